From an optimization exercise on the open Yosys and OpenROAD flow, aimed at small area; shortcuts taken in it are not production practice. RTL that was checked went through simulation tests only; none was proved equivalent to the original. The runs stand in the order in which they began. Some may have run side by side, so a run need not build on the results above it, and the first need not be the original design. The series may have gaps, and a smaller design here may also do less where the tests do not look. No functional check of the RTL was part of run 10. The clock cells of runs 11, 13 to 20 and 22 to 24 come from the design's own scripts or RTL, not from TritonCTS. The clock input has no modelled driver; a real chip could not lean on it and would need a root buffer or a full tree.

==> design.v <==
module spi_master
(
input               clk             ,
input               rst_n           ,
output              SPI4wire_SCK    ,
output              SPI4wire_CS_N   ,
output              SPI4wire_MOSI   ,
input               SPI4wire_MISO   ,
input   [15:0]      par_freq_div    , 
input   [7:0]       par_adr_sclknum , 
input   [7:0]       par_dat_sclknum , 
input               par_cpha        ,
input               par_cpol        ,
input               tx_tvalid       ,
input   [31:0]      tx_tdata        , 
output              tx_tready       ,
output              rx_tvalid       ,
output  [31:0]      rx_tdata          
);
wire [7:0] SCLK_NUM;
reg [7:0] sck_cnt;
reg [15:0]div_cnt;
reg [3:0] state;
reg tx_tready_inte;
reg sck;
reg cs_n;
reg flag;
reg [31:0] shift_txdata;
reg [31:0] shift_rxdata;
reg rx_tvalid_inte;
reg [31:0] rx_tdata_inte;
wire shift_txdata_31; 
assign rx_tdata = rx_tdata_inte;
assign rx_tvalid = rx_tvalid_inte;
assign SCLK_NUM = par_adr_sclknum + par_dat_sclknum;
assign tx_tready = tx_tready_inte;
assign shift_txdata_31 = shift_txdata[31];
assign SPI4wire_SCK = sck;
assign SPI4wire_CS_N = cs_n;
assign SPI4wire_MOSI = shift_txdata_31;
always@(posedge clk or negedge rst_n)
begin
    if(rst_n == 1'b0)
    begin
        state <= 'd0;
        div_cnt <= 'd0;
        sck_cnt <= 'd0;
    end
    else 
    begin
    case(state)
    'd0:    begin
                if(tx_tvalid && tx_tready)
                    state <= 'd1;
                else 
                    state <= 'd0;
            end
    'd1:    begin
                if(div_cnt < par_freq_div-1)
                    div_cnt <= div_cnt + 1'b1;
                else if(sck_cnt < SCLK_NUM+1)
                begin
                    div_cnt <= 'd0;
                    sck_cnt <= sck_cnt + 1'b1;
                end
                else 
                begin
                    div_cnt <= 'd0;
                    sck_cnt <= 'd0;
                    state <= 'd2;
                end
            end
    'd2:    begin
                state <= 'd0;
            end
    endcase
    end
end
always@(posedge clk or negedge rst_n)
begin
    if(rst_n == 1'b0)
        tx_tready_inte <= 'd0;
    else if(state == 'd0)
    begin
        if(tx_tvalid && tx_tready)
            tx_tready_inte <= 'd0;
        else 
            tx_tready_inte <= 'd1;
    end
    else 
        tx_tready_inte <= 'd0;
end
always@(posedge clk or negedge rst_n)
begin
    if(rst_n == 1'b0)
        sck <= 'd0;
    else if(state == 'd0)
        sck <= par_cpol;
    else if(((div_cnt == par_freq_div-1)||(div_cnt == (par_freq_div>>1)-1)) && (sck_cnt>=1) && (sck_cnt < SCLK_NUM+1))
        sck <= !sck;
    else 
        sck <= sck;
end
always@(posedge clk or negedge rst_n)
begin
    if(rst_n == 1'b0)
        cs_n <= 'd1;
    else if((state==1) && (div_cnt==0) && (sck_cnt==0))
        cs_n <= 'd0;
    else if((state==1)&&(div_cnt == par_freq_div-1)&&(sck_cnt == SCLK_NUM+1))
        cs_n <= 'd1;
end
always@(posedge clk or negedge rst_n)
begin
    if(rst_n == 1'b0)
        shift_txdata <= 32'd0;
    else if(tx_tvalid && tx_tready)
        shift_txdata <= tx_tdata;
    else if(((div_cnt == par_freq_div-1)) && (sck_cnt>=1) && (sck_cnt < SCLK_NUM) && (par_cpha == 0))
        shift_txdata <= {shift_txdata[30:0],1'b0};
    else if(((div_cnt == (par_freq_div>>1)-1)) && (sck_cnt>=2) && (sck_cnt < SCLK_NUM+1)&& (par_cpha == 1))
        shift_txdata <= {shift_txdata[30:0],1'b0};
end
always@(posedge clk or negedge rst_n)
begin
    if(rst_n == 1'b0)
        shift_rxdata <= 32'd0;
    else if(state == 'd2)
        shift_rxdata <= 32'd0;
    else if(((div_cnt == (par_freq_div>>1)-1)) && (sck_cnt>=1) && (sck_cnt < SCLK_NUM+1)&& (par_cpha == 0))
        shift_rxdata <= {shift_rxdata[30:0],SPI4wire_MISO};
    else if(((div_cnt == par_freq_div-1)) && (sck_cnt>=1) && (sck_cnt < SCLK_NUM+1)&& (par_cpha == 1))
        shift_rxdata <= {shift_rxdata[30:0],SPI4wire_MISO};
end
always@(posedge clk or negedge rst_n)
begin
    if(rst_n == 1'b0)
        flag <= 'd1;
    else if(tx_tvalid && tx_tready)
        flag <= tx_tdata[31];   
end
always@(posedge clk or negedge rst_n)
begin
    if(rst_n == 1'b0)
    begin
        rx_tvalid_inte <= 1'b0;
        rx_tdata_inte <= 32'd0;
    end
    else if(state == 'd2 && flag)
    begin
        rx_tvalid_inte <= 'd1;
        rx_tdata_inte <= shift_rxdata;
    end
    else 
        rx_tvalid_inte <= 'd0;
end
endmodule
==> run.sh <==
#!/bin/bash
# synth_recipe.tcl (not shown) runs the flow's synth.tcl, then flattens the netlist and writes it again
# the make line also repeats each setting of config.mk as NAME=value (left out here)
make -C /OpenROAD-flow-scripts/flow DESIGN_CONFIG=/design/flow/config.mk WORK_HOME=/design/flow/orfs CLKGATE_MAP_FILE= SYNTH_SCRIPT=/design/flow/synth_recipe.tcl finish
==> config.mk <==
export PLATFORM = sky130hd
export DESIGN_NAME = spi_master
export DESIGN_NICKNAME = spi_master
export VERILOG_FILES = /design/flow/design.v
export SDC_FILE = /design/flow/constraint.sdc
export NUM_CORES = 4
export LEC_CHECK = 0
export CAP_MARGIN = 20
export CORE_MARGIN = 2
export CORE_UTILIZATION = 40
export SLEW_MARGIN = 20
==> constraint.sdc <==
create_clock -name core_clock -period 6.0 [get_ports {clk}]
set_input_delay 1.2000 -clock core_clock [delete_from_list [all_inputs] [get_ports {clk}]]
set_output_delay 1.2000 -clock core_clock [all_outputs]
set_load 0.01 [all_outputs]
==> results.yml, run 1 <==
timing:
  clock_skew_ns: 0.00900
  setup_viol: 0
  fmax_ghz: 0.190
  finalSetupTns_ns: 0
  hold_viol_final: 0
  slew_headroom_pct: 35.8
  worst_slack_ns: 0.749
  fin_hold_ws_ns: 0.457
  rsz0062_at_grt: "false"
  worstMarginPinSlew_ns: 0.963
  slew_viol_final: 0
  finalCritPeriodShare_pct: 87.5
  post-route-min-period_ns: 5.25
grt:
  grt_pass1_wl_mm: 29.0
  antenna_found_initial: 0
  first_global_vias: 5952
  grt_use_total_pct: 16.4
  grt_max_degree: 82
  overflow: 0
die:
  ioPinCount: 107
  dieArea_um2: 21200
  die_w_um: 146
  start_util_pct: 41.0
  rows: 51
  core_um2: 19600
  chipHeight_um: 146
hold_path:
  hp-start: "flag"
  hold_depth: 2
  hold_path.class: "reg2reg"
  holdPathEnd: "flag"
worst_setup_path:
  cpPeakStageDelay_ns: 0.64
  required_ns: 6.30
  reg2reg_depth: 8
  crit_chain: "clkdlybuf4s50_1 > ha_1 > fa_1 > a211oi_1 > o21bai_1 > a21oi_1 > xnor2_1 > inv_1 > nor3_1 > xnor2_1 > ha_1 > nor2_1 > o211ai_1 > o22ai_1 > a31oi_1 > o311a_4 > mux2_2"
  crit_start: "par_adr_sclknum[0]"
  critPathBufInv: 2
  cp_max_fo: 32
  r2r-start: "div_cnt[3]"
  start_kind: "primary input"
  r2r_end: "shift_txdata[24]"
  cp_top_family: "compound AO/OA/AOI/OAI gates"
  path_class: "in2reg"
  slowest_stage: "o311a_4"
  worstSetupEndpointType: "flop"
  cp.arrival_ns: 5.55
  ff2ff_setup_slack_ns: 2.95
synthesis:
  synthMuxAreaShare_pct: 19.3
  synth_edf_count: 0
  synth_top_family_by_area: "multiplexers"
  synth_cells: 731
  synth_compound_area_share_pct: 7.46
  synth_area_um2: 8040
  synth_nets: 855
  synth_cell_types: 68
  yosys_warnings: 1
  synthXorXnorAreaFrac_pct: 5.89
  synth_simple_gate_area_share_pct: 15.3
  ys_ff_latch: 127
  ys.flop_type: "dfrtp_1"
  postSynth.asyncResetShare_pct: 100
  yosysSeqAreaShare_pct: 39.6
  synth_area_leaders: "dfrtp_1 39%, mux2_2 9.1%, ha_1 8.3%, mux2_4 5.4%, mux2i_1 4.7%"
  synth_top_area_share_pct: 38.9
  synth_fa_ha_area_share_pct: 8.50
  syn_area_per_cell_um2: 11.0
  yosys.area.top_type: "dfrtp_1"
drt:
  viasPerCell: 5.21
  antenna_left: 0
  drtPass1Iterations: 4
  routed_wl_mm: 17.1
  vias: 5742
  drt_iter0_drc: 277
  wl_per_cell_um: 15.5
  drc: 0
placed_design:
  detailedPlace.worstSlack_ns: 0.371
  dp_hpwl_mm: 12.4
  place_inst: 1071
  gp_congestion: 0.856
  port_buffers: 106
finish:
  syn_to_final_growth_pct: 22.0
  drive_gt1_share_pct: 16.9
  antenna_cells: 0
  nFillCells: 1800
  ff_latch_area_um2: 3180
  multiInputGateArea_um2: 4530
  fin_cells: 1103
  nets: 949
clock_network:
  cts_tree: "yes"
  clk_latency_ns: 0.42
  cts_max_level: 4
  cts_buffer_depth: 2
  cts_made_buffers: 17
  hold_buffers: 0
  clock-sinks: 127
  cts_setup_buffers: 0
  cts_root_buffer: "clkbuf_16"
  clk_pin_slew_worst_paths_ns: 0.06
  cts_resized: 0
job:
  max_cap_violations: 0
run_status:
  status: "finished clean"
flip-flops by register name, summed over array words and instances, names as in the netlist, 2 cells and up:
name and cells:
rx_tdata_inte 32, sck_cnt 8, div_cnt 16, shift_rxdata 32
state 2, shift_txdata 32
how the worst max path moves through the flow:
stage	end	cells past startpoint
2_1_floorplan	state[0]	16
3_3_place_gp	shift_txdata[1]	17
3_5_place_dp	shift_txdata[2]	17
4_1_cts	shift_txdata[1]	17
5_1_grt	sck_cnt[2]	17
6_report	shift_txdata[1]	17
routing by layer:
metal	vias up	share of wire [%]	track usage, %
li1	2815	-	-
met1	2787	46	21.1
met2	115	49	27.8
met3	25	3.5	3.42
met4	0	1.6	5.29
met5	-	0	0
logic make-up (layout without fill, tap and decap cells):
family	after synthesis	count (layout)
muxes	132	132
buffers and inverters	59	166
DFF	127	127
xor gates and xnor gates	54	54
adders and majority gates	54	54
and+or+nand+nor	214	214
AOI/OAI and AO/OA	91	91
worst register-to-register path: stages (launching register included):
cell and delay [ns]:
dfrtp_1 0.48, xnor2_1 0.26, nor2_1 0.06, nor3_1 0.14, nand4_1 0.15, nand4b_1 0.19
or4b_1 0.61, o311a_4 0.62, mux2_4 0.41
layout make-up:
class / instances / area share [%]
multi-input combinational: 545 / 46.2
sequential: 127 / 32.4
timing repair buffer: 111 / 11.3
clock buffer: 18 / 4.38
tap: 265 / 3.38
clock inverter: 14 / 1.38
inverter: 23 / 0.880
synth_stat cells, drive strengths merged, types with 23 or more instances:
cell    count
dfrtp     125
ha         53
inv        23
mux2       94
mux2i      38
nand2      35
nand2b     39
nand3      24
nor2       33
o21ai      24
xnor2      31
xor2       23
cells in the final DEF (no fill, tap or decap), types with 5 or more instances in the layout:
master | synthesis | final
a211oi_1 | 5 | 5
a21o_1 | 10 | 10
a21oi_1 | 20 | 20
and3_1 | 9 | 9
clkbuf_16 | 0 | 17
clkdlybuf4s50_1 | 0 | 105
dfrtp_1 | 125 | 125
ha_1 | 53 | 53
inv_1 | 23 | 23
mux2_2 | 65 | 65
mux2_4 | 29 | 29
mux2i_1 | 38 | 38
nand2_1 | 34 | 34
nand2b_1 | 39 | 39
nand3_1 | 24 | 24
nand4_1 | 13 | 13
nor2_1 | 33 | 33
nor2b_1 | 8 | 8
nor3_1 | 13 | 13
nor4_1 | 9 | 9
o21ai_0 | 24 | 24
o31ai_1 | 5 | 5
xnor2_1 | 31 | 31
xor2_1 | 23 | 23
through the flow:
step / cell area, um^2 / util (%)
6_report: 9810 / 50.1
5_1_grt: 9810 / 50.1
4_1_cts: 9800 / 50.0
3_5_place_dp: 9240 / 47.2
3_3_place_gp: 9240 / 47.2
2_1_floorplan: 8040 / -
Power of run 1 is not shown: the default activity estimate is doubtful for this run.
==> run 2: changes to the inputs <==
==> design.v (replaced) <==
module spi_master
(
input               clk             ,
input               rst_n           ,
output              SPI4wire_SCK    ,
output              SPI4wire_CS_N   ,
output              SPI4wire_MOSI   ,
input               SPI4wire_MISO   ,
input   [15:0]      par_freq_div    ,
input   [7:0]       par_adr_sclknum ,
input   [7:0]       par_dat_sclknum ,
input               par_cpha        ,
input               par_cpol        ,
input               tx_tvalid       ,
input   [31:0]      tx_tdata        ,
output              tx_tready       ,
output              rx_tvalid       ,
output  [31:0]      rx_tdata
);
localparam IDLE = 2'd0, LEAD = 2'd1, RUN = 2'd3, FIN = 2'd2;
reg [1:0]  state;
reg        tready;
reg        sck;
reg        cs_n;
reg        rvalid;
reg [14:0] half_cnt;    
reg        half;        
reg [5:0]  bit_cnt;     
reg [31:0] shreg;
reg        mosi;
reg        flag;
wire [5:0] sclk_num = par_adr_sclknum[5:0] + par_dat_sclknum[5:0];
wire       accept   = tx_tvalid & tready;
wire       idle     = (state == IDLE);
wire       active   = state[0];
wire       trail    = bit_cnt[5] & bit_cnt[4];
wire       term     = (half_cnt[14:1] == 14'd0) & (half_cnt[0] ^ (half & par_freq_div[0]));
wire       ev_mid   = active & term & ~half;
wire       ev_end   = active & term & half;
wire       in_bits  = (state == RUN) & ~trail;
wire       sample   = in_bits & (par_cpha ? ev_end : ev_mid);
wire       tx_step  = par_cpha ? (ev_mid & ~trail) : (ev_end & ~trail & (bit_cnt != 6'd0));
assign SPI4wire_SCK  = sck;
assign SPI4wire_CS_N = cs_n;
assign SPI4wire_MOSI = mosi;
assign tx_tready     = tready;
assign rx_tvalid     = rvalid;
assign rx_tdata      = shreg;
always @(posedge clk or negedge rst_n)
begin
    if (!rst_n) begin
        state  <= IDLE;
        tready <= 1'b0;
        sck    <= 1'b0;
        cs_n   <= 1'b1;
        rvalid <= 1'b0;
    end else begin
        case (state)
        IDLE: if (accept) state <= LEAD;
        LEAD: if (ev_end) state <= RUN;
        RUN:  if (ev_end & trail) state <= FIN;
        FIN:  state <= IDLE;
        endcase
        tready <= idle & ~accept;
        if (idle)
            sck <= par_cpol;
        else if (term & in_bits)
            sck <= ~sck;
        cs_n   <= ~active | (ev_end & trail);
        rvalid <= (state == FIN) & flag;
    end
end
always @(posedge clk)
begin
    if (~active | term)
        half_cnt <= par_freq_div[15:1];
    else
        half_cnt <= half_cnt - 1'b1;
    half <= active & (half ^ term);
    if (idle)
        bit_cnt <= sclk_num;
    else if (ev_end)
        bit_cnt <= bit_cnt - 1'b1;
end
integer i;
always @(posedge clk)
begin
    if (accept) begin
        for (i = 0; i < 32; i = i + 1)
            shreg[i] <= tx_tdata[i] & ((31 - i) < sclk_num);
        flag <= tx_tdata[31];
    end else if (sample)
        shreg <= {shreg[30:0], SPI4wire_MISO};
    if ((state == LEAD) | tx_step)
        mosi <= shreg[31];
end
endmodule
==> results.yml, run 2 <==
run_status:
  status: "finished clean"
timing:
  finalSetupTns_ns: 0
  setup_viol: 0
  fin_hold_ws_ns: 0.452
  worstMarginPinSlew_ns: 0.875
  fmax_ghz: 0.256
  rsz0062_at_grt: "false"
  clock_skew_ns: 0.00844
  slew_headroom_pct: 41.5
  hold_viol_final: 0
  slew_viol_final: 0
  finalCritPeriodShare_pct: 65.0
  post-route-min-period_ns: 3.90
drt:
  wl_per_cell_um: 16.0
  drc: 0
  antenna_left: 0
  drt_iter0_drc: 158
  viasPerCell: 5.32
  vias: 3078
  drtPass1Iterations: 4
  routed_wl_mm: 9.29
synthesis:
  synth.most_common_cell: "nand2_1"
  synth_edf_count: 40
  synth.cells.most_frequent: "67 x nand2_1, 41 x o21ai_0, 40 x edfxtp_1"
  yosysSeqAreaShare_pct: 47.6
  synth_area_leaders: "edfxtp_1 34%, dfxtp_1 9.1%, nand2_1 7.2%, o21ai_0 5.8%, xnor2_1 5.0%"
  synth_top_area_share_pct: 34.2
  ys_ff_latch: 62
  postSynth.asyncResetShare_pct: 9.68
  yosys_warnings: 1
  synth_area_um2: 3510
  ys.flop_type: "edfxtp_1"
  synth_nets: 452
  syn_area_per_cell_um2: 9.52
  synth_cells: 369
  yosys.area.top_type: "edfxtp_1"
  synth_cell_types: 54
placed_design:
  port_buffers: 102
  dp_hpwl_mm: 6.73
  post_dp_cell_area_um2: 4600
  gp_congestion: 0.832
clock_network:
  cts_buffer_depth: 2
  clk_latency_ns: 0.35
  cts_root_buffer: "clkbuf_8"
  cts_tree: "yes"
  clk_pin_slew_worst_paths_ns: 0.08
  clock-sinks: 62
  cts_made_buffers: 9
  hold_buffers: 0
  cts_setup_buffers: 0
  cts_resized: 0
  cts_max_level: 3
finish:
  syn_to_final_growth_pct: 36.9
  nets: 549
  largest_register_ff_count: 32
  top_register: "shreg"
  drive_gt1_share_pct: 5.73
  final_cell_mix: "102 x clkdlybuf4s50_1, 67 x nand2_1, 40 x o21ai_0, 40 x edfxtp_1"
  fin_util_pct: 55.7
  layout_commonest_cell: "clkdlybuf4s50_1"
  nFillCells: 807
  reg_top3: "shreg: 32 flops, half_cnt: 15 flops, bit_cnt: 6 flops"
  fin_area_um2: 4810
  antenna_cells: 0
grt:
  antenna_found_initial: 0
  first_global_vias: 2965
  grt_max_degree: 46
  grt_use_total_pct: 19.7
  overflow: 0
  grt_pass1_wl_mm: 15.1
die:
  dieArea_um2: 9550
  start_util_pct: 40.7
  core_um2: 8640
  die_w_um: 97.7
  rows: 34
  chipHeight_um: 97.7
  ioPinCount: 107
worst_setup_path:
  slowest_stage: "nor2b_1"
  worstSetupEndpointType: "flop"
  crit_chain: "clkdlybuf4s50_1 > ha_1 > nand2_2 > or3b_1 > nand3_1 > nor2b_1 > a21oi_1 > a32o_1"
  path_class: "in2reg"
  cp.arrival_ns: 4.00
  cpPeakStageDelay_ns: 0.65
  required_ns: 6.10
  start_kind: "primary input"
  cp_max_fo: 12
job:
  max_cap_violations: 0
hold_path:
  hold_path.class: "reg2reg"
-- run 2: routing by layer --
metal  routed length [um]  track usage, %
met3                  525            4.24
met2                 4180            30.6
met4                   86            5.24
met1                 4500            28.2
met5                    0               0
-- run 2: cell type report --
| class | count | area, um^2 | share of cell area, % |
|---|---|---|---|
| Timing Repair Buffer | 103 | 1030 | 21.4 |
| Clock inverter | 5 | 41.3 | 0.858 |
| Multi-Input combinational cell | 283 | 1730 | 36.0 |
| Sequential cell | 62 | 1670 | 34.8 |
| Tap cell | 108 | 135 | 2.81 |
| Clock buffer | 11 | 174 | 3.62 |
| Inverter | 7 | 26.3 | 0.546 |
-- run 2: cells by family after synthesis --
family	share of synthesized area, %
AO/OA/AOI/OAI	15.5
flip-flops	47.6
XOR/XNOR	7.23
AND/OR/NAND/NOR	21.6
buffers and inverters	3.17
adder cells (fa/ha/maj)	4.84
-- run 2: metrics by stage --
step	std cells	worst slack (ns)
finish	579	2.10
global route	579	1.85
CTS	579	2.14
detailed placement	563	1.77
global placement	563	1.76
floorplan	369	1.46
-- run 2: path summary, 6_finish.rpt --
| path | startpoint | end | slack (ns) | depth (start not counted) |
|---|---|---|---|---|
| setup / recovery | par_adr_sclknum[4] | shreg[8] | 2.10 | 8 |
| hold / removal | shreg[31] | mosi | 0.45 | 0 |
| setup reg to reg | tready | shreg[21] | 3.35 | 4 |
| hold reg to reg | shreg[31] | mosi | 0.45 | 0 |
| max in group asynchronous | rst_n | cs_n | 4.62 | 1 |
| min in group asynchronous | rst_n | sck | 1.10 | 1 |
-- run 2: worst max-delay path: cells and delay by family --
kind | cells | cell delay, ns
buf+inv | 1 | 0.40
fa+ha+maj | 1 | 0.54
simple gates | 4 | 1.23
compound gates | 2 | 0.62
Power of run 2 is not shown: the default activity estimate is doubtful for this run.
==> run 3: changes to the inputs <==
==> flow/run.sh (new file) <==
#!/bin/bash
# Standard ORFS layout; the only change is the port buffer cell (buf_1).
set -euo pipefail
export BUFFER_PORTS_ARGS="-buffer_cell sky130_fd_sc_hd__buf_1"
bash standard.sh finish > standard_flow.log 2>&1
==> standard.sh (new file) <==
#!/bin/bash
# synth_recipe.tcl (not shown) runs the flow's synth.tcl, then flattens the netlist and writes it again
# the make line also repeats each setting of config.mk as NAME=value (left out here)
make -C /OpenROAD-flow-scripts/flow DESIGN_CONFIG=/design/flow/config.mk WORK_HOME=/design/flow/orfs CLKGATE_MAP_FILE= SYNTH_SCRIPT=/design/flow/synth_recipe.tcl "${@:-finish}"
--- a/config.mk
+++ b/config.mk
@@ -8,4 +8,5 @@
 export CAP_MARGIN = 20
 export CORE_MARGIN = 2
 export CORE_UTILIZATION = 40
+export CTS_BUF_LIST = sky130_fd_sc_hd__clkbuf_1 sky130_fd_sc_hd__clkbuf_2 sky130_fd_sc_hd__clkbuf_4
 export SLEW_MARGIN = 20
removed: run.sh
==> results.yml, run 3 <==
timing:
  slew_viol_final: 0
  post-route-min-period_ns: 3.46
  slew_headroom_pct: 41.7
  finalSetupTns_ns: 0
  fmax_ghz: 0.289
  rsz0062_at_grt: "false"
  worst_slack_ns: 2.54
  setup_viol: 0
  clock_skew_ns: 0.0141
  hold_viol_final: 0
  worstMarginPinSlew_ns: 0.872
  finalCritPeriodShare_pct: 57.6
drt:
  drc: 0
  drt_iter0_drc: 226
  vias: 3047
  antenna_left: 0
  viasPerCell: 5.26
  drtPass1Iterations: 4
  routed_wl_mm: 8.66
  wl_per_cell_um: 15.0
finish:
  largest_register_ff_count: 32
  final_cell_mix: "102 x buf_1, 67 x nand2_1, 40 x o21ai_0, 40 x edfxtp_1"
  antenna_cells: 0
  nFillCells: 877
  syn_to_final_growth_pct: 16.8
  drive_gt1_share_pct: 5.31
  nets: 549
  top_register: "shreg"
  layout_commonest_cell: "buf_1"
  reg_top3: "shreg: 32 flops, half_cnt: 15 flops, bit_cnt: 6 flops"
worst_setup_path:
  cp.arrival_ns: 3.65
  path_class: "in2reg"
  required_ns: 6.19
  cp_max_fo: 12
  start_kind: "primary input"
  worstSetupEndpointType: "flop"
synthesis:
  ys.flop_type: "edfxtp_1"
  synth_cell_types: 54
  ys_ff_latch: 62
  postSynth.asyncResetShare_pct: 9.68
  yosys_warnings: 1
  synth.most_common_cell: "nand2_1"
  synth_edf_count: 40
  synth.cells.most_frequent: "67 x nand2_1, 41 x o21ai_0, 40 x edfxtp_1"
  syn_area_per_cell_um2: 9.52
  synth_top_area_share_pct: 34.2
  synth_nets: 452
  synth_area_leaders: "edfxtp_1 34%, dfxtp_1 9.1%, nand2_1 7.2%, o21ai_0 5.8%, xnor2_1 5.0%"
  yosysSeqAreaShare_pct: 47.6
  yosys.area.top_type: "edfxtp_1"
  synth_area_um2: 3510
  synth_cells: 369
clock_network:
  clk_pin_slew_worst_paths_ns: 0.11
  cts_setup_buffers: 0
  cts_made_buffers: 9
  clk_latency_ns: 0.42
  cts_buffer_depth: 2
  cts_resized: 0
  cts_root_buffer: "clkbuf_4"
  clock-sinks: 62
  hold_buffers: 0
  cts_max_level: 3
  cts_tree: "yes"
placed_design:
  gp_congestion: 0.865
  detailedPlace.worstSlack_ns: 2.09
  port_buffers: 102
  dp_hpwl_mm: 6.29
hold_path:
  hold_path.class: "reg2reg"
die:
  core_um2: 8640
  ioPinCount: 107
  rows: 34
  die_w_um: 97.7
  dieArea_um2: 9550
  start_util_pct: 40.7
  chipHeight_um: 97.7
grt:
  first_global_vias: 2811
  grt_pass1_wl_mm: 14.1
  grt_use_total_pct: 18.4
  grt_max_degree: 46
  antenna_found_initial: 0
  overflow: 0
job:
  max_cap_violations: 0
run_status:
  status: "finished clean"
## run 3: cell counts after synthesis
No cell type changed its count.
## run 3: path summary, 6_finish.rpt
check	startpoint	to	slack [ns]	cells past startpoint
hold reg to reg	shreg[31]	mosi	0.46	0
setup reg to reg	tready	shreg[23]	3.35	4
setup / recovery	par_adr_sclknum[4]	shreg[15]	2.54	8
min in group asynchronous	rst_n	state[1]	0.65	1
max in group asynchronous	rst_n	cs_n	5.03	1
hold / removal	shreg[31]	mosi	0.46	0
## run 3: cell type report
type	instances	area, um^2	share of cell area (%)
tap	108	135	3.29
clock buffer	10	71.3	1.74
clock inverter	6	76.3	1.86
timing repair buffer	103	390	9.51
sequential	62	1670	40.7
inverter	7	26.3	0.640
multi-input combinational	283	1730	42.2
## run 3: logic make-up after synthesis
logic type                 synth area share (%)
buffers and inverters                      3.17
and+or+nand+nor                            21.6
adders and majority gates                  4.84
DFF                                        47.6
AOI/OAI and AO/OA                          15.5
xor gates and xnor gates                   7.23
## run 3: layer usage
layer  routed length, um  part of all wire (%)  global-route usage (%)
met1                4230                    49                    27.5
met3                 493                   5.7                    3.24
met5                   0                     0                       0
met2                3800                    44                    26.9
met4                 137                   1.6                    6.73
## run 3: critical path, stage by stage
cell,delay [ns]
buf_1,0.08
ha_1,0.53
nand2_2,0.09
or3b_1,0.40
nand3_1,0.11
nor2b_1,0.63
a21oi_1,0.29
a32o_1,0.32
## run 3: per-stage QoR
stage | hold WS, ns | cell area, um^2 | utilization (%) | instances
3_5_place_dp | 0.440 | 3960 | 45.8 | 563
4_1_cts | 0.466 | 4110 | 47.5 | 579
3_3_place_gp | 0.449 | 3960 | 45.8 | 563
5_1_grt | 0.504 | 4110 | 47.5 | 579
6_report | 0.461 | 4110 | 47.5 | 579
2_1_floorplan | 0.433 | 3510 | - | 369
Power of run 3 is not shown: the default activity estimate is doubtful for this run.
==> run 4: changes to the inputs <==
--- a/design.v
+++ b/design.v
@@ -82,12 +82,17 @@
     else if (ev_end)
         bit_cnt <= bit_cnt - 1'b1;
 end
+wire [3:0]  t2 = {1'b0, sclk_num[1] & sclk_num[0], sclk_num[1], sclk_num[1] | sclk_num[0]};
+wire [7:0]  t3 = {t2 & {4{sclk_num[2]}}, t2 | {4{sclk_num[2]}}};
+wire [15:0] t4 = {t3 & {8{sclk_num[3]}}, t3 | {8{sclk_num[3]}}};
+wire        hi = sclk_num[5] | sclk_num[4];
+wire [31:0] keep = {(t4 & {16{sclk_num[4]}}) | {16{sclk_num[5]}}, t4 | {16{hi}}};
 integer i;
 always @(posedge clk)
 begin
     if (accept) begin
         for (i = 0; i < 32; i = i + 1)
-            shreg[i] <= tx_tdata[i] & ((31 - i) < sclk_num);
+            shreg[i] <= tx_tdata[i] & keep[31 - i];
         flag <= tx_tdata[31];
     end else if (sample)
         shreg <= {shreg[30:0], SPI4wire_MISO};
==> flow/run.sh (replaced) <==
#!/bin/bash
# Standard ORFS layout (standard.sh) with three changes:
#  - synthesis maps logic with an area-oriented ABC script (flow/area.abc);
#    everything else in the synthesis script is the standard flow's own synth_recipe.tcl
#  - port buffers use buf_1
#  - CTS without dummy loads and with larger sink clusters
set -euo pipefail
W=$PWD
{ head -1 synth_recipe.tcl
  echo "proc abc {args} { set i [lsearch \$args -script]; lset args [expr {\$i+1}] $W/flow/area.abc; yosys abc {*}\$args }"
  tail -n +2 synth_recipe.tcl; } > area_synth.tcl
export BUFFER_PORTS_ARGS="-buffer_cell sky130_fd_sc_hd__buf_1"
export CTS_ARGS="-sink_clustering_enable -repair_clock_nets -dont_use_dummy_load ${CTS_EXTRA:-}"
bash standard.sh SYNTH_SCRIPT=$W/area_synth.tcl finish > standard_flow.log 2>&1
==> flow/area.abc (new file) <==
strash
&get -n
&fraig -x
&put
scorr
dc2
strash
dc2
dc2
&get -n
&dch -f
&nf -R 1000
&put
--- a/config.mk
+++ b/config.mk
@@ -8,5 +8,4 @@
 export CAP_MARGIN = 20
 export CORE_MARGIN = 2
 export CORE_UTILIZATION = 40
-export CTS_BUF_LIST = sky130_fd_sc_hd__clkbuf_1 sky130_fd_sc_hd__clkbuf_2 sky130_fd_sc_hd__clkbuf_4
 export SLEW_MARGIN = 20
==> results.yml, run 4 <==
synthesis:
  synth.cells.most_frequent: "55 x nand2_1, 40 x edfxtp_1, 27 x nor2_1"
  yosys_warnings: 1
  ys.flop_type: "edfxtp_1"
  synth_cell_types: 30
  synth_cells: 308
  yosysSeqAreaShare_pct: 53.3
  synth_area_um2: 3140
  synth_top_area_share_pct: 38.3
  synth.most_common_cell: "nand2_1"
  postSynth.asyncResetShare_pct: 9.68
  synth_area_leaders: "edfxtp_1 38%, dfxtp_1 10%, nand2_1 6.6%, ha_1 4.8%, o21ai_0 4.1%"
  ys_ff_latch: 62
  syn_area_per_cell_um2: 10.2
  synth_nets: 391
  yosys.area.top_type: "edfxtp_1"
  synth_edf_count: 40
timing:
  finalCritPeriodShare_pct: 62.8
  rsz0062_at_grt: "false"
  hold_viol_final: 0
  slew_viol_final: 0
  slew_headroom_pct: 34.4
  post-route-min-period_ns: 3.77
  worst_slack_ns: 2.23
  clock_skew_ns: 0.0207
  finalSetupTns_ns: 0
  worstMarginPinSlew_ns: 0.980
  setup_viol: 0
  fmax_ghz: 0.265
clock_network:
  cts_made_buffers: 9
  clk_pin_slew_worst_paths_ns: 0.07
  cts_max_level: 3
  hold_buffers: 0
  cts_root_buffer: "clkbuf_8"
  clock-sinks: 62
  cts_tree: "yes"
  clk_latency_ns: 0.33
  cts_resized: 0
  cts_setup_buffers: 0
  cts_buffer_depth: 2
hold_path:
  hold_path.class: "reg2reg"
  hp-start: "flag"
  hold_depth: 1
worst_setup_path:
  r2r-start: "half_cnt[0]"
  path_class: "in2reg"
  cp.arrival_ns: 3.96
  required_ns: 6.19
  cp_max_fo: 13
  crit_start: "par_adr_sclknum[1]"
  reg2reg_depth: 11
  worstSetupEndpointType: "flop"
  start_kind: "primary input"
drt:
  drt_iter0_drc: 121
  vias: 2695
  viasPerCell: 5.15
  antenna_left: 0
  routed_wl_mm: 7.85
  wl_per_cell_um: 15.0
  drc: 0
  drtPass1Iterations: 4
grt:
  grt_pass1_wl_mm: 12.7
  grt_max_degree: 43
  grt_use_total_pct: 19.2
  overflow: 0
  first_global_vias: 2648
  antenna_found_initial: 0
run_status:
  status: "finished clean"
placed_design:
  detailedPlace.worstSlack_ns: 1.87
  post_dp_cell_area_um2: 3660
  port_buffers: 102
  gp_congestion: 0.790
  dp_hpwl_mm: 5.75
finish:
  layout_commonest_cell: "buf_1"
  antenna_cells: 0
  nets: 506
  syn_to_final_growth_pct: 20.8
  top_register: "shreg"
  fin_util_pct: 49.5
  largest_register_ff_count: 32
  drive_gt1_share_pct: 3.09
  final_cell_mix: "102 x buf_1, 55 x nand2_1, 40 x edfxtp_1, 26 x nor2_1, 26 x o21ai_0"
  fin_area_um2: 3790
  reg_top3: "shreg: 32 flops, half_cnt: 15 flops, bit_cnt: 6 flops"
die:
  rows: 32
  core_um2: 7650
  start_util_pct: 41.0
  dieArea_um2: 8570
  die_w_um: 92.6
  chipHeight_um: 92.6
  ioPinCount: 107
job:
  max_cap_violations: 0
run 4: cell count changes after synthesis, moves of 7 or more:
cell / change
clkbuf_1: -9
xnor2_1: -8
nand2_1: -12
nor2_1: +7
nor3_1: -8
nand3_1: -7
o21ai_0: -15
clkinv_1: +8
a31oi_1: +11
and2_1: -9
run 4: layout make-up:
| cell class | count | area, um^2 |
|---|---|---|
| inverters | 9 | 33.8 |
| repair buffers | 104 | 398 |
| clock buffers | 9 | 124 |
| flip-flops and latches | 62 | 1670 |
| fillers | 750 | 3860 |
| well taps | 102 | 128 |
| multi-input cells | 237 | 1430 |
run 4: stage by stage:
step,hold slack [ns],std cells
floorplan,0.435,308
global placement,0.477,514
detailed placement,0.472,514
CTS,0.484,523
global route,0.495,523
finish,0.491,523
run 4: path summary, 6_finish.rpt:
| kind | endpoint | slack (ns) |
|---|---|---|
| setup / recovery | shreg[15] | 2.23 |
| hold / removal | rvalid | 0.49 |
| setup reg to reg | half_cnt[14] | 3.07 |
| hold reg to reg | rvalid | 0.49 |
| max in group asynchronous | cs_n | 4.99 |
| min in group asynchronous | tready | 0.72 |
run 4: logic make-up (layout without fill, tap and decap cells):
logic type	Yosys count	in the layout	synth area share [%]
buffers and inverters	9	122	1.08
adder cells (fa/ha/maj)	13	13	5.42
AO/OA/AOI/OAI	88	88	18.3
flip-flops	62	62	53.3
AND/OR/NAND/NOR	118	118	16.8
XOR/XNOR	18	18	5.03
run 4: metal layers:
metal	up-vias	GRT usage, %	part of all wire [%]
li1	1370	-	-
met1	1243	24.2	44
met2	80	31.4	48
met3	2	6.43	7.0
met4	0	5.72	0.37
met5	-	0	0
run 4: worst max-delay path, cell delays in order:
cell and delay, ns:
buf_1 0.10, ha_1 0.29, a21o_1 0.15, a21oi_1 0.30, o21bai_1 0.10, a21oi_1 0.18, xnor2_1 0.26, nor2b_1 0.26
nor2_1 0.79, o211ai_1 0.20, nand2_1 0.11
Power of run 4 is not shown: the default activity estimate is doubtful for this run.
==> run 5: changes to the inputs <==
--- a/flow/run.sh
+++ b/flow/run.sh
@@ -10,5 +10,5 @@
   echo "proc abc {args} { set i [lsearch \$args -script]; lset args [expr {\$i+1}] $W/flow/area.abc; yosys abc {*}\$args }"
   tail -n +2 synth_recipe.tcl; } > area_synth.tcl
 export BUFFER_PORTS_ARGS="-buffer_cell sky130_fd_sc_hd__buf_1"
-export CTS_ARGS="-sink_clustering_enable -repair_clock_nets -dont_use_dummy_load ${CTS_EXTRA:-}"
+export CTS_ARGS="-sink_clustering_enable -repair_clock_nets -dont_use_dummy_load"
 bash standard.sh SYNTH_SCRIPT=$W/area_synth.tcl finish > standard_flow.log 2>&1
==> results.yml, run 5 <==
run_status:
  status: "finished clean"
timing:
  finalCritPeriodShare_pct: 62.8
  slew_headroom_pct: 34.4
  post-route-min-period_ns: 3.77
  clock_skew_ns: 0.0207
  rsz0062_at_grt: "false"
  worstMarginPinSlew_ns: 0.980
  setup_viol: 0
  fmax_ghz: 0.265
  slew_viol_final: 0
  finalSetupTns_ns: 0
  fin_hold_ws_ns: 0.491
  hold_viol_final: 0
placed_design:
  dp_hpwl_mm: 5.75
  post_dp_cell_area_um2: 3660
  gp_congestion: 0.790
  port_buffers: 102
drt:
  drt_iter0_drc: 121
  wl_per_cell_um: 15.0
  drc: 0
  antenna_left: 0
  drtPass1Iterations: 4
  viasPerCell: 5.15
  wl_met1_mm: 3.49
  wl_met3_um: 551
  vias: 2695
  routed_wl_mm: 7.85
  wl_met2_mm: 3.78
  dr.max_layer_used: "met4"
finish:
  syn_to_final_growth_pct: 20.8
  antenna_cells: 0
  final_cell_mix: "102 x buf_1, 55 x nand2_1, 40 x edfxtp_1, 26 x nor2_1, 26 x o21ai_0"
  fin_area_um2: 3790
  nets: 506
  layout_commonest_cell: "buf_1"
  reg_top3: "shreg: 32 flops, half_cnt: 15 flops, bit_cnt: 6 flops"
  drive_gt1_share_pct: 3.09
  largest_register_ff_count: 32
  top_register: "shreg"
synthesis:
  yosys_warnings: 1
  synth_area_um2: 3140
  syn_area_per_cell_um2: 10.2
  yosysSeqAreaShare_pct: 53.3
  synth.cells.most_frequent: "55 x nand2_1, 40 x edfxtp_1, 27 x nor2_1"
  synth_cell_types: 30
  synth_nets: 391
  ys_ff_latch: 62
  synth_area_leaders: "edfxtp_1 38%, dfxtp_1 10%, nand2_1 6.6%, ha_1 4.8%, o21ai_0 4.1%"
  ys.flop_type: "edfxtp_1"
  synth.most_common_cell: "nand2_1"
  synth_top_area_share_pct: 38.3
  yosys.area.top_type: "edfxtp_1"
  postSynth.asyncResetShare_pct: 9.68
  synth_cells: 308
  synth_edf_count: 40
worst_setup_path:
  r2r_end: "half_cnt[14]"
  crit_chain: "buf_1 > ha_1 > a21o_1 > a21oi_1 > o21bai_1 > a21oi_1 > xnor2_1 > nor2b_1 > nor2_1 > o211ai_1 > nand2_1"
  slowest_stage: "nor2_1"
  path_depth: 11
  worstSetupEndpointType: "flop"
  ff2ff_setup_slack_ns: 3.07
  cp.arrival_ns: 3.96
  reg2reg_depth: 11
  start_kind: "primary input"
  cp_max_fo: 13
  path_class: "in2reg"
  required_ns: 6.19
  cpPeakStageDelay_ns: 0.79
  crit_path_frequent_cell: "a21oi_1"
  cp_top_family: "simple AND/OR/NAND/NOR gates"
  critPathBufInv: 1
  r2r-start: "half_cnt[0]"
hold_path:
  hold_path.class: "reg2reg"
  hp-start: "flag"
  holdPathEnd: "rvalid"
  hold_depth: 1
grt:
  grt_use_total_pct: 19.2
  first_global_vias: 2648
  overflow: 0
  grt_max_degree: 43
  grt_pass1_wl_mm: 12.7
  antenna_found_initial: 0
die:
  rows: 32
  core_um2: 7650
  die_w_um: 92.6
  ioPinCount: 107
  start_util_pct: 41.0
  chipHeight_um: 92.6
  dieArea_um2: 8570
clock_network:
  cts_tree: "yes"
  clk_latency_ns: 0.33
  hold_buffers: 0
  cts_max_level: 3
  cts_buffer_depth: 2
  cts_root_buffer: "clkbuf_8"
  cts_made_buffers: 9
  cts_setup_buffers: 0
  cts_resized: 0
  clock-sinks: 62
  clk_pin_slew_worst_paths_ns: 0.07
job:
  max_cap_violations: 0
run 5: cell counts in the layout (fill, tap and decap cells not counted):
No cell type changed its count.
run 5: worst max-delay path by stage:
stage	endpoint	start	slack, ns
final	shreg[15]	par_adr_sclknum[1]	2.23
after global routing	shreg[15]	par_adr_sclknum[1]	2.02
after CTS	shreg[15]	par_adr_sclknum[1]	2.24
after detailed placement	shreg[15]	par_adr_sclknum[1]	1.87
after global placement	shreg[15]	par_adr_sclknum[1]	1.90
after floorplan	shreg[27]	par_adr_sclknum[1]	2.54
run 5: cell type report:
class,instances,area [um^2]
fillers,750,3860
multi-input cells,237,1430
clock buffers,9,124
flip-flops and latches,62,1670
repair buffers,104,398
well taps,102,128
inverters,9,33.8
run 5: stage by stage:
| step | instances | setup WS, ns | utilization (%) |
|---|---|---|---|
| 2_1_floorplan | 308 | 2.54 | - |
| 3_3_place_gp | 514 | 1.90 | 47.9 |
| 3_5_place_dp | 514 | 1.87 | 47.9 |
| 4_1_cts | 523 | 2.24 | 49.5 |
| 5_1_grt | 523 | 2.02 | 49.5 |
| 6_report | 523 | 2.23 | 49.5 |
run 5: per-layer routing:
| metal | vias up | global-route usage [%] |
|---|---|---|
| li1 | 1370 | - |
| met4 | 0 | 5.72 |
| met3 | 2 | 6.43 |
| met2 | 80 | 31.4 |
| met5 | - | 0 |
| met1 | 1243 | 24.2 |
run 5: cells by family after synthesis:
group	count (synthesis)	synth area share (%)
DFF	62	53.3
and+or+nand+nor	118	16.8
xor gates and xnor gates	18	5.03
AOI/OAI and AO/OA	88	18.3
buffers and inverters	9	1.08
adders and majority gates	13	5.42
Power of run 5 is not shown: the default activity estimate is doubtful for this run.
==> run 6: changes to the inputs <==
--- a/flow/run.sh
+++ b/flow/run.sh
@@ -10,5 +10,5 @@
   echo "proc abc {args} { set i [lsearch \$args -script]; lset args [expr {\$i+1}] $W/flow/area.abc; yosys abc {*}\$args }"
   tail -n +2 synth_recipe.tcl; } > area_synth.tcl
 export BUFFER_PORTS_ARGS="-buffer_cell sky130_fd_sc_hd__buf_1"
-export CTS_ARGS="-sink_clustering_enable -repair_clock_nets -dont_use_dummy_load"
+export CTS_ARGS="-sink_clustering_enable -repair_clock_nets -dont_use_dummy_load -sink_clustering_size 64 -sink_clustering_max_diameter 200 -buf_list {sky130_fd_sc_hd__clkbuf_4 sky130_fd_sc_hd__clkbuf_8 sky130_fd_sc_hd__clkbuf_16}"
 bash standard.sh SYNTH_SCRIPT=$W/area_synth.tcl finish > standard_flow.log 2>&1
==> results.yml, run 6 <==
grt:
  antenna_found_initial: 0
  first_global_vias: 2648
  grt_max_degree: 43
  overflow: 0
  grt_use_total_pct: 19.2
  grt_pass1_wl_mm: 12.7
drt:
  routed_wl_mm: 7.85
  drtPass1Iterations: 4
  drt_iter0_drc: 121
  viasPerCell: 5.15
  wl_per_cell_um: 15.0
  drc: 0
  vias: 2695
  antenna_left: 0
worst_setup_path:
  r2r-start: "half_cnt[0]"
  path_class: "in2reg"
  cp.arrival_ns: 3.96
  required_ns: 6.19
  worstSetupEndpointType: "flop"
  r2r_end: "half_cnt[14]"
  reg2reg_depth: 11
  ff2ff_setup_slack_ns: 3.07
  start_kind: "primary input"
  cp_max_fo: 13
synthesis:
  synth_nets: 391
  ys_ff_latch: 62
  yosys_warnings: 1
  postSynth.asyncResetShare_pct: 9.68
  synth.cells.most_frequent: "55 x nand2_1, 40 x edfxtp_1, 27 x nor2_1"
  ys.flop_type: "edfxtp_1"
  yosysSeqAreaShare_pct: 53.3
  syn_area_per_cell_um2: 10.2
  synth_top_area_share_pct: 38.3
  synth_area_leaders: "edfxtp_1 38%, dfxtp_1 10%, nand2_1 6.6%, ha_1 4.8%, o21ai_0 4.1%"
  synth_edf_count: 40
  yosys.area.top_type: "edfxtp_1"
  synth_area_um2: 3140
  synth.most_common_cell: "nand2_1"
  synth_cells: 308
  synth_cell_types: 30
finish:
  fin_area_um2: 3790
  antenna_cells: 0
  nets: 506
  final_cell_mix: "102 x buf_1, 55 x nand2_1, 40 x edfxtp_1, 26 x nor2_1, 26 x o21ai_0"
  top_register: "shreg"
  nFillCells: 750
  drive_gt1_share_pct: 3.09
  syn_to_final_growth_pct: 20.8
  largest_register_ff_count: 32
  reg_top3: "shreg: 32 flops, half_cnt: 15 flops, bit_cnt: 6 flops"
  fin_util_pct: 49.5
  layout_commonest_cell: "buf_1"
placed_design:
  post_dp_cell_area_um2: 3660
  gp_congestion: 0.790
  port_buffers: 102
  dp_hpwl_mm: 5.75
timing:
  finalCritPeriodShare_pct: 62.8
  clock_skew_ns: 0.0207
  setup_viol: 0
  slew_viol_final: 0
  post-route-min-period_ns: 3.77
  finalSetupTns_ns: 0
  worstMarginPinSlew_ns: 0.980
  fmax_ghz: 0.265
  hold_viol_final: 0
  slew_headroom_pct: 34.4
  rsz0062_at_grt: "false"
  fin_hold_ws_ns: 0.491
die:
  start_util_pct: 41.0
  dieArea_um2: 8570
  chipHeight_um: 92.6
  die_w_um: 92.6
  core_um2: 7650
  rows: 32
  ioPinCount: 107
clock_network:
  cts_setup_buffers: 0
  clk_latency_ns: 0.33
  clk_pin_slew_worst_paths_ns: 0.07
  cts_made_buffers: 9
  cts_resized: 0
  cts_max_level: 3
  cts_tree: "yes"
  hold_buffers: 0
  cts_root_buffer: "clkbuf_8"
  cts_buffer_depth: 2
  clock-sinks: 62
hold_path:
  hold_depth: 1
  hp-start: "flag"
  hold_path.class: "reg2reg"
  holdPathEnd: "rvalid"
run_status:
  status: "finished clean"
job:
  max_cap_violations: 0
run 6: cell counts in the layout (fill, tap and decap cells not counted):
No cell type changed its count.
run 6: worst max-delay path: stages:
cell	delay [ns]
buf_1	0.10
ha_1	0.29
a21o_1	0.15
a21oi_1	0.30
o21bai_1	0.10
a21oi_1	0.18
xnor2_1	0.26
nor2b_1	0.26
nor2_1	0.79
o211ai_1	0.20
nand2_1	0.11
run 6: per-layer routing:
metal	global-route usage, %	part of all wire (%)
met1	24.2	44
met2	31.4	48
met3	6.43	7.0
met4	5.72	0.37
met5	0	0
run 6: cell type report:
cell class	instances	area, um^2	share of cell area, %
Sequential cell	62	1670	44.2
Multi-Input combinational cell	237	1430	37.8
Timing Repair Buffer	104	398	10.5
Tap cell	102	128	3.37
Clock buffer	9	124	3.27
Inverter	9	33.8	0.892
run 6: how the worst max path moves through the flow:
stage | from | endpoint | slack (ns) | cells after the start
global placement | par_adr_sclknum[1] | shreg[15] | 1.90 | 11
CTS | par_adr_sclknum[1] | shreg[15] | 2.24 | 11
detailed placement | par_adr_sclknum[1] | shreg[15] | 1.87 | 11
finish | par_adr_sclknum[1] | shreg[15] | 2.23 | 11
global route | par_adr_sclknum[1] | shreg[15] | 2.02 | 11
floorplan | par_adr_sclknum[1] | shreg[27] | 2.54 | 11
run 6: kinds of logic after synthesis:
kind of cell    synth area share, %
compound gates                 18.3
flops                          53.3
simple gates                   16.8
xor+xnor                       5.03
fa+ha+maj                      5.42
buf+inv                        1.08
run 6: metrics by stage:
stage / worst slack, ns / std cells
2_1_floorplan: 2.54 / 308
3_3_place_gp: 1.90 / 514
3_5_place_dp: 1.87 / 514
4_1_cts: 2.24 / 523
5_1_grt: 2.02 / 523
6_report: 2.23 / 523
Power of run 6 is not shown: the default activity estimate is doubtful for this run.
==> run 7: changes to the inputs <==
==> flow/run.sh (replaced) <==
#!/bin/bash
# Standard ORFS layout (standard.sh) with these changes:
#  - synthesis maps logic with an area-oriented ABC script (flow/area.abc);
#    everything else in the synthesis script is the standard flow's own synth_recipe.tcl
#  - port buffers use buf_1
#  - CTS with clkbuf_4 only and no dummy loads; afterwards leaf buffers whose
#    flip-flops see a slow clock edge are upsized to clkbuf_8 (flow/post_cts.tcl)
set -euo pipefail
W=$PWD
{ head -1 synth_recipe.tcl
  echo "proc abc {args} { set i [lsearch \$args -script]; lset args [expr {\$i+1}] $W/flow/area.abc; yosys abc {*}\$args }"
  tail -n +2 synth_recipe.tcl; } > area_synth.tcl
export BUFFER_PORTS_ARGS="-buffer_cell sky130_fd_sc_hd__buf_1"
export CTS_ARGS="-sink_clustering_enable -repair_clock_nets -dont_use_dummy_load -buf_list {sky130_fd_sc_hd__clkbuf_4}"
export POST_CTS_TCL=$W/flow/post_cts.tcl
bash standard.sh SYNTH_SCRIPT=$W/area_synth.tcl finish > standard_flow.log 2>&1
==> flow/post_cts.tcl (new file) <==
# After CTS: upsize each leaf clock buffer (one that drives flip-flops) whose
# flip-flop clock pins see a slew above the threshold, then re-legalize.
proc upsize_leaf_clock_buffers { limit_ns bigger } {
  estimate_parasitics -placement
  set n 0
  foreach inst [[ord::get_db_block] getInsts] {
    set m [[$inst getMaster] getName]
    if {![string match sky130_fd_sc_hd__clkbuf_* $m] || $m == $bigger} continue
    set net [[$inst findITerm X] getNet]
    set worst 0.0
    set flops 0
    foreach pin [get_pins -of_objects [get_nets [$net getName]]] {
      if {[get_property $pin direction] != "input"} continue
      if {[get_property $pin name] != "CLK"} continue
      incr flops
      set s [get_property $pin slew_max]
      if {$s > $worst} { set worst $s }
    }
    puts "clock buffer [$inst getName] $m drives $flops flip-flops, worst clock-pin slew $worst"
    if {$flops > 0 && $worst > $limit_ns} {
      $inst swapMaster [[ord::get_db] findMaster $bigger]
      incr n
    }
  }
  puts "upsized $n clock buffers"
  if {$n > 0} {
    detailed_placement
    estimate_parasitics -placement
  }
}
upsize_leaf_clock_buffers 0.095 sky130_fd_sc_hd__clkbuf_8
==> results.yml, run 7 <==
finish:
  final_cell_mix: "102 x buf_1, 55 x nand2_1, 40 x edfxtp_1, 26 x nor2_1, 26 x o21ai_0"
  antenna_cells: 0
  top_register: "shreg"
  largest_register_ff_count: 32
  nets: 506
  drive_gt1_share_pct: 3.09
  nFillCells: 752
  syn_to_final_growth_pct: 19.6
  reg_top3: "shreg: 32 flops, half_cnt: 15 flops, bit_cnt: 6 flops"
  layout_commonest_cell: "buf_1"
synthesis:
  synthMuxAreaShare_pct: 0
  synth_cells: 308
  synth_cell_types: 30
  synth_top_area_share_pct: 38.3
  synthXorXnorAreaFrac_pct: 5.03
  synth.cells.most_frequent: "55 x nand2_1, 40 x edfxtp_1, 27 x nor2_1"
  synth_fa_ha_area_share_pct: 5.42
  synth_area_leaders: "edfxtp_1 38%, dfxtp_1 10%, nand2_1 6.6%, ha_1 4.8%, o21ai_0 4.1%"
  ys_ff_latch: 62
  synth_compound_area_share_pct: 18.3
  synth_edf_count: 40
  postSynth.asyncResetShare_pct: 9.68
  ys.flop_type: "edfxtp_1"
  synth_top_family_by_area: "compound AO/OA/AOI/OAI gates"
  yosys.area.top_type: "edfxtp_1"
  yosysSeqAreaShare_pct: 53.3
  synth_nets: 391
  synth.most_common_cell: "nand2_1"
  syn_area_per_cell_um2: 10.2
  yosys_warnings: 1
  synth_simple_gate_area_share_pct: 16.8
  synth_area_um2: 3140
die:
  core_um2: 7650
  rows: 32
  chipHeight_um: 92.6
  die_w_um: 92.6
  ioPinCount: 107
  dieArea_um2: 8570
  start_util_pct: 41.0
grt:
  overflow: 0
  first_global_vias: 2655
  antenna_found_initial: 0
  grt_use_total_pct: 19.2
  grt_pass1_wl_mm: 12.8
  grt_max_degree: 43
drt:
  routed_wl_mm: 7.78
  wl_per_cell_um: 14.9
  drt_iter0_drc: 106
  vias: 2692
  wl_met1_mm: 3.44
  wl_met2_mm: 3.75
  antenna_left: 0
  dr.max_layer_used: "met3"
  drtPass1Iterations: 4
  drc: 0
  viasPerCell: 5.15
  wl_met3_um: 598
worst_setup_path:
  start_kind: "primary input"
  required_ns: 6.24
  worstSetupEndpointType: "flop"
  reg2reg_depth: 11
  path_class: "in2reg"
  cp_max_fo: 13
  cp.arrival_ns: 3.94
clock_network:
  clock-sinks: 62
  clk_latency_ns: 0.39
  clk_pin_slew_worst_paths_ns: 0.09
  cts_tree: "yes"
timing:
  post-route-min-period_ns: 3.70
  worstMarginPinSlew_ns: 0.955
  hold_viol_final: 0
  finalSetupTns_ns: 0
  slew_viol_final: 0
  clock_skew_ns: 0.0213
  finalCritPeriodShare_pct: 61.7
  slew_headroom_pct: 36.1
  fmax_ghz: 0.270
  rsz0062_at_grt: "false"
  setup_viol: 0
job:
  max_cap_violations: 0
hold_path:
  hold_path.class: "reg2reg"
  hold_depth: 0
placed_design:
  gp_congestion: 0.790
  dp_hpwl_mm: 5.75
  port_buffers: 102
run_status:
  status: "finished clean"
## run 7: changes by cell type in the layout (fill, tap and decap cells not counted)
cell / change
clkbuf_4: +6
clkbuf_8: -6
## run 7: worst paths after layout
| kind | startpoint | endpoint | slack, ns |
|---|---|---|---|
| min in group asynchronous | rst_n | tready | 0.68 |
| hold reg to reg | shreg[31] | mosi | 0.51 |
| hold / removal | shreg[31] | mosi | 0.51 |
| setup reg to reg | half_cnt[0] | half_cnt[14] | 3.11 |
| setup / recovery | par_adr_sclknum[1] | shreg[15] | 2.30 |
| max in group asynchronous | rst_n | cs_n | 5.03 |
## run 7: area by class of cell
| class | count | area (um^2) | area share, % |
|---|---|---|---|
| Sequential cell | 62 | 1670 | 44.6 |
| Multi-Input combinational cell | 237 | 1430 | 38.2 |
| Timing Repair Buffer | 104 | 398 | 10.6 |
| Tap cell | 102 | 128 | 3.40 |
| Clock buffer | 9 | 86.3 | 2.30 |
| Inverter | 9 | 33.8 | 0.901 |
## run 7: kinds of logic (layout without fill, tap and decap cells)
family / after synthesis / after routing
DFF: 62 / 62
xor gates and xnor gates: 18 / 18
buffers and inverters: 9 / 122
AOI/OAI and AO/OA: 88 / 88
adders and majority gates: 13 / 13
and+or+nand+nor: 118 / 118
## run 7: routing by layer
| metal | up-vias | global-route usage [%] |
|---|---|---|
| met5 | - | 0 |
| met4 | 0 | 6.09 |
| met3 | 0 | 5.94 |
| met2 | 96 | 31.5 |
| met1 | 1224 | 24.2 |
| li1 | 1372 | - |
## run 7: through the flow
stage	cells	area (um^2)	utilization, %	hold WS, ns	setup slack, ns
6_report	523	3750	49.1	0.508	2.30
5_1_grt	523	3750	49.1	0.539	2.07
3_5_place_dp	514	3660	47.9	0.472	1.87
3_3_place_gp	514	3660	47.9	0.477	1.90
2_1_floorplan	308	3140	-	0.435	2.54
## run 7: worst max-delay path, stage by stage
cell,delay [ns]
buf_1,0.10
ha_1,0.29
a21o_1,0.15
a21oi_1,0.30
o21bai_1,0.10
a21oi_1,0.18
xnor2_1,0.26
nor2b_1,0.26
nor2_1,0.77
o211ai_1,0.20
nand2_1,0.11
Power of run 7 is not shown: the default activity estimate is doubtful for this run.
==> run 8: changes to the inputs <==
--- a/config.mk
+++ b/config.mk
@@ -7,5 +7,5 @@
 export LEC_CHECK = 0
 export CAP_MARGIN = 20
 export CORE_MARGIN = 2
-export CORE_UTILIZATION = 40
+export CORE_UTILIZATION = 65
 export SLEW_MARGIN = 20
==> results.yml, run 8 <==
timing:
  finalCritPeriodShare_pct: 61.2
  finalSetupTns_ns: 0
  setup_viol: 0
  hold_viol_final: 0
  rsz0062_at_grt: "false"
  slew_viol_final: 0
  fmax_ghz: 0.272
  worstMarginPinSlew_ns: 0.907
  slew_headroom_pct: 39.3
  post-route-min-period_ns: 3.67
  clock_skew_ns: 0.0261
worst_setup_path:
  start_kind: "primary input"
  required_ns: 6.26
  path_class: "in2reg"
  cp_max_fo: 13
  cp.arrival_ns: 3.93
  worstSetupEndpointType: "flop"
synthesis:
  synth_area_um2: 3140
  synth.cells.most_frequent: "55 x nand2_1, 40 x edfxtp_1, 27 x nor2_1"
  synth_cell_types: 30
  yosysSeqAreaShare_pct: 53.3
  synth.most_common_cell: "nand2_1"
  synth_top_area_share_pct: 38.3
  synth_edf_count: 40
  synth_nets: 391
  syn_area_per_cell_um2: 10.2
  synth_area_leaders: "edfxtp_1 38%, dfxtp_1 10%, nand2_1 6.6%, ha_1 4.8%, o21ai_0 4.1%"
  yosys_warnings: 1
  synth_cells: 308
  yosys.area.top_type: "edfxtp_1"
  postSynth.asyncResetShare_pct: 9.68
  ys.flop_type: "edfxtp_1"
  ys_ff_latch: 62
grt:
  grt_use_total_pct: 30.1
  overflow: 0
  grt_pass1_wl_mm: 12.2
  antenna_found_initial: 0
  first_global_vias: 2700
  grt_max_degree: 32
die:
  core_um2: 4690
  start_util_pct: 66.9
  chipHeight_um: 73.5
  rows: 25
  ioPinCount: 107
  dieArea_um2: 5400
  die_w_um: 73.5
finish:
  multiInputGateArea_um2: 1430
  nFillCells: 369
  reg_top3: "shreg: 32 flops, half_cnt: 15 flops, bit_cnt: 6 flops"
  fin_area_um2: 3680
  top_register: "shreg"
  ff_latch_area_um2: 1670
  final_cell_mix: "102 x buf_1, 55 x nand2_1, 40 x edfxtp_1, 26 x nor2_1, 26 x o21ai_0"
  nets: 506
  syn_to_final_growth_pct: 17.5
  layout_commonest_cell: "buf_1"
  drive_gt1_share_pct: 3.09
  antenna_cells: 0
  fin_util_pct: 78.5
  largest_register_ff_count: 32
drt:
  drtPass1Iterations: 6
  antenna_left: 0
  wl_per_cell_um: 16.1
  viasPerCell: 5.97
  vias: 2837
  drc: 0
  routed_wl_mm: 7.64
  drt_iter0_drc: 170
placed_design:
  dp_hpwl_mm: 5.67
  post_dp_cell_area_um2: 3600
  gp_congestion: 0.849
  port_buffers: 102
run_status:
  status: "finished clean"
clock_network:
  cts_tree: "yes"
  clock-sinks: 62
  clk_latency_ns: 0.41
  clk_pin_slew_worst_paths_ns: 0.09
hold_path:
  hold_path.class: "reg2reg"
job:
  max_cap_violations: 0
## run 8: cell counts after synthesis
Identical to the previous run, type by type.
## run 8: cell families after synthesis
group,count (synthesis),synth area share (%)
adder cells (fa/ha/maj),13,5.42
flip-flops,62,53.3
AO/OA/AOI/OAI,88,18.3
AND/OR/NAND/NOR,118,16.8
XOR/XNOR,18,5.03
buffers and inverters,9,1.08
## run 8: metal layers
metal / vias to the layer above / part of all wire, % / global-route usage (%)
met1: 1300 / 38 / 36.6
met3: 22 / 8.3 / 5.76
met2: 146 / 50 / 50.7
li1: 1369 / - / -
met4: 0 / 3.1 / 15.8
met5: - / 0 / 0
## run 8: worst max-delay path, cell delays in order
cell and delay (ns):
buf_1 0.10, ha_1 0.29, a21o_1 0.15, a21oi_1 0.28
o21bai_1 0.10, a21oi_1 0.17, xnor2_1 0.25, nor2b_1 0.26
nor2_1 0.74, o211ai_1 0.26, nand2_1 0.12
## run 8: worst paths after layout
check | startpoint | end | slack (ns) | depth (start not counted)
worst min register to register | shreg[31] | mosi | 0.45 | 0
worst max-delay path | par_adr_sclknum[1] | shreg[15] | 2.33 | 11
worst min-delay path | shreg[31] | mosi | 0.45 | 0
worst max register to register | half_cnt[11] | shreg[19] | 2.75 | 7
min in group asynchronous | rst_n | rvalid | 0.63 | 1
max in group asynchronous | rst_n | cs_n | 5.06 | 1
## run 8: final cells by class
class	count	share of cell area (%)
flip-flops and latches	62	45.4
repair buffers	104	10.8
well taps	54	1.83
inverters	9	0.917
multi-input cells	237	38.9
clock buffers	9	2.17
## run 8: through the flow
step                hold slack [ns]  setup WS [ns]  cells
floorplan                     0.435           2.54    308
global placement              0.428           2.05    466
detailed placement            0.433           2.03    466
global route                  0.468           2.13    475
finish                        0.452           2.33    475
Power of run 8 is not shown: the default activity estimate is doubtful for this run.
==> run 9: changes to the inputs <==
--- a/design.v
+++ b/design.v
@@ -17,12 +17,10 @@
 output              rx_tvalid       ,
 output  [31:0]      rx_tdata
 );
-localparam IDLE = 2'd0, LEAD = 2'd1, RUN = 2'd3, FIN = 2'd2;
-reg [1:0]  state;
-reg        tready;
+localparam I0 = 3'b000, I1 = 3'b001, IR = 3'b010, FN = 3'b011,
+           L1 = 3'b100, LD = 3'b101, RN = 3'b111;
+reg [2:0]  state;
 reg        sck;
-reg        cs_n;
-reg        rvalid;
 reg [14:0] half_cnt;    
 reg        half;        
 reg [5:0]  bit_cnt;     
@@ -30,14 +28,17 @@
 reg        mosi;
 reg        flag;
 wire [5:0] sclk_num = par_adr_sclknum[5:0] + par_dat_sclknum[5:0];
+wire       tready   = (state == I1);
+wire       rvalid   = (state == IR);
+wire       cs_n     = ~(state[2] & state[0]);
 wire       accept   = tx_tvalid & tready;
-wire       idle     = (state == IDLE);
-wire       active   = state[0];
+wire       idle     = ~state[2] & ~(state[1] & state[0]);
+wire       active   = state[2];
 wire       trail    = bit_cnt[5] & bit_cnt[4];
 wire       term     = (half_cnt[14:1] == 14'd0) & (half_cnt[0] ^ (half & par_freq_div[0]));
 wire       ev_mid   = active & term & ~half;
 wire       ev_end   = active & term & half;
-wire       in_bits  = (state == RUN) & ~trail;
+wire       in_bits  = state[2] & state[1] & ~trail;
 wire       sample   = in_bits & (par_cpha ? ev_end : ev_mid);
 wire       tx_step  = par_cpha ? (ev_mid & ~trail) : (ev_end & ~trail & (bit_cnt != 6'd0));
 assign SPI4wire_SCK  = sck;
@@ -49,25 +50,22 @@
 always @(posedge clk or negedge rst_n)
 begin
     if (!rst_n) begin
-        state  <= IDLE;
-        tready <= 1'b0;
+        state  <= I0;
         sck    <= 1'b0;
-        cs_n   <= 1'b1;
-        rvalid <= 1'b0;
     end else begin
         case (state)
-        IDLE: if (accept) state <= LEAD;
-        LEAD: if (ev_end) state <= RUN;
-        RUN:  if (ev_end & trail) state <= FIN;
-        FIN:  state <= IDLE;
+        I0, IR: state <= I1;
+        I1: if (tx_tvalid) state <= L1;
+        L1: state <= LD;
+        LD: if (ev_end) state <= RN;
+        RN: if (ev_end & trail) state <= FN;
+        FN: state <= flag ? IR : I0;
+        default: state <= I0;
         endcase
-        tready <= idle & ~accept;
         if (idle)
             sck <= par_cpol;
         else if (term & in_bits)
             sck <= ~sck;
-        cs_n   <= ~active | (ev_end & trail);
-        rvalid <= (state == FIN) & flag;
     end
 end
 always @(posedge clk)
@@ -96,7 +94,7 @@
         flag <= tx_tdata[31];
     end else if (sample)
         shreg <= {shreg[30:0], SPI4wire_MISO};
-    if ((state == LEAD) | tx_step)
+    if ((state[2] & ~state[1]) | tx_step)
         mosi <= shreg[31];
 end
 endmodule
==> results.yml, run 9 <==
clock_network:
  clock-sinks: 60
  cts_tree: "yes"
  clk_pin_slew_worst_paths_ns: 0.09
  clk_latency_ns: 0.39
synthesis:
  synth.cells.most_frequent: "59 x nand2_1, 40 x edfxtp_1, 28 x o21ai_0"
  ys_ff_latch: 60
  ys.flop_type: "edfxtp_1"
  synth_area_leaders: "edfxtp_1 39%, dfxtp_1 10%, nand2_1 7.2%, o21ai_0 4.6%, a32o_1 4.2%"
  synth_cells: 308
  yosys.area.top_type: "edfxtp_1"
  postSynth.asyncResetShare_pct: 6.67
  synth_cell_types: 35
  syn_area_per_cell_um2: 9.99
  synth_top_area_share_pct: 39.1
  synth_nets: 387
  synth_edf_count: 40
  synth_area_um2: 3080
  synth.most_common_cell: "nand2_1"
  yosysSeqAreaShare_pct: 52.7
  yosys_warnings: 1
finish:
  reg_top3: "shreg: 32 flops, half_cnt: 15 flops, bit_cnt: 6 flops"
  multiInputGateArea_um2: 1430
  drive_gt1_share_pct: 3.08
  final_cell_mix: "102 x buf_1, 59 x nand2_1, 40 x edfxtp_1, 28 x o21ai_0, 21 x nor2_1"
  antenna_cells: 0
  nets: 503
  syn_to_final_growth_pct: 17.9
  top_register: "shreg"
  layout_commonest_cell: "buf_1"
  nFillCells: 342
  largest_register_ff_count: 32
  ff_latch_area_um2: 1620
die:
  chipHeight_um: 72.8
  dieArea_um2: 5300
  core_um2: 4630
  start_util_pct: 66.4
  ioPinCount: 107
  die_w_um: 72.8
  rows: 25
timing:
  post-route-min-period_ns: 3.71
  fmax_ghz: 0.270
  slew_viol_final: 0
  setup_viol: 0
  rsz0062_at_grt: "false"
  slew_headroom_pct: 31.1
  finalCritPeriodShare_pct: 61.8
  worstMarginPinSlew_ns: 1.03
  clock_skew_ns: 0.0245
  finalSetupTns_ns: 0
  hold_viol_final: 0
worst_setup_path:
  worstSetupEndpointType: "flop"
  cpPeakStageDelay_ns: 0.61
  crit_chain: "buf_1 > ha_1 > a21o_1 > a21oi_1 > o21bai_1 > a21oi_1 > xnor2_1 > buf_4 > nor2b_1 > nor2_1 > a32o_1"
  slowest_stage: "nor2b_1"
  required_ns: 6.15
  critPathBufInv: 2
  start_kind: "primary input"
  cp_max_fo: 12
  cp.arrival_ns: 3.85
  path_class: "in2reg"
  crit_path_frequent_cell: "a21oi_1"
  cp_top_family: "compound AO/OA/AOI/OAI gates"
drt:
  wl_per_cell_um: 15.3
  viasPerCell: 5.92
  drt_iter0_drc: 142
  vias: 2816
  drtPass1Iterations: 5
  routed_wl_mm: 7.29
  antenna_left: 0
  drc: 0
grt:
  grt_pass1_wl_mm: 11.6
  antenna_found_initial: 0
  grt_max_degree: 43
  grt_use_total_pct: 28.8
  overflow: 0
  first_global_vias: 2609
placed_design:
  dp_hpwl_mm: 5.32
  gp_congestion: 0.833
  port_buffers: 102
run_status:
  status: "finished clean"
job:
  max_cap_violations: 0
hold_path:
  hold_path.class: "reg2reg"
==> run 9: path summary, 6_finish.rpt <==
| kind | to | slack (ns) | cells past startpoint | from |
|---|---|---|---|---|
| setup / recovery | shreg[14] | 2.29 | 11 | par_adr_sclknum[1] |
| hold / removal | mosi | 0.50 | 0 | shreg[31] |
| setup reg to reg | shreg[16] | 3.01 | 8 | half_cnt[11] |
| hold reg to reg | mosi | 0.50 | 0 | shreg[31] |
| max in group asynchronous | sck | 5.20 | 1 | rst_n |
| min in group asynchronous | state[0] | 0.63 | 1 | rst_n |
==> run 9: worst register-to-register path, cell delays in order, from the launching register on <==
cell	delay (ns)
dfxtp_1	0.34
nor4_1	0.52
nand3_1	0.13
nor4_1	0.59
nand3_1	0.30
a21oi_1	0.19
o21ai_0	0.10
nand2_1	0.07
buf_4	0.38
==> run 9: per-layer routing <==
| layer | share of wire [%] | track usage, % |
|---|---|---|
| met2 | 50 | 50.6 |
| met4 | 2.1 | 11.7 |
| met1 | 41 | 34.1 |
| met3 | 6.7 | 6.22 |
| met5 | 0 | 0 |
==> run 9: kinds of logic (layout without fill, tap and decap cells) <==
kind of cell               Yosys count  count (layout)  synth area share, %
and+or+nand+nor                    132             132                 19.9
muxes                                1               1                0.366
xor gates and xnor gates            17              17                 4.84
AOI/OAI and AO/OA                   81              81                 17.3
adders and majority gates            9               9                 3.91
DFF                                 60              60                 52.7
buffers and inverters                8             122                0.976
==> run 9: final cells by class <==
type                       instances  area share [%]
timing repair buffer             105            11.2
clock buffer                       9            2.04
multi-input combinational        240            39.4
inverter                           8           0.828
tap                               54            1.86
sequential                        60            44.7
==> run 9: through the flow <==
step	area, um^2	std cells	hold slack (ns)	utilization, %	setup slack (ns)
2_1_floorplan	3080	308	0.466	-	2.36
3_3_place_gp	3550	467	0.471	76.6	1.97
3_5_place_dp	3550	467	0.460	76.6	1.92
5_1_grt	3620	476	0.519	78.3	2.09
6_report	3620	476	0.497	78.3	2.29
Power of run 9 is not shown: the default activity estimate is doubtful for this run.
==> run 10: changes to the inputs <==
--- a/design.v
+++ b/design.v
@@ -17,7 +17,7 @@
 output              rx_tvalid       ,
 output  [31:0]      rx_tdata
 );
-localparam I0 = 3'b000, I1 = 3'b001, IR = 3'b010, FN = 3'b011,
+localparam I1 = 3'b000, I0 = 3'b001, IR = 3'b010, FN = 3'b011,
            L1 = 3'b100, LD = 3'b101, RN = 3'b111;
 reg [2:0]  state;
 reg        sck;
@@ -33,7 +33,7 @@
 wire       cs_n     = ~(state[2] & state[0]);
 wire       accept   = tx_tvalid & tready;
 wire       idle     = ~state[2] & ~(state[1] & state[0]);
-wire       active   = state[2];
+wire       active   = state[2];    
 wire       trail    = bit_cnt[5] & bit_cnt[4];
 wire       term     = (half_cnt[14:1] == 14'd0) & (half_cnt[0] ^ (half & par_freq_div[0]));
 wire       ev_mid   = active & term & ~half;
==> results.yml, run 10 <==
run_status:
  status: "finished clean"
synthesis:
  synth.most_common_cell: "nand2_1"
  ys_ff_latch: 60
  synth_nets: 386
  yosys_warnings: 1
  synth_area_leaders: "edfxtp_1 39%, dfxtp_1 10%, nand2_1 6.8%, a32o_1 4.6%, xnor2_1 4.6%"
  synth_top_area_share_pct: 39.0
  ys.flop_type: "edfxtp_1"
  synth_area_um2: 3080
  synth_edf_count: 40
  postSynth.asyncResetShare_pct: 6.67
  yosys.area.top_type: "edfxtp_1"
  yosysSeqAreaShare_pct: 52.7
  syn_area_per_cell_um2: 10.0
  synth_cell_types: 32
  synth.cells.most_frequent: "56 x nand2_1, 40 x edfxtp_1, 27 x nor2_1"
  synth_cells: 307
finish:
  final_cell_mix: "102 x buf_1, 56 x nand2_1, 40 x edfxtp_1, 26 x nor2_1, 23 x o21ai_0"
  fin_util_pct: 78.2
  drive_gt1_share_pct: 3.10
  reg_top3: "shreg: 32 flops, half_cnt: 15 flops, bit_cnt: 6 flops"
  fin_cells: 474
  syn_to_final_growth_pct: 17.6
  layout_commonest_cell: "buf_1"
  top_register: "shreg"
  antenna_cells: 0
  nFillCells: 353
  largest_register_ff_count: 32
  nets: 501
timing:
  hold_viol_final: 0
  post-route-min-period_ns: 4.33
  worstMarginPinSlew_ns: 1.03
  clock_skew_ns: 0.0267
  finalCritPeriodShare_pct: 72.2
  finalSetupTns_ns: 0
  fmax_ghz: 0.231
  rsz0062_at_grt: "false"
  slew_viol_final: 0
  setup_viol: 0
  slew_headroom_pct: 31.6
die:
  dieArea_um2: 5300
  ioPinCount: 107
  start_util_pct: 66.5
  rows: 25
  die_w_um: 72.8
  chipHeight_um: 72.8
  core_um2: 4630
drt:
  routed_wl_mm: 7.65
  drt_iter0_drc: 179
  drc: 0
  drtPass1Iterations: 5
  viasPerCell: 5.97
  vias: 2829
  wl_per_cell_um: 16.1
  antenna_left: 0
job:
  max_cap_violations: 0
clock_network:
  clk_pin_slew_worst_paths_ns: 0.08
  clock-sinks: 60
  cts_tree: "yes"
  clk_latency_ns: 0.41
placed_design:
  gp_congestion: 0.927
  place_inst: 465
  port_buffers: 102
  dp_hpwl_mm: 5.45
worst_setup_path:
  cp_max_fo: 14
  start_kind: "primary input"
  path_class: "in2reg"
  cp.arrival_ns: 4.47
  ff2ff_setup_slack_ns: 2.85
  required_ns: 6.14
  worstSetupEndpointType: "flop"
hold_path:
  hold_path.class: "reg2reg"
grt:
  first_global_vias: 2540
  overflow: 0
  grt_max_degree: 38
  antenna_found_initial: 0
  grt_pass1_wl_mm: 11.9
  grt_use_total_pct: 29.7
-- run 10: kinds of logic after synthesis --
logic type / share of synthesized area [%]
simple gates: 18.8
compound gates: 17.2
flops: 52.7
xor+xnor: 5.98
fa+ha+maj: 3.90
buf+inv: 0.976
mux: 0.366
-- run 10: worst max-delay path: stages --
cell and delay [ns]:
buf_1 0.10, ha_1 0.29, a21o_1 0.11, a21oi_1 0.11, o21bai_1 0.14, a21oi_1 0.09
xnor2_1 0.80, nand2b_1 0.42, and2_0 0.59, nor2b_1 0.31, a32o_1 0.29
-- run 10: path summary, 6_finish.rpt --
path / start / to / cells after the start
max reg2reg: state[0] / shreg[2] / 7
max: par_adr_sclknum[1] / shreg[2] / 11
min reg2reg: flag / state[0] / 1
max in group asynchronous: rst_n / state[0] / 1
min in group asynchronous: rst_n / sck / 1
min: flag / state[0] / 1
-- run 10: final cells by class --
| cell class | count | area [um^2] | area share, % |
|---|---|---|---|
| flip-flops and latches | 60 | 1620 | 44.8 |
| multi-input cells | 239 | 1430 | 39.4 |
| repair buffers | 104 | 398 | 11.0 |
| clock buffers | 9 | 73.8 | 2.04 |
| well taps | 54 | 67.6 | 1.87 |
| inverters | 8 | 30.0 | 0.830 |
-- run 10: routing by layer --
| metal | wire (um) | global-route usage [%] | part of all wire [%] |
|---|---|---|---|
| met5 | 0 | 0 | 0 |
| met4 | 182 | 12.3 | 2.4 |
| met3 | 535 | 7.73 | 7.0 |
| met2 | 3910 | 48.3 | 51 |
| met1 | 3020 | 37.9 | 40 |
-- run 10: metrics by stage --
stage / hold slack, ns / instance area [um^2] / worst slack [ns]
after floorplan: 0.392 / 3080 / 2.15
after global placement: 0.417 / 3540 / 1.37
after detailed placement: 0.419 / 3540 / 1.29
after global routing: 0.465 / 3620 / 1.44
final: 0.434 / 3620 / 1.67
Power of run 10 is not shown: the default activity estimate is doubtful for this run.
==> run 11: changes to the inputs <==
--- a/design.v
+++ b/design.v
@@ -34,13 +34,13 @@
 wire       accept   = tx_tvalid & tready;
 wire       idle     = ~state[2] & ~(state[1] & state[0]);
 wire       active   = state[2];    
-wire       trail    = bit_cnt[5] & bit_cnt[4];
 wire       term     = (half_cnt[14:1] == 14'd0) & (half_cnt[0] ^ (half & par_freq_div[0]));
 wire       ev_mid   = active & term & ~half;
 wire       ev_end   = active & term & half;
-wire       in_bits  = state[2] & state[1] & ~trail;
+wire       last_end = bit_cnt[5] & ~bit_cnt[0];           
+wire       in_bits  = state[2] & state[1] & (half ? ~last_end : ~bit_cnt[5]);
 wire       sample   = in_bits & (par_cpha ? ev_end : ev_mid);
-wire       tx_step  = par_cpha ? (ev_mid & ~trail) : (ev_end & ~trail & (bit_cnt != 6'd0));
+wire       tx_step  = ~bit_cnt[5] & (par_cpha ? ev_mid : ev_end);
 assign SPI4wire_SCK  = sck;
 assign SPI4wire_CS_N = cs_n;
 assign SPI4wire_MOSI = mosi;
@@ -58,7 +58,7 @@
         I1: if (tx_tvalid) state <= L1;
         L1: state <= LD;
         LD: if (ev_end) state <= RN;
-        RN: if (ev_end & trail) state <= FN;
+        RN: if (ev_end & last_end) state <= FN;
         FN: state <= flag ? IR : I0;
         default: state <= I0;
         endcase
@@ -77,7 +77,7 @@
     half <= active & (half ^ term);
     if (idle)
         bit_cnt <= sclk_num;
-    else if (ev_end)
+    else if (ev_mid)
         bit_cnt <= bit_cnt - 1'b1;
 end
 wire [3:0]  t2 = {1'b0, sclk_num[1] & sclk_num[0], sclk_num[1], sclk_num[1] | sclk_num[0]};
--- a/flow/run.sh
+++ b/flow/run.sh
@@ -3,8 +3,8 @@
 #  - synthesis maps logic with an area-oriented ABC script (flow/area.abc);
 #    everything else in the synthesis script is the standard flow's own synth_recipe.tcl
 #  - port buffers use buf_1
-#  - CTS with clkbuf_4 only and no dummy loads; afterwards leaf buffers whose
-#    flip-flops see a slow clock edge are upsized to clkbuf_8 (flow/post_cts.tcl)
+#  - CTS, then the clock tree is rebuilt as four buffers driven by the clock
+#    port, one per cluster of flip-flops (flow/post_cts.tcl)
 set -euo pipefail
 W=$PWD
 { head -1 synth_recipe.tcl
==> flow/post_cts.tcl (replaced) <==
# After CTS: rebuild the clock tree as four clkbuf_8 buffers driven by the
# clock port, one per cluster of flip-flops; a buffer whose flip-flops see a
# clock slew above 0.1 ns becomes clkbuf_16.
source [file dirname [info script]]/rebuild_clock.tcl
rebuild_clock_tree 4 sky130_fd_sc_hd__clkbuf_8 sky130_fd_sc_hd__clkbuf_16 0.1
==> flow/rebuild_clock.tcl (new file) <==
# After CTS: replace the clock tree by $k buffers driven by the clock port
# directly, one per cluster of flip-flops (k-means on their locations). Each
# buffer is $master at the centroid of its cluster, upsized to $bigger if its
# flip-flops see a clock slew above $limit_ns.
proc rebuild_clock_tree { k master bigger limit_ns } {
  set block [ord::get_db_block]
  set db [ord::get_db]
  set clk [$block findNet clk]
  # walk the tree from the clock port
  set sinks {}; set bufs {}; set nets {}
  set todo [list $clk]
  while {[llength $todo]} {
    set net [lindex $todo 0]; set todo [lrange $todo 1 end]
    foreach it [$net getITerms] {
      if {[$it isOutputSignal]} continue
      set inst [$it getInst]
      set m [[$inst getMaster] getName]
      if {[string match sky130_fd_sc_hd__clkbuf_* $m]} {
        lappend bufs $inst
        set o [[$inst findITerm X] getNet]
        lappend nets $o; lappend todo $o
      } elseif {[[$it getMTerm] getName] == "CLK"} {
        lappend sinks $it
      } else {
        puts "rebuild_clock_tree: clock drives [$inst getName]/[[$it getMTerm] getName], skipped"; return
      }
    }
  }
  set n [llength $sinks]
  if {$n < $k} { puts "rebuild_clock_tree: $n sinks, skipped"; return }
  set xs {}; set ys {}
  foreach it $sinks {
    set bb [[$it getInst] getBBox]
    lappend xs [expr {([$bb xMin] + [$bb xMax]) / 2.0}]
    lappend ys [expr {([$bb yMin] + [$bb yMax]) / 2.0}]
  }
  # k-means, seeded with sinks spread along the sorted x+y order
  set order [lsort -real -indices [lmap x $xs y $ys {expr {$x + $y}}]]
  set cx {}; set cy {}
  for {set c 0} {$c < $k} {incr c} {
    set i [lindex $order [expr {int(($c + 0.5) * $n / $k)}]]
    lappend cx [lindex $xs $i]; lappend cy [lindex $ys $i]
  }
  for {set iter 0} {$iter < 50} {incr iter} {
    set asg {}
    for {set i 0} {$i < $n} {incr i} {
      set best -1
      for {set c 0} {$c < $k} {incr c} {
        set d [expr {abs([lindex $xs $i] - [lindex $cx $c]) + abs([lindex $ys $i] - [lindex $cy $c])}]
        if {$best < 0 || $d < $best} { set best $d; set bc $c }
      }
      lappend asg $bc
    }
    for {set c 0} {$c < $k} {incr c} { set sx($c) 0.0; set sy($c) 0.0; set sn($c) 0 }
    for {set i 0} {$i < $n} {incr i} {
      set c [lindex $asg $i]
      set sx($c) [expr {$sx($c) + [lindex $xs $i]}]; set sy($c) [expr {$sy($c) + [lindex $ys $i]}]; incr sn($c)
    }
    for {set c 0} {$c < $k} {incr c} {
      if {$sn($c) > 0} { lset cx $c [expr {$sx($c) / $sn($c)}]; lset cy $c [expr {$sy($c) / $sn($c)}] }
    }
  }
  # remove the old tree
  foreach it $sinks { $it disconnect }
  foreach b $bufs {
    foreach it [$b getITerms] { if {[$it getNet] != "NULL"} { $it disconnect } }
    odb::dbInst_destroy $b
  }
  foreach net $nets { odb::dbNet_destroy $net }
  # new buffers
  set newbufs {}
  for {set c 0} {$c < $k} {incr c} {
    if {$sn($c) == 0} continue
    set inst [odb::dbInst_create $block [$db findMaster $master] clkbuf_leaf_$c]
    set net [odb::dbNet_create $block clknet_leaf_$c]
    $net setSigType CLOCK
    [$inst findITerm A] connect $clk
    [$inst findITerm X] connect $net
    $inst setLocation [expr {int([lindex $cx $c])}] [expr {int([lindex $cy $c])}]
    $inst setPlacementStatus PLACED
    lappend newbufs $inst
    set bufnet($c) $net
  }
  for {set i 0} {$i < $n} {incr i} { [lindex $sinks $i] connect $bufnet([lindex $asg $i]) }
  for {set c 0} {$c < $k} {incr c} { puts "rebuild_clock_tree: cluster $c has $sn($c) flip-flops" }
  detailed_placement
  estimate_parasitics -placement
  set up 0
  foreach inst $newbufs {
    set net [[$inst findITerm X] getNet]
    set worst 0.0
    foreach pin [get_pins -of_objects [get_nets [$net getName]]] {
      if {[get_property $pin direction] != "input"} continue
      set s [get_property $pin slew_max]
      if {$s > $worst} { set worst $s }
    }
    puts "rebuild_clock_tree: [$inst getName] worst clock-pin slew $worst"
    if {$worst > $limit_ns} { $inst swapMaster [$db findMaster $bigger]; incr up }
  }
  if {$up > 0} {
    detailed_placement
    estimate_parasitics -placement
  }
  puts "rebuild_clock_tree: [llength $newbufs] buffers, $up upsized"
}
==> results.yml, run 11 <==
grt:
  grt_pass1_wl_mm: 11.5
  grt_max_degree: 42
  first_global_vias: 2521
  grt_use_total_pct: 28.5
  overflow: 0
  antenna_found_initial: 0
timing:
  slew_viol_final: 0
  finalSetupTns_ns: 0
  rsz0062_at_grt: "false"
  fin_hold_ws_ns: 0.464
  finalCritPeriodShare_pct: 64.0
  worstMarginPinSlew_ns: 1.03
  clock_skew_ns: 0.0145
  hold_viol_final: 0
  setup_viol: 0
  slew_headroom_pct: 31.2
  fmax_ghz: 0.261
  post-route-min-period_ns: 3.84
synthesis:
  synth_simple_gate_area_share_pct: 16.4
  synth_fa_ha_area_share_pct: 3.54
  synth_area_leaders: "edfxtp_1 40%, dfxtp_1 11%, nand2_1 6.8%, a32o_1 4.6%, xnor2_1 4.3%"
  postSynth.asyncResetShare_pct: 6.67
  synthXorXnorAreaFrac_pct: 6.63
  synth_cell_types: 36
  synthMuxAreaShare_pct: 0.371
  synth_cells: 298
  synth_nets: 376
  ys_ff_latch: 60
  yosysSeqAreaShare_pct: 53.4
  yosys.area.top_type: "edfxtp_1"
  yosys_warnings: 1
  synth_compound_area_share_pct: 18.6
  synth_area_um2: 3040
  ys.flop_type: "edfxtp_1"
  synth.cells.most_frequent: "55 x nand2_1, 40 x edfxtp_1, 26 x nor2_1"
  synth_top_area_share_pct: 39.5
  synth_edf_count: 40
  syn_area_per_cell_um2: 10.2
  synth.most_common_cell: "nand2_1"
  synth_top_family_by_area: "compound AO/OA/AOI/OAI gates"
die:
  rows: 24
  ioPinCount: 107
  chipHeight_um: 72.4
  core_um2: 4410
  start_util_pct: 68.8
  dieArea_um2: 5240
  die_w_um: 72.4
finish:
  nets: 488
  final_cell_mix: "102 x buf_1, 55 x nand2_1, 40 x edfxtp_1, 26 x nor2_1"
  antenna_cells: 0
  drive_gt1_share_pct: 2.21
  syn_to_final_growth_pct: 17.5
  layout_commonest_cell: "buf_1"
  nFillCells: 327
  top_register: "shreg"
  reg_top3: "shreg: 32 flops, half_cnt: 15 flops, bit_cnt: 6 flops"
  largest_register_ff_count: 32
clock_network:
  clk_pin_slew_worst_paths_ns: 0.10
  clock-sinks: 60
  clk_latency_ns: 0.15
worst_setup_path:
  cp_max_fo: 13
  path_class: "in2reg"
  worstSetupEndpointType: "flop"
  required_ns: 5.91
  start_kind: "primary input"
  crit_chain: "buf_1 > ha_1 > a21o_1 > a21oi_1 > o21bai_1 > a21oi_1 > xnor2_1 > and2_0 > nand2_1 > o211ai_1 > nand2_1"
  cp.arrival_ns: 3.75
  slowest_stage: "xnor2_1"
  cpPeakStageDelay_ns: 0.73
run_status:
  status: "finished clean"
placed_design:
  dp_hpwl_mm: 5.30
  port_buffers: 102
  gp_congestion: 0.800
hold_path:
  hold_path.class: "reg2reg"
job:
  max_cap_violations: 0
drt:
  drc: 0
  wl_per_cell_um: 15.6
  viasPerCell: 6.00
  drt_iter0_drc: 185
  vias: 2761
  antenna_left: 0
  routed_wl_mm: 7.17
  drtPass1Iterations: 5
[run 11: routing by layer]
metal	vias to the layer above	GRT usage (%)	wire (um)
li1	1336	-	-
met1	1269	38.3	2960
met2	146	47.4	3540
met3	10	4.44	559
met4	0	9.85	107
met5	-	0	0
[run 11: per-stage QoR]
stage	instance area, um^2	worst slack [ns]	utilization [%]	instances
global route	3570	1.98	80.9	460
floorplan	3040	2.52	-	298
global placement	3520	2.06	79.6	456
finish	3570	2.16	80.9	460
detailed placement	3520	2.02	79.6	456
[run 11: kinds of logic after synthesis]
| kind of cell | after synthesis |
|---|---|
| mux | 1 |
| fa+ha+maj | 8 |
| flops | 60 |
| simple gates | 112 |
| compound gates | 85 |
| buf+inv | 9 |
| xor+xnor | 23 |
[run 11: area by class of cell]
type,count,area (um^2),share of cell area (%)
sequential,60,1620,45.4
multi-input combinational,229,1380,38.7
timing repair buffer,106,413,11.6
tap,52,65.1,1.82
buffer,4,55.1,1.54
inverter,9,33.8,0.946
[run 11: path summary, 6_finish.rpt]
check,startpoint,to,slack (ns),depth (start not counted)
max in group asynchronous,rst_n,state[0],4.90,1
worst min register to register,shreg[31],mosi,0.46,0
worst min-delay path,shreg[31],mosi,0.46,0
worst max register to register,half_cnt[6],shreg[4],3.55,8
worst max-delay path,par_dat_sclknum[1],shreg[31],2.16,11
min in group asynchronous,rst_n,sck,0.85,1
[run 11: worst max-delay path, delay by kind of cell]
kind	cells	cell delay, ns
xor gates and xnor gates	1	0.73
and+or+nand+nor	3	0.72
adders and majority gates	1	0.29
buffers and inverters	1	0.13
AOI/OAI and AO/OA	5	0.67
Power of run 11 is not shown: the default activity estimate is doubtful for this run.
==> run 12: changes to the inputs <==
--- a/flow/run.sh
+++ b/flow/run.sh
@@ -3,8 +3,8 @@
 #  - synthesis maps logic with an area-oriented ABC script (flow/area.abc);
 #    everything else in the synthesis script is the standard flow's own synth_recipe.tcl
 #  - port buffers use buf_1
-#  - CTS, then the clock tree is rebuilt as four buffers driven by the clock
-#    port, one per cluster of flip-flops (flow/post_cts.tcl)
+#  - CTS with clkbuf_4 only and no dummy loads; afterwards leaf buffers whose
+#    flip-flops see a slow clock edge are upsized to clkbuf_8 (flow/post_cts.tcl)
 set -euo pipefail
 W=$PWD
 { head -1 synth_recipe.tcl
==> flow/post_cts.tcl (replaced) <==
# After CTS: upsize each leaf clock buffer (one that drives flip-flops) whose
# flip-flop clock pins see a slew above the threshold, then re-legalize.
proc upsize_leaf_clock_buffers { limit_ns bigger } {
  estimate_parasitics -placement
  set n 0
  foreach inst [[ord::get_db_block] getInsts] {
    set m [[$inst getMaster] getName]
    if {![string match sky130_fd_sc_hd__clkbuf_* $m] || $m == $bigger} continue
    set net [[$inst findITerm X] getNet]
    set worst 0.0
    set flops 0
    foreach pin [get_pins -of_objects [get_nets [$net getName]]] {
      if {[get_property $pin direction] != "input"} continue
      if {[get_property $pin name] != "CLK"} continue
      incr flops
      set s [get_property $pin slew_max]
      if {$s > $worst} { set worst $s }
    }
    puts "clock buffer [$inst getName] $m drives $flops flip-flops, worst clock-pin slew $worst"
    if {$flops > 0 && $worst > $limit_ns} {
      $inst swapMaster [[ord::get_db] findMaster $bigger]
      incr n
    }
  }
  puts "upsized $n clock buffers"
  if {$n > 0} {
    detailed_placement
    estimate_parasitics -placement
  }
}
upsize_leaf_clock_buffers 0.095 sky130_fd_sc_hd__clkbuf_8
removed: flow/rebuild_clock.tcl
==> results.yml, run 12 <==
worst_setup_path:
  cp_top_family: "simple AND/OR/NAND/NOR gates"
  path_class: "in2reg"
  worstSetupEndpointType: "flop"
  crit_chain: "buf_1 > ha_1 > a21o_1 > a21oi_1 > o21bai_1 > a21oi_1 > xnor2_1 > and2_0 > nand2_1 > o211ai_1 > nand2_1"
  cp.arrival_ns: 3.77
  start_kind: "primary input"
  cp_max_fo: 13
  cpPeakStageDelay_ns: 0.73
  slowest_stage: "xnor2_1"
  critPathBufInv: 1
  required_ns: 6.16
drt:
  wl_met1_mm: 2.96
  vias: 2790
  drt_iter0_drc: 187
  viasPerCell: 6.00
  dr.max_layer_used: "met4"
  wl_met2_mm: 3.53
  drtPass1Iterations: 5
  wl_met3_um: 578
  antenna_left: 0
  routed_wl_mm: 7.25
  wl_per_cell_um: 15.6
  drc: 0
synthesis:
  postSynth.asyncResetShare_pct: 6.67
  synth_edf_count: 40
  yosys.area.top_type: "edfxtp_1"
  synth_area_leaders: "edfxtp_1 40%, dfxtp_1 11%, nand2_1 6.8%, a32o_1 4.6%, xnor2_1 4.3%"
  synth.cells.most_frequent: "55 x nand2_1, 40 x edfxtp_1, 26 x nor2_1"
  ys_ff_latch: 60
  syn_area_per_cell_um2: 10.2
  synth_nets: 376
  ys.flop_type: "edfxtp_1"
  synth_top_family_by_area: "compound AO/OA/AOI/OAI gates"
  yosys_warnings: 1
  synth_simple_gate_area_share_pct: 16.4
  synth_area_um2: 3040
  synth_compound_area_share_pct: 18.6
  synth_fa_ha_area_share_pct: 3.54
  synth_cell_types: 36
  synthMuxAreaShare_pct: 0.371
  synth_top_area_share_pct: 39.5
  synth_cells: 298
  yosysSeqAreaShare_pct: 53.4
  synth.most_common_cell: "nand2_1"
  synthXorXnorAreaFrac_pct: 6.63
grt:
  overflow: 0
  first_global_vias: 2606
  grt_use_total_pct: 29.2
  grt_max_degree: 42
  grt_pass1_wl_mm: 11.6
  antenna_found_initial: 0
die:
  start_util_pct: 68.8
  die_w_um: 72.4
  core_um2: 4410
  rows: 24
  dieArea_um2: 5240
  ioPinCount: 107
  chipHeight_um: 72.4
timing:
  slew_headroom_pct: 32.4
  finalSetupTns_ns: 0
  worstMarginPinSlew_ns: 1.01
  fmax_ghz: 0.277
  slew_viol_final: 0
  clock_skew_ns: 0.0235
  rsz0062_at_grt: "false"
  setup_viol: 0
  post-route-min-period_ns: 3.61
  finalCritPeriodShare_pct: 60.2
  hold_viol_final: 0
finish:
  nets: 493
  layout_commonest_cell: "buf_1"
  nFillCells: 328
  reg_top3: "shreg: 32 flops, half_cnt: 15 flops, bit_cnt: 6 flops"
  multiInputGateArea_um2: 1380
  ff_latch_area_um2: 1620
  top_register: "shreg"
  fin_util_pct: 81.2
  drive_gt1_share_pct: 3.39
  final_cell_mix: "102 x buf_1, 55 x nand2_1, 40 x edfxtp_1, 26 x nor2_1"
  antenna_cells: 0
  largest_register_ff_count: 32
  syn_to_final_growth_pct: 18.0
placed_design:
  gp_congestion: 0.800
  port_buffers: 102
  dp_hpwl_mm: 5.30
clock_network:
  clk_pin_slew_worst_paths_ns: 0.09
  clk_latency_ns: 0.40
  clock-sinks: 60
  cts_tree: "yes"
run_status:
  status: "finished clean"
job:
  max_cap_violations: 0
hold_path:
  hold_path.class: "reg2reg"
==> run 12: cell count changes in the layout (fill, tap and decap cells not counted) <==
cell,previous run,this run
clkbuf_8,4,0
clkbuf_4,0,9
==> run 12: final timing paths <==
path	to	slack (ns)	from	cells past startpoint
setup / recovery	shreg[31]	2.39	par_adr_sclknum[1]	11
hold / removal	mosi	0.46	shreg[31]	0
setup reg to reg	shreg[7]	3.50	half_cnt[6]	8
hold reg to reg	mosi	0.46	shreg[31]	0
max in group asynchronous	state[0]	5.15	rst_n	1
min in group asynchronous	sck	0.61	rst_n	1
==> run 12: logic make-up (layout without fill, tap and decap cells) <==
family,after synthesis,in the layout
simple gates,112,112
compound gates,85,85
flops,60,60
xor+xnor,23,23
buf+inv,9,124
fa+ha+maj,8,8
mux,1,1
==> run 12: cell type report <==
type	instances	share of cell area, %
flip-flops and latches	60	45.3
well taps	52	1.82
multi-input cells	229	38.5
repair buffers	106	11.5
clock buffers	9	1.89
inverters	9	0.943
==> run 12: worst register-to-register path, stage by stage (launching register included) <==
cell and delay, ns:
dfxtp_1 0.34, nor4_1 0.32, nor2b_1 0.25, and4_1 0.30, nand3_1 0.17, a21oi_1 0.18
o21ai_0 0.10, nand2_1 0.07, buf_4 0.37
==> run 12: per-layer routing <==
metal / vias to the layer above / track usage (%)
met5: - / 0
met2: 154 / 46.8
met3: 21 / 5.28
met4: 0 / 14.9
met1: 1272 / 38.1
li1: 1343 / -
==> run 12: through the flow <==
stage | cells | instance area, um^2 | setup slack [ns] | hold slack (ns)
after floorplan | 298 | 3040 | 2.52 | 0.392
after global placement | 456 | 3520 | 2.06 | 0.447
after detailed placement | 456 | 3520 | 2.02 | 0.448
after global routing | 465 | 3580 | 2.22 | 0.480
final | 465 | 3580 | 2.39 | 0.462
Power of run 12 is not shown: the default activity estimate is doubtful for this run.
==> run 13: changes to the inputs <==
--- a/flow/run.sh
+++ b/flow/run.sh
@@ -3,8 +3,8 @@
 #  - synthesis maps logic with an area-oriented ABC script (flow/area.abc);
 #    everything else in the synthesis script is the standard flow's own synth_recipe.tcl
 #  - port buffers use buf_1
-#  - CTS with clkbuf_4 only and no dummy loads; afterwards leaf buffers whose
-#    flip-flops see a slow clock edge are upsized to clkbuf_8 (flow/post_cts.tcl)
+#  - CTS, then the clock tree is rebuilt as four buffers driven by the clock
+#    port, one per cluster of flip-flops (flow/post_cts.tcl)
 set -euo pipefail
 W=$PWD
 { head -1 synth_recipe.tcl
==> flow/post_cts.tcl (replaced) <==
# After CTS: rebuild the clock tree as four clkbuf_8 buffers driven by the
# clock port, one per cluster of flip-flops; a buffer whose flip-flops see a
# clock slew above 0.1 ns becomes clkbuf_16.
source [file dirname [info script]]/rebuild_clock.tcl
rebuild_clock_tree 4 sky130_fd_sc_hd__clkbuf_8 sky130_fd_sc_hd__clkbuf_16 0.1
==> flow/rebuild_clock.tcl: back to that of run 11 <==
--- a/config.mk
+++ b/config.mk
@@ -8,4 +8,5 @@
 export CAP_MARGIN = 20
 export CORE_MARGIN = 2
 export CORE_UTILIZATION = 65
+export GPL_TIMING_DRIVEN = 0
 export SLEW_MARGIN = 20
==> results.yml, run 13 <==
die:
  core_um2: 4410
  ioPinCount: 107
  start_util_pct: 68.8
  die_w_um: 72.4
  chipHeight_um: 72.4
  rows: 24
  dieArea_um2: 5240
synthesis:
  synth_area_um2: 3040
  syn_area_per_cell_um2: 10.2
  ys.flop_type: "edfxtp_1"
  synth_cells: 298
  synth_edf_count: 40
  synth_area_leaders: "edfxtp_1 40%, dfxtp_1 11%, nand2_1 6.8%, a32o_1 4.6%, xnor2_1 4.3%"
  synth.cells.most_frequent: "55 x nand2_1, 40 x edfxtp_1, 26 x nor2_1"
  postSynth.asyncResetShare_pct: 6.67
  synth_cell_types: 36
  ys_ff_latch: 60
  yosys_warnings: 1
  synth_nets: 376
  yosysSeqAreaShare_pct: 53.4
  yosys.area.top_type: "edfxtp_1"
  synth.most_common_cell: "nand2_1"
  synth_top_area_share_pct: 39.5
placed_design:
  detailedPlace.worstSlack_ns: 1.70
  port_buffers: 102
  gp_congestion: 0.805
  dp_hpwl_mm: 5.48
finish:
  final_cell_mix: "102 x buf_1, 53 x nand2_1, 40 x edfxtp_1, 26 x nor2_1, 23 x o21ai_0"
  layout_commonest_cell: "buf_1"
  nets: 484
  top_register: "shreg"
  reg_top3: "shreg: 32 flops, half_cnt: 15 flops, bit_cnt: 6 flops"
  drive_gt1_share_pct: 1.98
  largest_register_ff_count: 32
  syn_to_final_growth_pct: 17.2
  antenna_cells: 0
drt:
  drc: 0
  wl_per_cell_um: 16.8
  wl_met2_mm: 3.79
  drtPass1Iterations: 5
  viasPerCell: 6.07
  routed_wl_mm: 7.65
  drt_iter0_drc: 228
  wl_met1_mm: 3.13
  vias: 2770
  antenna_left: 0
  dr.max_layer_used: "met4"
  wl_met3_um: 530
timing:
  worstMarginPinSlew_ns: 1.09
  finalCritPeriodShare_pct: 66.2
  rsz0062_at_grt: "false"
  finalSetupTns_ns: 0
  worst_slack_ns: 2.03
  clock_skew_ns: 0.0252
  fmax_ghz: 0.252
  hold_viol_final: 0
  slew_viol_final: 0
  setup_viol: 0
  post-route-min-period_ns: 3.97
  slew_headroom_pct: 27.4
hold_path:
  hold_path.class: "reg2reg"
run_status:
  status: "finished clean"
worst_setup_path:
  crit_chain: "buf_1 > ha_1 > a21o_1 > a21oi_1 > o21bai_1 > a21oi_1 > xnor2_1 > a21oi_2 > nor2b_1 > a32o_1"
  slowest_stage: "xnor2_1"
  start_kind: "primary input"
  cp.arrival_ns: 3.85
  cp_max_fo: 14
  required_ns: 5.88
  cpPeakStageDelay_ns: 0.79
  crit_path_frequent_cell: "a21oi_1"
  path_class: "in2reg"
  worstSetupEndpointType: "flop"
grt:
  grt_max_degree: 42
  grt_pass1_wl_mm: 12.1
  first_global_vias: 2691
  overflow: 0
  grt_use_total_pct: 29.9
  antenna_found_initial: 0
clock_network:
  clk_latency_ns: 0.15
  clk_pin_slew_worst_paths_ns: 0.09
  clock-sinks: 60
job:
  max_cap_violations: 0
==> run 13: cell counts after synthesis <==
Identical to the previous run, type by type.
==> run 13: routing by layer <==
metal / vias up / track usage [%]
li1: 1323 / -
met3: 23 / 6.39
met5: - / 0
met2: 128 / 52.0
met4: 0 / 9.85
met1: 1296 / 37.2
==> run 13: per-stage QoR <==
stage,cells,hold slack (ns),area (um^2),utilization (%)
after floorplan,298,0.392,3040,-
after global placement,452,0.444,3490,79.0
after detailed placement,452,0.448,3490,79.1
after global routing,456,0.484,3560,80.7
final,456,0.472,3560,80.7
==> run 13: final timing paths <==
| check | cells after the start | start | to | slack [ns] |
|---|---|---|---|---|
| setup / recovery | 10 | par_adr_sclknum[1] | shreg[2] | 2.03 |
| hold / removal | 0 | shreg[31] | mosi | 0.47 |
| setup reg to reg | 5 | state[2] | shreg[2] | 3.26 |
| hold reg to reg | 0 | shreg[31] | mosi | 0.47 |
| max in group asynchronous | 1 | rst_n | state[0] | 4.91 |
| min in group asynchronous | 1 | rst_n | state[1] | 0.85 |
==> run 13: worst max-delay path, delay by kind of cell <==
kind | cells | cell delay (ns)
AOI/OAI and AO/OA | 6 | 1.16
xor gates and xnor gates | 1 | 0.79
adders and majority gates | 1 | 0.29
buffers and inverters | 1 | 0.12
and+or+nand+nor | 1 | 0.27
==> run 13: area by class of cell <==
type | instances | area (um^2)
plain buffers | 4 | 66.3
inverters | 9 | 33.8
multi-input cells | 229 | 1390
fillers | 303 | 853
flip-flops and latches | 60 | 1620
well taps | 52 | 65.1
repair buffers | 102 | 383
==> run 13: cells by family (layout without fill, tap and decap cells) <==
family          count (synthesis)  after routing  share of synthesized area [%]
fa+ha+maj                       8              8                           3.54
compound gates                 85             85                           18.6
buf+inv                         9            115                           1.11
mux                             1              1                          0.371
flops                          60             60                           53.4
simple gates                  112            112                           16.4
xor+xnor                       23             23                           6.63
Power of run 13 is not shown: the default activity estimate is doubtful for this run.
==> run 14: changes to the inputs <==
==> flow/run.sh (replaced) <==
#!/bin/bash
# Standard ORFS layout (standard.sh) with these changes:
#  - synthesis maps logic with an area-oriented ABC script (flow/area.abc) and
#    leaves adders to ABC (ADDER_MAP_FILE empty); everything else in the
#    synthesis script is the standard flow's own synth_recipe.tcl
#  - port buffers use buf_1
#  - CTS, then the clock tree is rebuilt as four buffers driven by the clock
#    port, one per cluster of flip-flops (flow/post_cts.tcl)
set -euo pipefail
W=$PWD
{ head -1 synth_recipe.tcl
  echo "proc abc {args} { set i [lsearch \$args -script]; lset args [expr {\$i+1}] $W/flow/area.abc; yosys abc {*}\$args }"
  tail -n +2 synth_recipe.tcl; } > area_synth.tcl
export BUFFER_PORTS_ARGS="-buffer_cell sky130_fd_sc_hd__buf_1"
export CTS_ARGS="-sink_clustering_enable -repair_clock_nets -dont_use_dummy_load -buf_list {sky130_fd_sc_hd__clkbuf_4}"
export POST_CTS_TCL=$W/flow/post_cts.tcl
bash standard.sh SYNTH_SCRIPT=$W/area_synth.tcl ADDER_MAP_FILE= finish > standard_flow.log 2>&1
==> flow/area.abc (replaced) <==
strash
&get -n
&fraig -x
&put
scorr
dc2
strash
balance -l; resub -K 6 -l; rewrite -l; resub -K 6 -N 2 -l; refactor -l; resub -K 8 -l; balance -l; resub -K 8 -N 2 -l; rewrite -l; resub -K 10 -l; rewrite -z -l; resub -K 10 -N 2 -l; balance -l; resub -K 12 -l; refactor -z -l; resub -K 12 -N 2 -l; rewrite -z -l; balance -l
&get -n
&deepsyn -T 30
&put
&get -n
&dch -f
&nf -R 1000
&put
==> results.yml, run 14 <==
finish:
  layout_commonest_cell: "buf_1"
  largest_register_ff_count: 32
  reg_top3: "shreg: 32 flops, half_cnt: 15 flops, bit_cnt: 6 flops"
  top_register: "shreg"
  syn_to_final_growth_pct: 19.7
  fin_area_um2: 3470
  drive_gt1_share_pct: 2.60
  final_cell_mix: "102 x buf_1, 53 x nand2_1, 40 x edfxtp_1, 26 x o21ai_0, 18 x a21oi_1"
  nets: 457
  antenna_cells: 0
grt:
  grt_max_degree: 38
  overflow: 0
  first_global_vias: 2554
  antenna_found_initial: 0
  grt_pass1_wl_mm: 11.4
  grt_use_total_pct: 28.8
worst_setup_path:
  cp.arrival_ns: 4.57
  reg2reg_depth: 6
  crit_chain: "buf_1 > nand2_1 > o21ai_0 > maj3_1 > maj3_1 > maj3_1 > xnor2_1 > and2_0 > a21oi_1 > nor2b_1 > a32o_1"
  slowest_stage: "xnor2_1"
  required_ns: 5.92
  worstSetupEndpointType: "flop"
  r2r_end: "shreg[3]"
  start_kind: "primary input"
  r2r-start: "state[2]"
  ff2ff_setup_slack_ns: 3.30
  cpPeakStageDelay_ns: 0.65
  crit_path_frequent_cell: "maj3_1"
  path_class: "in2reg"
  cp_max_fo: 11
timing:
  clock_skew_ns: 0.0219
  slew_headroom_pct: 43.1
  setup_viol: 0
  slew_viol_final: 0
  post-route-min-period_ns: 4.65
  rsz0062_at_grt: "false"
  hold_viol_final: 0
  finalCritPeriodShare_pct: 77.5
  worstMarginPinSlew_ns: 0.844
  finalSetupTns_ns: 0
  fmax_ghz: 0.215
synthesis:
  yosysSeqAreaShare_pct: 56.0
  synth.cells.most_frequent: "54 x nand2_1, 40 x edfxtp_1, 28 x o21ai_0"
  postSynth.asyncResetShare_pct: 6.67
  synth_cell_types: 31
  ys.flop_type: "edfxtp_1"
  yosys.area.top_type: "edfxtp_1"
  synth_area_um2: 2900
  synth.most_common_cell: "nand2_1"
  yosys_warnings: 1
  syn_area_per_cell_um2: 10.5
  synth_nets: 347
  synth_edf_count: 40
  synth_top_area_share_pct: 41.4
  synth_cells: 277
  synth_area_leaders: "edfxtp_1 41%, dfxtp_1 11%, nand2_1 7.0%, a32o_1 5.5%, o21ai_0 4.8%"
  ys_ff_latch: 60
hold_path:
  hold_depth: 1
  hp-start: "flag"
  holdPathEnd: "state[0]"
  hold_path.class: "reg2reg"
placed_design:
  port_buffers: 102
  post_dp_cell_area_um2: 3400
  gp_congestion: 0.822
  dp_hpwl_mm: 5.20
drt:
  wl_per_cell_um: 16.0
  drc: 0
  drtPass1Iterations: 4
  viasPerCell: 5.99
  drt_iter0_drc: 218
  antenna_left: 0
  vias: 2616
  routed_wl_mm: 7.00
clock_network:
  clock-sinks: 60
  clk_pin_slew_worst_paths_ns: 0.10
  clk_latency_ns: 0.16
die:
  chipHeight_um: 70.8
  ioPinCount: 107
  rows: 24
  start_util_pct: 67.1
  die_w_um: 70.8
  dieArea_um2: 5010
  core_um2: 4320
run_status:
  status: "finished clean"
job:
  max_cap_violations: 0
[run 14: kinds of logic (layout without fill, tap and decap cells)]
logic type | count (synthesis) | after routing | synth area share [%]
adder cells (fa/ha/maj) | 3 | 3 | 1.04
multiplexers | 1 | 1 | 0.345
XOR/XNOR | 24 | 24 | 7.25
flip-flops | 60 | 60 | 56.0
AO/OA/AOI/OAI | 82 | 82 | 19.1
buffers and inverters | 3 | 111 | 0.388
AND/OR/NAND/NOR | 104 | 104 | 16.0
[run 14: worst max-delay path by stage]
stage                             from        end  slack, ns  cells past startpoint
detailed placement  par_adr_sclknum[0]  shreg[19]       1.20                     11
floorplan              par_freq_div[0]   shreg[0]       1.48                      5
global route        par_adr_sclknum[0]  shreg[18]       1.12                     11
global placement       par_freq_div[0]   shreg[3]       0.34                      6
finish              par_adr_sclknum[0]  shreg[19]       1.35                     11
[run 14: per-layer routing]
metal / GRT usage, % / vias up / part of all wire, %
met2: 46.5 / 115 / 49
met1: 37.5 / 1223 / 41
met3: 8.69 / 16 / 7.5
met4: 9.43 / 0 / 2.4
li1: - / 1262 / -
met5: 0 / - / 0
[run 14: through the flow]
| step | hold WS (ns) | std cells | util [%] | setup WS (ns) |
|---|---|---|---|---|
| finish | 0.445 | 437 | 80.3 | 1.35 |
| global route | 0.451 | 437 | 80.3 | 1.12 |
| detailed placement | 0.431 | 433 | 78.7 | 1.20 |
| global placement | 0.433 | 431 | 77.4 | 0.338 |
| floorplan | 0.391 | 277 | - | 1.48 |
[run 14: layout make-up]
cell class / instances / area [um^2]
Sequential cell: 60 / 1620
Multi-Input combinational cell: 214 / 1280
Fill cell: 308 / 853
Timing Repair Buffer: 104 / 422
Buffer: 4 / 66.3
Tap cell: 52 / 65.1
Inverter: 3 / 11.3
[run 14: worst max-delay path: cells and delay by family]
kind                     cells  cell delay, ns
XOR/XNOR                     1            0.65
adder cells (fa/ha/maj)      3            1.21
buffers and inverters        1            0.12
AO/OA/AOI/OAI                3            0.65
AND/OR/NAND/NOR              3            0.74
Power of run 14 is not shown: the default activity estimate is doubtful for this run.
==> run 15: changes to the inputs <==
--- a/config.mk
+++ b/config.mk
@@ -5,8 +5,8 @@
 export SDC_FILE = /design/flow/constraint.sdc
 export NUM_CORES = 4
 export LEC_CHECK = 0
-export CAP_MARGIN = 20
+export CAP_MARGIN = 0
 export CORE_MARGIN = 2
 export CORE_UTILIZATION = 65
 export GPL_TIMING_DRIVEN = 0
-export SLEW_MARGIN = 20
+export SLEW_MARGIN = 0
==> results.yml, run 15 <==
die:
  die_w_um: 70.8
  start_util_pct: 67.1
  dieArea_um2: 5010
  ioPinCount: 107
  core_um2: 4320
  chipHeight_um: 70.8
  rows: 24
synthesis:
  ys_ff_latch: 60
  synth.cells.most_frequent: "54 x nand2_1, 40 x edfxtp_1, 28 x o21ai_0"
  yosysSeqAreaShare_pct: 56.0
  synth_cells: 277
  yosys_warnings: 1
  synth_cell_types: 31
  synth_area_um2: 2900
  ys.flop_type: "edfxtp_1"
  synth_area_leaders: "edfxtp_1 41%, dfxtp_1 11%, nand2_1 7.0%, a32o_1 5.5%, o21ai_0 4.8%"
  syn_area_per_cell_um2: 10.5
  postSynth.asyncResetShare_pct: 6.67
  yosys.area.top_type: "edfxtp_1"
  synth_edf_count: 40
  synth_top_area_share_pct: 41.4
  synth_nets: 347
  synth.most_common_cell: "nand2_1"
timing:
  finalCritPeriodShare_pct: 78.3
  fin_hold_ws_ns: 0.434
  setup_viol: 0
  finalSetupTns_ns: 0
  slew_headroom_pct: 14.8
  post-route-min-period_ns: 4.70
  rsz0062_at_grt: "false"
  worst_slack_ns: 1.30
  worstMarginPinSlew_ns: 1.27
  slew_viol_final: 0
  fmax_ghz: 0.213
  hold_viol_final: 0
  clock_skew_ns: 0.0107
placed_design:
  gp_congestion: 0.822
  dp_hpwl_mm: 5.21
  place_inst: 433
  detailedPlace.worstSlack_ns: 1.17
  port_buffers: 102
finish:
  final_cell_mix: "102 x buf_1, 54 x nand2_1, 40 x edfxtp_1, 26 x o21ai_0, 18 x a21oi_1"
  top_register: "shreg"
  antenna_cells: 0
  largest_register_ff_count: 32
  reg_top3: "shreg: 32 flops, half_cnt: 15 flops, bit_cnt: 6 flops"
  syn_to_final_growth_pct: 19.5
  nets: 457
  fin_cells: 437
  layout_commonest_cell: "buf_1"
  drive_gt1_share_pct: 2.34
worst_setup_path:
  worstSetupEndpointType: "flop"
  required_ns: 5.91
  path_class: "in2reg"
  cp_max_fo: 11
  cp.arrival_ns: 4.60
  start_kind: "primary input"
clock_network:
  clk_pin_slew_worst_paths_ns: 0.09
  clk_latency_ns: 0.15
  clock-sinks: 60
grt:
  grt_use_total_pct: 28.8
  grt_max_degree: 38
  first_global_vias: 2537
  grt_pass1_wl_mm: 11.5
  antenna_found_initial: 0
  overflow: 0
drt:
  vias: 2612
  drtPass1Iterations: 5
  viasPerCell: 5.98
  routed_wl_mm: 7.01
  drt_iter0_drc: 233
  wl_per_cell_um: 16.0
  drc: 0
  antenna_left: 0
job:
  max_cap_violations: 0
hold_path:
  hold_path.class: "reg2reg"
run_status:
  status: "finished clean"
==> run 15: changes by cell type in the layout (fill, tap and decap cells not counted) <==
cell / before / now
buf_12: 0 / 1
buf_16: 1 / 0
buf_6: 1 / 0
buf_8: 0 / 1
nand2_1: 53 / 54
nand2_2: 1 / 0
==> run 15: logic make-up after synthesis <==
logic type	after synthesis	synth area share, %
flip-flops	60	56.0
multiplexers	1	0.345
AND/OR/NAND/NOR	104	16.0
AO/OA/AOI/OAI	82	19.1
adder cells (fa/ha/maj)	3	1.04
buffers and inverters	3	0.388
XOR/XNOR	24	7.25
==> run 15: path summary, 6_finish.rpt <==
kind                            depth (start not counted)   endpoint          startpoint  slack (ns)
max in group asynchronous                               1   state[0]               rst_n        4.87
worst min register to register                          1   state[0]                flag        0.43
worst min-delay path                                    1   state[0]                flag        0.43
min in group asynchronous                               1   state[1]               rst_n        0.87
worst max-delay path                                   11  shreg[19]  par_adr_sclknum[0]        1.30
worst max register to register                          6   shreg[6]            state[0]        2.79
==> run 15: layout make-up <==
type                            count  area, um^2
Buffer                              4        66.3
Inverter                            3        11.3
Timing Repair Buffer              104         418
Multi-Input combinational cell    214        1280
Tap cell                           52        65.1
Sequential cell                    60        1620
Fill cell                         295         860
==> run 15: per-stage QoR <==
step	area (um^2)	utilization (%)
after detailed placement	3400	78.6
after floorplan	2900	-
final	3460	80.1
after global placement	3350	77.4
after global routing	3460	80.1
==> run 15: layer usage <==
layer  GRT usage, %  vias up  part of all wire [%]
met1           37.6     1225                    41
li1               -     1260                     -
met2           48.8      117                    50
met3           6.70       10                   8.1
met5              0        -                     0
met4           7.34        0                   1.4
==> run 15: worst max-delay path: stages <==
cell and delay (ns):
buf_1 0.12, nand2_1 0.12, o21ai_0 0.15, maj3_1 0.41, maj3_1 0.41, maj3_1 0.39
xnor2_1 0.68, and2_0 0.35, a21oi_1 0.20, nor2b_1 0.28, a32o_1 0.28
Power of run 15 is not shown: the default activity estimate is doubtful for this run.
==> run 16: changes to the inputs <==
--- a/flow/run.sh
+++ b/flow/run.sh
@@ -14,4 +14,5 @@
 export BUFFER_PORTS_ARGS="-buffer_cell sky130_fd_sc_hd__buf_1"
 export CTS_ARGS="-sink_clustering_enable -repair_clock_nets -dont_use_dummy_load -buf_list {sky130_fd_sc_hd__clkbuf_4}"
 export POST_CTS_TCL=$W/flow/post_cts.tcl
+export PRE_RESIZE_TCL=$W/flow/pre_resize.tcl
 bash standard.sh SYNTH_SCRIPT=$W/area_synth.tcl ADDER_MAP_FILE= finish > standard_flow.log 2>&1
==> flow/pre_resize.tcl (new file) <==
# Before repair_design: keep its slew/capacitance buffers small.
set_dont_use {sky130_fd_sc_hd__buf_6 sky130_fd_sc_hd__buf_8 sky130_fd_sc_hd__buf_12 sky130_fd_sc_hd__buf_16}
--- a/config.mk
+++ b/config.mk
@@ -5,8 +5,8 @@
 export SDC_FILE = /design/flow/constraint.sdc
 export NUM_CORES = 4
 export LEC_CHECK = 0
-export CAP_MARGIN = 0
+export CAP_MARGIN = 20
 export CORE_MARGIN = 2
 export CORE_UTILIZATION = 65
 export GPL_TIMING_DRIVEN = 0
-export SLEW_MARGIN = 0
+export SLEW_MARGIN = 20
==> results.yml, run 16 <==
synthesis:
  synth_top_area_share_pct: 41.4
  synth_edf_count: 40
  synth_top_family_by_area: "compound AO/OA/AOI/OAI gates"
  synth_simple_gate_area_share_pct: 16.0
  synth_nets: 347
  synth_area_um2: 2900
  postSynth.asyncResetShare_pct: 6.67
  synth_area_leaders: "edfxtp_1 41%, dfxtp_1 11%, nand2_1 7.0%, a32o_1 5.5%, o21ai_0 4.8%"
  synthXorXnorAreaFrac_pct: 7.25
  synth_cell_types: 31
  yosysSeqAreaShare_pct: 56.0
  yosys.area.top_type: "edfxtp_1"
  synth.most_common_cell: "nand2_1"
  synth_fa_ha_area_share_pct: 1.04
  syn_area_per_cell_um2: 10.5
  synth.cells.most_frequent: "54 x nand2_1, 40 x edfxtp_1, 28 x o21ai_0"
  ys_ff_latch: 60
  synth_compound_area_share_pct: 19.1
  synth_cells: 277
  ys.flop_type: "edfxtp_1"
  yosys_warnings: 1
  synthMuxAreaShare_pct: 0.345
timing:
  slew_headroom_pct: 43.2
  fmax_ghz: 0.214
  worstMarginPinSlew_ns: 0.842
  setup_viol: 0
  hold_viol_final: 0
  slew_viol_final: 0
  finalSetupTns_ns: 0
  clock_skew_ns: 0.0145
  rsz0062_at_grt: "false"
  finalCritPeriodShare_pct: 77.8
  post-route-min-period_ns: 4.67
worst_setup_path:
  required_ns: 5.91
  start_kind: "primary input"
  crit_path_frequent_cell: "maj3_1"
  worstSetupEndpointType: "flop"
  path_class: "in2reg"
  cp.arrival_ns: 4.58
  crit_chain: "buf_1 > nand2_1 > o21ai_0 > maj3_1 > maj3_1 > maj3_1 > xnor2_1 > and2_0 > a21oi_1 > nor2b_1 > a32o_1"
  cpPeakStageDelay_ns: 0.70
  cp_max_fo: 11
  slowest_stage: "xnor2_1"
grt:
  overflow: 0
  grt_pass1_wl_mm: 11.3
  grt_max_degree: 38
  first_global_vias: 2505
  grt_use_total_pct: 28.3
  antenna_found_initial: 0
run_status:
  status: "finished clean"
clock_network:
  clock-sinks: 60
  clk_pin_slew_worst_paths_ns: 0.10
  clk_latency_ns: 0.15
die:
  dieArea_um2: 5010
  chipHeight_um: 70.8
  die_w_um: 70.8
  core_um2: 4320
  ioPinCount: 107
  start_util_pct: 67.1
  rows: 24
drt:
  viasPerCell: 5.87
  routed_wl_mm: 6.90
  vias: 2565
  antenna_left: 0
  drt_iter0_drc: 214
  drtPass1Iterations: 4
  drc: 0
  wl_per_cell_um: 15.8
placed_design:
  dp_hpwl_mm: 5.13
  port_buffers: 102
  gp_congestion: 0.822
finish:
  nets: 457
  drive_gt1_share_pct: 2.60
  largest_register_ff_count: 32
  nFillCells: 304
  syn_to_final_growth_pct: 19.2
  top_register: "shreg"
  layout_commonest_cell: "buf_1"
  final_cell_mix: "102 x buf_1, 53 x nand2_1, 40 x edfxtp_1, 26 x o21ai_0, 18 x a21oi_1"
  reg_top3: "shreg: 32 flops, half_cnt: 15 flops, bit_cnt: 6 flops"
  antenna_cells: 0
hold_path:
  hold_path.class: "reg2reg"
job:
  max_cap_violations: 0
-- run 16: critical path: cells and delay by family --
| kind | cells | cell delay, ns |
|---|---|---|
| adder cells (fa/ha/maj) | 3 | 1.19 |
| AND/OR/NAND/NOR | 3 | 0.72 |
| XOR/XNOR | 1 | 0.70 |
| AO/OA/AOI/OAI | 3 | 0.63 |
| buffers and inverters | 1 | 0.12 |
-- run 16: area by class of cell --
class	count	area, um^2	share of cell area, %
Inverter	3	11.3	0.326
Multi-Input combinational cell	214	1280	37.1
Sequential cell	60	1620	46.9
Buffer	4	66.3	1.92
Tap cell	52	65.1	1.88
Timing Repair Buffer	104	409	11.8
-- run 16: through the flow --
stage,hold WS [ns],setup slack (ns),cell area (um^2),util [%],std cells
6_report,0.442,1.33,3460,80.0,437
3_5_place_dp,0.431,1.19,3390,78.4,433
3_3_place_gp,0.433,0.338,3350,77.4,431
2_1_floorplan,0.391,1.48,2900,-,277
5_1_grt,0.465,1.09,3460,80.0,437
-- run 16: cells by family after synthesis --
kind of cell / after synthesis
AOI/OAI and AO/OA: 82
and+or+nand+nor: 104
buffers and inverters: 3
DFF: 60
muxes: 1
adders and majority gates: 3
xor gates and xnor gates: 24
-- run 16: path summary, 6_finish.rpt --
path / from / to / slack [ns] / depth (start not counted)
setup / recovery: par_adr_sclknum[0] / shreg[19] / 1.33 / 11
hold / removal: flag / state[0] / 0.44 / 1
setup reg to reg: half_cnt[7] / shreg[26] / 3.27 / 6
hold reg to reg: flag / state[0] / 0.44 / 1
max in group asynchronous: rst_n / state[0] / 4.88 / 1
min in group asynchronous: rst_n / sck / 0.87 / 1
-- run 16: routing by layer --
metal  global-route usage, %  vias up  share of wire (%)  wire [um]
li1                        -     1261                  -          -
met2                    45.8      102                 48       3330
met1                    39.2     1192                 43       2970
met4                    8.81        0                1.6        107
met3                    5.41       10                7.2        495
met5                       0        -                  0          0
Power of run 16 is not shown: the default activity estimate is doubtful for this run.
==> run 17: changes to the inputs <==
--- a/flow/run.sh
+++ b/flow/run.sh
@@ -6,6 +6,9 @@
 #  - port buffers use buf_1
 #  - CTS, then the clock tree is rebuilt as four buffers driven by the clock
 #    port, one per cluster of flip-flops (flow/post_cts.tcl)
+#  - repair_design may not use buffers above buf_4 (flow/pre_resize.tcl), and
+#    afterwards cells are downsized where no limit or timing needs them
+#    (flow/post_resize.tcl)
 set -euo pipefail
 W=$PWD
 { head -1 synth_recipe.tcl
@@ -15,4 +18,5 @@
 export CTS_ARGS="-sink_clustering_enable -repair_clock_nets -dont_use_dummy_load -buf_list {sky130_fd_sc_hd__clkbuf_4}"
 export POST_CTS_TCL=$W/flow/post_cts.tcl
 export PRE_RESIZE_TCL=$W/flow/pre_resize.tcl
+export POST_RESIZE_TCL=$W/flow/post_resize.tcl
 bash standard.sh SYNTH_SCRIPT=$W/area_synth.tcl ADDER_MAP_FILE= finish > standard_flow.log 2>&1
==> flow/downsize.tcl (new file) <==
# Greedy downsizing: swap each combinational cell (largest first) to the
# smallest cell of its family that leaves no max slew, max capacitance or max
# fanout violation and keeps the worst setup slack at least $min_slack ns.
proc downsize_cells { min_slack } {
  set db [ord::get_db]
  set block [ord::get_db_block]
  set libs [$db getLibs]
  # family -> masters sorted by area
  set fam [dict create]
  foreach lib $libs {
    foreach m [$lib getMasters] {
      set n [$m getName]
      if {![regexp {^(sky130_fd_sc_hd__[a-z0-9]+)_([0-9]+)$} $n -> base drive]} continue
      dict lappend fam $base [list [expr {[$m getWidth] * [$m getHeight]}] $n]
    }
  }
  set cands {}
  foreach inst [$block getInsts] {
    set m [$inst getMaster]
    set n [$m getName]
    if {[$inst isFixed]} continue
    if {![regexp {^(sky130_fd_sc_hd__[a-z0-9]+)_([0-9]+)$} $n -> base drive]} continue
    if {[string match *df* $base] || [string match *clk* $base] || [string match *tap* $base] || [string match *fill* $base] || [string match *decap* $base] || [string match *conb* $base]} continue
    lappend cands [list [expr {[$m getWidth] * [$m getHeight]}] $inst $base]
  }
  set cands [lsort -real -decreasing -index 0 $cands]
  set saved 0
  foreach c $cands {
    lassign $c area inst base
    set cur [[$inst getMaster] getName]
    foreach opt [lsort -real -index 0 [dict get $fam $base]] {
      lassign $opt oarea oname
      if {$oarea >= $area} break
      set m [$db findMaster $oname]
      if {$m == "NULL"} continue
      $inst swapMaster $m
      if {[sta::max_slew_violation_count] == 0 && [sta::max_capacitance_violation_count] == 0 && [sta::max_fanout_violation_count] == 0 && [sta::worst_slack_cmd max] >= $min_slack * 1e-9} {
        set saved [expr {$saved + $area - $oarea}]
        set cur $oname
        break
      }
      $inst swapMaster [$db findMaster $cur]
    }
  }
  puts "downsize_cells: saved [expr {$saved / 1e6}] um2"
}
==> flow/post_resize.tcl (new file) <==
# After repair_design: give back drive strength that the design does not need.
source [file dirname [info script]]/downsize.tcl
downsize_cells 0.5
==> results.yml, run 17 <==
placed_design:
  port_buffers: 102
  detailedPlace.worstSlack_ns: 1.16
  post_dp_cell_area_um2: 3370
  dp_hpwl_mm: 5.15
  gp_congestion: 0.822
finish:
  ff_latch_area_um2: 1620
  multiInputGateArea_um2: 1270
  reg_top3: "shreg: 32 flops, half_cnt: 15 flops, bit_cnt: 6 flops"
  nFillCells: 319
  layout_commonest_cell: "buf_1"
  syn_to_final_growth_pct: 18.2
  nets: 457
  final_cell_mix: "103 x buf_1, 53 x nand2_1, 40 x edfxtp_1, 27 x o21ai_0, 18 x a21oi_1"
  fin_area_um2: 3430
  fin_util_pct: 79.3
  antenna_cells: 0
  drive_gt1_share_pct: 1.82
  top_register: "shreg"
  largest_register_ff_count: 32
drt:
  drc: 0
  viasPerCell: 5.92
  routed_wl_mm: 6.88
  drtPass1Iterations: 4
  wl_per_cell_um: 15.7
  vias: 2586
  drt_iter0_drc: 265
  antenna_left: 0
grt:
  first_global_vias: 2513
  antenna_found_initial: 0
  grt_use_total_pct: 28.3
  grt_pass1_wl_mm: 11.3
  overflow: 0
  grt_max_degree: 38
synthesis:
  synth_edf_count: 40
  yosysSeqAreaShare_pct: 56.0
  synth.cells.most_frequent: "54 x nand2_1, 40 x edfxtp_1, 28 x o21ai_0"
  synth_top_area_share_pct: 41.4
  synth_area_um2: 2900
  syn_area_per_cell_um2: 10.5
  ys_ff_latch: 60
  synth_nets: 347
  synth.most_common_cell: "nand2_1"
  ys.flop_type: "edfxtp_1"
  synth_area_leaders: "edfxtp_1 41%, dfxtp_1 11%, nand2_1 7.0%, a32o_1 5.5%, o21ai_0 4.8%"
  yosys.area.top_type: "edfxtp_1"
  synth_cells: 277
  synth_cell_types: 31
  postSynth.asyncResetShare_pct: 6.67
  yosys_warnings: 1
worst_setup_path:
  start_kind: "primary input"
  worstSetupEndpointType: "flop"
  cp_max_fo: 11
  cp.arrival_ns: 4.57
  required_ns: 5.91
  path_class: "in2reg"
timing:
  fmax_ghz: 0.215
  slew_viol_final: 0
  setup_viol: 0
  slew_headroom_pct: 31.2
  worstMarginPinSlew_ns: 1.03
  rsz0062_at_grt: "false"
  finalCritPeriodShare_pct: 77.6
  post-route-min-period_ns: 4.66
  hold_viol_final: 0
  clock_skew_ns: 0.0153
  worst_slack_ns: 1.34
  finalSetupTns_ns: 0
die:
  die_w_um: 70.8
  start_util_pct: 67.1
  chipHeight_um: 70.8
  core_um2: 4320
  dieArea_um2: 5010
  rows: 24
  ioPinCount: 107
job:
  max_cap_violations: 0
hold_path:
  hold_path.class: "reg2reg"
run_status:
  status: "finished clean"
clock_network:
  clk_pin_slew_worst_paths_ns: 0.10
  clock-sinks: 60
  clk_latency_ns: 0.16
==> run 17: cell counts after synthesis <==
Identical to the previous run, type by type.
==> run 17: stage by stage <==
stage                     std cells  hold slack [ns]
final                           437            0.455
after global routing            437            0.465
after detailed placement        433            0.439
after global placement          431            0.433
after floorplan                 277            0.391
==> run 17: logic make-up (layout without fill, tap and decap cells) <==
group           Yosys count  count (layout)  share of synthesized area (%)
flops                    60              60                           56.0
xor+xnor                 24              24                           7.25
simple gates            104             104                           16.0
buf+inv                   3             111                          0.388
compound gates           82              82                           19.1
fa+ha+maj                 3               3                           1.04
mux                       1               1                          0.345
==> run 17: area by class of cell <==
type	count	area share (%)
inverter	3	0.328
timing repair buffer	104	11.8
buffer	4	1.61
multi-input combinational	214	37.0
tap	52	1.90
sequential	60	47.3
==> run 17: critical path: stages <==
cell,delay (ns)
buf_1,0.12
nand2_1,0.11
o21ai_0,0.15
maj3_1,0.41
maj3_1,0.40
maj3_1,0.39
xnor2_1,0.68
and2_0,0.36
a21oi_1,0.20
nor2b_1,0.26
a32o_1,0.28
==> run 17: path summary, 6_finish.rpt <==
| kind | start | endpoint | slack (ns) | cells after the start |
|---|---|---|---|---|
| max in group asynchronous | rst_n | state[0] | 4.90 | 1 |
| min in group asynchronous | rst_n | state[2] | 0.85 | 1 |
| max | par_adr_sclknum[0] | shreg[19] | 1.34 | 11 |
| min | flag | state[0] | 0.46 | 1 |
| max reg2reg | half_cnt[7] | shreg[8] | 2.89 | 6 |
| min reg2reg | flag | state[0] | 0.46 | 1 |
==> run 17: routing by layer <==
| layer | global-route usage, % | share of wire (%) |
|---|---|---|
| met1 | 38.0 | 42 |
| met2 | 47.5 | 49 |
| met3 | 4.99 | 7.8 |
| met4 | 8.60 | 1.7 |
| met5 | 0 | 0 |
Power of run 17 is not shown: the default activity estimate is doubtful for this run.
==> run 18: changes to the inputs <==
--- a/design.v
+++ b/design.v
@@ -27,13 +27,13 @@
 reg [31:0] shreg;
 reg        mosi;
 reg        flag;
-wire [5:0] sclk_num = par_adr_sclknum[5:0] + par_dat_sclknum[5:0];
 wire       tready   = (state == I1);
 wire       rvalid   = (state == IR);
 wire       cs_n     = ~(state[2] & state[0]);
 wire       accept   = tx_tvalid & tready;
 wire       idle     = ~state[2] & ~(state[1] & state[0]);
 wire       active   = state[2];    
+wire [5:0] sclk_num = (idle ? par_adr_sclknum[5:0] : bit_cnt) + (par_dat_sclknum[5:0] | {6{~idle}});
 wire       term     = (half_cnt[14:1] == 14'd0) & (half_cnt[0] ^ (half & par_freq_div[0]));
 wire       ev_mid   = active & term & ~half;
 wire       ev_end   = active & term & half;
@@ -75,10 +75,8 @@
     else
         half_cnt <= half_cnt - 1'b1;
     half <= active & (half ^ term);
-    if (idle)
+    if (idle | ev_mid)
         bit_cnt <= sclk_num;
-    else if (ev_mid)
-        bit_cnt <= bit_cnt - 1'b1;
 end
 wire [3:0]  t2 = {1'b0, sclk_num[1] & sclk_num[0], sclk_num[1], sclk_num[1] | sclk_num[0]};
 wire [7:0]  t3 = {t2 & {4{sclk_num[2]}}, t2 | {4{sclk_num[2]}}};
--- a/flow/area.abc
+++ b/flow/area.abc
@@ -13,3 +13,4 @@
 &dch -f
 &nf -R 1000
 &put
+mfs3 -ae
==> results.yml, run 18 <==
synthesis:
  synth_top_area_share_pct: 41.9
  synth_edf_count: 40
  synth_area_um2: 2870
  ys.flop_type: "edfxtp_1"
  yosys.area.top_type: "edfxtp_1"
  synth_cells: 279
  synth.cells.most_frequent: "51 x nand2_1, 40 x edfxtp_1, 31 x o21ai_0"
  yosysSeqAreaShare_pct: 56.6
  yosys_warnings: 1
  ys_ff_latch: 60
  synth_area_leaders: "edfxtp_1 42%, dfxtp_1 11%, nand2_1 6.7%, a32o_1 6.3%, o21ai_0 5.4%"
  synth_nets: 349
  postSynth.asyncResetShare_pct: 6.67
  synth_cell_types: 32
  synth.most_common_cell: "nand2_1"
  syn_area_per_cell_um2: 10.3
drt:
  routed_wl_mm: 6.78
  antenna_left: 0
  wl_per_cell_um: 15.4
  vias: 2602
  drc: 0
  drtPass1Iterations: 5
  drt_iter0_drc: 194
  viasPerCell: 5.91
timing:
  rsz0062_at_grt: "false"
  finalCritPeriodShare_pct: 74.9
  slew_headroom_pct: 41.4
  finalSetupTns_ns: 0
  worstMarginPinSlew_ns: 0.870
  clock_skew_ns: 0.0213
  setup_viol: 0
  post-route-min-period_ns: 4.49
  slew_viol_final: 0
  fmax_ghz: 0.223
  hold_viol_final: 0
clock_network:
  clk_latency_ns: 0.16
  clk_pin_slew_worst_paths_ns: 0.10
  clock-sinks: 60
die:
  core_um2: 4290
  chipHeight_um: 70.4
  die_w_um: 70.4
  start_util_pct: 66.8
  ioPinCount: 107
  rows: 24
  dieArea_um2: 4960
hold_path:
  hold_path.class: "reg2reg"
finish:
  antenna_cells: 0
  fin_cells: 440
  layout_commonest_cell: "buf_1"
  top_register: "shreg"
  syn_to_final_growth_pct: 18.6
  final_cell_mix: "103 x buf_1, 50 x nand2_1, 40 x edfxtp_1, 29 x o21ai_0, 21 x nor2_1"
  reg_top3: "shreg: 32 flops, half_cnt: 15 flops, bit_cnt: 6 flops"
  nets: 460
  drive_gt1_share_pct: 2.06
  nFillCells: 335
  largest_register_ff_count: 32
run_status:
  status: "finished clean"
grt:
  antenna_found_initial: 0
  first_global_vias: 2326
  overflow: 0
  grt_max_degree: 37
  grt_use_total_pct: 27.7
  grt_pass1_wl_mm: 10.8
placed_design:
  port_buffers: 102
  gp_congestion: 0.831
  place_inst: 435
  dp_hpwl_mm: 5.03
worst_setup_path:
  required_ns: 6.03
  path_class: "in2reg"
  start_kind: "primary input"
  cp_max_fo: 8
  worstSetupEndpointType: "flop"
  cp.arrival_ns: 4.52
job:
  max_cap_violations: 0
run 18: changes by cell type after synthesis, sizes merged, moves of 3 or more:
cell and change:
nand2 -3, a21o -3, a22o -4, maj3 -3, mux2i +4, o21ai +3
clkinv +9, nor3 +4, a21oi -6, xor2 -3, nor2 +5
run 18: worst paths after layout:
kind                       cells past startpoint          startpoint   endpoint  slack (ns)
max                                           15  par_adr_sclknum[1]  shreg[19]        1.51
min                                            0           shreg[31]       mosi        0.49
max reg2reg                                   14            state[0]  shreg[19]        1.56
min reg2reg                                    0           shreg[31]       mosi        0.49
max in group asynchronous                      1               rst_n   state[0]        4.86
min in group asynchronous                      1               rst_n   state[1]        0.88
run 18: layer usage:
| layer | track usage [%] | part of all wire (%) | vias to the layer above |
|---|---|---|---|
| met1 | 38.8 | 42 | 1219 |
| li1 | - | - | 1253 |
| met2 | 44.0 | 48 | 120 |
| met5 | 0 | 0 | - |
| met4 | 6.84 | 1.9 | 0 |
| met3 | 6.35 | 8.2 | 10 |
run 18: layout make-up:
type / count / area, um^2 / area share, %
Inverter: 12 / 45.0 / 1.32
Buffer: 4 / 66.3 / 1.95
Multi-Input combinational cell: 207 / 1200 / 35.3
Timing Repair Buffer: 105 / 399 / 11.7
Sequential cell: 60 / 1620 / 47.7
Tap cell: 52 / 65.1 / 1.91
run 18: stage by stage:
| stage | hold slack [ns] | area [um^2] | utilization, % | setup slack, ns |
|---|---|---|---|---|
| floorplan | 0.398 | 2870 | - | 1.48 |
| global placement | 0.452 | 3310 | 77.2 | 0.254 |
| detailed placement | 0.456 | 3320 | 77.4 | 1.44 |
| global route | 0.494 | 3400 | 79.2 | 1.15 |
| finish | 0.492 | 3400 | 79.2 | 1.51 |
run 18: critical path, cell delays in order:
cell and delay (ns):
buf_1 0.08, nor2_1 0.12, a21oi_1 0.09, a21boi_0 0.14, o21ai_0 0.16, nand2_1 0.11
a21oi_1 0.22, o21bai_1 0.14, o21ai_0 0.33, xor2_1 0.47, nand2_1 0.23, nand2_1 0.32
clkinv_1 0.23, o21ai_0 0.38, a32o_1 0.29
run 18: logic make-up (layout without fill, tap and decap cells):
kind of cell	Yosys count	count (layout)	synth area share (%)
AOI/OAI and AO/OA	76	76	17.9
xor gates and xnor gates	19	19	5.81
buffers and inverters	12	121	1.57
DFF	60	60	56.6
muxes	5	5	1.75
and+or+nand+nor	107	107	16.4
Power of run 18 is not shown: the default activity estimate is doubtful for this run.
==> run 19: changes to the inputs <==
--- a/flow/downsize.tcl
+++ b/flow/downsize.tcl
@@ -1,5 +1,5 @@
 # Greedy downsizing: swap each combinational cell (largest first) to the
-# smallest cell of its family that leaves no max slew, max capacitance or max
+# smallest cell of its family (bufbuf may become buf) that leaves no max slew, max capacitance or max
 # fanout violation and keeps the worst setup slack at least $min_slack ns.
 proc downsize_cells { min_slack } {
   set db [ord::get_db]
@@ -11,7 +11,10 @@
     foreach m [$lib getMasters] {
       set n [$m getName]
       if {![regexp {^(sky130_fd_sc_hd__[a-z0-9]+)_([0-9]+)$} $n -> base drive]} continue
-      dict lappend fam $base [list [expr {[$m getWidth] * [$m getHeight]}] $n]
+      set a [expr {[$m getWidth] * [$m getHeight]}]
+      dict lappend fam $base [list $a $n]
+      # buffers of both kinds are interchangeable
+      if {$base == "sky130_fd_sc_hd__buf" && $n != "sky130_fd_sc_hd__buf_16"} { dict lappend fam sky130_fd_sc_hd__bufbuf [list $a $n] }
     }
   }
   set cands {}
==> flow/pre_resize.tcl (replaced) <==
# Before repair_design: keep its slew/capacitance buffers small.
set_dont_use {sky130_fd_sc_hd__buf_6 sky130_fd_sc_hd__buf_8 sky130_fd_sc_hd__buf_12 sky130_fd_sc_hd__buf_16 sky130_fd_sc_hd__bufbuf_8 sky130_fd_sc_hd__bufbuf_16}
==> results.yml, run 19 <==
run_status:
  status: "finished clean"
synthesis:
  ys.flop_type: "edfxtp_1"
  synthXorXnorAreaFrac_pct: 5.81
  synth_fa_ha_area_share_pct: 0
  synth_top_area_share_pct: 41.9
  synth_area_leaders: "edfxtp_1 42%, dfxtp_1 11%, nand2_1 6.7%, a32o_1 6.3%, o21ai_0 5.4%"
  postSynth.asyncResetShare_pct: 6.67
  synth.cells.most_frequent: "51 x nand2_1, 40 x edfxtp_1, 31 x o21ai_0"
  synth_area_um2: 2870
  synth_cell_types: 32
  synth_simple_gate_area_share_pct: 16.4
  syn_area_per_cell_um2: 10.3
  synth_edf_count: 40
  yosysSeqAreaShare_pct: 56.6
  synth_nets: 349
  ys_ff_latch: 60
  yosys_warnings: 1
  synth.most_common_cell: "nand2_1"
  yosys.area.top_type: "edfxtp_1"
  synthMuxAreaShare_pct: 1.75
  synth_compound_area_share_pct: 17.9
  synth_cells: 279
  synth_top_family_by_area: "compound AO/OA/AOI/OAI gates"
worst_setup_path:
  critPathBufInv: 2
  cp_max_fo: 8
  ff2ff_setup_slack_ns: 1.56
  required_ns: 6.03
  r2r_end: "shreg[19]"
  slowest_stage: "xor2_1"
  cpPeakStageDelay_ns: 0.47
  cp_top_family: "compound AO/OA/AOI/OAI gates"
  start_kind: "primary input"
  path_class: "in2reg"
  cp.arrival_ns: 4.52
  r2r-start: "state[0]"
  reg2reg_depth: 14
  crit_chain: "buf_1 > nor2_1 > a21oi_1 > a21boi_0 > o21ai_0 > nand2_1 > a21oi_1 > o21bai_1 > o21ai_0 > xor2_1 > nand2_1 > nand2_1 > clkinv_1 > o21ai_0 > a32o_1"
  worstSetupEndpointType: "flop"
finish:
  layout_commonest_cell: "buf_1"
  largest_register_ff_count: 32
  fin_util_pct: 79.2
  drive_gt1_share_pct: 2.06
  reg_top3: "shreg: 32 flops, half_cnt: 15 flops, bit_cnt: 6 flops"
  final_cell_mix: "103 x buf_1, 50 x nand2_1, 40 x edfxtp_1, 29 x o21ai_0, 21 x nor2_1"
  fin_cells: 440
  nets: 460
  antenna_cells: 0
  top_register: "shreg"
  syn_to_final_growth_pct: 18.6
die:
  core_um2: 4290
  start_util_pct: 66.8
  chipHeight_um: 70.4
  dieArea_um2: 4960
  die_w_um: 70.4
  rows: 24
  ioPinCount: 107
timing:
  worstMarginPinSlew_ns: 0.870
  post-route-min-period_ns: 4.49
  slew_headroom_pct: 41.4
  setup_viol: 0
  hold_viol_final: 0
  clock_skew_ns: 0.0213
  rsz0062_at_grt: "false"
  fin_hold_ws_ns: 0.492
  finalCritPeriodShare_pct: 74.9
  finalSetupTns_ns: 0
  fmax_ghz: 0.223
  slew_viol_final: 0
drt:
  drt_iter0_drc: 194
  drc: 0
  routed_wl_mm: 6.78
  wl_per_cell_um: 15.4
  viasPerCell: 5.91
  drtPass1Iterations: 5
  antenna_left: 0
  vias: 2602
job:
  max_cap_violations: 0
placed_design:
  gp_congestion: 0.831
  port_buffers: 102
  place_inst: 435
  dp_hpwl_mm: 5.03
grt:
  antenna_found_initial: 0
  grt_pass1_wl_mm: 10.8
  grt_use_total_pct: 27.7
  overflow: 0
  first_global_vias: 2326
  grt_max_degree: 37
clock_network:
  clock-sinks: 60
  clk_pin_slew_worst_paths_ns: 0.10
  clk_latency_ns: 0.16
hold_path:
  hp-start: "shreg[31]"
  hold_path.class: "reg2reg"
  hold_depth: 0
  holdPathEnd: "mosi"
## run 19: cell counts after synthesis
Identical to the previous run, type by type.
## run 19: worst max path at each step
stage / from / slack [ns] / cells past startpoint / endpoint
floorplan: par_freq_div[0] / 1.48 / 5 / shreg[0]
global placement: par_freq_div[0] / 0.25 / 6 / shreg[9]
detailed placement: par_adr_sclknum[1] / 1.44 / 15 / shreg[19]
global route: state[0] / 1.15 / 14 / shreg[19]
finish: par_adr_sclknum[1] / 1.51 / 15 / shreg[19]
## run 19: logic make-up (layout without fill, tap and decap cells)
family / count (synthesis) / in the layout
mux: 5 / 5
compound gates: 76 / 76
simple gates: 107 / 107
buf+inv: 12 / 121
xor+xnor: 19 / 19
flops: 60 / 60
## run 19: cell type report
cell class | count | area [um^2]
fillers | 335 | 895
well taps | 52 | 65.1
plain buffers | 4 | 66.3
repair buffers | 105 | 399
multi-input cells | 207 | 1200
flip-flops and latches | 60 | 1620
inverters | 12 | 45.0
## run 19: layer usage
metal	track usage (%)	vias up	routed length [um]
li1	-	1253	-
met1	38.8	1219	2850
met4	6.84	0	132
met5	0	-	0
met2	44.0	120	3240
met3	6.35	10	557
## run 19: metrics by stage
step	cell area, um^2	setup WS, ns
after global routing	3400	1.15
after detailed placement	3320	1.44
after floorplan	2870	1.48
final	3400	1.51
after global placement	3310	0.254
Power of run 19 is not shown: the default activity estimate is doubtful for this run.
==> run 20: changes to the inputs <==
--- a/design.v
+++ b/design.v
@@ -83,15 +83,16 @@
 wire [15:0] t4 = {t3 & {8{sclk_num[3]}}, t3 | {8{sclk_num[3]}}};
 wire        hi = sclk_num[5] | sclk_num[4];
 wire [31:0] keep = {(t4 & {16{sclk_num[4]}}) | {16{sclk_num[5]}}, t4 | {16{hi}}};
+wire sh_hold = ~accept & ~sample;
 integer i;
 always @(posedge clk)
 begin
-    if (accept) begin
-        for (i = 0; i < 32; i = i + 1)
-            shreg[i] <= tx_tdata[i] & keep[31 - i];
+    for (i = 0; i < 32; i = i + 1)
+        shreg[i] <= (tx_tdata[i] & keep[31 - i] & accept)
+                  | ((i == 0 ? SPI4wire_MISO : shreg[i - 1]) & sample)
+                  | (shreg[i] & sh_hold);
+    if (accept)
         flag <= tx_tdata[31];
-    end else if (sample)
-        shreg <= {shreg[30:0], SPI4wire_MISO};
     if ((state[2] & ~state[1]) | tx_step)
         mosi <= shreg[31];
 end
--- a/flow/downsize.tcl
+++ b/flow/downsize.tcl
@@ -1,5 +1,6 @@
 # Greedy downsizing: swap each combinational cell (largest first) to the
-# smallest cell of its family (bufbuf may become buf) that leaves no max slew, max capacitance or max
+# smallest cell of its family (a bufbuf may become a buf) that leaves no
+# max slew, max capacitance or max
 # fanout violation and keeps the worst setup slack at least $min_slack ns.
 proc downsize_cells { min_slack } {
   set db [ord::get_db]
--- a/flow/rebuild_clock.tcl
+++ b/flow/rebuild_clock.tcl
@@ -1,5 +1,6 @@
 # After CTS: replace the clock tree by $k buffers driven by the clock port
-# directly, one per cluster of flip-flops (k-means on their locations). Each
+# directly, one per cluster of flip-flops (balanced k-means on their
+# locations). Each
 # buffer is $master at the centroid of its cluster, upsized to $bigger if its
 # flip-flops see a clock slew above $limit_ns.
 proc rebuild_clock_tree { k master bigger limit_ns } {
@@ -41,20 +42,28 @@
     set i [lindex $order [expr {int(($c + 0.5) * $n / $k)}]]
     lappend cx [lindex $xs $i]; lappend cy [lindex $ys $i]
   }
-  for {set iter 0} {$iter < 50} {incr iter} {
-    set asg {}
+  # k-means with balanced clusters: each pass assigns sinks greedily by
+  # distance, at most ceil(n/k) sinks per cluster, then recenters
+  set cap [expr {($n + $k - 1) / $k}]
+  for {set iter 0} {$iter < 30} {incr iter} {
+    set pairs {}
     for {set i 0} {$i < $n} {incr i} {
-      set best -1
       for {set c 0} {$c < $k} {incr c} {
-        set d [expr {abs([lindex $xs $i] - [lindex $cx $c]) + abs([lindex $ys $i] - [lindex $cy $c])}]
-        if {$best < 0 || $d < $best} { set best $d; set bc $c }
+        lappend pairs [list [expr {abs([lindex $xs $i] - [lindex $cx $c]) + abs([lindex $ys $i] - [lindex $cy $c])}] $i $c]
       }
-      lappend asg $bc
     }
-    for {set c 0} {$c < $k} {incr c} { set sx($c) 0.0; set sy($c) 0.0; set sn($c) 0 }
+    set asg [lrepeat $n -1]
+    for {set c 0} {$c < $k} {incr c} { set sn($c) 0 }
+    foreach p [lsort -real -index 0 $pairs] {
+      lassign $p d i c
+      if {[lindex $asg $i] >= 0 || $sn($c) >= $cap} continue
+      lset asg $i $c
+      incr sn($c)
+    }
+    for {set c 0} {$c < $k} {incr c} { set sx($c) 0.0; set sy($c) 0.0 }
     for {set i 0} {$i < $n} {incr i} {
       set c [lindex $asg $i]
-      set sx($c) [expr {$sx($c) + [lindex $xs $i]}]; set sy($c) [expr {$sy($c) + [lindex $ys $i]}]; incr sn($c)
+      set sx($c) [expr {$sx($c) + [lindex $xs $i]}]; set sy($c) [expr {$sy($c) + [lindex $ys $i]}]
     }
     for {set c 0} {$c < $k} {incr c} {
       if {$sn($c) > 0} { lset cx $c [expr {$sx($c) / $sn($c)}]; lset cy $c [expr {$sy($c) / $sn($c)}] }
==> results.yml, run 20 <==
finish:
  drive_gt1_share_pct: 1.65
  top_register: "shreg"
  layout_commonest_cell: "buf_1"
  largest_register_ff_count: 32
  reg_top3: "shreg: 32 flops, half_cnt: 15 flops, bit_cnt: 6 flops"
  syn_to_final_growth_pct: 19.3
  antenna_cells: 0
  final_cell_mix: "102 x buf_1, 70 x nand2_1, 48 x dfxtp_1, 41 x o21ai_0, 27 x a22oi_1"
  nets: 497
synthesis:
  synth_area_leaders: "dfxtp_1 35%, nand2_1 9.6%, edfxtp_1 8.8%, o21ai_0 7.5%, a22oi_1 7.4%"
  synth_simple_gate_area_share_pct: 19.0
  synth_area_um2: 2730
  synthMuxAreaShare_pct: 0.778
  synthXorXnorAreaFrac_pct: 6.73
  synth_top_family_by_area: "compound AO/OA/AOI/OAI gates"
  ys.flop_type: "dfxtp_1"
  synth.cells.most_frequent: "70 x nand2_1, 48 x dfxtp_1, 41 x o21ai_0"
  synth_fa_ha_area_share_pct: 0
  yosysSeqAreaShare_pct: 47.7
  synth.most_common_cell: "nand2_1"
  yosys.area.top_type: "dfxtp_1"
  synth_nets: 389
  synth_cell_types: 35
  syn_area_per_cell_um2: 8.57
  postSynth.asyncResetShare_pct: 6.67
  ys_ff_latch: 60
  yosys_warnings: 1
  synth_cells: 319
  synth_edf_count: 8
  synth_top_area_share_pct: 35.2
  synth_compound_area_share_pct: 24.2
clock_network:
  clk_pin_slew_worst_paths_ns: 0.10
  clock-sinks: 60
  clk_latency_ns: 0.15
drt:
  viasPerCell: 5.93
  routed_wl_mm: 6.98
  drtPass1Iterations: 5
  vias: 2815
  antenna_left: 0
  drt_iter0_drc: 201
  wl_per_cell_um: 14.7
  drc: 0
timing:
  post-route-min-period_ns: 4.87
  fmax_ghz: 0.205
  slew_headroom_pct: 32.9
  finalCritPeriodShare_pct: 81.2
  worstMarginPinSlew_ns: 1.01
  setup_viol: 0
  worst_slack_ns: 1.13
  clock_skew_ns: 0.0129
  slew_viol_final: 0
  rsz0062_at_grt: "false"
  hold_viol_final: 0
  finalSetupTns_ns: 0
placed_design:
  gp_congestion: 0.829
  detailedPlace.worstSlack_ns: 1.33
  dp_hpwl_mm: 4.99
  port_buffers: 102
hold_path:
  hold_path.class: "reg2reg"
  holdPathEnd: "state[0]"
  hold_depth: 1
  hp-start: "flag"
worst_setup_path:
  worstSetupEndpointType: "flop"
  crit_start: "state[2]"
  cp_max_fo: 14
  start_kind: "flop"
  r2r-start: "state[2]"
  cp.arrival_ns: 4.96
  required_ns: 6.09
  ff2ff_setup_slack_ns: 1.13
  reg2reg_depth: 14
  r2r_end: "shreg[25]"
  path_class: "reg2reg"
die:
  ioPinCount: 107
  core_um2: 4030
  rows: 23
  start_util_pct: 67.8
  dieArea_um2: 4740
  chipHeight_um: 68.8
  die_w_um: 68.8
grt:
  grt_use_total_pct: 29.0
  grt_max_degree: 34
  first_global_vias: 2226
  grt_pass1_wl_mm: 10.2
  antenna_found_initial: 0
  overflow: 0
run_status:
  status: "finished clean"
job:
  max_cap_violations: 0
-- run 20: changes by cell type in the layout (fill, tap and decap cells not counted), moves of 4 or more --
| cell | previous run | this run |
|---|---|---|
| dfxtp_1 | 16 | 48 |
| edfxtp_1 | 40 | 8 |
| a22oi_1 | 0 | 27 |
| nand2_1 | 50 | 70 |
| a32o_1 | 18 | 0 |
| o21ai_0 | 29 | 41 |
| nor2_1 | 21 | 14 |
| a221o_1 | 0 | 5 |
| a22o_1 | 4 | 0 |
| mux2i_1 | 5 | 1 |
| xnor2_1 | 7 | 11 |
-- run 20: cell type report --
type                    count  area (um^2)
multi-input cells         247         1400
flip-flops and latches     60         1300
fillers                   306          769
repair buffers            102          383
plain buffers               4         66.3
well taps                  50         62.6
inverters                  12         45.0
-- run 20: worst max-delay path, cell delays in order (launching register included) --
cell and delay (ns):
dfrtp_1 0.50, a21oi_1 0.82, clkinv_1 0.52, a21oi_1 0.39, a21oi_1 0.15, o32ai_1 0.22
nand2_1 0.15, o31ai_1 0.15, a21oi_1 0.17, xnor2_1 0.32, or2_0 0.34, clkinv_1 0.24
a21oi_1 0.56, o21ai_0 0.18, nand2_1 0.09
-- run 20: worst max path at each step --
| stage | endpoint | slack (ns) | depth (start not counted) |
|---|---|---|---|
| global placement | shreg[31] | 0.54 | 8 |
| finish | shreg[25] | 1.13 | 14 |
| floorplan | shreg[11] | 1.84 | 7 |
| global route | shreg[19] | 0.85 | 14 |
| detailed placement | shreg[25] | 1.33 | 14 |
-- run 20: routing by layer --
layer  track usage (%)  vias up  wire (um)
met3              5.84        6        594
met2              46.9      139       3260
met4              4.66        0         53
met5                 0        -          0
li1                  -     1372          -
met1              41.0     1298       3080
-- run 20: cell families (layout without fill, tap and decap cells) --
kind of cell	count (synthesis)	after routing
DFF	60	60
xor gates and xnor gates	21	21
buffers and inverters	12	118
and+or+nand+nor	120	120
AOI/OAI and AO/OA	104	104
muxes	2	2
-- run 20: stage by stage --
stage	cell area (um^2)	hold WS [ns]	cells	utilization (%)
detailed placement	3180	0.452	471	79.0
global placement	3180	0.447	471	78.9
floorplan	2730	0.385	319	-
global route	3260	0.450	475	80.9
finish	3260	0.452	475	80.9
Power of run 20 is not shown: the default activity estimate is doubtful for this run.
==> run 21: changes to the inputs <==
--- a/config.mk
+++ b/config.mk
@@ -7,6 +7,6 @@
 export LEC_CHECK = 0
 export CAP_MARGIN = 20
 export CORE_MARGIN = 2
-export CORE_UTILIZATION = 65
+export CORE_UTILIZATION = 80
 export GPL_TIMING_DRIVEN = 0
 export SLEW_MARGIN = 20
==> results.yml, run 21 <==
die:
  ioPinCount: 107
  start_util_pct: 82.5
  chipHeight_um: 62.4
  rows: 21
  die_w_um: 62.4
synthesis:
  yosysSeqAreaShare_pct: 47.7
  synth.cells.most_frequent: "70 x nand2_1, 48 x dfxtp_1, 41 x o21ai_0"
  synth_cell_types: 35
  synth_top_family_by_area: "compound AO/OA/AOI/OAI gates"
  synthXorXnorAreaFrac_pct: 6.73
  synth_top_area_share_pct: 35.2
  synth.most_common_cell: "nand2_1"
  synthMuxAreaShare_pct: 0.778
  ys_ff_latch: 60
  synth_nets: 389
  synth_area_um2: 2730
  synth_cells: 319
  syn_area_per_cell_um2: 8.57
  synth_edf_count: 8
  synth_compound_area_share_pct: 24.2
  postSynth.asyncResetShare_pct: 6.67
  synth_fa_ha_area_share_pct: 0
  yosys.area.top_type: "dfxtp_1"
  synth_area_leaders: "dfxtp_1 35%, nand2_1 9.6%, edfxtp_1 8.8%, o21ai_0 7.5%, a22oi_1 7.4%"
  synth_simple_gate_area_share_pct: 19.0
  ys.flop_type: "dfxtp_1"
  yosys_warnings: 1
run_status:
  stop_stage: "global placement (3_3_place_gp)"
  error_line: "[ERROR GPL-0301] Utilization 106.085 % exceeds 100%."
  status: "aborted with a tool error"
placed_design:
  port_buffers: 102
==> run 21: cell counts after synthesis <==
Identical to the previous run, type by type.
==> run 21: cells by family after synthesis <==
kind of cell           after synthesis
AND/OR/NAND/NOR                    120
buffers and inverters               12
flip-flops                          60
AO/OA/AOI/OAI                      104
XOR/XNOR                            21
multiplexers                         2
==> run 22: changes to the inputs <==
--- a/flow/area.abc
+++ b/flow/area.abc
@@ -14,3 +14,9 @@
 &nf -R 1000
 &put
 mfs3 -ae
+strash
+&get -n
+&dch -f
+&nf -R 1000
+&put
+mfs3 -ae
--- a/config.mk
+++ b/config.mk
@@ -7,6 +7,6 @@
 export LEC_CHECK = 0
 export CAP_MARGIN = 20
 export CORE_MARGIN = 2
-export CORE_UTILIZATION = 80
+export CORE_UTILIZATION = 65
 export GPL_TIMING_DRIVEN = 0
 export SLEW_MARGIN = 20
==> results.yml, run 22 <==
synthesis:
  syn_area_per_cell_um2: 8.54
  yosys.area.top_type: "dfxtp_1"
  synth_cells: 314
  ys.flop_type: "dfxtp_1"
  synth_cell_types: 32
  synth_area_um2: 2680
  synth_edf_count: 8
  synth_nets: 384
  yosysSeqAreaShare_pct: 48.6
  synth.most_common_cell: "nand2_1"
  postSynth.asyncResetShare_pct: 6.67
  yosys_warnings: 1
  synth_area_leaders: "dfxtp_1 36%, nand2_1 11%, edfxtp_1 9.0%, a22oi_1 7.8%, o21ai_0 7.5%"
  synth.cells.most_frequent: "76 x nand2_1, 48 x dfxtp_1, 40 x o21ai_0"
  ys_ff_latch: 60
  synth_top_area_share_pct: 35.8
drt:
  wl_per_cell_um: 14.6
  drc: 0
  vias: 2792
  drt_iter0_drc: 203
  viasPerCell: 5.92
  antenna_left: 0
  routed_wl_mm: 6.90
  drtPass1Iterations: 5
job:
  max_cap_violations: 0
finish:
  drive_gt1_share_pct: 1.90
  nFillCells: 290
  reg_top3: "shreg: 32 flops, half_cnt: 15 flops, bit_cnt: 6 flops"
  nets: 494
  syn_to_final_growth_pct: 20.1
  final_cell_mix: "103 x buf_1, 76 x nand2_1, 48 x dfxtp_1, 39 x o21ai_0, 28 x a22oi_1"
  layout_commonest_cell: "buf_1"
  antenna_cells: 0
  top_register: "shreg"
  largest_register_ff_count: 32
clock_network:
  clock-sinks: 60
  clk_latency_ns: 0.15
  clk_pin_slew_worst_paths_ns: 0.09
worst_setup_path:
  slowest_stage: "o21ai_0"
  cp.arrival_ns: 4.72
  path_class: "reg2reg"
  cp_top_family: "compound AO/OA/AOI/OAI gates"
  critPathBufInv: 2
  required_ns: 6.05
  worstSetupEndpointType: "flop"
  cpPeakStageDelay_ns: 0.85
  start_kind: "flop"
  crit_chain: "clkinv_1 > nand2_1 > clkinv_1 > and3_1 > a21oi_1 > a21oi_1 > o32ai_1 > a21oi_1 > o21ai_0 > xor2_1 > o21ai_0 > nand2_1 > nand2_1 > a31oi_1 > a221o_1"
  cp_max_fo: 13
grt:
  first_global_vias: 2399
  grt_pass1_wl_mm: 10.5
  overflow: 0
  grt_use_total_pct: 29.8
  antenna_found_initial: 0
  grt_max_degree: 34
die:
  core_um2: 3970
  rows: 23
  ioPinCount: 107
  chipHeight_um: 68.2
  start_util_pct: 67.5
  dieArea_um2: 4650
  die_w_um: 68.2
timing:
  slew_headroom_pct: 31.0
  clock_skew_ns: 0.0161
  setup_viol: 0
  finalSetupTns_ns: 0
  finalCritPeriodShare_pct: 77.9
  fmax_ghz: 0.214
  slew_viol_final: 0
  worstMarginPinSlew_ns: 1.02
  post-route-min-period_ns: 4.67
  rsz0062_at_grt: "false"
  hold_viol_final: 0
placed_design:
  port_buffers: 102
  gp_congestion: 0.796
  dp_hpwl_mm: 4.99
hold_path:
  hold_path.class: "reg2reg"
run_status:
  status: "finished clean"
-- run 22: metal layers --
layer  GRT usage, %  part of all wire, %
met2           48.2                   48
met4           8.75                  1.6
met5              0                    0
met3           7.07                  8.3
met1           39.7                   42
-- run 22: kinds of logic after synthesis --
kind of cell              Yosys count  share of synthesized area, %
buffers and inverters               5                         0.700
xor gates and xnor gates           21                          6.86
DFF                                60                          48.6
AOI/OAI and AO/OA                  98                          22.9
and+or+nand+nor                   129                          20.6
muxes                               1                         0.373
-- run 22: cell type report --
cell class / count / area (um^2) / share of cell area, %
Buffer: 4 / 66.3 / 2.06
Inverter: 5 / 18.8 / 0.583
Multi-Input combinational cell: 249 / 1380 / 42.7
Sequential cell: 60 / 1300 / 40.5
Tap cell: 50 / 62.6 / 1.94
Timing Repair Buffer: 104 / 394 / 12.2
-- run 22: final timing paths --
kind	slack, ns	from	to	depth (start not counted)
max in group asynchronous	4.89	rst_n	state[0]	1
min	0.46	flag	state[0]	1
min reg2reg	0.46	flag	state[0]	1
max	1.33	state[2]	shreg[21]	15
min in group asynchronous	0.87	rst_n	state[2]	1
max reg2reg	1.33	state[2]	shreg[21]	15
-- run 22: worst register-to-register path, cell delays in order, from the launching register on --
cell	delay [ns]
dfrtp_1	0.48
clkinv_1	0.16
nand2_1	0.34
clkinv_1	0.36
and3_1	0.28
a21oi_1	0.24
a21oi_1	0.16
o32ai_1	0.22
a21oi_1	0.16
o21ai_0	0.24
xor2_1	0.19
o21ai_0	0.85
nand2_1	0.40
nand2_1	0.16
a31oi_1	0.06
a221o_1	0.29
-- run 22: stage by stage --
stage	utilization [%]	hold slack (ns)	worst slack, ns	std cells	cell area (um^2)
detailed placement	79.0	0.435	1.38	467	3140
floorplan	-	0.385	1.95	314	2680
global route	81.1	0.486	0.851	472	3220
finish	81.1	0.462	1.33	472	3220
global placement	78.7	0.422	0.684	466	3130
Power of run 22 is not shown: the default activity estimate is doubtful for this run.
==> run 23: changes to the inputs <==
==> flow/post_cts.tcl (replaced) <==
# After CTS: rebuild the clock tree as four clkbuf_8 buffers driven by the
# clock port, one per cluster of flip-flops; a buffer whose flip-flops see a
# clock slew above 0.115 ns becomes clkbuf_16.
source [file dirname [info script]]/rebuild_clock.tcl
rebuild_clock_tree 4 sky130_fd_sc_hd__clkbuf_8 sky130_fd_sc_hd__clkbuf_16 0.115
==> results.yml, run 23 <==
die:
  die_w_um: 68.2
  ioPinCount: 107
  start_util_pct: 67.5
  chipHeight_um: 68.2
  rows: 23
  dieArea_um2: 4650
  core_um2: 3970
synthesis:
  yosysSeqAreaShare_pct: 48.6
  postSynth.asyncResetShare_pct: 6.67
  synth.most_common_cell: "nand2_1"
  synth_cell_types: 32
  ys_ff_latch: 60
  synth_area_leaders: "dfxtp_1 36%, nand2_1 11%, edfxtp_1 9.0%, a22oi_1 7.8%, o21ai_0 7.5%"
  syn_area_per_cell_um2: 8.54
  synth_edf_count: 8
  yosys.area.top_type: "dfxtp_1"
  synth_area_um2: 2680
  synth_nets: 384
  synth.cells.most_frequent: "76 x nand2_1, 48 x dfxtp_1, 40 x o21ai_0"
  yosys_warnings: 1
  ys.flop_type: "dfxtp_1"
  synth_cells: 314
  synth_top_area_share_pct: 35.8
grt:
  grt_use_total_pct: 29.7
  grt_max_degree: 34
  top_usage_layer: "met2"
  overflow: 0
  antenna_found_initial: 0
  grt_pass1_wl_mm: 10.4
  first_global_vias: 2372
  use_met1_pct: 39.7
  gr-usage-met2_pct: 48.1
  met3_usage_pct: 7.40
worst_setup_path:
  slowest_stage: "o21ai_0"
  cp_max_fo: 13
  cpPeakStageDelay_ns: 0.84
  path_class: "reg2reg"
  worstSetupEndpointType: "flop"
  required_ns: 6.05
  crit_chain: "clkinv_1 > nand2_1 > clkinv_1 > and3_1 > a21oi_1 > a21oi_1 > o32ai_1 > a21oi_1 > o21ai_0 > xor2_1 > o21ai_0 > nand2_1 > nand2_1 > a31oi_1 > a221o_1"
  cp.arrival_ns: 4.72
  start_kind: "flop"
drt:
  antenna_left: 0
  drt_iter0_drc: 182
  drc: 0
  drtPass1Iterations: 4
  wl_per_cell_um: 14.5
  viasPerCell: 5.89
  vias: 2779
  routed_wl_mm: 6.82
finish:
  drive_gt1_share_pct: 1.90
  nets: 494
  top_register: "shreg"
  syn_to_final_growth_pct: 19.6
  antenna_cells: 0
  final_cell_mix: "103 x buf_1, 76 x nand2_1, 48 x dfxtp_1, 39 x o21ai_0, 28 x a22oi_1"
  reg_top3: "shreg: 32 flops, half_cnt: 15 flops, bit_cnt: 6 flops"
  layout_commonest_cell: "buf_1"
  largest_register_ff_count: 32
  fin_util_pct: 80.8
clock_network:
  clk_pin_slew_worst_paths_ns: 0.11
  clock-sinks: 60
  clk_latency_ns: 0.16
placed_design:
  detailedPlace.worstSlack_ns: 1.38
  dp_hpwl_mm: 4.99
  gp_congestion: 0.796
  port_buffers: 102
timing:
  finalSetupTns_ns: 0
  clock_skew_ns: 0.0159
  slew_headroom_pct: 32.2
  worstMarginPinSlew_ns: 1.01
  slew_viol_final: 0
  post-route-min-period_ns: 4.67
  fin_hold_ws_ns: 0.430
  rsz0062_at_grt: "false"
  hold_viol_final: 0
  fmax_ghz: 0.214
  setup_viol: 0
  finalCritPeriodShare_pct: 77.8
  worst_slack_ns: 1.33
hold_path:
  hold_path.class: "reg2reg"
job:
  max_cap_violations: 0
run_status:
  status: "finished clean"
run 23: layer usage:
| layer | wire [um] | part of all wire, % |
|---|---|---|
| met1 | 2880 | 42 |
| met2 | 3260 | 48 |
| met3 | 591 | 8.7 |
| met4 | 91 | 1.3 |
| met5 | 0 | 0 |
run 23: path summary, 6_finish.rpt:
check / start / endpoint / slack, ns / depth (start not counted)
worst min register to register: flag / state[0] / 0.43 / 1
max in group asynchronous: rst_n / state[0] / 4.92 / 1
worst max-delay path: state[2] / shreg[21] / 1.33 / 15
worst min-delay path: flag / state[0] / 0.43 / 1
min in group asynchronous: rst_n / state[1] / 0.84 / 1
worst max register to register: state[2] / shreg[21] / 1.33 / 15
run 23: per-stage QoR:
| stage | instances | instance area [um^2] |
|---|---|---|
| global placement | 466 | 3130 |
| detailed placement | 467 | 3140 |
| floorplan | 314 | 2680 |
| finish | 472 | 3210 |
| global route | 472 | 3210 |
run 23: area by class of cell:
cell class                 instances  area [um^2]
timing repair buffer             104          394
tap                               50         62.6
fill                             297          763
multi-input combinational        249         1380
buffer                             4         55.1
sequential                        60         1300
inverter                           5         18.8
run 23: kinds of logic after synthesis:
kind of cell | Yosys count | synth area share [%]
simple gates | 129 | 20.6
compound gates | 98 | 22.9
mux | 1 | 0.373
xor+xnor | 21 | 6.86
buf+inv | 5 | 0.700
flops | 60 | 48.6
run 23: worst max-delay path: cells and delay by family (launching register included):
family | cells | cell delay, ns
AOI/OAI and AO/OA | 8 | 2.20
xor gates and xnor gates | 1 | 0.19
buffers and inverters | 2 | 0.51
DFF | 1 | 0.49
and+or+nand+nor | 4 | 1.16
Power of run 23 is not shown: the default activity estimate is doubtful for this run.
==> run 24: changes to the inputs <==
--- a/config.mk
+++ b/config.mk
@@ -5,8 +5,8 @@
 export SDC_FILE = /design/flow/constraint.sdc
 export NUM_CORES = 4
 export LEC_CHECK = 0
-export CAP_MARGIN = 20
+export CAP_MARGIN = 5
 export CORE_MARGIN = 2
 export CORE_UTILIZATION = 65
 export GPL_TIMING_DRIVEN = 0
-export SLEW_MARGIN = 20
+export SLEW_MARGIN = 5
==> results.yml, run 24 <==
grt:
  use_met1_pct: 39.6
  met3_usage_pct: 7.40
  gr-usage-met2_pct: 50.8
  top_usage_layer: "met2"
  grt_pass1_wl_mm: 10.6
  antenna_found_initial: 0
  overflow: 0
  grt_max_degree: 31
  grt_use_total_pct: 30.2
  first_global_vias: 2372
drt:
  routed_wl_mm: 7.08
  vias: 2823
  drc: 0
  drtPass1Iterations: 5
  wl_per_cell_um: 15.0
  viasPerCell: 5.97
  antenna_left: 0
  drt_iter0_drc: 284
synthesis:
  synth_top_family_by_area: "compound AO/OA/AOI/OAI gates"
  synth.most_common_cell: "nand2_1"
  yosys.area.top_type: "dfxtp_1"
  synth_edf_count: 8
  synth_fa_ha_area_share_pct: 0
  yosys_warnings: 1
  syn_area_per_cell_um2: 8.54
  synth_simple_gate_area_share_pct: 20.6
  ys_ff_latch: 60
  synth_cell_types: 32
  synthMuxAreaShare_pct: 0.373
  synth_nets: 384
  ys.flop_type: "dfxtp_1"
  synth_cells: 314
  synthXorXnorAreaFrac_pct: 6.86
  synth_compound_area_share_pct: 22.9
  postSynth.asyncResetShare_pct: 6.67
  synth_area_leaders: "dfxtp_1 36%, nand2_1 11%, edfxtp_1 9.0%, a22oi_1 7.8%, o21ai_0 7.5%"
  synth_top_area_share_pct: 35.8
  yosysSeqAreaShare_pct: 48.6
  synth.cells.most_frequent: "76 x nand2_1, 48 x dfxtp_1, 40 x o21ai_0"
  synth_area_um2: 2680
timing:
  hold_viol_final: 0
  finalCritPeriodShare_pct: 79.6
  finalSetupTns_ns: 0
  slew_viol_final: 0
  post-route-min-period_ns: 4.78
  fmax_ghz: 0.209
  worstMarginPinSlew_ns: 1.02
  slew_headroom_pct: 31.7
  rsz0062_at_grt: "false"
  setup_viol: 0
  clock_skew_ns: 0.0121
placed_design:
  dp_hpwl_mm: 5.16
  gp_congestion: 0.796
  port_buffers: 102
die:
  die_w_um: 68.2
  chipHeight_um: 68.2
  dieArea_um2: 4650
  start_util_pct: 67.5
  rows: 23
  ioPinCount: 107
  core_um2: 3970
worst_setup_path:
  path_class: "reg2reg"
  required_ns: 6.05
  start_kind: "flop"
  cp.arrival_ns: 4.83
  cp_max_fo: 13
  worstSetupEndpointType: "flop"
clock_network:
  clk_latency_ns: 0.16
  clock-sinks: 60
  clk_pin_slew_worst_paths_ns: 0.10
finish:
  top_register: "shreg"
  largest_register_ff_count: 32
  final_cell_mix: "105 x buf_1, 76 x nand2_1, 48 x dfxtp_1, 40 x o21ai_0, 28 x a22oi_1"
  reg_top3: "shreg: 32 flops, half_cnt: 15 flops, bit_cnt: 6 flops"
  syn_to_final_growth_pct: 19.1
  nets: 495
  antenna_cells: 0
  layout_commonest_cell: "buf_1"
  drive_gt1_share_pct: 1.18
job:
  max_cap_violations: 0
run_status:
  status: "finished clean"
hold_path:
  hold_path.class: "reg2reg"
[run 24: worst max-delay path, cell delays in order (launching register included)]
cell and delay, ns:
dfrtp_1 0.50, clkinv_1 0.16, nand2_1 0.35, clkinv_1 0.37, and3_1 0.29, a21oi_1 0.26, a21oi_1 0.16, o32ai_1 0.23
a21oi_1 0.16, o21ai_0 0.26, xor2_1 0.20, o21ai_0 0.83, nand2_1 0.39, nand2_1 0.16, a31oi_1 0.06, a221o_1 0.29
[run 24: stage by stage]
| stage | instances | hold WS [ns] | util, % | worst slack [ns] | area [um^2] |
|---|---|---|---|---|---|
| after floorplan | 314 | 0.385 | - | 1.95 | 2680 |
| after global placement | 466 | 0.422 | 78.7 | 0.684 | 3130 |
| after detailed placement | 469 | 0.437 | 79.0 | 1.33 | 3140 |
| after global routing | 473 | 0.469 | 80.4 | 0.735 | 3190 |
| final | 473 | 0.450 | 80.4 | 1.22 | 3190 |
[run 24: final cells by class]
cell class	instances	area (um^2)
buffer	4	55.1
fill	295	778
inverter	5	18.8
multi-input combinational	249	1360
sequential	60	1300
tap	50	62.6
timing repair buffer	105	394
[run 24: cells by family after synthesis]
family / Yosys count
xor gates and xnor gates: 21
muxes: 1
buffers and inverters: 5
DFF: 60
AOI/OAI and AO/OA: 98
and+or+nand+nor: 129
[run 24: worst paths after layout]
path	start	endpoint	depth (start not counted)	slack, ns
setup / recovery	state[2]	shreg[21]	15	1.22
hold / removal	flag	state[0]	1	0.45
setup reg to reg	state[2]	shreg[21]	15	1.22
hold reg to reg	flag	state[0]	1	0.45
max in group asynchronous	rst_n	state[0]	1	4.91
min in group asynchronous	rst_n	state[2]	1	0.85
[run 24: per-layer routing]
| layer | wire (um) | vias to the layer above |
|---|---|---|
| li1 | - | 1355 |
| met1 | 2910 | 1317 |
| met2 | 3420 | 143 |
| met3 | 668 | 8 |
| met4 | 78 | 0 |
| met5 | 0 | - |
Power of run 24 is not shown: the default activity estimate is doubtful for this run.

-- static timing again, ports no longer ideal --
Ports are ideal in the flow. The routed layouts listed here were re-timed in OpenROAD. Step 1 (the two cells are an assumption about what drives the block):
set clk [get_ports {clk}]
set_driving_cell -lib_cell sky130_fd_sc_hd__clkbuf_16 $clk
set_driving_cell -lib_cell sky130_fd_sc_hd__buf_2 [delete_from_list [all_inputs] $clk]
Step 2 moves the port delays by t, midway between the first and last clock arrival at a register: inputs arrive t later, outputs are due t later. That takes back most of the time a late clock gives input paths. Slacks: ideal / step 1 / step 2; pairs: ideal / step 1.
run	shift t [ns]	setup slack, ns	worst setup path at the end
run 1	0.449	0.749 / 0.765 / 0.317	input to register
run 2	0.374	2.100 / 2.113 / 1.738	input to register
run 3	0.442	2.543 / 2.552 / 2.110	input to register
run 4	0.352	2.230 / 2.240 / 1.888	input to register
run 5	0.352	2.230 / 2.240 / 1.888	input to register
run 6	0.352	2.230 / 2.240 / 1.888	input to register
run 7	0.408	2.300 / 2.304 / 1.895	input to register
run 8	0.430	2.327 / 2.337 / 1.906	input to register
run 9	0.403	2.294 / 2.293 / 1.890	input to register
run 10	0.423	1.667 / 1.669 / 1.245	input to register
run 11	0.206	2.162 / 2.195 / 1.989	input to register
run 12	0.415	2.387 / 2.385 / 1.970	input to register
run 13	0.201	2.030 / 2.071 / 1.870	input to register
run 14	0.209	1.351 / 1.390 / 1.182	input to register
run 15	0.205	1.301 / 1.339 / 1.135	input to register
run 16	0.211	1.329 / 1.373 / 1.162	input to register
run 17	0.205	1.342 / 1.378 / 1.173	input to register
run 18	0.208	1.508 / 1.547 / 1.339	input to register
run 19	0.208	1.508 / 1.547 / 1.339	input to register
run 20	0.207	1.130 / 1.130 / 1.130	register to register
run 22	0.203	1.329 / 1.329 / 1.329	register to register
run 23	0.209	1.329 / 1.329 / 1.329	register to register
run 24	0.207	1.222 / 1.222 / 1.222	register to register
After both steps setup and hold are still met in every run listed. The setup slack of run 3, which loses most, moves by +0.009 ns with the drivers and by -0.433 ns with both steps.
